Context: an optimization exercise on an open-source flow, tuned for small area and a short achievable clock period. The choices shown serve that exercise and are no tape-out recipe. Where RTL was checked, it was by simulation tests only, not by an equivalence proof against the original. The runs stand in the order in which they began. Some may have run side by side, so a run need not build on the results above it, and the first need not be the original design. Some runs may be left out. An edit can pass the tests and still lose a function that they never use. Only the layout flow was run in run 2; the RTL was not checked for function there. Power figures rest on the tool's default switching activity, not on a simulated workload.

<file path="design/flow/run.sh">
#!/bin/bash
# synth_recipe.tcl (not shown) runs the flow's synth.tcl, then flattens the netlist and writes it again
# the make line also repeats each setting of config.mk as NAME=value (left out here)
make -C /OpenROAD-flow-scripts/flow DESIGN_CONFIG=/design/flow/config.mk WORK_HOME=/design/flow/orfs CLKGATE_MAP_FILE= SYNTH_SCRIPT=/design/flow/synth_recipe.tcl finish
</file>
<file path="design/flow/constraint.sdc">
create_clock -name core_clock -period 17.0 [get_ports {CLK}]
set_input_delay 3.4000 -clock core_clock [delete_from_list [all_inputs] [get_ports {CLK}]]
set_output_delay 3.4000 -clock core_clock [all_outputs]
set_load 0.01 [all_outputs]
</file>
<file path="design/flow/design.v">
module MUX #(parameter WIDTH =32) (
input        wire       [WIDTH-1:0]      In1,
input        wire       [WIDTH-1:0]      In2,
input        wire                        sel,
output       wire       [WIDTH-1:0]      out
);
assign out = (sel==1'b0) ? In1 : In2 ;
endmodule
module Adder #(parameter WIDTH =32) (
input        wire       [WIDTH-1:0]      A,
input        wire       [WIDTH-1:0]      B,
output       wire       [WIDTH-1:0]      C
);
assign C = A+B;
endmodule
module shift_left_twice #(parameter WIDTH =32) (
input        wire       [WIDTH-1:0]      IN,
output       wire       [WIDTH-1:0]      OUT
);
assign OUT = (IN << 2);
endmodule
module Sign_Extend #(parameter WIDTH = 32, parameter Imm_Size = 16)
(
input    wire     [Imm_Size-1:0]     Imm,
output   reg     [WIDTH-1:0]        SignImm
);
always @(*) 
begin
    if (Imm[Imm_Size-1]) 
    begin
        SignImm = {{(WIDTH-Imm_Size){1'b1}},Imm};
    end else 
    begin
        SignImm = {{(WIDTH-Imm_Size){1'b0}},Imm};
    end
end 
endmodule
module Program_Counter #(parameter WIDTH = 32 ) (
input   wire                      CLK ,
input   wire                      RST ,
input	wire	[WIDTH-1:0]		  PC_in,
output  reg     [WIDTH-1:0]		  PC
);
always @(posedge CLK or negedge RST) 
begin
  if (!RST) 
  begin
    PC <= 'b0;
  end else 
  begin
    PC <= PC_in;
  end  
end
endmodule
module Register_File #(parameter WIDTH =32, parameter DEPTH =100, parameter REG_ADDR=5) ( 
input	wire	[REG_ADDR-1:0]		A1,
input	wire	[REG_ADDR-1:0]		A2,
input	wire	[REG_ADDR-1:0]		A3,
input	wire	[WIDTH-1:0]			WD3,
input	wire						WE3,
input                               CLK,RST,
output  wire    [WIDTH-1:0]         RD1,RD2
);
reg     [WIDTH-1:0]     Reg_File    [0:DEPTH-1];
integer j;
always @(posedge CLK or negedge RST ) 
begin
    if (!RST) 
    begin
        for (j=0 ; j<=(DEPTH-1) ; j=j+1 ) 
        begin
            Reg_File[j] <= 'b0 ;
        end
    end else if (WE3) 
    begin
        Reg_File[A3] <= WD3 ;
    end  
end
assign RD1 = Reg_File[A1] ;
assign RD2 = Reg_File[A2] ;
endmodule
module ALU #(parameter WIDTH = 32)
(
input	wire	[WIDTH-1:0]		SrcA,
input	wire	[WIDTH-1:0]		SrcB,
input	wire	[2:0]			ALUControl,
output	reg		[WIDTH-1:0]		ALUResult,
output	wire					Zero
);
always @(*)
begin
	case (ALUControl)
    3'b000:begin
        ALUResult = SrcA & SrcB;
    end
    3'b001 : begin
		ALUResult = SrcA | SrcB ;
    end
    3'b010 : begin
		ALUResult = SrcA + SrcB ;
	end
	3'b100 : begin
		ALUResult = SrcA - SrcB ;
	end
    3'b101 : begin
	    ALUResult = SrcA * SrcB ;
	end
	3'b110 : begin
	    if (SrcA < SrcB) begin
            ALUResult = 'b1;
        end else begin
            ALUResult = 'b0;
        end
    end
	default : begin
		ALUResult = 'b0 ;
	end
	endcase
end
assign Zero = ( ALUResult == 'b0 ) ;
endmodule
module ALU_Decoder #(parameter Funct_size = 6 ) (
input   wire     [Funct_size-1:0]   Funct,
input   wire     [1:0]              ALUOp,
output  reg      [2:0]              ALUControl
);
always @(*) 
begin
    case (ALUOp)
        2'b00:
        begin
            ALUControl = 3'b010; 
        end
        2'b01:
        begin
            ALUControl = 3'b100;
        end
        2'b10:
        begin
            case (Funct)
                'b10_0000:     
                begin
                    ALUControl = 3'b010;
                end
                'b10_0010:     
                begin
                    ALUControl = 3'b100;
                end
                'b10_1010:     
                begin
                    ALUControl = 3'b110;
                end
                'b01_1100:     
                begin
                    ALUControl = 3'b101;
                end
                default: 
                begin
                    ALUControl = 3'b010;
                end
            endcase
        end
        2'b11 : 	
	    begin
		    ALUControl = 3'b010 ;
	    end
        default: 
        begin
            ALUControl = 3'b010;
        end 
    endcase
end 
endmodule
module Main_Decoder (
input   wire    [5:0]    Opcode,
output  reg                 Jump, MemtoReg, MemWrite ,Branch ,ALUSrc ,RegDst ,RegWrite,
output  reg     [1:0]    ALUOp
);
always @(*) 
begin
    case (Opcode)
    6'b10_0011:      
    begin
        Jump = 1'b0;
        ALUOp = 2'b00;
        MemWrite = 1'b0;
        RegWrite = 1'b1;
        RegDst = 1'b0;
        ALUSrc = 1'b1;
        MemtoReg = 1'b1;
        Branch = 1'b0;
    end
    6'b10_1011:      
    begin
        Jump = 1'b0;
        ALUOp = 2'b00;
        MemWrite = 1'b1;
        RegWrite = 1'b0;
        RegDst = 1'b0;
        ALUSrc = 1'b1;
        MemtoReg = 1'b1;
        Branch = 1'b0;
    end
    6'b00_0000 :      
    begin
        Jump = 1'b0;
        ALUOp = 2'b10;
        MemWrite = 1'b0;
        RegWrite = 1'b1;
        RegDst = 1'b1;
        ALUSrc = 1'b0;
        MemtoReg = 1'b0;
        Branch = 1'b0;
    end
    6'b00_1000 :      
    begin
        Jump = 1'b0;
        ALUOp = 2'b00;
        MemWrite = 1'b0;
        RegWrite = 1'b1;
        RegDst = 1'b0;
        ALUSrc = 1'b1;
        MemtoReg = 1'b0;
        Branch = 1'b0;
    end
    6'b00_0100 :      
    begin
        Jump = 1'b0;
        ALUOp = 2'b01;
        MemWrite = 1'b0;
        RegWrite = 1'b0;
        RegDst = 1'b0;
        ALUSrc = 1'b0;
        MemtoReg = 1'b0;
        Branch = 1'b1;
    end
    6'b00_0010:      
    begin
        Jump = 1'b1;
        ALUOp = 2'b00;
        MemWrite = 1'b0;
        RegWrite = 1'b0;
        RegDst = 1'b0;
        ALUSrc = 1'b0;
        MemtoReg = 1'b0;
        Branch = 1'b0;
    end
    default:            
    begin
        Jump = 1'b0;
        ALUOp = 2'b00;
        MemWrite = 1'b0;
        RegWrite = 1'b0;
        RegDst = 1'b0;
        ALUSrc = 1'b0;
        MemtoReg = 1'b0;
        Branch = 1'b0;
    end
endcase
end
endmodule
module Control_Unit (
input wire [5:0] Funct,
input wire [5:0] Opcode,
input wire       Zero,
output wire [2:0] ALUControl,
output wire       Jump,
output wire       PCSrc,
output wire       MemtoReg,
output wire       ALUSrc,
output wire       RegDst,
output wire       RegWrite,
output wire       MemWrite
);
wire [1:0] ALUOp;
wire       Branch;
ALU_Decoder U1 (
.ALUControl(ALUControl),
.ALUOp(ALUOp),
.Funct(Funct)
);
Main_Decoder U2 (
.Jump(Jump),
.MemtoReg(MemtoReg),
.MemWrite(MemWrite),
.Branch(Branch),
.ALUSrc(ALUSrc),
.RegDst(RegDst),
.RegWrite(RegWrite),
.ALUOp(ALUOp),
.Opcode(Opcode)
);
assign PCSrc = Zero & Branch;
endmodule
module Datapath #(
    parameter  WIDTH = 32,
    parameter  DEPTH = 100,
    parameter  IMMEDIATE_size = 16,
    parameter  REG_ADDR_size = 5,
    parameter Target_Addr_size = 26) 
(
input wire                  CLK,
input wire                  RST,
input wire                  Jump,
input wire  [2:0]           ALUControl,
input wire                  PCSrc,
input wire                  MemtoReg,
input wire                  ALUSrc,
input wire                  RegDst,
input wire                  RegWrite,
input wire  [WIDTH-1:0]     ReadData,
input wire  [REG_ADDR_size-1:0]           Rs_Addr,
input wire  [REG_ADDR_size-1:0]           Rt_Addr,
input wire	[REG_ADDR_size-1:0]		      Rd_Addr,
input wire  [IMMEDIATE_size-1:0]          Immediate_value,
input wire	[Target_Addr_size-1:0]	      Target_addr,    
output wire                 Zero,
output wire [WIDTH-1:0]     PC,
output wire [WIDTH-1:0]     ALUOut_ALUResult,
output wire [WIDTH-1:0]     WriteData
);
wire	[REG_ADDR_size-1:0]	    WriteReg ;
wire	[WIDTH-1:0]			    Result ;
wire	[WIDTH-1:0]			    SrcA ;
wire	[WIDTH-1:0]			    SrcB ;	
wire	[WIDTH-1:0]			    SignImm ;	
wire	[WIDTH-1:0]			    shift_left_out1 ;
wire	[Target_Addr_size+1:0]	shift_left_out2 ;
wire	[WIDTH-1:0]			    PCBranch ;
wire	[WIDTH-1:0]			    PCPlus4 ;
wire	[WIDTH-1:0]			    PC_in ;
wire	[WIDTH-1:0]			    PC_in_mux_out ;
wire    [WIDTH-1:0]             PCJump;
Register_File #(.WIDTH(WIDTH), .DEPTH(1 << REG_ADDR_size), .REG_ADDR(REG_ADDR_size))	Register_File_U1
(
.A1(Rs_Addr),
.A2(Rt_Addr),
.A3(WriteReg),
.WD3(Result),
.WE3(RegWrite),
.CLK(CLK),
.RST(RST),
.RD1(SrcA),
.RD2(WriteData)
);
MUX #(.WIDTH(WIDTH))	ALU_SrcB_MUX_U1
(
.In1(WriteData),
.In2(SignImm),
.sel(ALUSrc),
.out(SrcB)
);
MUX #(.WIDTH(REG_ADDR_size))	WriteReg_MUX_U2 
(
.In1(Rt_Addr),
.In2(Rd_Addr),
.sel(RegDst),
.out(WriteReg)
);
ALU #(.WIDTH(WIDTH))    ALU_U1 
(
.SrcA(SrcA),
.SrcB(SrcB),
.ALUControl(ALUControl),
.ALUResult(ALUOut_ALUResult),
.Zero(Zero)
);
MUX #(.WIDTH(WIDTH))	Result_MUX_U3 
(
.In1(ALUOut_ALUResult),
.In2(ReadData),
.sel(MemtoReg),
.out(Result)
);
Sign_Extend #(.WIDTH(WIDTH), .Imm_Size(IMMEDIATE_size))	Sign_Extend_U1 
(
.Imm(Immediate_value),
.SignImm(SignImm)
);
shift_left_twice #(.WIDTH(WIDTH))	shift_left_SignImm_U1
(
.IN(SignImm),
.OUT(shift_left_out1)
);
Adder #(.WIDTH(WIDTH))			PCBranch_Adder_U1
(
.A(shift_left_out1),
.B(PCPlus4),
.C(PCBranch)
);
shift_left_twice #(.WIDTH(Target_Addr_size+2))	shift_left_Target_addr_U1
(
.IN({2'b00,Target_addr}),
.OUT(shift_left_out2)
);
Adder #(.WIDTH(WIDTH))			PCPlus4_Adder_U1
(
.A(PC),
.B(32'd4),
.C(PCPlus4)
);
Program_Counter #(.WIDTH(WIDTH))	PC_U1
(
.PC_in(PC_in),
.CLK(CLK),
.RST(RST),
.PC(PC)
);
MUX #(.WIDTH(WIDTH))	PC_in_MUX_stage1_U1 
(
.In1(PCPlus4),
.In2(PCBranch),
.sel(PCSrc),
.out(PC_in_mux_out)
);
assign PCJump={PCPlus4[31:28],shift_left_out2[27:0]};
MUX #(.WIDTH(WIDTH))	PC_in_MUX_stage2_U1 
(
.In1(PC_in_mux_out),
.In2(PCJump),
.sel(Jump),
.out(PC_in)
);
endmodule
module MIPS #(
    parameter  WIDTH = 32,
    parameter  DEPTH = 100,
    parameter  IMMEDIATE_size = 16,
    parameter  REG_ADDR_size = 5,
    parameter Target_Addr_size = 26)  
(
input       wire        CLK,RST,
output      wire [WIDTH-1:0] PC,
input       wire [WIDTH-1:0] Instr,
output      wire [WIDTH-1:0] ALUOut,
output      wire [WIDTH-1:0] WriteData,
output      wire             MemWrite,
input       wire [WIDTH-1:0] ReadData
);
wire						Jump;
wire	[2:0]				ALUControl ;
wire                        Zero ;
wire                        PCSrc ;
wire                        MemtoReg ;
wire                        ALUSrc ;
wire                        RegDst ;
wire                        RegWrite ;
Control_Unit 	Control_Unit_U1
(
.Funct(Instr[5:0]),
.Opcode(Instr[31:26]),
.Zero(Zero),
.ALUControl(ALUControl),
.Jump(Jump),
.PCSrc(PCSrc),
.MemtoReg(MemtoReg),
.ALUSrc(ALUSrc),
.RegDst(RegDst),
.RegWrite(RegWrite),
.MemWrite(MemWrite)
);
Datapath #(.WIDTH(WIDTH), .DEPTH(DEPTH), .IMMEDIATE_size(IMMEDIATE_size), .REG_ADDR_size(REG_ADDR_size), .Target_Addr_size(Target_Addr_size) )		Datapath_U1
(
.CLK(CLK),
.RST(RST),
.Jump(Jump),
.ALUControl(ALUControl),
.PCSrc(PCSrc),
.MemtoReg(MemtoReg),
.ALUSrc(ALUSrc),
.RegDst(RegDst),
.RegWrite(RegWrite),
.ReadData(ReadData),
.Rs_Addr(Instr[25:21]),
.Rt_Addr(Instr[20:16]),
.Rd_Addr(Instr[15:11]),
.Immediate_value(Instr[15:0]),
.Target_addr(Instr[25:0]),    
.Zero(Zero),
.PC(PC),
.ALUOut_ALUResult(ALUOut),
.WriteData(WriteData)
);
endmodule
</file>
<file path="design/flow/config.mk">
export PLATFORM = sky130hd
export DESIGN_NAME = MIPS
export DESIGN_NICKNAME = MIPS
export VERILOG_FILES = /design/flow/design.v
export SDC_FILE = /design/flow/constraint.sdc
export NUM_CORES = 8
export LEC_CHECK = 0
export CAP_MARGIN = 20
export CORE_MARGIN = 2
export CORE_UTILIZATION = 40
export SETUP_SLACK_MARGIN = 0.5
export SLEW_MARGIN = 20
</file>
==> run summary, run 1 <==
STA
Across all hold checks on the routed design, the worst slack comes to 502 ps. The setup TNS is 0 ps. The number of pins exceeding their max-slew limit in the final report is 0. The worst slew slack as a fraction of its limit is 0.129. The final worst setup slack is 184 ps. Setup violations remaining at the end of the flow were counted as 0. The fmax is 59.5 MHz. Of the available clock period, the critical path in the final layout requires 0.989. The transition at the pin with the smallest max-transition slack is approximately 1300 ps. The count of endpoints failing hold in the final timing report is 0. Subtracting the final worst setup slack from the clock period gives approximately 17000 ps. The clock arrives with between 70 and 80 ps of skew. Setup repair after global routing could not meet its margin everywhere.

Route
The number of nets still failing antenna checks after routing is 0. The average routed wire per standard cell is 37.3 um. Summed over all layers, the routed wires come to 468000 um. The number of search-and-repair iterations in the first detailed-routing pass is 30. For this run, design rule violations remaining after detail routing come to 0. Using the TritonRoute via totals, the vias-per-cell ratio works out to 6.59.

The detailed router's first-iteration violation count is 13300. The via count is roughly 83000.

Place
The routability-driven placement congestion ratio is 1.11. The detailed-placement wirelength estimate is 349000 um. The number of instances in the placed design is 12200.

The count of buffers added on input and output ports is 160. Prior to clock tree synthesis, the placed netlist has a worst setup slack of -1110 ps.

Critical path
The capturing element type of the critical path is an output port. The largest single stage delay on the critical path is 560 ps. STA puts the critical path data arrival time at between 10000 and 15000 ps. Counting stages on the worst path, the most repeated cell is fa_1. The critical path in this run is classified as in2out.

At the worst endpoint, the required time is 13600 ps. The worst-path cell with the longest stage delay is fa_1. Tracing the worst setup path back leads to its startpoint at Instr[24]. The worst setup path is launched from an input pin. The start of the worst register-to-register path is Datapath_U1.Register_File_U1.Reg_File[30][7].

The critical-path maximum fanout is 14. Setup slack on the worst reg-to-reg path comes out at 3150 ps.

GRT
The largest net degree at the start of global routing is between 150 and 200. The first global-routing pass estimated 643000 um of wire. The number of global-route vias before repair was 78700.

Summed over all layers, the global routing overflow is 0. The total track usage is 0.477. The number of antenna violations at the first check in global routing is 47.

Floorplanning
The number of standard-cell rows in the floorplan is about 160. The overall die area is 193000 um2. The width of the chip is 439 um.

The region available for standard cell placement spans 188000 um2. The starting utilization of the core area is 0.403. 163 I/O pins were placed. The die is ~440 um tall.

Synth
Yosys attributes the largest share of cell area to dfrtp_1 35%, fa_1 11%, o21ai_0 7.2%, nand2_1 6.9%, nand3_1 3.9%. For this run, the number of Yosys warnings is 7. The synthesized area is 75600 um2.

The share of synthesized area in the top cell type comes to 0.349. A synthesized cell averages around 8.3 um2. By count the netlist is led by 1395 x nand2_1, 1094 x o21ai_0, 1054 x dfrtp_1. Of all flip-flops after synthesis, the portion carrying an async set or reset was 1.00. dfrtp_1 takes more of the synthesized area than any other cell. After synthesis, the netlist uses slightly below 100 different library cells. The most repeated cell in the gate-level netlist after synthesis is nand2_1. Of the synthesized area, sequential elements account for 0.349. The number of instances in the synthesized netlist is 9060.

The predominant post-synthesis flop cell is dfrtp_1. In this run, synthesis produced a sequential element count of between 1000 and 1500. The number of synthesized flops with an enable pin is 0.

Pwr
The leakage power is 45.4 nW. The worst-case IR drop observed on VDD is about 0.094 mV. Dividing total power by cell area gives a power density of slightly below 70 nW/um2.

Finish
The net total in the final layout is around 11000. For this run, the share of the core covered by cells in the final layout is 0.512. The number of filler cells placed in the layout is 18000. The fraction of final layout cells with drive strength greater than 1 is 0.197. The post-layout instance count excluding filler cells is roughly 13000. The area growth from synthesis to layout is 27.2%.

Hold path
In this run the most critical hold path is launched from Datapath_U1.Register_File_U1.Reg_File[11][28]. The type of the tightest min-delay check is reg2reg.

Clock tree
After clock tree synthesis, the clock-pin slew on the worst setup and hold paths is around 60 ps. The clock drives 1054 sinks. The clock insertion delay at the later pin of the skew report is just over 800 ps. The root buffer cell is clkbuf_16. The number of buffers between clock root and the deepest sink is 3. The number of buffers added by the clock tree synthesis step is 119. The H-tree generated during clock tree synthesis spans 3 levels.

TritonCTS built the clock tree.

Flow run
The max-capacitance violation count is 0.

Outcome
The flow ran to the end and the layout has no timing, DRC or antenna violations.
==> worst paths after layout <==
kind	end	cells past startpoint
max reg2reg	Datapath_U1.PC_U1.PC[16]	67
min reg2reg	Datapath_U1.Register_File_U1.Reg_File[11][28]	2
max in group asynchronous	Datapath_U1.PC_U1.PC[28]	4
min	Datapath_U1.Register_File_U1.Reg_File[11][28]	2
max	ALUOut[31]	46
min in group asynchronous	Datapath_U1.Register_File_U1.Reg_File[21][25]	1
==> per-layer routing <==
layer	part of all wire	track usage	routed length, um	vias up
met2	0.40	0.673	188000	6662
li1	-	-	-	33300
met3	0.13	0.154	61900	1909
met1	0.38	0.618	176000	40600
met5	0.00058	0	270	-
met4	0.090	0.332	42100	32
==> registers in the layout, summed over array words and instances (netlist names) <==
| signal | flops |
|---|---|
| Datapath_U1.PC_U1.PC | 30 |
| Datapath_U1.Register_File_U1.Reg_File | 1024 |
==> logic make-up after synthesis <==
group / after synthesis / share of synthesized area
AOI/OAI and AO/OA: 2169 / 0.182
xor gates and xnor gates: 137 / 0.0181
adders and majority gates: 630 / 0.145
buffers and inverters: 1403 / 0.0710
DFF: 1054 / 0.349
muxes: 72 / 0.0102
other: 1 / 0.0000496
and+or+nand+nor: 3594 / 0.225
==> power breakdown <==
group	leakage [nW]	internal, mW	switching (mW)	total [mW]
Sequential	14.6	2.57	0.0687	2.64
Combinational	28.7	0.439	0.797	1.24
Clock	2.02	1.60	1.19	2.79
Total	45.4	4.61	2.06	6.66
==> worst max-delay path, delay by kind of cell <==
family	cells	cell delay, ps
fa+ha+maj	9	3900
compound gates	12	2690
xor+xnor	1	130
simple gates	7	910
buf+inv	17	2300
==> placed cells by master, fill, tap and decap left out, types with 168 or more instances in the layout <==
master / instances
nand3_1: 583
o21ai_0: 1075
inv_1: 616
nand2_1: 1357
nor2_1: 489
dfrtp_1: 1054
a22oi_1: 301
nand4_1: 243
and3_1: 464
buf_12: 168
fa_1: 403
buf_4: 1079
ha_1: 206
==> metrics by stage <==
step	power, mW	area, um2
finish	6.66	96200
floorplan	3.19	75600
detailed placement	3.83	89300
global route	6.81	96100
CTS	6.61	95600
global placement	3.82	89300
==> final cells by class <==
cell class                      instances  area, um2  share of cell area
Sequential cell                      1054      26400               0.274
Inverter                              659       2500              0.0260
Clock inverter                         54        714             0.00743
Multi-Input combinational cell       6605      46000               0.478
Tap cell                             2495       3120              0.0325
Antenna cell                           23       57.6            0.000598
Timing Repair Buffer                 1478      14000               0.145
Clock buffer                          168       3410              0.0355
==> what timing repair did <==
item                                    CTS  global route
endpoints found under the hold margin     0             0
pin swaps                                82            44
endpoints found under the setup margin   16            44
gates cloned                              3             0
gates resized for setup                 316            85
setup buffers                           109             7
hold buffers                              0             0
==> inputs of run 2 (changes only) <==
==> design/flow/design.v (replaced) <==
module Register_File (
input  wire        CLK, RST,
input  wire        WE,
input  wire [4:0]  WA,
input  wire [31:0] WD,
input  wire [4:0]  A1, A2,
output wire [31:0] RD1, RD2
);
reg  [31:0] valid;
wire [31:0] wsel = WE ? (32'b1 << WA) : 32'b0;
wire [31:0] live = valid & ~wsel;
always @(posedge CLK or negedge RST) begin
  if (!RST) valid <= 32'b0;
  else      valid <= valid | wsel;
end
wire [31:0] sel1 = live & (32'b1 << A1);
wire [31:0] sel2 = live & (32'b1 << A2);
wire        hit1 = WE & (WA == A1);
wire        hit2 = WE & (WA == A2);
wire [31:0] rd1_or [0:32];
wire [31:0] rd2_or [0:32];
assign rd1_or[0] = {32{hit1}} & WD;
assign rd2_or[0] = {32{hit2}} & WD;
genvar i;
generate
  for (i = 0; i < 32; i = i + 1) begin : ENTRY
    reg [31:0] q;
    always @(posedge CLK)
      if (wsel[i]) q <= WD;
    assign rd1_or[i+1] = rd1_or[i] | ({32{sel1[i]}} & q);
    assign rd2_or[i+1] = rd2_or[i] | ({32{sel2[i]}} & q);
  end
endgenerate
assign RD1 = rd1_or[32];
assign RD2 = rd2_or[32];
endmodule
module ALU (
input  wire [31:0] X,
input  wire [31:0] Y,
output wire [31:0] S,
output wire [31:0] C,
output wire        NEG0
);
wire one0 = Y[0] ^ 1'b0;
wire two0 = (Y[1] & ~Y[0] & ~1'b0) | (~Y[1] & Y[0] & 1'b0);
wire neg0 = Y[1];
wire pp0_0 = ((one0 & X[0]) | (two0 & 1'b0)) ^ neg0;
wire pp0_1 = ((one0 & X[1]) | (two0 & X[0])) ^ neg0;
wire pp0_2 = ((one0 & X[2]) | (two0 & X[1])) ^ neg0;
wire pp0_3 = ((one0 & X[3]) | (two0 & X[2])) ^ neg0;
wire pp0_4 = ((one0 & X[4]) | (two0 & X[3])) ^ neg0;
wire pp0_5 = ((one0 & X[5]) | (two0 & X[4])) ^ neg0;
wire pp0_6 = ((one0 & X[6]) | (two0 & X[5])) ^ neg0;
wire pp0_7 = ((one0 & X[7]) | (two0 & X[6])) ^ neg0;
wire pp0_8 = ((one0 & X[8]) | (two0 & X[7])) ^ neg0;
wire pp0_9 = ((one0 & X[9]) | (two0 & X[8])) ^ neg0;
wire pp0_10 = ((one0 & X[10]) | (two0 & X[9])) ^ neg0;
wire pp0_11 = ((one0 & X[11]) | (two0 & X[10])) ^ neg0;
wire pp0_12 = ((one0 & X[12]) | (two0 & X[11])) ^ neg0;
wire pp0_13 = ((one0 & X[13]) | (two0 & X[12])) ^ neg0;
wire pp0_14 = ((one0 & X[14]) | (two0 & X[13])) ^ neg0;
wire pp0_15 = ((one0 & X[15]) | (two0 & X[14])) ^ neg0;
wire pp0_16 = ((one0 & X[16]) | (two0 & X[15])) ^ neg0;
wire pp0_17 = ((one0 & X[17]) | (two0 & X[16])) ^ neg0;
wire pp0_18 = ((one0 & X[18]) | (two0 & X[17])) ^ neg0;
wire pp0_19 = ((one0 & X[19]) | (two0 & X[18])) ^ neg0;
wire pp0_20 = ((one0 & X[20]) | (two0 & X[19])) ^ neg0;
wire pp0_21 = ((one0 & X[21]) | (two0 & X[20])) ^ neg0;
wire pp0_22 = ((one0 & X[22]) | (two0 & X[21])) ^ neg0;
wire pp0_23 = ((one0 & X[23]) | (two0 & X[22])) ^ neg0;
wire pp0_24 = ((one0 & X[24]) | (two0 & X[23])) ^ neg0;
wire pp0_25 = ((one0 & X[25]) | (two0 & X[24])) ^ neg0;
wire pp0_26 = ((one0 & X[26]) | (two0 & X[25])) ^ neg0;
wire pp0_27 = ((one0 & X[27]) | (two0 & X[26])) ^ neg0;
wire pp0_28 = ((one0 & X[28]) | (two0 & X[27])) ^ neg0;
wire pp0_29 = ((one0 & X[29]) | (two0 & X[28])) ^ neg0;
wire pp0_30 = ((one0 & X[30]) | (two0 & X[29])) ^ neg0;
wire pp0_31 = ((one0 & X[31]) | (two0 & X[30])) ^ neg0;
wire one1 = Y[2] ^ Y[1];
wire two1 = (Y[3] & ~Y[2] & ~Y[1]) | (~Y[3] & Y[2] & Y[1]);
wire neg1 = Y[3];
wire pp1_0 = ((one1 & X[0]) | (two1 & 1'b0)) ^ neg1;
wire pp1_1 = ((one1 & X[1]) | (two1 & X[0])) ^ neg1;
wire pp1_2 = ((one1 & X[2]) | (two1 & X[1])) ^ neg1;
wire pp1_3 = ((one1 & X[3]) | (two1 & X[2])) ^ neg1;
wire pp1_4 = ((one1 & X[4]) | (two1 & X[3])) ^ neg1;
wire pp1_5 = ((one1 & X[5]) | (two1 & X[4])) ^ neg1;
wire pp1_6 = ((one1 & X[6]) | (two1 & X[5])) ^ neg1;
wire pp1_7 = ((one1 & X[7]) | (two1 & X[6])) ^ neg1;
wire pp1_8 = ((one1 & X[8]) | (two1 & X[7])) ^ neg1;
wire pp1_9 = ((one1 & X[9]) | (two1 & X[8])) ^ neg1;
wire pp1_10 = ((one1 & X[10]) | (two1 & X[9])) ^ neg1;
wire pp1_11 = ((one1 & X[11]) | (two1 & X[10])) ^ neg1;
wire pp1_12 = ((one1 & X[12]) | (two1 & X[11])) ^ neg1;
wire pp1_13 = ((one1 & X[13]) | (two1 & X[12])) ^ neg1;
wire pp1_14 = ((one1 & X[14]) | (two1 & X[13])) ^ neg1;
wire pp1_15 = ((one1 & X[15]) | (two1 & X[14])) ^ neg1;
wire pp1_16 = ((one1 & X[16]) | (two1 & X[15])) ^ neg1;
wire pp1_17 = ((one1 & X[17]) | (two1 & X[16])) ^ neg1;
wire pp1_18 = ((one1 & X[18]) | (two1 & X[17])) ^ neg1;
wire pp1_19 = ((one1 & X[19]) | (two1 & X[18])) ^ neg1;
wire pp1_20 = ((one1 & X[20]) | (two1 & X[19])) ^ neg1;
wire pp1_21 = ((one1 & X[21]) | (two1 & X[20])) ^ neg1;
wire pp1_22 = ((one1 & X[22]) | (two1 & X[21])) ^ neg1;
wire pp1_23 = ((one1 & X[23]) | (two1 & X[22])) ^ neg1;
wire pp1_24 = ((one1 & X[24]) | (two1 & X[23])) ^ neg1;
wire pp1_25 = ((one1 & X[25]) | (two1 & X[24])) ^ neg1;
wire pp1_26 = ((one1 & X[26]) | (two1 & X[25])) ^ neg1;
wire pp1_27 = ((one1 & X[27]) | (two1 & X[26])) ^ neg1;
wire pp1_28 = ((one1 & X[28]) | (two1 & X[27])) ^ neg1;
wire pp1_29 = ((one1 & X[29]) | (two1 & X[28])) ^ neg1;
wire one2 = Y[4] ^ Y[3];
wire two2 = (Y[5] & ~Y[4] & ~Y[3]) | (~Y[5] & Y[4] & Y[3]);
wire neg2 = Y[5];
wire pp2_0 = ((one2 & X[0]) | (two2 & 1'b0)) ^ neg2;
wire pp2_1 = ((one2 & X[1]) | (two2 & X[0])) ^ neg2;
wire pp2_2 = ((one2 & X[2]) | (two2 & X[1])) ^ neg2;
wire pp2_3 = ((one2 & X[3]) | (two2 & X[2])) ^ neg2;
wire pp2_4 = ((one2 & X[4]) | (two2 & X[3])) ^ neg2;
wire pp2_5 = ((one2 & X[5]) | (two2 & X[4])) ^ neg2;
wire pp2_6 = ((one2 & X[6]) | (two2 & X[5])) ^ neg2;
wire pp2_7 = ((one2 & X[7]) | (two2 & X[6])) ^ neg2;
wire pp2_8 = ((one2 & X[8]) | (two2 & X[7])) ^ neg2;
wire pp2_9 = ((one2 & X[9]) | (two2 & X[8])) ^ neg2;
wire pp2_10 = ((one2 & X[10]) | (two2 & X[9])) ^ neg2;
wire pp2_11 = ((one2 & X[11]) | (two2 & X[10])) ^ neg2;
wire pp2_12 = ((one2 & X[12]) | (two2 & X[11])) ^ neg2;
wire pp2_13 = ((one2 & X[13]) | (two2 & X[12])) ^ neg2;
wire pp2_14 = ((one2 & X[14]) | (two2 & X[13])) ^ neg2;
wire pp2_15 = ((one2 & X[15]) | (two2 & X[14])) ^ neg2;
wire pp2_16 = ((one2 & X[16]) | (two2 & X[15])) ^ neg2;
wire pp2_17 = ((one2 & X[17]) | (two2 & X[16])) ^ neg2;
wire pp2_18 = ((one2 & X[18]) | (two2 & X[17])) ^ neg2;
wire pp2_19 = ((one2 & X[19]) | (two2 & X[18])) ^ neg2;
wire pp2_20 = ((one2 & X[20]) | (two2 & X[19])) ^ neg2;
wire pp2_21 = ((one2 & X[21]) | (two2 & X[20])) ^ neg2;
wire pp2_22 = ((one2 & X[22]) | (two2 & X[21])) ^ neg2;
wire pp2_23 = ((one2 & X[23]) | (two2 & X[22])) ^ neg2;
wire pp2_24 = ((one2 & X[24]) | (two2 & X[23])) ^ neg2;
wire pp2_25 = ((one2 & X[25]) | (two2 & X[24])) ^ neg2;
wire pp2_26 = ((one2 & X[26]) | (two2 & X[25])) ^ neg2;
wire pp2_27 = ((one2 & X[27]) | (two2 & X[26])) ^ neg2;
wire one3 = Y[6] ^ Y[5];
wire two3 = (Y[7] & ~Y[6] & ~Y[5]) | (~Y[7] & Y[6] & Y[5]);
wire neg3 = Y[7];
wire pp3_0 = ((one3 & X[0]) | (two3 & 1'b0)) ^ neg3;
wire pp3_1 = ((one3 & X[1]) | (two3 & X[0])) ^ neg3;
wire pp3_2 = ((one3 & X[2]) | (two3 & X[1])) ^ neg3;
wire pp3_3 = ((one3 & X[3]) | (two3 & X[2])) ^ neg3;
wire pp3_4 = ((one3 & X[4]) | (two3 & X[3])) ^ neg3;
wire pp3_5 = ((one3 & X[5]) | (two3 & X[4])) ^ neg3;
wire pp3_6 = ((one3 & X[6]) | (two3 & X[5])) ^ neg3;
wire pp3_7 = ((one3 & X[7]) | (two3 & X[6])) ^ neg3;
wire pp3_8 = ((one3 & X[8]) | (two3 & X[7])) ^ neg3;
wire pp3_9 = ((one3 & X[9]) | (two3 & X[8])) ^ neg3;
wire pp3_10 = ((one3 & X[10]) | (two3 & X[9])) ^ neg3;
wire pp3_11 = ((one3 & X[11]) | (two3 & X[10])) ^ neg3;
wire pp3_12 = ((one3 & X[12]) | (two3 & X[11])) ^ neg3;
wire pp3_13 = ((one3 & X[13]) | (two3 & X[12])) ^ neg3;
wire pp3_14 = ((one3 & X[14]) | (two3 & X[13])) ^ neg3;
wire pp3_15 = ((one3 & X[15]) | (two3 & X[14])) ^ neg3;
wire pp3_16 = ((one3 & X[16]) | (two3 & X[15])) ^ neg3;
wire pp3_17 = ((one3 & X[17]) | (two3 & X[16])) ^ neg3;
wire pp3_18 = ((one3 & X[18]) | (two3 & X[17])) ^ neg3;
wire pp3_19 = ((one3 & X[19]) | (two3 & X[18])) ^ neg3;
wire pp3_20 = ((one3 & X[20]) | (two3 & X[19])) ^ neg3;
wire pp3_21 = ((one3 & X[21]) | (two3 & X[20])) ^ neg3;
wire pp3_22 = ((one3 & X[22]) | (two3 & X[21])) ^ neg3;
wire pp3_23 = ((one3 & X[23]) | (two3 & X[22])) ^ neg3;
wire pp3_24 = ((one3 & X[24]) | (two3 & X[23])) ^ neg3;
wire pp3_25 = ((one3 & X[25]) | (two3 & X[24])) ^ neg3;
wire one4 = Y[8] ^ Y[7];
wire two4 = (Y[9] & ~Y[8] & ~Y[7]) | (~Y[9] & Y[8] & Y[7]);
wire neg4 = Y[9];
wire pp4_0 = ((one4 & X[0]) | (two4 & 1'b0)) ^ neg4;
wire pp4_1 = ((one4 & X[1]) | (two4 & X[0])) ^ neg4;
wire pp4_2 = ((one4 & X[2]) | (two4 & X[1])) ^ neg4;
wire pp4_3 = ((one4 & X[3]) | (two4 & X[2])) ^ neg4;
wire pp4_4 = ((one4 & X[4]) | (two4 & X[3])) ^ neg4;
wire pp4_5 = ((one4 & X[5]) | (two4 & X[4])) ^ neg4;
wire pp4_6 = ((one4 & X[6]) | (two4 & X[5])) ^ neg4;
wire pp4_7 = ((one4 & X[7]) | (two4 & X[6])) ^ neg4;
wire pp4_8 = ((one4 & X[8]) | (two4 & X[7])) ^ neg4;
wire pp4_9 = ((one4 & X[9]) | (two4 & X[8])) ^ neg4;
wire pp4_10 = ((one4 & X[10]) | (two4 & X[9])) ^ neg4;
wire pp4_11 = ((one4 & X[11]) | (two4 & X[10])) ^ neg4;
wire pp4_12 = ((one4 & X[12]) | (two4 & X[11])) ^ neg4;
wire pp4_13 = ((one4 & X[13]) | (two4 & X[12])) ^ neg4;
wire pp4_14 = ((one4 & X[14]) | (two4 & X[13])) ^ neg4;
wire pp4_15 = ((one4 & X[15]) | (two4 & X[14])) ^ neg4;
wire pp4_16 = ((one4 & X[16]) | (two4 & X[15])) ^ neg4;
wire pp4_17 = ((one4 & X[17]) | (two4 & X[16])) ^ neg4;
wire pp4_18 = ((one4 & X[18]) | (two4 & X[17])) ^ neg4;
wire pp4_19 = ((one4 & X[19]) | (two4 & X[18])) ^ neg4;
wire pp4_20 = ((one4 & X[20]) | (two4 & X[19])) ^ neg4;
wire pp4_21 = ((one4 & X[21]) | (two4 & X[20])) ^ neg4;
wire pp4_22 = ((one4 & X[22]) | (two4 & X[21])) ^ neg4;
wire pp4_23 = ((one4 & X[23]) | (two4 & X[22])) ^ neg4;
wire one5 = Y[10] ^ Y[9];
wire two5 = (Y[11] & ~Y[10] & ~Y[9]) | (~Y[11] & Y[10] & Y[9]);
wire neg5 = Y[11];
wire pp5_0 = ((one5 & X[0]) | (two5 & 1'b0)) ^ neg5;
wire pp5_1 = ((one5 & X[1]) | (two5 & X[0])) ^ neg5;
wire pp5_2 = ((one5 & X[2]) | (two5 & X[1])) ^ neg5;
wire pp5_3 = ((one5 & X[3]) | (two5 & X[2])) ^ neg5;
wire pp5_4 = ((one5 & X[4]) | (two5 & X[3])) ^ neg5;
wire pp5_5 = ((one5 & X[5]) | (two5 & X[4])) ^ neg5;
wire pp5_6 = ((one5 & X[6]) | (two5 & X[5])) ^ neg5;
wire pp5_7 = ((one5 & X[7]) | (two5 & X[6])) ^ neg5;
wire pp5_8 = ((one5 & X[8]) | (two5 & X[7])) ^ neg5;
wire pp5_9 = ((one5 & X[9]) | (two5 & X[8])) ^ neg5;
wire pp5_10 = ((one5 & X[10]) | (two5 & X[9])) ^ neg5;
wire pp5_11 = ((one5 & X[11]) | (two5 & X[10])) ^ neg5;
wire pp5_12 = ((one5 & X[12]) | (two5 & X[11])) ^ neg5;
wire pp5_13 = ((one5 & X[13]) | (two5 & X[12])) ^ neg5;
wire pp5_14 = ((one5 & X[14]) | (two5 & X[13])) ^ neg5;
wire pp5_15 = ((one5 & X[15]) | (two5 & X[14])) ^ neg5;
wire pp5_16 = ((one5 & X[16]) | (two5 & X[15])) ^ neg5;
wire pp5_17 = ((one5 & X[17]) | (two5 & X[16])) ^ neg5;
wire pp5_18 = ((one5 & X[18]) | (two5 & X[17])) ^ neg5;
wire pp5_19 = ((one5 & X[19]) | (two5 & X[18])) ^ neg5;
wire pp5_20 = ((one5 & X[20]) | (two5 & X[19])) ^ neg5;
wire pp5_21 = ((one5 & X[21]) | (two5 & X[20])) ^ neg5;
wire one6 = Y[12] ^ Y[11];
wire two6 = (Y[13] & ~Y[12] & ~Y[11]) | (~Y[13] & Y[12] & Y[11]);
wire neg6 = Y[13];
wire pp6_0 = ((one6 & X[0]) | (two6 & 1'b0)) ^ neg6;
wire pp6_1 = ((one6 & X[1]) | (two6 & X[0])) ^ neg6;
wire pp6_2 = ((one6 & X[2]) | (two6 & X[1])) ^ neg6;
wire pp6_3 = ((one6 & X[3]) | (two6 & X[2])) ^ neg6;
wire pp6_4 = ((one6 & X[4]) | (two6 & X[3])) ^ neg6;
wire pp6_5 = ((one6 & X[5]) | (two6 & X[4])) ^ neg6;
wire pp6_6 = ((one6 & X[6]) | (two6 & X[5])) ^ neg6;
wire pp6_7 = ((one6 & X[7]) | (two6 & X[6])) ^ neg6;
wire pp6_8 = ((one6 & X[8]) | (two6 & X[7])) ^ neg6;
wire pp6_9 = ((one6 & X[9]) | (two6 & X[8])) ^ neg6;
wire pp6_10 = ((one6 & X[10]) | (two6 & X[9])) ^ neg6;
wire pp6_11 = ((one6 & X[11]) | (two6 & X[10])) ^ neg6;
wire pp6_12 = ((one6 & X[12]) | (two6 & X[11])) ^ neg6;
wire pp6_13 = ((one6 & X[13]) | (two6 & X[12])) ^ neg6;
wire pp6_14 = ((one6 & X[14]) | (two6 & X[13])) ^ neg6;
wire pp6_15 = ((one6 & X[15]) | (two6 & X[14])) ^ neg6;
wire pp6_16 = ((one6 & X[16]) | (two6 & X[15])) ^ neg6;
wire pp6_17 = ((one6 & X[17]) | (two6 & X[16])) ^ neg6;
wire pp6_18 = ((one6 & X[18]) | (two6 & X[17])) ^ neg6;
wire pp6_19 = ((one6 & X[19]) | (two6 & X[18])) ^ neg6;
wire one7 = Y[14] ^ Y[13];
wire two7 = (Y[15] & ~Y[14] & ~Y[13]) | (~Y[15] & Y[14] & Y[13]);
wire neg7 = Y[15];
wire pp7_0 = ((one7 & X[0]) | (two7 & 1'b0)) ^ neg7;
wire pp7_1 = ((one7 & X[1]) | (two7 & X[0])) ^ neg7;
wire pp7_2 = ((one7 & X[2]) | (two7 & X[1])) ^ neg7;
wire pp7_3 = ((one7 & X[3]) | (two7 & X[2])) ^ neg7;
wire pp7_4 = ((one7 & X[4]) | (two7 & X[3])) ^ neg7;
wire pp7_5 = ((one7 & X[5]) | (two7 & X[4])) ^ neg7;
wire pp7_6 = ((one7 & X[6]) | (two7 & X[5])) ^ neg7;
wire pp7_7 = ((one7 & X[7]) | (two7 & X[6])) ^ neg7;
wire pp7_8 = ((one7 & X[8]) | (two7 & X[7])) ^ neg7;
wire pp7_9 = ((one7 & X[9]) | (two7 & X[8])) ^ neg7;
wire pp7_10 = ((one7 & X[10]) | (two7 & X[9])) ^ neg7;
wire pp7_11 = ((one7 & X[11]) | (two7 & X[10])) ^ neg7;
wire pp7_12 = ((one7 & X[12]) | (two7 & X[11])) ^ neg7;
wire pp7_13 = ((one7 & X[13]) | (two7 & X[12])) ^ neg7;
wire pp7_14 = ((one7 & X[14]) | (two7 & X[13])) ^ neg7;
wire pp7_15 = ((one7 & X[15]) | (two7 & X[14])) ^ neg7;
wire pp7_16 = ((one7 & X[16]) | (two7 & X[15])) ^ neg7;
wire pp7_17 = ((one7 & X[17]) | (two7 & X[16])) ^ neg7;
wire one8 = Y[16] ^ Y[15];
wire two8 = (Y[17] & ~Y[16] & ~Y[15]) | (~Y[17] & Y[16] & Y[15]);
wire neg8 = Y[17];
wire pp8_0 = ((one8 & X[0]) | (two8 & 1'b0)) ^ neg8;
wire pp8_1 = ((one8 & X[1]) | (two8 & X[0])) ^ neg8;
wire pp8_2 = ((one8 & X[2]) | (two8 & X[1])) ^ neg8;
wire pp8_3 = ((one8 & X[3]) | (two8 & X[2])) ^ neg8;
wire pp8_4 = ((one8 & X[4]) | (two8 & X[3])) ^ neg8;
wire pp8_5 = ((one8 & X[5]) | (two8 & X[4])) ^ neg8;
wire pp8_6 = ((one8 & X[6]) | (two8 & X[5])) ^ neg8;
wire pp8_7 = ((one8 & X[7]) | (two8 & X[6])) ^ neg8;
wire pp8_8 = ((one8 & X[8]) | (two8 & X[7])) ^ neg8;
wire pp8_9 = ((one8 & X[9]) | (two8 & X[8])) ^ neg8;
wire pp8_10 = ((one8 & X[10]) | (two8 & X[9])) ^ neg8;
wire pp8_11 = ((one8 & X[11]) | (two8 & X[10])) ^ neg8;
wire pp8_12 = ((one8 & X[12]) | (two8 & X[11])) ^ neg8;
wire pp8_13 = ((one8 & X[13]) | (two8 & X[12])) ^ neg8;
wire pp8_14 = ((one8 & X[14]) | (two8 & X[13])) ^ neg8;
wire pp8_15 = ((one8 & X[15]) | (two8 & X[14])) ^ neg8;
wire one9 = Y[18] ^ Y[17];
wire two9 = (Y[19] & ~Y[18] & ~Y[17]) | (~Y[19] & Y[18] & Y[17]);
wire neg9 = Y[19];
wire pp9_0 = ((one9 & X[0]) | (two9 & 1'b0)) ^ neg9;
wire pp9_1 = ((one9 & X[1]) | (two9 & X[0])) ^ neg9;
wire pp9_2 = ((one9 & X[2]) | (two9 & X[1])) ^ neg9;
wire pp9_3 = ((one9 & X[3]) | (two9 & X[2])) ^ neg9;
wire pp9_4 = ((one9 & X[4]) | (two9 & X[3])) ^ neg9;
wire pp9_5 = ((one9 & X[5]) | (two9 & X[4])) ^ neg9;
wire pp9_6 = ((one9 & X[6]) | (two9 & X[5])) ^ neg9;
wire pp9_7 = ((one9 & X[7]) | (two9 & X[6])) ^ neg9;
wire pp9_8 = ((one9 & X[8]) | (two9 & X[7])) ^ neg9;
wire pp9_9 = ((one9 & X[9]) | (two9 & X[8])) ^ neg9;
wire pp9_10 = ((one9 & X[10]) | (two9 & X[9])) ^ neg9;
wire pp9_11 = ((one9 & X[11]) | (two9 & X[10])) ^ neg9;
wire pp9_12 = ((one9 & X[12]) | (two9 & X[11])) ^ neg9;
wire pp9_13 = ((one9 & X[13]) | (two9 & X[12])) ^ neg9;
wire one10 = Y[20] ^ Y[19];
wire two10 = (Y[21] & ~Y[20] & ~Y[19]) | (~Y[21] & Y[20] & Y[19]);
wire neg10 = Y[21];
wire pp10_0 = ((one10 & X[0]) | (two10 & 1'b0)) ^ neg10;
wire pp10_1 = ((one10 & X[1]) | (two10 & X[0])) ^ neg10;
wire pp10_2 = ((one10 & X[2]) | (two10 & X[1])) ^ neg10;
wire pp10_3 = ((one10 & X[3]) | (two10 & X[2])) ^ neg10;
wire pp10_4 = ((one10 & X[4]) | (two10 & X[3])) ^ neg10;
wire pp10_5 = ((one10 & X[5]) | (two10 & X[4])) ^ neg10;
wire pp10_6 = ((one10 & X[6]) | (two10 & X[5])) ^ neg10;
wire pp10_7 = ((one10 & X[7]) | (two10 & X[6])) ^ neg10;
wire pp10_8 = ((one10 & X[8]) | (two10 & X[7])) ^ neg10;
wire pp10_9 = ((one10 & X[9]) | (two10 & X[8])) ^ neg10;
wire pp10_10 = ((one10 & X[10]) | (two10 & X[9])) ^ neg10;
wire pp10_11 = ((one10 & X[11]) | (two10 & X[10])) ^ neg10;
wire one11 = Y[22] ^ Y[21];
wire two11 = (Y[23] & ~Y[22] & ~Y[21]) | (~Y[23] & Y[22] & Y[21]);
wire neg11 = Y[23];
wire pp11_0 = ((one11 & X[0]) | (two11 & 1'b0)) ^ neg11;
wire pp11_1 = ((one11 & X[1]) | (two11 & X[0])) ^ neg11;
wire pp11_2 = ((one11 & X[2]) | (two11 & X[1])) ^ neg11;
wire pp11_3 = ((one11 & X[3]) | (two11 & X[2])) ^ neg11;
wire pp11_4 = ((one11 & X[4]) | (two11 & X[3])) ^ neg11;
wire pp11_5 = ((one11 & X[5]) | (two11 & X[4])) ^ neg11;
wire pp11_6 = ((one11 & X[6]) | (two11 & X[5])) ^ neg11;
wire pp11_7 = ((one11 & X[7]) | (two11 & X[6])) ^ neg11;
wire pp11_8 = ((one11 & X[8]) | (two11 & X[7])) ^ neg11;
wire pp11_9 = ((one11 & X[9]) | (two11 & X[8])) ^ neg11;
wire one12 = Y[24] ^ Y[23];
wire two12 = (Y[25] & ~Y[24] & ~Y[23]) | (~Y[25] & Y[24] & Y[23]);
wire neg12 = Y[25];
wire pp12_0 = ((one12 & X[0]) | (two12 & 1'b0)) ^ neg12;
wire pp12_1 = ((one12 & X[1]) | (two12 & X[0])) ^ neg12;
wire pp12_2 = ((one12 & X[2]) | (two12 & X[1])) ^ neg12;
wire pp12_3 = ((one12 & X[3]) | (two12 & X[2])) ^ neg12;
wire pp12_4 = ((one12 & X[4]) | (two12 & X[3])) ^ neg12;
wire pp12_5 = ((one12 & X[5]) | (two12 & X[4])) ^ neg12;
wire pp12_6 = ((one12 & X[6]) | (two12 & X[5])) ^ neg12;
wire pp12_7 = ((one12 & X[7]) | (two12 & X[6])) ^ neg12;
wire one13 = Y[26] ^ Y[25];
wire two13 = (Y[27] & ~Y[26] & ~Y[25]) | (~Y[27] & Y[26] & Y[25]);
wire neg13 = Y[27];
wire pp13_0 = ((one13 & X[0]) | (two13 & 1'b0)) ^ neg13;
wire pp13_1 = ((one13 & X[1]) | (two13 & X[0])) ^ neg13;
wire pp13_2 = ((one13 & X[2]) | (two13 & X[1])) ^ neg13;
wire pp13_3 = ((one13 & X[3]) | (two13 & X[2])) ^ neg13;
wire pp13_4 = ((one13 & X[4]) | (two13 & X[3])) ^ neg13;
wire pp13_5 = ((one13 & X[5]) | (two13 & X[4])) ^ neg13;
wire one14 = Y[28] ^ Y[27];
wire two14 = (Y[29] & ~Y[28] & ~Y[27]) | (~Y[29] & Y[28] & Y[27]);
wire neg14 = Y[29];
wire pp14_0 = ((one14 & X[0]) | (two14 & 1'b0)) ^ neg14;
wire pp14_1 = ((one14 & X[1]) | (two14 & X[0])) ^ neg14;
wire pp14_2 = ((one14 & X[2]) | (two14 & X[1])) ^ neg14;
wire pp14_3 = ((one14 & X[3]) | (two14 & X[2])) ^ neg14;
wire one15 = Y[30] ^ Y[29];
wire two15 = (Y[31] & ~Y[30] & ~Y[29]) | (~Y[31] & Y[30] & Y[29]);
wire neg15 = Y[31];
wire pp15_0 = ((one15 & X[0]) | (two15 & 1'b0)) ^ neg15;
wire pp15_1 = ((one15 & X[1]) | (two15 & X[0])) ^ neg15;
wire s0 = pp0_24 ^ pp1_22;
wire c0 = pp0_24 & pp1_22;
wire s1 = pp0_25 ^ pp1_23;
wire c1 = pp0_25 & pp1_23;
wire s2 = pp0_26 ^ pp1_24 ^ pp2_22;
wire c2 = (pp0_26 & pp1_24) | (pp0_26 & pp2_22) | (pp1_24 & pp2_22);
wire s3 = pp3_20 ^ pp4_18;
wire c3 = pp3_20 & pp4_18;
wire s4 = pp0_27 ^ pp1_25 ^ pp2_23;
wire c4 = (pp0_27 & pp1_25) | (pp0_27 & pp2_23) | (pp1_25 & pp2_23);
wire s5 = pp3_21 ^ pp4_19;
wire c5 = pp3_21 & pp4_19;
wire s6 = pp0_28 ^ pp1_26 ^ pp2_24;
wire c6 = (pp0_28 & pp1_26) | (pp0_28 & pp2_24) | (pp1_26 & pp2_24);
wire s7 = pp3_22 ^ pp4_20 ^ pp5_18;
wire c7 = (pp3_22 & pp4_20) | (pp3_22 & pp5_18) | (pp4_20 & pp5_18);
wire s8 = pp6_16 ^ pp7_14;
wire c8 = pp6_16 & pp7_14;
wire s9 = pp0_29 ^ pp1_27 ^ pp2_25;
wire c9 = (pp0_29 & pp1_27) | (pp0_29 & pp2_25) | (pp1_27 & pp2_25);
wire s10 = pp3_23 ^ pp4_21 ^ pp5_19;
wire c10 = (pp3_23 & pp4_21) | (pp3_23 & pp5_19) | (pp4_21 & pp5_19);
wire s11 = pp6_17 ^ pp7_15;
wire c11 = pp6_17 & pp7_15;
wire s12 = pp0_30 ^ pp1_28 ^ pp2_26;
wire c12 = (pp0_30 & pp1_28) | (pp0_30 & pp2_26) | (pp1_28 & pp2_26);
wire s13 = pp3_24 ^ pp4_22 ^ pp5_20;
wire c13 = (pp3_24 & pp4_22) | (pp3_24 & pp5_20) | (pp4_22 & pp5_20);
wire s14 = pp6_18 ^ pp7_16 ^ pp8_14;
wire c14 = (pp6_18 & pp7_16) | (pp6_18 & pp8_14) | (pp7_16 & pp8_14);
wire s15 = pp9_12 ^ pp10_10;
wire c15 = pp9_12 & pp10_10;
wire s16 = pp0_31 ^ pp1_29 ^ pp2_27;
wire c16 = (pp0_31 & pp1_29) | (pp0_31 & pp2_27) | (pp1_29 & pp2_27);
wire s17 = pp3_25 ^ pp4_23 ^ pp5_21;
wire c17 = (pp3_25 & pp4_23) | (pp3_25 & pp5_21) | (pp4_23 & pp5_21);
wire s18 = pp6_19 ^ pp7_17 ^ pp8_15;
wire c18 = (pp6_19 & pp7_17) | (pp6_19 & pp8_15) | (pp7_17 & pp8_15);
wire s19 = pp9_13 ^ pp10_11;
wire c19 = pp9_13 & pp10_11;
wire s20 = pp0_16 ^ pp1_14;
wire c20 = pp0_16 & pp1_14;
wire s21 = pp0_17 ^ pp1_15;
wire c21 = pp0_17 & pp1_15;
wire s22 = pp0_18 ^ pp1_16 ^ pp2_14;
wire c22 = (pp0_18 & pp1_16) | (pp0_18 & pp2_14) | (pp1_16 & pp2_14);
wire s23 = pp3_12 ^ pp4_10;
wire c23 = pp3_12 & pp4_10;
wire s24 = pp0_19 ^ pp1_17 ^ pp2_15;
wire c24 = (pp0_19 & pp1_17) | (pp0_19 & pp2_15) | (pp1_17 & pp2_15);
wire s25 = pp3_13 ^ pp4_11;
wire c25 = pp3_13 & pp4_11;
wire s26 = pp0_20 ^ pp1_18 ^ pp2_16;
wire c26 = (pp0_20 & pp1_18) | (pp0_20 & pp2_16) | (pp1_18 & pp2_16);
wire s27 = pp3_14 ^ pp4_12 ^ pp5_10;
wire c27 = (pp3_14 & pp4_12) | (pp3_14 & pp5_10) | (pp4_12 & pp5_10);
wire s28 = pp6_8 ^ pp7_6;
wire c28 = pp6_8 & pp7_6;
wire s29 = pp0_21 ^ pp1_19 ^ pp2_17;
wire c29 = (pp0_21 & pp1_19) | (pp0_21 & pp2_17) | (pp1_19 & pp2_17);
wire s30 = pp3_15 ^ pp4_13 ^ pp5_11;
wire c30 = (pp3_15 & pp4_13) | (pp3_15 & pp5_11) | (pp4_13 & pp5_11);
wire s31 = pp6_9 ^ pp7_7;
wire c31 = pp6_9 & pp7_7;
wire s32 = pp0_22 ^ pp1_20 ^ pp2_18;
wire c32 = (pp0_22 & pp1_20) | (pp0_22 & pp2_18) | (pp1_20 & pp2_18);
wire s33 = pp3_16 ^ pp4_14 ^ pp5_12;
wire c33 = (pp3_16 & pp4_14) | (pp3_16 & pp5_12) | (pp4_14 & pp5_12);
wire s34 = pp6_10 ^ pp7_8 ^ pp8_6;
wire c34 = (pp6_10 & pp7_8) | (pp6_10 & pp8_6) | (pp7_8 & pp8_6);
wire s35 = pp9_4 ^ pp10_2;
wire c35 = pp9_4 & pp10_2;
wire s36 = pp0_23 ^ pp1_21 ^ pp2_19;
wire c36 = (pp0_23 & pp1_21) | (pp0_23 & pp2_19) | (pp1_21 & pp2_19);
wire s37 = pp3_17 ^ pp4_15 ^ pp5_13;
wire c37 = (pp3_17 & pp4_15) | (pp3_17 & pp5_13) | (pp4_15 & pp5_13);
wire s38 = pp6_11 ^ pp7_9 ^ pp8_7;
wire c38 = (pp6_11 & pp7_9) | (pp6_11 & pp8_7) | (pp7_9 & pp8_7);
wire s39 = pp9_5 ^ pp10_3;
wire c39 = pp9_5 & pp10_3;
wire s40 = pp2_20 ^ pp3_18 ^ pp4_16;
wire c40 = (pp2_20 & pp3_18) | (pp2_20 & pp4_16) | (pp3_18 & pp4_16);
wire s41 = pp5_14 ^ pp6_12 ^ pp7_10;
wire c41 = (pp5_14 & pp6_12) | (pp5_14 & pp7_10) | (pp6_12 & pp7_10);
wire s42 = pp8_8 ^ pp9_6 ^ pp10_4;
wire c42 = (pp8_8 & pp9_6) | (pp8_8 & pp10_4) | (pp9_6 & pp10_4);
wire s43 = pp11_2 ^ pp12_0 ^ neg12;
wire c43 = (pp11_2 & pp12_0) | (pp11_2 & neg12) | (pp12_0 & neg12);
wire s44 = pp2_21 ^ pp3_19 ^ pp4_17;
wire c44 = (pp2_21 & pp3_19) | (pp2_21 & pp4_17) | (pp3_19 & pp4_17);
wire s45 = pp5_15 ^ pp6_13 ^ pp7_11;
wire c45 = (pp5_15 & pp6_13) | (pp5_15 & pp7_11) | (pp6_13 & pp7_11);
wire s46 = pp8_9 ^ pp9_7 ^ pp10_5;
wire c46 = (pp8_9 & pp9_7) | (pp8_9 & pp10_5) | (pp9_7 & pp10_5);
wire s47 = pp11_3 ^ pp12_1 ^ s1;
wire c47 = (pp11_3 & pp12_1) | (pp11_3 & s1) | (pp12_1 & s1);
wire s48 = pp5_16 ^ pp6_14 ^ pp7_12;
wire c48 = (pp5_16 & pp6_14) | (pp5_16 & pp7_12) | (pp6_14 & pp7_12);
wire s49 = pp8_10 ^ pp9_8 ^ pp10_6;
wire c49 = (pp8_10 & pp9_8) | (pp8_10 & pp10_6) | (pp9_8 & pp10_6);
wire s50 = pp11_4 ^ pp12_2 ^ pp13_0;
wire c50 = (pp11_4 & pp12_2) | (pp11_4 & pp13_0) | (pp12_2 & pp13_0);
wire s51 = neg13 ^ s2 ^ s3;
wire c51 = (neg13 & s2) | (neg13 & s3) | (s2 & s3);
wire s52 = pp5_17 ^ pp6_15 ^ pp7_13;
wire c52 = (pp5_17 & pp6_15) | (pp5_17 & pp7_13) | (pp6_15 & pp7_13);
wire s53 = pp8_11 ^ pp9_9 ^ pp10_7;
wire c53 = (pp8_11 & pp9_9) | (pp8_11 & pp10_7) | (pp9_9 & pp10_7);
wire s54 = pp11_5 ^ pp12_3 ^ pp13_1;
wire c54 = (pp11_5 & pp12_3) | (pp11_5 & pp13_1) | (pp12_3 & pp13_1);
wire s55 = s4 ^ s5 ^ c2;
wire c55 = (s4 & s5) | (s4 & c2) | (s5 & c2);
wire s56 = pp8_12 ^ pp9_10 ^ pp10_8;
wire c56 = (pp8_12 & pp9_10) | (pp8_12 & pp10_8) | (pp9_10 & pp10_8);
wire s57 = pp11_6 ^ pp12_4 ^ pp13_2;
wire c57 = (pp11_6 & pp12_4) | (pp11_6 & pp13_2) | (pp12_4 & pp13_2);
wire s58 = pp14_0 ^ neg14 ^ s6;
wire c58 = (pp14_0 & neg14) | (pp14_0 & s6) | (neg14 & s6);
wire s59 = s7 ^ s8 ^ c4;
wire c59 = (s7 & s8) | (s7 & c4) | (s8 & c4);
wire s60 = pp8_13 ^ pp9_11 ^ pp10_9;
wire c60 = (pp8_13 & pp9_11) | (pp8_13 & pp10_9) | (pp9_11 & pp10_9);
wire s61 = pp11_7 ^ pp12_5 ^ pp13_3;
wire c61 = (pp11_7 & pp12_5) | (pp11_7 & pp13_3) | (pp12_5 & pp13_3);
wire s62 = pp14_1 ^ s9 ^ s10;
wire c62 = (pp14_1 & s9) | (pp14_1 & s10) | (s9 & s10);
wire s63 = s11 ^ c6 ^ c7;
wire c63 = (s11 & c6) | (s11 & c7) | (c6 & c7);
wire s64 = pp11_8 ^ pp12_6 ^ pp13_4;
wire c64 = (pp11_8 & pp12_6) | (pp11_8 & pp13_4) | (pp12_6 & pp13_4);
wire s65 = pp14_2 ^ pp15_0 ^ neg15;
wire c65 = (pp14_2 & pp15_0) | (pp14_2 & neg15) | (pp15_0 & neg15);
wire s66 = s12 ^ s13 ^ s14;
wire c66 = (s12 & s13) | (s12 & s14) | (s13 & s14);
wire s67 = s15 ^ c9 ^ c10;
wire c67 = (s15 & c9) | (s15 & c10) | (c9 & c10);
wire s68 = pp11_9 ^ pp12_7 ^ pp13_5;
wire c68 = (pp11_9 & pp12_7) | (pp11_9 & pp13_5) | (pp12_7 & pp13_5);
wire s69 = pp14_3 ^ pp15_1 ^ s16;
wire c69 = (pp14_3 & pp15_1) | (pp14_3 & s16) | (pp15_1 & s16);
wire s70 = s17 ^ s18 ^ s19;
wire c70 = (s17 & s18) | (s17 & s19) | (s18 & s19);
wire s71 = c12 ^ c13 ^ c14;
wire c71 = (c12 & c13) | (c12 & c14) | (c13 & c14);
wire s72 = pp0_10 ^ pp1_8;
wire c72 = pp0_10 & pp1_8;
wire s73 = pp0_11 ^ pp1_9;
wire c73 = pp0_11 & pp1_9;
wire s74 = pp0_12 ^ pp1_10 ^ pp2_8;
wire c74 = (pp0_12 & pp1_10) | (pp0_12 & pp2_8) | (pp1_10 & pp2_8);
wire s75 = pp3_6 ^ pp4_4;
wire c75 = pp3_6 & pp4_4;
wire s76 = pp0_13 ^ pp1_11 ^ pp2_9;
wire c76 = (pp0_13 & pp1_11) | (pp0_13 & pp2_9) | (pp1_11 & pp2_9);
wire s77 = pp3_7 ^ pp4_5;
wire c77 = pp3_7 & pp4_5;
wire s78 = pp0_14 ^ pp1_12 ^ pp2_10;
wire c78 = (pp0_14 & pp1_12) | (pp0_14 & pp2_10) | (pp1_12 & pp2_10);
wire s79 = pp3_8 ^ pp4_6 ^ pp5_4;
wire c79 = (pp3_8 & pp4_6) | (pp3_8 & pp5_4) | (pp4_6 & pp5_4);
wire s80 = pp6_2 ^ pp7_0;
wire c80 = pp6_2 & pp7_0;
wire s81 = pp0_15 ^ pp1_13 ^ pp2_11;
wire c81 = (pp0_15 & pp1_13) | (pp0_15 & pp2_11) | (pp1_13 & pp2_11);
wire s82 = pp3_9 ^ pp4_7 ^ pp5_5;
wire c82 = (pp3_9 & pp4_7) | (pp3_9 & pp5_5) | (pp4_7 & pp5_5);
wire s83 = pp6_3 ^ pp7_1;
wire c83 = pp6_3 & pp7_1;
wire s84 = pp2_12 ^ pp3_10 ^ pp4_8;
wire c84 = (pp2_12 & pp3_10) | (pp2_12 & pp4_8) | (pp3_10 & pp4_8);
wire s85 = pp5_6 ^ pp6_4 ^ pp7_2;
wire c85 = (pp5_6 & pp6_4) | (pp5_6 & pp7_2) | (pp6_4 & pp7_2);
wire s86 = pp8_0 ^ neg8 ^ s20;
wire c86 = (pp8_0 & neg8) | (pp8_0 & s20) | (neg8 & s20);
wire s87 = pp2_13 ^ pp3_11 ^ pp4_9;
wire c87 = (pp2_13 & pp3_11) | (pp2_13 & pp4_9) | (pp3_11 & pp4_9);
wire s88 = pp5_7 ^ pp6_5 ^ pp7_3;
wire c88 = (pp5_7 & pp6_5) | (pp5_7 & pp7_3) | (pp6_5 & pp7_3);
wire s89 = pp8_1 ^ s21 ^ c20;
wire c89 = (pp8_1 & s21) | (pp8_1 & c20) | (s21 & c20);
wire s90 = pp5_8 ^ pp6_6 ^ pp7_4;
wire c90 = (pp5_8 & pp6_6) | (pp5_8 & pp7_4) | (pp6_6 & pp7_4);
wire s91 = pp8_2 ^ pp9_0 ^ neg9;
wire c91 = (pp8_2 & pp9_0) | (pp8_2 & neg9) | (pp9_0 & neg9);
wire s92 = s22 ^ s23 ^ c21;
wire c92 = (s22 & s23) | (s22 & c21) | (s23 & c21);
wire s93 = pp5_9 ^ pp6_7 ^ pp7_5;
wire c93 = (pp5_9 & pp6_7) | (pp5_9 & pp7_5) | (pp6_7 & pp7_5);
wire s94 = pp8_3 ^ pp9_1 ^ s24;
wire c94 = (pp8_3 & pp9_1) | (pp8_3 & s24) | (pp9_1 & s24);
wire s95 = s25 ^ c22 ^ c23;
wire c95 = (s25 & c22) | (s25 & c23) | (c22 & c23);
wire s96 = pp8_4 ^ pp9_2 ^ pp10_0;
wire c96 = (pp8_4 & pp9_2) | (pp8_4 & pp10_0) | (pp9_2 & pp10_0);
wire s97 = neg10 ^ s26 ^ s27;
wire c97 = (neg10 & s26) | (neg10 & s27) | (s26 & s27);
wire s98 = s28 ^ c24 ^ c25;
wire c98 = (s28 & c24) | (s28 & c25) | (c24 & c25);
wire s99 = pp8_5 ^ pp9_3 ^ pp10_1;
wire c99 = (pp8_5 & pp9_3) | (pp8_5 & pp10_1) | (pp9_3 & pp10_1);
wire s100 = s29 ^ s30 ^ s31;
wire c100 = (s29 & s30) | (s29 & s31) | (s30 & s31);
wire s101 = c26 ^ c27 ^ c28;
wire c101 = (c26 & c27) | (c26 & c28) | (c27 & c28);
wire s102 = pp11_0 ^ neg11 ^ s32;
wire c102 = (pp11_0 & neg11) | (pp11_0 & s32) | (neg11 & s32);
wire s103 = s33 ^ s34 ^ s35;
wire c103 = (s33 & s34) | (s33 & s35) | (s34 & s35);
wire s104 = c29 ^ c30 ^ c31;
wire c104 = (c29 & c30) | (c29 & c31) | (c30 & c31);
wire s105 = pp11_1 ^ s36 ^ s37;
wire c105 = (pp11_1 & s36) | (pp11_1 & s37) | (s36 & s37);
wire s106 = s38 ^ s39 ^ c32;
wire c106 = (s38 & s39) | (s38 & c32) | (s39 & c32);
wire s107 = c33 ^ c34 ^ c35;
wire c107 = (c33 & c34) | (c33 & c35) | (c34 & c35);
wire s108 = s0 ^ s40 ^ s41;
wire c108 = (s0 & s40) | (s0 & s41) | (s40 & s41);
wire s109 = s42 ^ s43 ^ c36;
wire c109 = (s42 & s43) | (s42 & c36) | (s43 & c36);
wire s110 = c37 ^ c38 ^ c39;
wire c110 = (c37 & c38) | (c37 & c39) | (c38 & c39);
wire s111 = c0 ^ s44 ^ s45;
wire c111 = (c0 & s44) | (c0 & s45) | (s44 & s45);
wire s112 = s46 ^ s47 ^ c40;
wire c112 = (s46 & s47) | (s46 & c40) | (s47 & c40);
wire s113 = c41 ^ c42 ^ c43;
wire c113 = (c41 & c42) | (c41 & c43) | (c42 & c43);
wire s114 = c1 ^ s48 ^ s49;
wire c114 = (c1 & s48) | (c1 & s49) | (s48 & s49);
wire s115 = s50 ^ s51 ^ c44;
wire c115 = (s50 & s51) | (s50 & c44) | (s51 & c44);
wire s116 = c45 ^ c46 ^ c47;
wire c116 = (c45 & c46) | (c45 & c47) | (c46 & c47);
wire s117 = c3 ^ s52 ^ s53;
wire c117 = (c3 & s52) | (c3 & s53) | (s52 & s53);
wire s118 = s54 ^ s55 ^ c48;
wire c118 = (s54 & s55) | (s54 & c48) | (s55 & c48);
wire s119 = c49 ^ c50 ^ c51;
wire c119 = (c49 & c50) | (c49 & c51) | (c50 & c51);
wire s120 = c5 ^ s56 ^ s57;
wire c120 = (c5 & s56) | (c5 & s57) | (s56 & s57);
wire s121 = s58 ^ s59 ^ c52;
wire c121 = (s58 & s59) | (s58 & c52) | (s59 & c52);
wire s122 = c53 ^ c54 ^ c55;
wire c122 = (c53 & c54) | (c53 & c55) | (c54 & c55);
wire s123 = c8 ^ s60 ^ s61;
wire c123 = (c8 & s60) | (c8 & s61) | (s60 & s61);
wire s124 = s62 ^ s63 ^ c56;
wire c124 = (s62 & s63) | (s62 & c56) | (s63 & c56);
wire s125 = c57 ^ c58 ^ c59;
wire c125 = (c57 & c58) | (c57 & c59) | (c58 & c59);
wire s126 = c11 ^ s64 ^ s65;
wire c126 = (c11 & s64) | (c11 & s65) | (s64 & s65);
wire s127 = s66 ^ s67 ^ c60;
wire c127 = (s66 & s67) | (s66 & c60) | (s67 & c60);
wire s128 = c61 ^ c62 ^ c63;
wire c128 = (c61 & c62) | (c61 & c63) | (c62 & c63);
wire s129 = c15 ^ s68 ^ s69;
wire c129 = (c15 & s68) | (c15 & s69) | (s68 & s69);
wire s130 = s70 ^ s71 ^ c64;
wire c130 = (s70 & s71) | (s70 & c64) | (s71 & c64);
wire s131 = c65 ^ c66 ^ c67;
wire c131 = (c65 & c66) | (c65 & c67) | (c66 & c67);
wire s132 = pp0_6 ^ pp1_4;
wire c132 = pp0_6 & pp1_4;
wire s133 = pp0_7 ^ pp1_5;
wire c133 = pp0_7 & pp1_5;
wire s134 = pp0_8 ^ pp1_6 ^ pp2_4;
wire c134 = (pp0_8 & pp1_6) | (pp0_8 & pp2_4) | (pp1_6 & pp2_4);
wire s135 = pp3_2 ^ pp4_0;
wire c135 = pp3_2 & pp4_0;
wire s136 = pp0_9 ^ pp1_7 ^ pp2_5;
wire c136 = (pp0_9 & pp1_7) | (pp0_9 & pp2_5) | (pp1_7 & pp2_5);
wire s137 = pp3_3 ^ pp4_1;
wire c137 = pp3_3 & pp4_1;
wire s138 = pp2_6 ^ pp3_4 ^ pp4_2;
wire c138 = (pp2_6 & pp3_4) | (pp2_6 & pp4_2) | (pp3_4 & pp4_2);
wire s139 = pp5_0 ^ neg5 ^ s72;
wire c139 = (pp5_0 & neg5) | (pp5_0 & s72) | (neg5 & s72);
wire s140 = pp2_7 ^ pp3_5 ^ pp4_3;
wire c140 = (pp2_7 & pp3_5) | (pp2_7 & pp4_3) | (pp3_5 & pp4_3);
wire s141 = pp5_1 ^ s73 ^ c72;
wire c141 = (pp5_1 & s73) | (pp5_1 & c72) | (s73 & c72);
wire s142 = pp5_2 ^ pp6_0 ^ neg6;
wire c142 = (pp5_2 & pp6_0) | (pp5_2 & neg6) | (pp6_0 & neg6);
wire s143 = s74 ^ s75 ^ c73;
wire c143 = (s74 & s75) | (s74 & c73) | (s75 & c73);
wire s144 = pp5_3 ^ pp6_1 ^ s76;
wire c144 = (pp5_3 & pp6_1) | (pp5_3 & s76) | (pp6_1 & s76);
wire s145 = s77 ^ c74 ^ c75;
wire c145 = (s77 & c74) | (s77 & c75) | (c74 & c75);
wire s146 = neg7 ^ s78 ^ s79;
wire c146 = (neg7 & s78) | (neg7 & s79) | (s78 & s79);
wire s147 = s80 ^ c76 ^ c77;
wire c147 = (s80 & c76) | (s80 & c77) | (c76 & c77);
wire s148 = s81 ^ s82 ^ s83;
wire c148 = (s81 & s82) | (s81 & s83) | (s82 & s83);
wire s149 = c78 ^ c79 ^ c80;
wire c149 = (c78 & c79) | (c78 & c80) | (c79 & c80);
wire s150 = s84 ^ s85 ^ s86;
wire c150 = (s84 & s85) | (s84 & s86) | (s85 & s86);
wire s151 = c81 ^ c82 ^ c83;
wire c151 = (c81 & c82) | (c81 & c83) | (c82 & c83);
wire s152 = s87 ^ s88 ^ s89;
wire c152 = (s87 & s88) | (s87 & s89) | (s88 & s89);
wire s153 = c84 ^ c85 ^ c86;
wire c153 = (c84 & c85) | (c84 & c86) | (c85 & c86);
wire s154 = s90 ^ s91 ^ s92;
wire c154 = (s90 & s91) | (s90 & s92) | (s91 & s92);
wire s155 = c87 ^ c88 ^ c89;
wire c155 = (c87 & c88) | (c87 & c89) | (c88 & c89);
wire s156 = s93 ^ s94 ^ s95;
wire c156 = (s93 & s94) | (s93 & s95) | (s94 & s95);
wire s157 = c90 ^ c91 ^ c92;
wire c157 = (c90 & c91) | (c90 & c92) | (c91 & c92);
wire s158 = s96 ^ s97 ^ s98;
wire c158 = (s96 & s97) | (s96 & s98) | (s97 & s98);
wire s159 = c93 ^ c94 ^ c95;
wire c159 = (c93 & c94) | (c93 & c95) | (c94 & c95);
wire s160 = s99 ^ s100 ^ s101;
wire c160 = (s99 & s100) | (s99 & s101) | (s100 & s101);
wire s161 = c96 ^ c97 ^ c98;
wire c161 = (c96 & c97) | (c96 & c98) | (c97 & c98);
wire s162 = s102 ^ s103 ^ s104;
wire c162 = (s102 & s103) | (s102 & s104) | (s103 & s104);
wire s163 = c99 ^ c100 ^ c101;
wire c163 = (c99 & c100) | (c99 & c101) | (c100 & c101);
wire s164 = s105 ^ s106 ^ s107;
wire c164 = (s105 & s106) | (s105 & s107) | (s106 & s107);
wire s165 = c102 ^ c103 ^ c104;
wire c165 = (c102 & c103) | (c102 & c104) | (c103 & c104);
wire s166 = s108 ^ s109 ^ s110;
wire c166 = (s108 & s109) | (s108 & s110) | (s109 & s110);
wire s167 = c105 ^ c106 ^ c107;
wire c167 = (c105 & c106) | (c105 & c107) | (c106 & c107);
wire s168 = s111 ^ s112 ^ s113;
wire c168 = (s111 & s112) | (s111 & s113) | (s112 & s113);
wire s169 = c108 ^ c109 ^ c110;
wire c169 = (c108 & c109) | (c108 & c110) | (c109 & c110);
wire s170 = s114 ^ s115 ^ s116;
wire c170 = (s114 & s115) | (s114 & s116) | (s115 & s116);
wire s171 = c111 ^ c112 ^ c113;
wire c171 = (c111 & c112) | (c111 & c113) | (c112 & c113);
wire s172 = s117 ^ s118 ^ s119;
wire c172 = (s117 & s118) | (s117 & s119) | (s118 & s119);
wire s173 = c114 ^ c115 ^ c116;
wire c173 = (c114 & c115) | (c114 & c116) | (c115 & c116);
wire s174 = s120 ^ s121 ^ s122;
wire c174 = (s120 & s121) | (s120 & s122) | (s121 & s122);
wire s175 = c117 ^ c118 ^ c119;
wire c175 = (c117 & c118) | (c117 & c119) | (c118 & c119);
wire s176 = s123 ^ s124 ^ s125;
wire c176 = (s123 & s124) | (s123 & s125) | (s124 & s125);
wire s177 = c120 ^ c121 ^ c122;
wire c177 = (c120 & c121) | (c120 & c122) | (c121 & c122);
wire s178 = s126 ^ s127 ^ s128;
wire c178 = (s126 & s127) | (s126 & s128) | (s127 & s128);
wire s179 = c123 ^ c124 ^ c125;
wire c179 = (c123 & c124) | (c123 & c125) | (c124 & c125);
wire s180 = s129 ^ s130 ^ s131;
wire c180 = (s129 & s130) | (s129 & s131) | (s130 & s131);
wire s181 = c126 ^ c127 ^ c128;
wire c181 = (c126 & c127) | (c126 & c128) | (c127 & c128);
wire s182 = pp0_4 ^ pp1_2;
wire c182 = pp0_4 & pp1_2;
wire s183 = pp0_5 ^ pp1_3;
wire c183 = pp0_5 & pp1_3;
wire s184 = pp2_2 ^ pp3_0 ^ neg3;
wire c184 = (pp2_2 & pp3_0) | (pp2_2 & neg3) | (pp3_0 & neg3);
wire s185 = pp2_3 ^ pp3_1 ^ s133;
wire c185 = (pp2_3 & pp3_1) | (pp2_3 & s133) | (pp3_1 & s133);
wire s186 = neg4 ^ s134 ^ s135;
wire c186 = (neg4 & s134) | (neg4 & s135) | (s134 & s135);
wire s187 = s136 ^ s137 ^ c134;
wire c187 = (s136 & s137) | (s136 & c134) | (s137 & c134);
wire s188 = s138 ^ s139 ^ c136;
wire c188 = (s138 & s139) | (s138 & c136) | (s139 & c136);
wire s189 = s140 ^ s141 ^ c138;
wire c189 = (s140 & s141) | (s140 & c138) | (s141 & c138);
wire s190 = s142 ^ s143 ^ c140;
wire c190 = (s142 & s143) | (s142 & c140) | (s143 & c140);
wire s191 = s144 ^ s145 ^ c142;
wire c191 = (s144 & s145) | (s144 & c142) | (s145 & c142);
wire s192 = s146 ^ s147 ^ c144;
wire c192 = (s146 & s147) | (s146 & c144) | (s147 & c144);
wire s193 = s148 ^ s149 ^ c146;
wire c193 = (s148 & s149) | (s148 & c146) | (s149 & c146);
wire s194 = s150 ^ s151 ^ c148;
wire c194 = (s150 & s151) | (s150 & c148) | (s151 & c148);
wire s195 = s152 ^ s153 ^ c150;
wire c195 = (s152 & s153) | (s152 & c150) | (s153 & c150);
wire s196 = s154 ^ s155 ^ c152;
wire c196 = (s154 & s155) | (s154 & c152) | (s155 & c152);
wire s197 = s156 ^ s157 ^ c154;
wire c197 = (s156 & s157) | (s156 & c154) | (s157 & c154);
wire s198 = s158 ^ s159 ^ c156;
wire c198 = (s158 & s159) | (s158 & c156) | (s159 & c156);
wire s199 = s160 ^ s161 ^ c158;
wire c199 = (s160 & s161) | (s160 & c158) | (s161 & c158);
wire s200 = s162 ^ s163 ^ c160;
wire c200 = (s162 & s163) | (s162 & c160) | (s163 & c160);
wire s201 = s164 ^ s165 ^ c162;
wire c201 = (s164 & s165) | (s164 & c162) | (s165 & c162);
wire s202 = s166 ^ s167 ^ c164;
wire c202 = (s166 & s167) | (s166 & c164) | (s167 & c164);
wire s203 = s168 ^ s169 ^ c166;
wire c203 = (s168 & s169) | (s168 & c166) | (s169 & c166);
wire s204 = s170 ^ s171 ^ c168;
wire c204 = (s170 & s171) | (s170 & c168) | (s171 & c168);
wire s205 = s172 ^ s173 ^ c170;
wire c205 = (s172 & s173) | (s172 & c170) | (s173 & c170);
wire s206 = s174 ^ s175 ^ c172;
wire c206 = (s174 & s175) | (s174 & c172) | (s175 & c172);
wire s207 = s176 ^ s177 ^ c174;
wire c207 = (s176 & s177) | (s176 & c174) | (s177 & c174);
wire s208 = s178 ^ s179 ^ c176;
wire c208 = (s178 & s179) | (s178 & c176) | (s179 & c176);
wire s209 = s180 ^ s181 ^ c178;
wire c209 = (s180 & s181) | (s180 & c178) | (s181 & c178);
wire s210 = pp0_2 ^ pp1_0;
wire c210 = pp0_2 & pp1_0;
wire s211 = pp0_3 ^ pp1_1;
wire c211 = pp0_3 & pp1_1;
wire s212 = pp2_0 ^ neg2 ^ s182;
wire c212 = (pp2_0 & neg2) | (pp2_0 & s182) | (neg2 & s182);
wire s213 = pp2_1 ^ s183 ^ c182;
wire c213 = (pp2_1 & s183) | (pp2_1 & c182) | (s183 & c182);
wire s214 = s132 ^ s184 ^ c183;
wire c214 = (s132 & s184) | (s132 & c183) | (s184 & c183);
wire s215 = c132 ^ s185 ^ c184;
wire c215 = (c132 & s185) | (c132 & c184) | (s185 & c184);
wire s216 = c133 ^ s186 ^ c185;
wire c216 = (c133 & s186) | (c133 & c185) | (s186 & c185);
wire s217 = c135 ^ s187 ^ c186;
wire c217 = (c135 & s187) | (c135 & c186) | (s187 & c186);
wire s218 = c137 ^ s188 ^ c187;
wire c218 = (c137 & s188) | (c137 & c187) | (s188 & c187);
wire s219 = c139 ^ s189 ^ c188;
wire c219 = (c139 & s189) | (c139 & c188) | (s189 & c188);
wire s220 = c141 ^ s190 ^ c189;
wire c220 = (c141 & s190) | (c141 & c189) | (s190 & c189);
wire s221 = c143 ^ s191 ^ c190;
wire c221 = (c143 & s191) | (c143 & c190) | (s191 & c190);
wire s222 = c145 ^ s192 ^ c191;
wire c222 = (c145 & s192) | (c145 & c191) | (s192 & c191);
wire s223 = c147 ^ s193 ^ c192;
wire c223 = (c147 & s193) | (c147 & c192) | (s193 & c192);
wire s224 = c149 ^ s194 ^ c193;
wire c224 = (c149 & s194) | (c149 & c193) | (s194 & c193);
wire s225 = c151 ^ s195 ^ c194;
wire c225 = (c151 & s195) | (c151 & c194) | (s195 & c194);
wire s226 = c153 ^ s196 ^ c195;
wire c226 = (c153 & s196) | (c153 & c195) | (s196 & c195);
wire s227 = c155 ^ s197 ^ c196;
wire c227 = (c155 & s197) | (c155 & c196) | (s197 & c196);
wire s228 = c157 ^ s198 ^ c197;
wire c228 = (c157 & s198) | (c157 & c197) | (s198 & c197);
wire s229 = c159 ^ s199 ^ c198;
wire c229 = (c159 & s199) | (c159 & c198) | (s199 & c198);
wire s230 = c161 ^ s200 ^ c199;
wire c230 = (c161 & s200) | (c161 & c199) | (s200 & c199);
wire s231 = c163 ^ s201 ^ c200;
wire c231 = (c163 & s201) | (c163 & c200) | (s201 & c200);
wire s232 = c165 ^ s202 ^ c201;
wire c232 = (c165 & s202) | (c165 & c201) | (s202 & c201);
wire s233 = c167 ^ s203 ^ c202;
wire c233 = (c167 & s203) | (c167 & c202) | (s203 & c202);
wire s234 = c169 ^ s204 ^ c203;
wire c234 = (c169 & s204) | (c169 & c203) | (s204 & c203);
wire s235 = c171 ^ s205 ^ c204;
wire c235 = (c171 & s205) | (c171 & c204) | (s205 & c204);
wire s236 = c173 ^ s206 ^ c205;
wire c236 = (c173 & s206) | (c173 & c205) | (s206 & c205);
wire s237 = c175 ^ s207 ^ c206;
wire c237 = (c175 & s207) | (c175 & c206) | (s207 & c206);
wire s238 = c177 ^ s208 ^ c207;
wire c238 = (c177 & s208) | (c177 & c207) | (s208 & c207);
wire s239 = c179 ^ s209 ^ c208;
wire c239 = (c179 & s209) | (c179 & c208) | (s209 & c208);
assign S[0] = pp0_0;
assign C[0] = 1'b0;
assign S[1] = pp0_1;
assign C[1] = 1'b0;
assign S[2] = neg1;
assign C[2] = s210;
assign S[3] = s211;
assign C[3] = c210;
assign S[4] = s212;
assign C[4] = c211;
assign S[5] = s213;
assign C[5] = c212;
assign S[6] = s214;
assign C[6] = c213;
assign S[7] = s215;
assign C[7] = c214;
assign S[8] = s216;
assign C[8] = c215;
assign S[9] = s217;
assign C[9] = c216;
assign S[10] = s218;
assign C[10] = c217;
assign S[11] = s219;
assign C[11] = c218;
assign S[12] = s220;
assign C[12] = c219;
assign S[13] = s221;
assign C[13] = c220;
assign S[14] = s222;
assign C[14] = c221;
assign S[15] = s223;
assign C[15] = c222;
assign S[16] = s224;
assign C[16] = c223;
assign S[17] = s225;
assign C[17] = c224;
assign S[18] = s226;
assign C[18] = c225;
assign S[19] = s227;
assign C[19] = c226;
assign S[20] = s228;
assign C[20] = c227;
assign S[21] = s229;
assign C[21] = c228;
assign S[22] = s230;
assign C[22] = c229;
assign S[23] = s231;
assign C[23] = c230;
assign S[24] = s232;
assign C[24] = c231;
assign S[25] = s233;
assign C[25] = c232;
assign S[26] = s234;
assign C[26] = c233;
assign S[27] = s235;
assign C[27] = c234;
assign S[28] = s236;
assign C[28] = c235;
assign S[29] = s237;
assign C[29] = c236;
assign S[30] = s238;
assign C[30] = c237;
assign S[31] = s239;
assign C[31] = c238;
assign NEG0 = neg0;
endmodule
module MIPS #(
    parameter  WIDTH = 32,
    parameter  DEPTH = 100,
    parameter  IMMEDIATE_size = 16,
    parameter  REG_ADDR_size = 5,
    parameter Target_Addr_size = 26)
(
input       wire        CLK,RST,
output      wire [WIDTH-1:0] PC,
input       wire [WIDTH-1:0] Instr,
output      wire [WIDTH-1:0] ALUOut,
output      wire [WIDTH-1:0] WriteData,
output      wire             MemWrite,
input       wire [WIDTH-1:0] ReadData
);
wire [5:0]  op    = Instr[31:26];
wire [5:0]  funct = Instr[5:0];
wire [4:0]  rs    = Instr[25:21];
wire [4:0]  rt    = Instr[20:16];
wire [4:0]  rd    = Instr[15:11];
wire [31:0] simm  = {{16{Instr[15]}}, Instr[15:0]};
wire op_r    = (op == 6'b000000);
wire op_addi = (op == 6'b001000);
wire op_lw   = (op == 6'b100011);
wire op_sw   = (op == 6'b101011);
wire op_beq  = (op == 6'b000100);
wire op_j    = (op == 6'b000010);
wire f_sub = (funct == 6'b100010);
wire f_slt = (funct == 6'b101010);
wire f_mul = (funct == 6'b011100);
wire is_sub = op_r & f_sub;
wire is_slt = op_r & f_slt;
wire is_mul = op_r & f_mul;
wire is_add = op_r & ~f_sub & ~f_slt & ~f_mul;
wire       reg_write = op_r | op_addi | op_lw;
wire [4:0] dest      = op_r ? rd : rt;
reg         wb_v;
reg  [4:0]  wb_d;
reg  [31:0] wb_s, wb_c;
reg         wb_ci;
wire [31:0] wb_sum = wb_s + wb_c + {31'b0, wb_ci};
wire [31:0] rsv, rtv;
Register_File RF (
.CLK(CLK), .RST(RST),
.WE(wb_v), .WA(wb_d), .WD(wb_sum),
.A1(rs), .A2(rt),
.RD1(rsv), .RD2(rtv)
);
wire [31:0] mul_s, mul_c;
wire        mul_ci;
ALU MUL (.X(rsv), .Y(rtv), .S(mul_s), .C(mul_c), .NEG0(mul_ci));
wire lt = (rsv < rtv);
wire [31:0] nxt_s = op_lw  ? ReadData :
                    is_slt ? {31'b0, lt} :
                    is_mul ? mul_s : rsv;
wire [31:0] nxt_c = is_mul  ? mul_c :
                    op_addi ? simm :
                    is_sub  ? ~rtv :
                    is_add  ? rtv : 32'b0;
wire        nxt_ci = is_sub | (is_mul & mul_ci);
always @(posedge CLK or negedge RST) begin
  if (!RST) wb_v <= 1'b0;
  else      wb_v <= reg_write;
end
always @(posedge CLK) begin
  wb_d  <= dest;
  wb_s  <= nxt_s;
  wb_c  <= nxt_c;
  wb_ci <= nxt_ci;
end
assign ALUOut    = rsv + simm;
assign WriteData = rtv;
assign MemWrite  = op_sw;
reg  [31:2] pc_q;
wire [31:2] pc4    = pc_q + 30'd1;
wire [31:2] pc_br  = pc4 + simm[29:0];
wire        take   = op_beq & (rsv == rtv);
wire [31:2] pc_nxt = op_j ? {pc4[31:28], Instr[25:0]} :
                     take ? pc_br : pc4;
always @(posedge CLK or negedge RST) begin
  if (!RST) pc_q <= 30'b0;
  else      pc_q <= pc_nxt;
end
assign PC = {pc_q, 2'b00};
endmodule
--- a/design/flow/config.mk
+++ b/design/flow/config.mk
@@ -5,6 +5,7 @@
 export SDC_FILE = /design/flow/constraint.sdc
 export NUM_CORES = 8
 export LEC_CHECK = 0
+export ABC_AREA = 1
 export CAP_MARGIN = 20
 export CORE_MARGIN = 2
 export CORE_UTILIZATION = 40
==> run summary, run 2 <==
Place
The number of instances in the placed design is 10800. The routability-driven placement congestion ratio is 1.16. Summed over all nets, the half-perimeter wirelength after detailed placement is 329000 um. At the placement stage, the worst setup path has a slack of 2580 ps. The number of I/O port buffers is 160.

Pwr
Summed over all cells, the static leakage comes to 35.9 nW. In this run the power density over the cells is 95.3 nW/um2. The peak ir drop on the vdd network is 0.0956 mV.

Outcome
The flow ran to the end and the layout has no timing, DRC or antenna violations.

Synth
The number of synthesized flops with an enable pin is 1024. Of all flip-flops after synthesis, the portion carrying an async set or reset was 0.0545. The largest total area in the synthesized netlist belongs to edfxtp_1. The number of synthesized register bits is around 1200.

Synthesis instantiated 76 different standard cells from the library. The share of the Yosys chip area taken by registers is 0.463. The Yosys step of the flow raised 2 warnings.

The share of Yosys cell area claimed by the top area cell type is 0.422. Synthesis handed over a netlist of 8244 instances. In this run the cell area of the synthesized design comes to 72900 um2.

In the synthesized netlist the dominant register cell turns out to be edfxtp_1. Ranked by total cell area, the synthesized netlist is headed by edfxtp_1 42%, nand2_1 8.9%, inv_1 5.4%, fa_1 5.2%, nor2_1 4.3%. Dividing the synthesized area by the synthesized cell count gives ~8.8 um2. By count the netlist is led by 1719 x nand2_1, 1050 x inv_1, 1024 x edfxtp_1. The most repeated cell in the gate-level netlist after synthesis is nand2_1.

Clock tree
The total of cells resized after clock tree synthesis is 0. The number of buffers between clock root and the deepest sink is 3. The number of hold buffers added after CTS was 0.

The register clock-pin slew on the reported worst setup and hold paths is 60 ps. TritonCTS built the clock tree. The number of sinks on the clock net is 1157. The clock insertion delay at the later pin of the skew report is about 900 ps. The H-tree was split into 4 levels.

Buffers added to address setup during post-CTS repair amount to 0. CTS placed an instance of clkbuf_16 at the clock tree root. The number of buffers added by the clock tree synthesis step is approximately 140.

STA
The part of the cycle the worst path needs is 0.879. Setup violations remaining at the end of the flow were counted as 0. The number of pins exceeding their max-slew limit in the final report is 0. Between clock sinks in the finished design, the worst skew comes to 101 ps. The final worst setup slack is roughly 2100 ps.

Based on the critical path, the design can be clocked at up to 67.0 MHz. At the pin with the least slew margin, the transition time is 1340 ps. Setup repair after global routing left no endpoint under its margin. The count of endpoints failing hold in the final timing report is 0. In the final timing run, aggregate negative setup slack is 0 ps. The worst pin sits at a relative slew slack of 0.104. The shortest clock period the worst path allows after layout is 14930 ps.

GRT
Entering global routing, the biggest net connects 63 pins. The first-pass GRT wire length is 641000 um. In the global route stage, overall resource usage came out at 0.521.

The number of global-route vias before repair is 70200. The number of antenna violations at the first check in global routing is 69. Summed over all layers, the global routing overflow is 0.

Route
In this run the remaining antenna-violating nets after routing total 0. The final routed wirelength across all metal layers is 497000 um. The final routed DRC violation total is 0. After detailed routing, the average wire length per cell comes to 44.9 um.

Detailed routing inserted a total of approximately 78000 vias. Using the TritonRoute via totals, the vias-per-cell ratio works out to 7.02. The detailed router finished its first iteration with 16100 violations. The first detailed-routing pass ran for 10 iterations.

Hold path
The type of the tightest min-delay check is reg2reg. The worst hold path was traced through 2 stages. The end of the worst hold path is RF.valid[4]. The origin of the worst min-delay path is RF.valid[4].

Critical path
The worst path arrival time is about 12000 ps. The startpoint identified for the worst register-to-register timing path is wb_v. The number of cells on the worst reg-to-reg path is 30. For the worst setup path, the data required time is around 14000 ps.

The worst register-to-register path has a setup slack of 6150 ps. The worst-path cell with the longest stage delay is inv_1. The worst setup path is captured at an output port.

In this design, the stage delay of the slowest critical-path cell is 910 ps. The capture instance of the worst register-to-register path is wb_s[27]. The kind of launch point of the worst setup path is an input pin. The most prevalent standard cell on the critical path is nand2_1.

The critical-path maximum fanout is 11. The worst setup path category is in2out.

Floorplanning
The number of standard-cell rows in the floorplan is 156. The number of placed I/O pins is 163. The overall die area is 186000 um2.

The starting utilization of the core area is 0.403. Measured along the x axis, the die boundary spans 431 um. Measured along the y axis, the die boundary spans 431 um. The region available for standard cell placement spans 181000 um2.

Finish
At the end of the flow the core is filled with cells to 0.460. From synthesis to final layout, the design area changed by 14.2%. The register with the most flip-flops in the layout has approximately 1000 of them. Summing all flip-flop and latch instances after layout gives between 30000 and 40000 um2. The most flop-heavy register is RF.ENTRY.q. The most common cell after layout, fill and taps aside is nand2_1. In the final layout, the multi-input gates occupy ~33000 um2. Counting the fill cells in the layout gives 17600. The post-layout instance count excluding filler cells is 11100. The final layout contains 8928 nets. Of the cells placed in the final design, the portion with a size suffix greater than 1 is 0.0980. The library cells used most frequently in the layout, excluding fill and tap cells, are 1719 x nand2_1, 1024 x edfxtp_1, 1018 x inv_1.

Flow run
The max-capacitance violation count is 0.
[run 2: cell types whose count changed after synthesis, sizes merged, moves of 223 or more]
| cell | delta |
|---|---|
| o21ai | -653 |
| fa | -223 |
| nand2 | +352 |
| and3 | -462 |
| o22ai | +415 |
| edfxtp | +1024 |
| nand3 | -234 |
| xor2 | +263 |
| clkbuf | -498 |
| nor2 | +328 |
| dfrtp | -991 |
| inv | +452 |
| nand4 | +228 |
| a22oi | -232 |
[run 2: worst max-delay path by stage]
| stage | start | endpoint | slack (ps) | cells after the start |
|---|---|---|---|---|
| 2_1_floorplan | Instr[21] | ALUOut[28] | 5470 | 34 |
| 3_3_place_gp | Instr[24] | ALUOut[29] | 2480 | 33 |
| 3_5_place_dp | Instr[24] | ALUOut[29] | 2580 | 33 |
| 4_1_cts | Instr[24] | ALUOut[29] | 2570 | 33 |
| 5_1_grt | Instr[24] | ALUOut[28] | 1910 | 32 |
| 6_report | Instr[24] | ALUOut[29] | 2070 | 33 |
[run 2: worst max-delay path, delay by kind of cell]
| kind | cells | cell delay, ps |
|---|---|---|
| AOI/OAI and AO/OA | 7 | 1590 |
| xor gates and xnor gates | 1 | 170 |
| adders and majority gates | 1 | 530 |
| buffers and inverters | 6 | 2710 |
| and+or+nand+nor | 18 | 3060 |
[run 2: per-layer routing]
layer | wire length (um) | GRT usage | vias to the layer above
met4 | 54900 | 0.434 | 45
li1 | - | - | 28900
met1 | 166000 | 0.598 | 37200
met2 | 190000 | 0.695 | 8745
met3 | 85800 | 0.292 | 2936
met5 | 628 | 0.0151 | -
[run 2: power breakdown]
part	internal (mW)	switching, mW	total [mW]
sequential	3.16	0.0683	3.23
clock	1.78	1.39	3.17
combinational	0.492	1.04	1.54
[run 2: cell families (layout without fill, tap and decap cells)]
group	after synthesis	in the layout	share of synthesized area
XOR/XNOR	332	332	0.0401
AO/OA/AOI/OAI	1329	1329	0.111
flip-flops	1157	1157	0.463
other	1	86	0.0000514
AND/OR/NAND/NOR	3604	3604	0.224
multiplexers	4	4	0.000566
adder cells (fa/ha/maj)	340	340	0.0777
buffers and inverters	1477	1863	0.0837
[run 2: final cells by class]
cell class,instances,share of cell area
antenna,84,0.00252
clock inverter,77,0.0120
sequential,1157,0.405
clock buffer,172,0.0440
inverter,1106,0.0507
multi-input combinational,5611,0.399
timing repair buffer,508,0.0513
tap,2370,0.0356
[run 2: through the flow]
stage / power, mW / instance area, um2 / hold WS, ps
CTS: 7.83 / 83000 / 475
finish: 7.94 / 83300 / 470
detailed placement: 4.74 / 78400 / 461
floorplan: 4.08 / 72900 / 428
global placement: 4.73 / 78300 / 456
global route: 8.10 / 83100 / 491
--- run 3: outline of the changes from run 2 ---
design/flow/design.v: 994 -> 2384 lines; modules unchanged: 0
  AOI222: new, 6 lines
  NAND4: new, 6 lines
  NAND3: new, 6 lines
  NOR3: new, 6 lines
  NOR4: new, 6 lines
  OAI22: new, 6 lines
  OAI31: new, 6 lines
  NAND2: new, 3 lines
  NOR2: new, 3 lines
  INV: new, 3 lines
  OAI21: new, 3 lines
  AOI21: new, 3 lines
  XOR2: new, 3 lines
  XNOR2: new, 3 lines
  Adder: new, 747 lines, not shown
  Register_File: edited, 36 -> 32 lines
  Read_Port: new, 22 lines
  ALU: edited, 873 -> 1425 lines, shown in part
  MIPS: edited, 85 -> 95 lines
==> module AOI222 as of run 3 <==
module AOI222 (
input  wire a1, a2, b1, b2, c1, c2,
output wire y
);
assign y = ~((a1 & a2) | (b1 & b2) | (c1 & c2));
endmodule
==> module NAND4 as of run 3 <==
module NAND4 (
input  wire a, b, c, d,
output wire y
);
assign y = ~(a & b & c & d);
endmodule
==> module NAND3 as of run 3 <==
module NAND3 (
input  wire a, b, c,
output wire y
);
assign y = ~(a & b & c);
endmodule
==> module NOR3 as of run 3 <==
module NOR3 (
input  wire a, b, c,
output wire y
);
assign y = ~(a | b | c);
endmodule
==> module NOR4 as of run 3 <==
module NOR4 (
input  wire a, b, c, d,
output wire y
);
assign y = ~(a | b | c | d);
endmodule
==> module OAI22 as of run 3 <==
module OAI22 (
input  wire a1, a2, b1, b2,
output wire y
);
assign y = ~((a1 | a2) & (b1 | b2));
endmodule
==> module OAI31 as of run 3 <==
module OAI31 (
input  wire a1, a2, a3, b1,
output wire y
);
assign y = ~((a1 | a2 | a3) & b1);
endmodule
==> module NAND2 as of run 3 <==
module NAND2 (input wire a, b, output wire y);
assign y = ~(a & b);
endmodule
==> module NOR2 as of run 3 <==
module NOR2 (input wire a, b, output wire y);
assign y = ~(a | b);
endmodule
==> module INV as of run 3 <==
module INV (input wire a, output wire y);
assign y = ~a;
endmodule
==> module OAI21 as of run 3 <==
module OAI21 (input wire a1, a2, b1, output wire y);
assign y = ~((a1 | a2) & b1);
endmodule
==> module AOI21 as of run 3 <==
module AOI21 (input wire a1, a2, b1, output wire y);
assign y = ~((a1 & a2) | b1);
endmodule
==> module XOR2 as of run 3 <==
module XOR2 (input wire a, b, output wire y);
assign y = a ^ b;
endmodule
==> module XNOR2 as of run 3 <==
module XNOR2 (input wire a, b, output wire y);
assign y = ~(a ^ b);
endmodule
==> module Register_File as of run 3 <==
module Register_File (
input  wire        CLK, RST,
input  wire        WE,
input  wire [4:0]  WA,
input  wire [31:0] WD,
input  wire [4:0]  A1, A2,
output wire [95:0] H1, H2,
output wire [31:0] RN1, RN2
);
reg  [31:0] valid;
wire [31:0] wsel = WE ? (32'b1 << WA) : 32'b0;
wire [31:0] live = valid & ~wsel;
always @(posedge CLK or negedge RST) begin
  if (!RST) valid <= 32'b0;
  else      valid <= valid | wsel;
end
wire [32:0] sel1 = {WE & (WA == A1), live & (32'b1 << A1)};
wire [32:0] sel2 = {WE & (WA == A2), live & (32'b1 << A2)};
wire [32*33-1:0] qa;
assign qa[32*32 +: 32] = WD;
genvar i;
generate
  for (i = 0; i < 32; i = i + 1) begin : ENTRY
    reg [31:0] q;
    always @(posedge CLK)
      if (wsel[i]) q <= WD;
    assign qa[32*i +: 32] = q;
  end
endgenerate
Read_Port P1 (.sel(sel1), .qa(qa), .h(H1), .rn(RN1));
Read_Port P2 (.sel(sel2), .qa(qa), .h(H2), .rn(RN2));
endmodule
==> module Read_Port as of run 3 <==
module Read_Port (
input  wire [32:0]       sel,
input  wire [32*33-1:0]  qa,
output wire [95:0]       h,
output wire [31:0]       rn
);
genvar b, k;
generate
  for (b = 0; b < 32; b = b + 1) begin : BIT
    wire [10:0] t;
    for (k = 0; k < 11; k = k + 1) begin : T
      AOI222 u (.a1(sel[3*k]),   .a2(qa[32*(3*k)   + b]),
                .b1(sel[3*k+1]), .b2(qa[32*(3*k+1) + b]),
                .c1(sel[3*k+2]), .c2(qa[32*(3*k+2) + b]), .y(t[k]));
    end
    NAND4 u0 (.a(t[0]), .b(t[1]), .c(t[2]),  .d(t[3]), .y(h[b]));
    NAND4 u1 (.a(t[4]), .b(t[5]), .c(t[6]),  .d(t[7]), .y(h[32+b]));
    NAND3 u2 (.a(t[8]), .b(t[9]), .c(t[10]),           .y(h[64+b]));
    NOR3  u3 (.a(h[b]), .b(h[32+b]), .c(h[64+b]), .y(rn[b]));
  end
endgenerate
endmodule
==> module ALU as of run 3, first 46 of 1425 lines <==
module ALU (
input  wire [31:0] XN,
input  wire [31:0] YN,
output wire [31:0] S,
output wire [31:0] C,
output wire [31:0] D,
output wire        NEG0
);
wire onen0 = ~(YN[0] ^ 1'b1);
wire twon0 = ~((~YN[1] & YN[0] & 1'b1) | (YN[1] & ~YN[0] & ~1'b1));
wire neg0 = ~YN[1];
wire pp0_0, mg0_0;
NOR2 u0 (.a(onen0), .b(XN[0]), .y(mg0_0));
XOR2 u1 (.a(mg0_0), .b(neg0), .y(pp0_0));
wire pp0_1, mg0_1;
OAI22 u2 (.a1(onen0), .a2(XN[1]), .b1(twon0), .b2(XN[0]), .y(mg0_1));
XOR2 u3 (.a(mg0_1), .b(neg0), .y(pp0_1));
wire pp0_2, mg0_2;
OAI22 u4 (.a1(onen0), .a2(XN[2]), .b1(twon0), .b2(XN[1]), .y(mg0_2));
XOR2 u5 (.a(mg0_2), .b(neg0), .y(pp0_2));
wire pp0_3, mg0_3;
OAI22 u6 (.a1(onen0), .a2(XN[3]), .b1(twon0), .b2(XN[2]), .y(mg0_3));
XOR2 u7 (.a(mg0_3), .b(neg0), .y(pp0_3));
wire pp0_4, mg0_4;
OAI22 u8 (.a1(onen0), .a2(XN[4]), .b1(twon0), .b2(XN[3]), .y(mg0_4));
XOR2 u9 (.a(mg0_4), .b(neg0), .y(pp0_4));
wire pp0_5, mg0_5;
OAI22 u10 (.a1(onen0), .a2(XN[5]), .b1(twon0), .b2(XN[4]), .y(mg0_5));
XOR2 u11 (.a(mg0_5), .b(neg0), .y(pp0_5));
wire pp0_6, mg0_6;
OAI22 u12 (.a1(onen0), .a2(XN[6]), .b1(twon0), .b2(XN[5]), .y(mg0_6));
XOR2 u13 (.a(mg0_6), .b(neg0), .y(pp0_6));
wire pp0_7, mg0_7;
OAI22 u14 (.a1(onen0), .a2(XN[7]), .b1(twon0), .b2(XN[6]), .y(mg0_7));
XOR2 u15 (.a(mg0_7), .b(neg0), .y(pp0_7));
wire pp0_8, mg0_8;
OAI22 u16 (.a1(onen0), .a2(XN[8]), .b1(twon0), .b2(XN[7]), .y(mg0_8));
XOR2 u17 (.a(mg0_8), .b(neg0), .y(pp0_8));
wire pp0_9, mg0_9;
OAI22 u18 (.a1(onen0), .a2(XN[9]), .b1(twon0), .b2(XN[8]), .y(mg0_9));
XOR2 u19 (.a(mg0_9), .b(neg0), .y(pp0_9));
wire pp0_10, mg0_10;
OAI22 u20 (.a1(onen0), .a2(XN[10]), .b1(twon0), .b2(XN[9]), .y(mg0_10));
XOR2 u21 (.a(mg0_10), .b(neg0), .y(pp0_10));
wire pp0_11, mg0_11;
OAI22 u22 (.a1(onen0), .a2(XN[11]), .b1(twon0), .b2(XN[10]), .y(mg0_11));
==> module MIPS, changes in run 3 <==
@@ -37,18 +37,26 @@
 reg         wb_v;
 reg  [4:0]  wb_d;
 reg  [31:0] wb_s, wb_c;
+reg  [31:20] wb_e;
 reg         wb_ci;
-wire [31:0] wb_sum = wb_s + wb_c + {31'b0, wb_ci};
-wire [31:0] rsv, rtv;
+wire [31:0] wb_e32 = {wb_e, 20'b0};
+wire [31:0] wb_t   = wb_s ^ wb_c ^ wb_e32;
+wire [31:0] wb_u   = (wb_s & wb_c) | (wb_s & wb_e32) | (wb_c & wb_e32);
+wire [31:0] wb_sum = wb_t + {wb_u[30:0], 1'b0} + {31'b0, wb_ci};
+wire [95:0] rsh, rth;
+wire [31:0] rsn, rtn;
+wire [31:0] rsv = ~rsn;
+wire [31:0] rtv = ~rtn;
 Register_File RF (
 .CLK(CLK), .RST(RST),
 .WE(wb_v), .WA(wb_d), .WD(wb_sum),
 .A1(rs), .A2(rt),
-.RD1(rsv), .RD2(rtv)
+.H1(rsh), .H2(rth),
+.RN1(rsn), .RN2(rtn)
 );
-wire [31:0] mul_s, mul_c;
+wire [31:0] mul_s, mul_c, mul_e;
 wire        mul_ci;
-ALU MUL (.X(rsv), .Y(rtv), .S(mul_s), .C(mul_c), .NEG0(mul_ci));
+ALU MUL (.XN(rsn), .YN(rtn), .S(mul_s), .C(mul_c), .D(mul_e), .NEG0(mul_ci));
 wire lt = (rsv < rtv);
 wire [31:0] nxt_s = op_lw  ? ReadData :
                     is_slt ? {31'b0, lt} :
@@ -57,6 +65,7 @@
                     op_addi ? simm :
                     is_sub  ? ~rtv :
                     is_add  ? rtv : 32'b0;
+wire [31:20] nxt_e = is_mul ? mul_e[31:20] : 12'b0;
 wire        nxt_ci = is_sub | (is_mul & mul_ci);
 always @(posedge CLK or negedge RST) begin
   if (!RST) wb_v <= 1'b0;
@@ -66,9 +75,10 @@
   wb_d  <= dest;
   wb_s  <= nxt_s;
   wb_c  <= nxt_c;
+  wb_e  <= nxt_e;
   wb_ci <= nxt_ci;
 end
-assign ALUOut    = rsv + simm;
+Adder AGU (.H(rsh), .AN(rsn), .B(simm), .S(ALUOut));
 assign WriteData = rtv;
 assign MemWrite  = op_sw;
 reg  [31:2] pc_q;
==> design/flow/config.mk (replaced) <==
export PLATFORM = sky130hd
export DESIGN_NAME = MIPS
export DESIGN_NICKNAME = MIPS
export VERILOG_FILES = /design/flow/design.v
export SDC_FILE = /design/flow/constraint.sdc
export NUM_CORES = 8
export LEC_CHECK = 0
export CAP_MARGIN = 20
export CORE_MARGIN = 2
export CORE_UTILIZATION = 40
export SETUP_SLACK_MARGIN = 5
export SLEW_MARGIN = 20
export SYNTH_HIERARCHICAL = 1
==> run summary, run 3 <==
Outcome
The run finished with no timing, DRC or antenna violations.

Route
The detail route stage leaves a number of antenna-violating nets equal to 0. The via count is 54100. In the routed design, unresolved DRC markers number 0. Dividing the detail-routed wire length by the instance count gives 35.7 um.

The mean number of vias per cell is about 7.0. The detailed router's first-iteration violation count is 11000. The final routed wirelength across all metal layers is between 200000 and 300000 um. The first detailed-routing pass took 13 iterations.

Floorplanning
The number of placed I/O pins is between 150 and 200. The core region is 160000 um2. The starting utilization of the core area is 0.402. The floorplan step set the die height to 405 um.

The width of the chip is just over 400 um. After floorplanning, the core was divided into 147 placement rows. The floorplan step defined a die boundary enclosing 164000 um2.

Clock tree
Clock-pin slew was measured on the worst setup and hold paths at 60 ps. In this run the number of H-tree levels came out at 4. The root buffer cell chosen for the clock tree is clkbuf_16. The number of buffers added by the clock tree synthesis step is approximately 130. The count of hold-fix buffers inserted at cts is 0. The number of sinks on the clock net is 1169. At the later pin of the worst-skew pair, clock insertion delay measures 810 ps. The number of buffers between clock root and the deepest sink is 3. TritonCTS built the clock tree.

Finish
The area growth from synthesis to layout is 17.1%. With fillers left out, the area of the finished cells amounts to between 70000 and 80000 um2. Leaving out fill and tap cells, the most frequent cell in the layout is edfxtp_1.

The number of filler cells placed in the layout is ~14000. RF.ENTRY.q holds more flip-flops than any other register. In the layout the commonest cells are 1024 x edfxtp_1, 704 x a222oi_1, 396 x inv_1.

The net total in the final layout is 5877. The fraction of final layout cells with drive strength greater than 1 is 0.155. The number of flip-flops under the largest register name is 1024.

The finished layout holds 7735 standard cells, fillers aside.

Critical path
The worst setup path category is in2out. The critical-path maximum fanout is 32. At the worst endpoint, the arrival time is between 8000 and 9000 ps. Data on the critical path is required at its endpoint by 13600 ps. The kind of launch point of the worst setup path is an input pin. The capturing element type of the critical path is an output port.

STA
The part of the cycle the worst path needs is 0.703. Subtracting the final worst setup slack from the clock period gives 11940 ps. Setup repair after global routing left no endpoint under its margin. In the final timing run, aggregate negative setup slack is 0 ps. The worst slew slack as a fraction of its limit is 0.165. The total of endpoints with negative setup slack in the final report is 0.

The number of pins exceeding their max-slew limit in the final report is 0. The final worst setup slack is 5060 ps. Across the routed clock network, the largest skew measured is 60.4 ps.

At the pin with the least slew margin, the transition time is 1250 ps. For this run, the top clock speed supported by timing is roughly 84 MHz. The count of endpoints failing hold in the final timing report came to 0.

Pwr
The net load switching power is approximately 2.2 mW. The fraction of power spent switching nets is 0.288. Cell internal power was estimated by the tool at 5.33 mW. IR analysis of the VDD net gives a maximum drop of 0.0969 mV. The leakage power is 28.4 nW. In this run the power density over the cells is 99.3 nW/um2. The share of total power dissipated in the clock network is 0.391. The share of power burned in combinational logic is 0.176. The share of total power dissipated in sequential elements is 0.433. The post-layout total power is ~7.5 mW.

Place
The routability-driven placement congestion ratio is 0.963. The total placed instance area is roughly 71000 um2. Input and output buffers added on the ports amount to 160. The detailed-placement wirelength estimate is 178000 um. Before CTS, the worst setup slack after placement is 4630 ps. The number of instances in the placed design is 7465.

Synth
The number of warning messages in the yosys log is 8. The cell area that synthesis handed to floorplanning was 64300 um2. After synthesis, the mean cell area works out to around 13 um2. The number of instances in the synthesized netlist is 5043.

GRT
The largest net degree at the start of global routing is 64. The total overflow left after global routing is 0. The first global-routing pass estimated around 380000 um of wire. The total track usage is 0.330. The number of antenna violations at the first check in global routing is 16. The number of global-route vias before repair came to 52100.

Hold path
The type of the tightest min-delay check is reg2reg.

Flow run
Across the run, the number of max-cap violations was 0.
[run 3: layout make-up]
type | count | area (um2) | area share
tap | 2160 | 2700 | 0.0359
timing repair buffer | 433 | 3650 | 0.0484
sequential | 1169 | 34000 | 0.451
multi-input combinational | 3329 | 29100 | 0.387
antenna | 3 | 7.51 | 0.0000996
clock buffer | 162 | 3450 | 0.0457
inverter | 398 | 1500 | 0.0199
clock inverter | 81 | 946 | 0.0126
[run 3: final timing paths]
kind	cells after the start	from	endpoint	slack [ps]
min in group asynchronous	2	RST	pc_q[23]	2780
worst min-delay path	1	RF.valid[13]	RF.valid[13]	470
max in group asynchronous	2	RST	RF.valid[21]	13560
worst min register to register	1	RF.valid[13]	RF.valid[13]	470
worst max register to register	27	wb_s[14]	wb_c[31]	7860
worst max-delay path	14	Instr[22]	ALUOut[15]	5060
[run 3: critical path: stages]
cell and delay [ps]:
dlymetal6s2s_1 500, or2_2 520, nor3_2 80, buf_4 350, a222oi_1 800, nand3_2 360
o31ai_2 480, o21ai_1 240, a21oi_2 210, o21ai_1 150, a21oi_2 190, inv_1 70
xor2_1 520, clkdlybuf4s50_1 660
[run 3: power groups by stage]
| stage | clock network (mW) | registers (mW) | logic [mW] |
|---|---|---|---|
| floorplan | 0 | 3.30 | 0.815 |
| global placement | 0 | 3.30 | 1.26 |
| detailed placement | 0 | 3.30 | 1.27 |
| CTS | 2.94 | 3.24 | 1.29 |
| global route | 3.05 | 3.25 | 1.42 |
| finish | 2.92 | 3.24 | 1.31 |
[run 3: layer usage]
layer  up-vias  GRT usage  wire, um
met1     26500      0.420     97400
li1      21600          -         -
met2      4853      0.480    116000
met4        18      0.213     20500
met3      1062      0.111     42400
met5         -          0       134
[run 3: repair_timing]
action | in CTS | in global routing
setup buffers | 7 | 17
pin swaps | 8 | 13
endpoints found under the setup margin | 23 | 27
gates resized for setup | 11 | 23
[run 3: through the flow]
stage / hold WS, ps / util
6_report: 466 / 0.470
5_1_grt: 473 / 0.470
4_1_cts: 466 / 0.469
3_5_place_dp: 449 / 0.441
3_3_place_gp: 445 / 0.441
2_1_floorplan: 426 / -
## Run 4: large edit since run 3, in outline
design/flow/design.v: 2384 -> 2451 lines; modules unchanged: 17
  ALU: edited, 1425 -> 1489 lines, shown in part
  MIPS: edited, 95 -> 98 lines
==> module ALU, changes in run 4, first 43 of 1636 lines <==
@@ -4,872 +4,905 @@
 output wire [31:0] S,
 output wire [31:0] C,
 output wire [31:0] D,
+output wire [31:0] F,
 output wire        NEG0
 );
-wire onen0 = ~(YN[0] ^ 1'b1);
-wire twon0 = ~((~YN[1] & YN[0] & 1'b1) | (YN[1] & ~YN[0] & ~1'b1));
-wire neg0 = ~YN[1];
+wire onen0, t0, twon0, neg0;
+assign onen0 = YN[0];
+XOR2 u0 (.a(YN[1]), .b(YN[0]), .y(t0));
+NAND2 u1 (.a(onen0), .b(t0), .y(twon0));
+INV u2 (.a(YN[1]), .y(neg0));
 wire pp0_0, mg0_0;
-NOR2 u0 (.a(onen0), .b(XN[0]), .y(mg0_0));
-XOR2 u1 (.a(mg0_0), .b(neg0), .y(pp0_0));
+NOR2 u3 (.a(onen0), .b(XN[0]), .y(mg0_0));
+XOR2 u4 (.a(mg0_0), .b(neg0), .y(pp0_0));
 wire pp0_1, mg0_1;
-OAI22 u2 (.a1(onen0), .a2(XN[1]), .b1(twon0), .b2(XN[0]), .y(mg0_1));
-XOR2 u3 (.a(mg0_1), .b(neg0), .y(pp0_1));
+OAI22 u5 (.a1(onen0), .a2(XN[1]), .b1(twon0), .b2(XN[0]), .y(mg0_1));
+XOR2 u6 (.a(mg0_1), .b(neg0), .y(pp0_1));
 wire pp0_2, mg0_2;
-OAI22 u4 (.a1(onen0), .a2(XN[2]), .b1(twon0), .b2(XN[1]), .y(mg0_2));
-XOR2 u5 (.a(mg0_2), .b(neg0), .y(pp0_2));
+OAI22 u7 (.a1(onen0), .a2(XN[2]), .b1(twon0), .b2(XN[1]), .y(mg0_2));
+XOR2 u8 (.a(mg0_2), .b(neg0), .y(pp0_2));
 wire pp0_3, mg0_3;
-OAI22 u6 (.a1(onen0), .a2(XN[3]), .b1(twon0), .b2(XN[2]), .y(mg0_3));
-XOR2 u7 (.a(mg0_3), .b(neg0), .y(pp0_3));
+OAI22 u9 (.a1(onen0), .a2(XN[3]), .b1(twon0), .b2(XN[2]), .y(mg0_3));
+XOR2 u10 (.a(mg0_3), .b(neg0), .y(pp0_3));
 wire pp0_4, mg0_4;
-OAI22 u8 (.a1(onen0), .a2(XN[4]), .b1(twon0), .b2(XN[3]), .y(mg0_4));
-XOR2 u9 (.a(mg0_4), .b(neg0), .y(pp0_4));
+OAI22 u11 (.a1(onen0), .a2(XN[4]), .b1(twon0), .b2(XN[3]), .y(mg0_4));
+XOR2 u12 (.a(mg0_4), .b(neg0), .y(pp0_4));
 wire pp0_5, mg0_5;
-OAI22 u10 (.a1(onen0), .a2(XN[5]), .b1(twon0), .b2(XN[4]), .y(mg0_5));
-XOR2 u11 (.a(mg0_5), .b(neg0), .y(pp0_5));
==> module MIPS, changes in run 4 <==
@@ -38,11 +38,12 @@
 reg  [4:0]  wb_d;
 reg  [31:0] wb_s, wb_c;
 reg  [31:20] wb_e;
+reg         wb_f;
 reg         wb_ci;
 wire [31:0] wb_e32 = {wb_e, 20'b0};
 wire [31:0] wb_t   = wb_s ^ wb_c ^ wb_e32;
 wire [31:0] wb_u   = (wb_s & wb_c) | (wb_s & wb_e32) | (wb_c & wb_e32);
-wire [31:0] wb_sum = wb_t + {wb_u[30:0], 1'b0} + {31'b0, wb_ci};
+wire [31:0] wb_sum = (wb_t + {wb_u[30:0], 1'b0} + {31'b0, wb_ci}) ^ {wb_f, 31'b0};
 wire [95:0] rsh, rth;
 wire [31:0] rsn, rtn;
 wire [31:0] rsv = ~rsn;
@@ -54,9 +55,9 @@
 .H1(rsh), .H2(rth),
 .RN1(rsn), .RN2(rtn)
 );
-wire [31:0] mul_s, mul_c, mul_e;
+wire [31:0] mul_s, mul_c, mul_e, mul_f;
 wire        mul_ci;
-ALU MUL (.XN(rsn), .YN(rtn), .S(mul_s), .C(mul_c), .D(mul_e), .NEG0(mul_ci));
+ALU MUL (.XN(rsn), .YN(rtn), .S(mul_s), .C(mul_c), .D(mul_e), .F(mul_f), .NEG0(mul_ci));
 wire lt = (rsv < rtv);
 wire [31:0] nxt_s = op_lw  ? ReadData :
                     is_slt ? {31'b0, lt} :
@@ -66,6 +67,7 @@
                     is_sub  ? ~rtv :
                     is_add  ? rtv : 32'b0;
 wire [31:20] nxt_e = is_mul ? mul_e[31:20] : 12'b0;
+wire        nxt_f  = is_mul & mul_f[31];
 wire        nxt_ci = is_sub | (is_mul & mul_ci);
 always @(posedge CLK or negedge RST) begin
   if (!RST) wb_v <= 1'b0;
@@ -76,6 +78,7 @@
   wb_s  <= nxt_s;
   wb_c  <= nxt_c;
   wb_e  <= nxt_e;
+  wb_f  <= nxt_f;
   wb_ci <= nxt_ci;
 end
 Adder AGU (.H(rsh), .AN(rsn), .B(simm), .S(ALUOut));
removed: design/flow/run.sh
==> design/flow/flow/run.sh (new file) <==
#!/bin/bash
# Own flow: the standard layout (standard.sh, its synthesis unchanged) with
# two changes to the layout steps:
#  - setup repair aims for 7 ns of slack (SETUP_SLACK_MARGIN=7), so the
#    layout is sized for a shorter period than the 17 ns it is built at;
#  - the port buffers are buf_2 cells (BUFFER_PORTS_ARGS).
# make's output goes to make.log here; each ORFS step's full log is in
# orfs/logs/<platform>/MIPS/base/.
set -euo pipefail
cd "$(dirname "$0")/.."
sed 's|"\${@:-finish}"|SETUP_SLACK_MARGIN=7 "BUFFER_PORTS_ARGS=-buffer_cell sky130_fd_sc_hd__buf_2" "${@:-finish}"|' \
  standard.sh > own_standard.sh
grep -q 'SETUP_SLACK_MARGIN=7' own_standard.sh
bash own_standard.sh finish > make.log 2>&1
==> design/flow/standard.sh (new file) <==
#!/bin/bash
# synth_recipe.tcl (not shown) runs the flow's synth.tcl, then flattens the netlist and writes it again
# the make line also repeats each setting of config.mk as NAME=value (left out here)
make -C /OpenROAD-flow-scripts/flow DESIGN_CONFIG=/design/flow/config.mk WORK_HOME=/design/flow/orfs CLKGATE_MAP_FILE= SYNTH_SCRIPT=/design/flow/synth_recipe.tcl "${@:-finish}"
--- a/design/flow/config.mk
+++ b/design/flow/config.mk
@@ -7,7 +7,8 @@
 export LEC_CHECK = 0
 export CAP_MARGIN = 20
 export CORE_MARGIN = 2
-export CORE_UTILIZATION = 40
-export SETUP_SLACK_MARGIN = 5
+export CORE_UTILIZATION = 55
+export CTS_CLUSTER_DIAMETER = 80
+export CTS_CLUSTER_SIZE = 30
 export SLEW_MARGIN = 20
 export SYNTH_HIERARCHICAL = 1
==> run summary, run 4 <==
Outcome
The run finished with no timing, DRC or antenna violations.

Critical path
The kind of launch point of the worst setup path is an input pin. The critical path depth in cells is 16. The worst setup path is of the in2out kind. The capturing element type of the critical path is an output port. Measured in cells, the most critical reg-to-reg path has a length of 25.

In this run the critical register-to-register path is launched from wb_d[4]. The worst register-to-register path ends at wb_s[18]. The worst path arrival time is roughly 6800 ps. The endpoint of the most critical setup path is ALUOut[27]. The sum of buffers and inverters on the critical path is 5.

The worst-case register-to-register setup slack is 8380 ps. The required time of the critical path is 13600 ps. The highest cell delay on the worst timing path is 680 ps. The critical path goes through buf_12, nand2b_4, buf_4, nor3_2, buf_6, a222oi_1, nand4_1, buf_4, nor4_4, nor2_2, a21oi_2, o21ai_2, a21oi_2, o21ai_2, xor2_4, buf_2. The worst-path cell with the longest stage delay is a222oi_1. The first element of the critical path is Instr[22]. The critical-path maximum fanout is 16. The kind of cell with the highest combined delay along the critical path is compound AO/OA/AOI/OAI gates.

STA
Across all hold checks on the routed design, the worst slack comes to 476 ps. Counting I/O delays and the setup requirement, the final critical path takes 10190 ps. The count of endpoints failing hold in the final timing report came to 0. The total of endpoints with negative setup slack in the final report is 0. The number of pins exceeding their max-slew limit in the final report is 0.

Setup repair after global routing could not meet its margin everywhere. The clock skew after layout is 52.1 ps. The fmax is 98.1 MHz. The final worst setup slack is 6810 ps. The setup TNS is 0 ps.

The worst slew slack as a fraction of its limit is 0.285. For the pin with the worst max-slew slack, the measured transition is 1070 ps. Of the available clock period, the critical path in the final layout requires 0.599.

Place
The number of I/O port buffers is 160. At the end of routability-driven placement, the weighted congestion stood at 0.959. The wire-length estimate of the detail-placed layout is roughly 170000 um. OpenSTA, run right after detailed placement, puts the worst setup slack at 5970 ps.

GRT
The number of antenna violations at the first check in global routing is 5. The first global-routing pass estimated 369000 um of wire. The number of global-route vias before repair is 50800.

The total overflow left after global routing is 0. Entering global routing, the biggest net connects 64 pins. The total track usage is 0.428.

Floorplanning
In this run the count of I/O pins placed on the die edge is 163. The starting utilization of the core area is 0.555. The floorplan has 125 rows. From bottom edge to top edge, the die measures ~350 um. The overall die area is 120000 um2. The width of the chip is roughly 350 um. The floorplan step defined a core boundary enclosing 116000 um2.

Finish
Counting flops per register, the top entry is RF.ENTRY.q. The number of flip-flops under the largest register name is just over 1000. Compared with the post-synthesis result, the final layout area differs by 16.1%. Leaving out fill and tap cells, the most frequent cells in the layout are 1024 x edfxtp_1, 704 x a222oi_1, 375 x inv_1. The net total in the final layout is 5949. Leaving out fill and tap cells, the most frequent cell in the layout is edfxtp_1. The fraction of final layout cells with drive strength greater than 1 is 0.233.

Pwr
For this design the ratio of total power to cell area is 85.0 nW/um2. The part of the power in the clock network is 0.274. The share of power burned in combinational logic is 0.217. The net load switching power is 1.99 mW. The internal portion of the total power is 4.38 mW.

The leakage power is 28.6 nW. The peak ir drop on the vdd network is 0.0866 mV. Of the total power, the share spent switching nets is 0.312. The fraction of power consumed by sequential logic is 0.508.

Route
The final routed DRC violation total is 0. In the routed layout, each cell is associated on average with a via count of 7.53. The via count is 53500. The average routed wire per standard cell is 37.3 um. The first routing iteration left 11200 violations.

The final routed wirelength across all metal layers is 265000 um. The number of nets still failing antenna checks after routing is 0. The first detailed-routing pass took 13 iterations.

Clock tree
The root buffer cell is clkbuf_16. The number of buffers added by the clock tree synthesis step is 57. The clock drives 1170 sinks. For this design, the CTS-stage hold fixing added 0 buffers. TritonCTS built the clock tree. The clock insertion delay at the later pin of the skew report is 750 ps. Counting along the longest clock path gives a buffer depth of 3. The register clock-pin slew on the reported worst setup and hold paths is about 110 ps. The H-tree level count is 2.

Flow run
Across the run, the number of max-cap violations was 0.

Hold path
The type of the tightest min-delay check is reg2reg.

Synth
Yosys printed 8 warnings. Dividing the synthesized area by the synthesized cell count gives 12.8 um2. The number of instances in the synthesized netlist is 5063. The synthesized area is roughly 65000 um2.
[run 4: worst min path at each step]
stage,to,depth (start not counted),start,slack (ps)
final,RF.valid[6],1,RF.valid[6],480
after global placement,RF.valid[30],1,RF.valid[30],440
after floorplan,RF.valid[23],1,RF.valid[23],430
after global routing,RF.valid[14],1,RF.valid[14],490
after CTS,RF.valid[30],1,RF.valid[30],470
after detailed placement,RF.valid[23],1,RF.valid[23],450
[run 4: power by group through the flow]
stage	Sequential, mW	Combinational [mW]	Clock, mW
floorplan	3.30	0.920	0
global placement	3.30	1.29	0
detailed placement	3.30	1.30	0
CTS	3.24	1.34	1.75
global route	3.24	1.50	1.85
finish	3.24	1.39	1.75
[run 4: per-layer routing]
metal | part of all wire | vias to the layer above | track usage
met5 | 0 | - | 0
met3 | 0.14 | 746 | 0.106
met2 | 0.42 | 4478 | 0.622
li1 | - | 21700 | -
met1 | 0.36 | 26500 | 0.580
met4 | 0.073 | 0 | 0.261
[run 4: layout make-up]
cell class | count | area, um2
inverter | 410 | 1550
antenna | 3 | 7.51
multi-input combinational | 3329 | 30900
clock buffer | 70 | 1520
tap | 1524 | 1910
fill | 8972 | 41400
sequential | 1170 | 34000
clock inverter | 29 | 507
timing repair buffer | 568 | 4540
[run 4: timing repair]
action	CTS	global route
pin swaps	126	94
buffers inserted	133	42
cloned	5	3
endpoints found under the setup margin	44	49
endpoints found under the hold margin	0	0
gates resized for setup	196	101
[run 4: metrics by stage]
step                      utilization  std cells  instance area [um2]  power, mW
after global routing            0.644       7100                75000       6.59
after floorplan                     -       5065                65600       4.22
after global placement          0.600       6815                69800       4.59
after detailed placement        0.600       6817                69800       4.60
final                           0.644       7103                75000       6.37
after CTS                       0.637       7054                74100       6.33
==> inputs of run 5 (changes only) <==
--- a/design/flow/design.v
+++ b/design/flow/design.v
@@ -61,6 +61,14 @@
 module XNOR2 (input wire a, b, output wire y);
 assign y = ~(a ^ b);
 endmodule
+module FA (input wire a, b, ci, output wire s, co);
+assign s  = a ^ b ^ ci;
+assign co = (a & b) | (a & ci) | (b & ci);
+endmodule
+module HA (input wire a, b, output wire s, co);
+assign s  = a ^ b;
+assign co = a & b;
+endmodule
 module Adder (
 input  wire [95:0] H,
 input  wire [31:0] AN,
@@ -1767,434 +1775,434 @@
 wire pp15_1, mg15_1;
 OAI22 u605 (.a1(onen15), .a2(XN[1]), .b1(twon15), .b2(XN[0]), .y(mg15_1));
 XOR2 u606 (.a(mg15_1), .b(neg15), .y(pp15_1));
-wire s0 = neg1 ^ pp0_2;
-wire c0 = neg1 & pp0_2;
-wire s1 = pp0_3 ^ pp1_1;
-wire c1 = pp0_3 & pp1_1;
-wire s2 = neg2 ^ pp0_4 ^ pp1_2;
-wire c2 = (neg2 & pp0_4) | (neg2 & pp1_2) | (pp0_4 & pp1_2);
-wire s3 = pp2_0 ^ c1;
-wire c3 = pp2_0 & c1;
-wire s4 = pp0_5 ^ pp1_3 ^ pp2_1;
-wire c4 = (pp0_5 & pp1_3) | (pp0_5 & pp2_1) | (pp1_3 & pp2_1);
-wire s5 = c2 ^ s4;
-wire c5 = c2 & s4;
-wire s6 = neg3 ^ pp0_6 ^ pp1_4;
-wire c6 = (neg3 & pp0_6) | (neg3 & pp1_4) | (pp0_6 & pp1_4);
-wire s7 = pp2_2 ^ pp3_0 ^ c4;
-wire c7 = (pp2_2 & pp3_0) | (pp2_2 & c4) | (pp3_0 & c4);
-wire s8 = s6 ^ c5;
-wire c8 = s6 & c5;
-wire s9 = pp0_7 ^ pp1_5 ^ pp2_3;
-wire c9 = (pp0_7 & pp1_5) | (pp0_7 & pp2_3) | (pp1_5 & pp2_3);
-wire s10 = pp3_1 ^ c6 ^ s9;
-wire c10 = (pp3_1 & c6) | (pp3_1 & s9) | (c6 & s9);
-wire s11 = c7 ^ s10;
-wire c11 = c7 & s10;
-wire s12 = neg4 ^ pp0_8 ^ pp1_6;
-wire c12 = (neg4 & pp0_8) | (neg4 & pp1_6) | (pp0_8 & pp1_6);
-wire s13 = pp2_4 ^ pp3_2 ^ pp4_0;
-wire c13 = (pp2_4 & pp3_2) | (pp2_4 & pp4_0) | (pp3_2 & pp4_0);
-wire s14 = c9 ^ s12 ^ s13;
-wire c14 = (c9 & s12) | (c9 & s13) | (s12 & s13);
-wire s15 = c10 ^ s14;
-wire c15 = c10 & s14;
-wire s16 = pp0_9 ^ pp1_7 ^ pp2_5;
-wire c16 = (pp0_9 & pp1_7) | (pp0_9 & pp2_5) | (pp1_7 & pp2_5);
-wire s17 = pp3_3 ^ pp4_1 ^ c12;
-wire c17 = (pp3_3 & pp4_1) | (pp3_3 & c12) | (pp4_1 & c12);
-wire s18 = c13 ^ s16 ^ c14;
-wire c18 = (c13 & s16) | (c13 & c14) | (s16 & c14);
-wire s19 = s17 ^ c15;
-wire c19 = s17 & c15;
-wire s20 = neg5 ^ pp0_10 ^ pp1_8;
-wire c20 = (neg5 & pp0_10) | (neg5 & pp1_8) | (pp0_10 & pp1_8);
-wire s21 = pp2_6 ^ pp3_4 ^ pp4_2;
-wire c21 = (pp2_6 & pp3_4) | (pp2_6 & pp4_2) | (pp3_4 & pp4_2);
-wire s22 = pp5_0 ^ c16 ^ s20;
-wire c22 = (pp5_0 & c16) | (pp5_0 & s20) | (c16 & s20);
-wire s23 = s21 ^ c17 ^ s22;
-wire c23 = (s21 & c17) | (s21 & s22) | (c17 & s22);
-wire s24 = c18 ^ s23;
-wire c24 = c18 & s23;
-wire s25 = pp0_11 ^ pp1_9 ^ pp2_7;
-wire c25 = (pp0_11 & pp1_9) | (pp0_11 & pp2_7) | (pp1_9 & pp2_7);
-wire s26 = pp3_5 ^ pp4_3 ^ pp5_1;
-wire c26 = (pp3_5 & pp4_3) | (pp3_5 & pp5_1) | (pp4_3 & pp5_1);
-wire s27 = c20 ^ c21 ^ s25;
-wire c27 = (c20 & c21) | (c20 & s25) | (c21 & s25);
-wire s28 = s26 ^ c22 ^ s27;
-wire c28 = (s26 & c22) | (s26 & s27) | (c22 & s27);
-wire s29 = c23 ^ s28;
-wire c29 = c23 & s28;
-wire s30 = neg6 ^ pp0_12 ^ pp1_10;
-wire c30 = (neg6 & pp0_12) | (neg6 & pp1_10) | (pp0_12 & pp1_10);
-wire s31 = pp2_8 ^ pp3_6 ^ pp4_4;
-wire c31 = (pp2_8 & pp3_6) | (pp2_8 & pp4_4) | (pp3_6 & pp4_4);
-wire s32 = pp5_2 ^ pp6_0 ^ c25;
-wire c32 = (pp5_2 & pp6_0) | (pp5_2 & c25) | (pp6_0 & c25);
-wire s33 = c26 ^ s30 ^ s31;
-wire c33 = (c26 & s30) | (c26 & s31) | (s30 & s31);
-wire s34 = c27 ^ s32 ^ s33;
-wire c34 = (c27 & s32) | (c27 & s33) | (s32 & s33);
-wire s35 = c28 ^ s34;
-wire c35 = c28 & s34;
-wire s36 = pp0_13 ^ pp1_11 ^ pp2_9;
-wire c36 = (pp0_13 & pp1_11) | (pp0_13 & pp2_9) | (pp1_11 & pp2_9);
-wire s37 = pp3_7 ^ pp4_5 ^ pp5_3;
-wire c37 = (pp3_7 & pp4_5) | (pp3_7 & pp5_3) | (pp4_5 & pp5_3);
-wire s38 = pp6_1 ^ c30 ^ c31;
-wire c38 = (pp6_1 & c30) | (pp6_1 & c31) | (c30 & c31);
-wire s39 = s36 ^ s37 ^ c32;
-wire c39 = (s36 & s37) | (s36 & c32) | (s37 & c32);
-wire s40 = c33 ^ s38 ^ s39;
-wire c40 = (c33 & s38) | (c33 & s39) | (s38 & s39);
-wire s41 = c34 ^ c35;
-wire c41 = c34 & c35;
-wire s42 = neg7 ^ pp0_14 ^ pp1_12;
-wire c42 = (neg7 & pp0_14) | (neg7 & pp1_12) | (pp0_14 & pp1_12);
-wire s43 = pp2_10 ^ pp3_8 ^ pp4_6;
-wire c43 = (pp2_10 & pp3_8) | (pp2_10 & pp4_6) | (pp3_8 & pp4_6);
-wire s44 = pp5_4 ^ pp6_2 ^ pp7_0;
-wire c44 = (pp5_4 & pp6_2) | (pp5_4 & pp7_0) | (pp6_2 & pp7_0);
-wire s45 = c36 ^ c37 ^ s42;
-wire c45 = (c36 & c37) | (c36 & s42) | (c37 & s42);
-wire s46 = s43 ^ s44 ^ c38;
-wire c46 = (s43 & s44) | (s43 & c38) | (s44 & c38);
-wire s47 = s45 ^ c39 ^ s46;
-wire c47 = (s45 & c39) | (s45 & s46) | (c39 & s46);
-wire s48 = c40 ^ s47;
-wire c48 = c40 & s47;
-wire s49 = pp0_15 ^ pp1_13 ^ pp2_11;
-wire c49 = (pp0_15 & pp1_13) | (pp0_15 & pp2_11) | (pp1_13 & pp2_11);
-wire s50 = pp3_9 ^ pp4_7 ^ pp5_5;
-wire c50 = (pp3_9 & pp4_7) | (pp3_9 & pp5_5) | (pp4_7 & pp5_5);
-wire s51 = pp6_3 ^ pp7_1 ^ c42;
-wire c51 = (pp6_3 & pp7_1) | (pp6_3 & c42) | (pp7_1 & c42);
-wire s52 = c43 ^ c44 ^ s49;
-wire c52 = (c43 & c44) | (c43 & s49) | (c44 & s49);
-wire s53 = s50 ^ c45 ^ s51;
-wire c53 = (s50 & c45) | (s50 & s51) | (c45 & s51);
-wire s54 = s52 ^ c46 ^ s53;
-wire c54 = (s52 & c46) | (s52 & s53) | (c46 & s53);
-wire s55 = c47 ^ s54;
-wire c55 = c47 & s54;
-wire s56 = neg8 ^ pp0_16 ^ pp1_14;
-wire c56 = (neg8 & pp0_16) | (neg8 & pp1_14) | (pp0_16 & pp1_14);
-wire s57 = pp2_12 ^ pp3_10 ^ pp4_8;
-wire c57 = (pp2_12 & pp3_10) | (pp2_12 & pp4_8) | (pp3_10 & pp4_8);
-wire s58 = pp5_6 ^ pp6_4 ^ pp7_2;
-wire c58 = (pp5_6 & pp6_4) | (pp5_6 & pp7_2) | (pp6_4 & pp7_2);
-wire s59 = pp8_0 ^ c49 ^ c50;
-wire c59 = (pp8_0 & c49) | (pp8_0 & c50) | (c49 & c50);
-wire s60 = s56 ^ s57 ^ s58;
-wire c60 = (s56 & s57) | (s56 & s58) | (s57 & s58);
-wire s61 = c51 ^ c52 ^ s59;
-wire c61 = (c51 & c52) | (c51 & s59) | (c52 & s59);
-wire s62 = s60 ^ c53 ^ s61;
-wire c62 = (s60 & c53) | (s60 & s61) | (c53 & s61);
-wire s63 = c54 ^ s62;
-wire c63 = c54 & s62;
-wire s64 = pp0_17 ^ pp1_15 ^ pp2_13;
-wire c64 = (pp0_17 & pp1_15) | (pp0_17 & pp2_13) | (pp1_15 & pp2_13);
-wire s65 = pp3_11 ^ pp4_9 ^ pp5_7;
-wire c65 = (pp3_11 & pp4_9) | (pp3_11 & pp5_7) | (pp4_9 & pp5_7);
-wire s66 = pp6_5 ^ pp7_3 ^ pp8_1;
-wire c66 = (pp6_5 & pp7_3) | (pp6_5 & pp8_1) | (pp7_3 & pp8_1);
-wire s67 = c56 ^ c57 ^ c58;
-wire c67 = (c56 & c57) | (c56 & c58) | (c57 & c58);
-wire s68 = s64 ^ s65 ^ s66;
-wire c68 = (s64 & s65) | (s64 & s66) | (s65 & s66);
-wire s69 = c59 ^ c60 ^ s67;
-wire c69 = (c59 & c60) | (c59 & s67) | (c60 & s67);
-wire s70 = s68 ^ c61 ^ s69;
-wire c70 = (s68 & c61) | (s68 & s69) | (c61 & s69);
-wire s71 = c62 ^ s70;
-wire c71 = c62 & s70;
-wire s72 = neg9 ^ pp0_18 ^ pp1_16;
-wire c72 = (neg9 & pp0_18) | (neg9 & pp1_16) | (pp0_18 & pp1_16);
-wire s73 = pp2_14 ^ pp3_12 ^ pp4_10;
-wire c73 = (pp2_14 & pp3_12) | (pp2_14 & pp4_10) | (pp3_12 & pp4_10);
-wire s74 = pp5_8 ^ pp6_6 ^ pp7_4;
-wire c74 = (pp5_8 & pp6_6) | (pp5_8 & pp7_4) | (pp6_6 & pp7_4);
-wire s75 = pp8_2 ^ pp9_0 ^ c64;
-wire c75 = (pp8_2 & pp9_0) | (pp8_2 & c64) | (pp9_0 & c64);
-wire s76 = c65 ^ c66 ^ s72;
-wire c76 = (c65 & c66) | (c65 & s72) | (c66 & s72);
-wire s77 = s73 ^ s74 ^ c67;
-wire c77 = (s73 & s74) | (s73 & c67) | (s74 & c67);
-wire s78 = c68 ^ s75 ^ s76;
-wire c78 = (c68 & s75) | (c68 & s76) | (s75 & s76);
-wire s79 = c69 ^ s77 ^ s78;
-wire c79 = (c69 & s77) | (c69 & s78) | (s77 & s78);
-wire s80 = c70 ^ s79;
-wire c80 = c70 & s79;
-wire s81 = pp0_19 ^ pp1_17 ^ pp2_15;
-wire c81 = (pp0_19 & pp1_17) | (pp0_19 & pp2_15) | (pp1_17 & pp2_15);
-wire s82 = pp3_13 ^ pp4_11 ^ pp5_9;
-wire c82 = (pp3_13 & pp4_11) | (pp3_13 & pp5_9) | (pp4_11 & pp5_9);
-wire s83 = pp6_7 ^ pp7_5 ^ pp8_3;
-wire c83 = (pp6_7 & pp7_5) | (pp6_7 & pp8_3) | (pp7_5 & pp8_3);
-wire s84 = pp9_1 ^ c72 ^ c73;
-wire c84 = (pp9_1 & c72) | (pp9_1 & c73) | (c72 & c73);
-wire s85 = c74 ^ s81 ^ s82;
-wire c85 = (c74 & s81) | (c74 & s82) | (s81 & s82);
-wire s86 = s83 ^ c75 ^ c76;
-wire c86 = (s83 & c75) | (s83 & c76) | (c75 & c76);
-wire s87 = s84 ^ s85 ^ c77;
-wire c87 = (s84 & s85) | (s84 & c77) | (s85 & c77);
-wire s88 = c78 ^ s86 ^ s87;
-wire c88 = (c78 & s86) | (c78 & s87) | (s86 & s87);
-wire s89 = c79 ^ c80;
-wire c89 = c79 & c80;
-wire s90 = neg10 ^ pp0_20 ^ pp1_18;
-wire c90 = (neg10 & pp0_20) | (neg10 & pp1_18) | (pp0_20 & pp1_18);
-wire s91 = pp2_16 ^ pp3_14 ^ pp4_12;
-wire c91 = (pp2_16 & pp3_14) | (pp2_16 & pp4_12) | (pp3_14 & pp4_12);
-wire s92 = pp5_10 ^ pp6_8 ^ pp7_6;
-wire c92 = (pp5_10 & pp6_8) | (pp5_10 & pp7_6) | (pp6_8 & pp7_6);
-wire s93 = pp8_4 ^ pp9_2 ^ pp10_0;
-wire c93 = (pp8_4 & pp9_2) | (pp8_4 & pp10_0) | (pp9_2 & pp10_0);
-wire s94 = c81 ^ c82 ^ c83;
-wire c94 = (c81 & c82) | (c81 & c83) | (c82 & c83);
-wire s95 = s90 ^ s91 ^ s92;
-wire c95 = (s90 & s91) | (s90 & s92) | (s91 & s92);
-wire s96 = s93 ^ c84 ^ c85;
-wire c96 = (s93 & c84) | (s93 & c85) | (c84 & c85);
-wire s97 = s94 ^ s95 ^ c86;
-wire c97 = (s94 & s95) | (s94 & c86) | (s95 & c86);
-wire s98 = s96 ^ c87 ^ s97;
-wire c98 = (s96 & c87) | (s96 & s97) | (c87 & s97);
-wire s99 = pp0_21 ^ pp1_19 ^ pp2_17;
-wire c99 = (pp0_21 & pp1_19) | (pp0_21 & pp2_17) | (pp1_19 & pp2_17);
-wire s100 = pp3_15 ^ pp4_13 ^ pp5_11;
-wire c100 = (pp3_15 & pp4_13) | (pp3_15 & pp5_11) | (pp4_13 & pp5_11);
-wire s101 = pp6_9 ^ pp7_7 ^ pp8_5;
-wire c101 = (pp6_9 & pp7_7) | (pp6_9 & pp8_5) | (pp7_7 & pp8_5);
-wire s102 = pp9_3 ^ pp10_1 ^ c90;
-wire c102 = (pp9_3 & pp10_1) | (pp9_3 & c90) | (pp10_1 & c90);
-wire s103 = c91 ^ c92 ^ c93;
-wire c103 = (c91 & c92) | (c91 & c93) | (c92 & c93);
-wire s104 = s99 ^ s100 ^ s101;
-wire c104 = (s99 & s100) | (s99 & s101) | (s100 & s101);
-wire s105 = c94 ^ c95 ^ s102;
-wire c105 = (c94 & c95) | (c94 & s102) | (c95 & s102);
-wire s106 = s103 ^ s104 ^ c96;
-wire c106 = (s103 & s104) | (s103 & c96) | (s104 & c96);
-wire s107 = s105 ^ c97;
-wire c107 = s105 & c97;
-wire s108 = neg11 ^ pp0_22 ^ pp1_20;
-wire c108 = (neg11 & pp0_22) | (neg11 & pp1_20) | (pp0_22 & pp1_20);
-wire s109 = pp2_18 ^ pp3_16 ^ pp4_14;
-wire c109 = (pp2_18 & pp3_16) | (pp2_18 & pp4_14) | (pp3_16 & pp4_14);
-wire s110 = pp5_12 ^ pp6_10 ^ pp7_8;
-wire c110 = (pp5_12 & pp6_10) | (pp5_12 & pp7_8) | (pp6_10 & pp7_8);
-wire s111 = pp8_6 ^ pp9_4 ^ pp10_2;
-wire c111 = (pp8_6 & pp9_4) | (pp8_6 & pp10_2) | (pp9_4 & pp10_2);
-wire s112 = pp11_0 ^ c99 ^ c100;
-wire c112 = (pp11_0 & c99) | (pp11_0 & c100) | (c99 & c100);
-wire s113 = c101 ^ s108 ^ s109;
-wire c113 = (c101 & s108) | (c101 & s109) | (s108 & s109);
-wire s114 = s110 ^ s111 ^ c102;
-wire c114 = (s110 & s111) | (s110 & c102) | (s111 & c102);
-wire s115 = c103 ^ c104 ^ s112;
-wire c115 = (c103 & c104) | (c103 & s112) | (c104 & s112);
-wire s116 = s113 ^ c105 ^ s114;
-wire c116 = (s113 & c105) | (s113 & s114) | (c105 & s114);
-wire s117 = s115 ^ c106;
-wire c117 = s115 & c106;
-wire s118 = pp0_23 ^ pp1_21 ^ pp2_19;
-wire c118 = (pp0_23 & pp1_21) | (pp0_23 & pp2_19) | (pp1_21 & pp2_19);
-wire s119 = pp3_17 ^ pp4_15 ^ pp5_13;
-wire c119 = (pp3_17 & pp4_15) | (pp3_17 & pp5_13) | (pp4_15 & pp5_13);
-wire s120 = pp6_11 ^ pp7_9 ^ pp8_7;
-wire c120 = (pp6_11 & pp7_9) | (pp6_11 & pp8_7) | (pp7_9 & pp8_7);
-wire s121 = pp9_5 ^ pp10_3 ^ pp11_1;
-wire c121 = (pp9_5 & pp10_3) | (pp9_5 & pp11_1) | (pp10_3 & pp11_1);
-wire s122 = c108 ^ c109 ^ c110;
-wire c122 = (c108 & c109) | (c108 & c110) | (c109 & c110);
-wire s123 = c111 ^ s118 ^ s119;
-wire c123 = (c111 & s118) | (c111 & s119) | (s118 & s119);
-wire s124 = s120 ^ s121 ^ c112;
-wire c124 = (s120 & s121) | (s120 & c112) | (s121 & c112);
-wire s125 = c113 ^ s122 ^ s123;
-wire c125 = (c113 & s122) | (c113 & s123) | (s122 & s123);
-wire s126 = c114 ^ c115 ^ s124;
-wire c126 = (c114 & c115) | (c114 & s124) | (c115 & s124);
-wire s127 = s125 ^ c116;
-wire c127 = s125 & c116;
-wire s128 = neg12 ^ pp0_24 ^ pp1_22;
-wire c128 = (neg12 & pp0_24) | (neg12 & pp1_22) | (pp0_24 & pp1_22);
-wire s129 = pp2_20 ^ pp3_18 ^ pp4_16;
-wire c129 = (pp2_20 & pp3_18) | (pp2_20 & pp4_16) | (pp3_18 & pp4_16);
-wire s130 = pp5_14 ^ pp6_12 ^ pp7_10;
-wire c130 = (pp5_14 & pp6_12) | (pp5_14 & pp7_10) | (pp6_12 & pp7_10);
-wire s131 = pp8_8 ^ pp9_6 ^ pp10_4;
-wire c131 = (pp8_8 & pp9_6) | (pp8_8 & pp10_4) | (pp9_6 & pp10_4);
-wire s132 = pp11_2 ^ pp12_0 ^ c118;
-wire c132 = (pp11_2 & pp12_0) | (pp11_2 & c118) | (pp12_0 & c118);
-wire s133 = c119 ^ c120 ^ c121;
-wire c133 = (c119 & c120) | (c119 & c121) | (c120 & c121);
-wire s134 = s128 ^ s129 ^ s130;
-wire c134 = (s128 & s129) | (s128 & s130) | (s129 & s130);
-wire s135 = s131 ^ c122 ^ c123;
-wire c135 = (s131 & c122) | (s131 & c123) | (c122 & c123);
-wire s136 = s132 ^ s133 ^ s134;
-wire c136 = (s132 & s133) | (s132 & s134) | (s133 & s134);
-wire s137 = c124 ^ c125 ^ s135;
-wire c137 = (c124 & c125) | (c124 & s135) | (c125 & s135);
-wire s138 = s136 ^ c126;
-wire c138 = s136 & c126;
-wire s139 = pp0_25 ^ pp1_23 ^ pp2_21;
-wire c139 = (pp0_25 & pp1_23) | (pp0_25 & pp2_21) | (pp1_23 & pp2_21);
-wire s140 = pp3_19 ^ pp4_17 ^ pp5_15;
-wire c140 = (pp3_19 & pp4_17) | (pp3_19 & pp5_15) | (pp4_17 & pp5_15);
-wire s141 = pp6_13 ^ pp7_11 ^ pp8_9;
-wire c141 = (pp6_13 & pp7_11) | (pp6_13 & pp8_9) | (pp7_11 & pp8_9);
-wire s142 = pp9_7 ^ pp10_5 ^ pp11_3;
-wire c142 = (pp9_7 & pp10_5) | (pp9_7 & pp11_3) | (pp10_5 & pp11_3);
-wire s143 = pp12_1 ^ c128 ^ c129;
-wire c143 = (pp12_1 & c128) | (pp12_1 & c129) | (c128 & c129);
-wire s144 = c130 ^ c131 ^ s139;
-wire c144 = (c130 & c131) | (c130 & s139) | (c131 & s139);
-wire s145 = s140 ^ s141 ^ s142;
-wire c145 = (s140 & s141) | (s140 & s142) | (s141 & s142);
-wire s146 = c132 ^ c133 ^ c134;
-wire c146 = (c132 & c133) | (c132 & c134) | (c133 & c134);
-wire s147 = s143 ^ s144 ^ s145;
-wire c147 = (s143 & s144) | (s143 & s145) | (s144 & s145);
-wire s148 = c135 ^ c136 ^ s146;
-wire c148 = (c135 & c136) | (c135 & s146) | (c136 & s146);
-wire s149 = s147 ^ c137;
-wire c149 = s147 & c137;
-wire s150 = neg13 ^ pp0_26 ^ pp1_24;
-wire c150 = (neg13 & pp0_26) | (neg13 & pp1_24) | (pp0_26 & pp1_24);
-wire s151 = pp2_22 ^ pp3_20 ^ pp4_18;
-wire c151 = (pp2_22 & pp3_20) | (pp2_22 & pp4_18) | (pp3_20 & pp4_18);
-wire s152 = pp5_16 ^ pp6_14 ^ pp7_12;
-wire c152 = (pp5_16 & pp6_14) | (pp5_16 & pp7_12) | (pp6_14 & pp7_12);
-wire s153 = pp8_10 ^ pp9_8 ^ pp10_6;
-wire c153 = (pp8_10 & pp9_8) | (pp8_10 & pp10_6) | (pp9_8 & pp10_6);
-wire s154 = pp11_4 ^ pp12_2 ^ pp13_0;
-wire c154 = (pp11_4 & pp12_2) | (pp11_4 & pp13_0) | (pp12_2 & pp13_0);
-wire s155 = c139 ^ c140 ^ c141;
-wire c155 = (c139 & c140) | (c139 & c141) | (c140 & c141);
-wire s156 = c142 ^ s150 ^ s151;
-wire c156 = (c142 & s150) | (c142 & s151) | (s150 & s151);
-wire s157 = s152 ^ s153 ^ s154;
-wire c157 = (s152 & s153) | (s152 & s154) | (s153 & s154);
-wire s158 = c143 ^ c144 ^ c145;
-wire c158 = (c143 & c144) | (c143 & c145) | (c144 & c145);
-wire s159 = s155 ^ s156 ^ s157;
-wire c159 = (s155 & s156) | (s155 & s157) | (s156 & s157);
-wire s160 = c146 ^ c147 ^ s158;
-wire c160 = (c146 & c147) | (c146 & s158) | (c147 & s158);
-wire s161 = s159 ^ c148;
-wire c161 = s159 & c148;
-wire s162 = pp0_27 ^ pp1_25 ^ pp2_23;
-wire c162 = (pp0_27 & pp1_25) | (pp0_27 & pp2_23) | (pp1_25 & pp2_23);
-wire s163 = pp3_21 ^ pp4_19 ^ pp5_17;
-wire c163 = (pp3_21 & pp4_19) | (pp3_21 & pp5_17) | (pp4_19 & pp5_17);
-wire s164 = pp6_15 ^ pp7_13 ^ pp8_11;
-wire c164 = (pp6_15 & pp7_13) | (pp6_15 & pp8_11) | (pp7_13 & pp8_11);
-wire s165 = pp9_9 ^ pp10_7 ^ pp11_5;
-wire c165 = (pp9_9 & pp10_7) | (pp9_9 & pp11_5) | (pp10_7 & pp11_5);
-wire s166 = pp12_3 ^ pp13_1 ^ c150;
-wire c166 = (pp12_3 & pp13_1) | (pp12_3 & c150) | (pp13_1 & c150);
-wire s167 = c151 ^ c152 ^ c153;
-wire c167 = (c151 & c152) | (c151 & c153) | (c152 & c153);
-wire s168 = c154 ^ s162 ^ s163;
-wire c168 = (c154 & s162) | (c154 & s163) | (s162 & s163);
-wire s169 = s164 ^ s165 ^ c155;
-wire c169 = (s164 & s165) | (s164 & c155) | (s165 & c155);
-wire s170 = c156 ^ c157 ^ s166;
-wire c170 = (c156 & c157) | (c156 & s166) | (c157 & s166);
-wire s171 = s167 ^ s168 ^ c158;
-wire c171 = (s167 & s168) | (s167 & c158) | (s168 & c158);
-wire s172 = s169 ^ c159 ^ s170;
-wire c172 = (s169 & c159) | (s169 & s170) | (c159 & s170);
-wire s173 = s171 ^ c160;
-wire c173 = s171 & c160;
-wire s174 = neg14 ^ pp0_28 ^ pp1_26;
-wire c174 = (neg14 & pp0_28) | (neg14 & pp1_26) | (pp0_28 & pp1_26);
-wire s175 = pp2_24 ^ pp3_22 ^ pp4_20;
-wire c175 = (pp2_24 & pp3_22) | (pp2_24 & pp4_20) | (pp3_22 & pp4_20);
-wire s176 = pp5_18 ^ pp6_16 ^ pp7_14;
-wire c176 = (pp5_18 & pp6_16) | (pp5_18 & pp7_14) | (pp6_16 & pp7_14);
-wire s177 = pp8_12 ^ pp9_10 ^ pp10_8;
-wire c177 = (pp8_12 & pp9_10) | (pp8_12 & pp10_8) | (pp9_10 & pp10_8);
-wire s178 = pp11_6 ^ pp12_4 ^ pp13_2;
-wire c178 = (pp11_6 & pp12_4) | (pp11_6 & pp13_2) | (pp12_4 & pp13_2);
-wire s179 = pp14_0 ^ c162 ^ c163;
-wire c179 = (pp14_0 & c162) | (pp14_0 & c163) | (c162 & c163);
-wire s180 = c164 ^ c165 ^ s174;
-wire c180 = (c164 & c165) | (c164 & s174) | (c165 & s174);
-wire s181 = s175 ^ s176 ^ s177;
-wire c181 = (s175 & s176) | (s175 & s177) | (s176 & s177);
-wire s182 = s178 ^ c166 ^ c167;
-wire c182 = (s178 & c166) | (s178 & c167) | (c166 & c167);
-wire s183 = c168 ^ s179 ^ s180;
-wire c183 = (c168 & s179) | (c168 & s180) | (s179 & s180);
-wire s184 = s181 ^ c169 ^ c170;
-wire c184 = (s181 & c169) | (s181 & c170) | (c169 & c170);
-wire s185 = s182 ^ s183 ^ c171;
-wire c185 = (s182 & s183) | (s182 & c171) | (s183 & c171);
-wire s186 = s184 ^ c172;
-wire c186 = s184 & c172;
-wire s187 = pp0_29 ^ pp1_27 ^ pp2_25;
-wire c187 = (pp0_29 & pp1_27) | (pp0_29 & pp2_25) | (pp1_27 & pp2_25);
-wire s188 = pp3_23 ^ pp4_21 ^ pp5_19;
-wire c188 = (pp3_23 & pp4_21) | (pp3_23 & pp5_19) | (pp4_21 & pp5_19);
-wire s189 = pp6_17 ^ pp7_15 ^ pp8_13;
-wire c189 = (pp6_17 & pp7_15) | (pp6_17 & pp8_13) | (pp7_15 & pp8_13);
-wire s190 = pp9_11 ^ pp10_9 ^ pp11_7;
-wire c190 = (pp9_11 & pp10_9) | (pp9_11 & pp11_7) | (pp10_9 & pp11_7);
-wire s191 = pp12_5 ^ pp13_3 ^ pp14_1;
-wire c191 = (pp12_5 & pp13_3) | (pp12_5 & pp14_1) | (pp13_3 & pp14_1);
-wire s192 = c174 ^ c175 ^ c176;
-wire c192 = (c174 & c175) | (c174 & c176) | (c175 & c176);
-wire s193 = c177 ^ c178 ^ s187;
-wire c193 = (c177 & c178) | (c177 & s187) | (c178 & s187);
-wire s194 = s188 ^ s189 ^ s190;
-wire c194 = (s188 & s189) | (s188 & s190) | (s189 & s190);
-wire s195 = s191 ^ c179 ^ c180;
-wire c195 = (s191 & c179) | (s191 & c180) | (c179 & c180);
-wire s196 = c181 ^ s192 ^ s193;
-wire c196 = (c181 & s192) | (c181 & s193) | (s192 & s193);
-wire s197 = s194 ^ c182 ^ c183;
-wire c197 = (s194 & c182) | (s194 & c183) | (c182 & c183);
-wire s198 = s195 ^ s196 ^ c184;
-wire c198 = (s195 & s196) | (s195 & c184) | (s196 & c184);
-wire s199 = s197 ^ c186;
-wire c199 = s197 & c186;
-wire s200 = neg15 ^ pp0_30 ^ pp1_28;
-wire c200 = (neg15 & pp0_30) | (neg15 & pp1_28) | (pp0_30 & pp1_28);
-wire s201 = pp2_26 ^ pp3_24 ^ pp4_22;
-wire c201 = (pp2_26 & pp3_24) | (pp2_26 & pp4_22) | (pp3_24 & pp4_22);
-wire s202 = pp5_20 ^ pp6_18 ^ pp7_16;
-wire c202 = (pp5_20 & pp6_18) | (pp5_20 & pp7_16) | (pp6_18 & pp7_16);
-wire s203 = pp8_14 ^ pp9_12 ^ pp10_10;
-wire c203 = (pp8_14 & pp9_12) | (pp8_14 & pp10_10) | (pp9_12 & pp10_10);
-wire s204 = pp11_8 ^ pp12_6 ^ pp13_4;
-wire c204 = (pp11_8 & pp12_6) | (pp11_8 & pp13_4) | (pp12_6 & pp13_4);
-wire s205 = pp14_2 ^ pp15_0 ^ c187;
-wire c205 = (pp14_2 & pp15_0) | (pp14_2 & c187) | (pp15_0 & c187);
-wire s206 = c188 ^ c189 ^ c190;
-wire c206 = (c188 & c189) | (c188 & c190) | (c189 & c190);
-wire s207 = c191 ^ s200 ^ s201;
-wire c207 = (c191 & s200) | (c191 & s201) | (s200 & s201);
-wire s208 = s202 ^ s203 ^ s204;
-wire c208 = (s202 & s203) | (s202 & s204) | (s203 & s204);
-wire s209 = c192 ^ c193 ^ c194;
-wire c209 = (c192 & c193) | (c192 & c194) | (c193 & c194);
-wire s210 = s205 ^ s206 ^ s207;
-wire c210 = (s205 & s206) | (s205 & s207) | (s206 & s207);
-wire s211 = s208 ^ c195 ^ c196;
-wire c211 = (s208 & c195) | (s208 & c196) | (c195 & c196);
-wire s212 = s209 ^ s210 ^ c197;
-wire c212 = (s209 & s210) | (s209 & c197) | (s210 & c197);
-wire s213 = s211 ^ c198;
-wire c213 = s211 & c198;
+wire s0, c0;
+HA u607 (.a(neg1), .b(pp0_2), .s(s0), .co(c0));
+wire s1, c1;
+HA u608 (.a(pp0_3), .b(pp1_1), .s(s1), .co(c1));
+wire s2, c2;
+FA u609 (.a(neg2), .b(pp0_4), .ci(pp1_2), .s(s2), .co(c2));
+wire s3, c3;
+HA u610 (.a(pp2_0), .b(c1), .s(s3), .co(c3));
+wire s4, c4;
+FA u611 (.a(pp0_5), .b(pp1_3), .ci(pp2_1), .s(s4), .co(c4));
+wire s5, c5;
+HA u612 (.a(c2), .b(s4), .s(s5), .co(c5));
+wire s6, c6;
+FA u613 (.a(neg3), .b(pp0_6), .ci(pp1_4), .s(s6), .co(c6));
+wire s7, c7;
+FA u614 (.a(pp2_2), .b(pp3_0), .ci(c4), .s(s7), .co(c7));
+wire s8, c8;
+HA u615 (.a(s6), .b(c5), .s(s8), .co(c8));
+wire s9, c9;
+FA u616 (.a(pp0_7), .b(pp1_5), .ci(pp2_3), .s(s9), .co(c9));
+wire s10, c10;
+FA u617 (.a(pp3_1), .b(c6), .ci(s9), .s(s10), .co(c10));
+wire s11, c11;
+HA u618 (.a(c7), .b(s10), .s(s11), .co(c11));
+wire s12, c12;
+FA u619 (.a(neg4), .b(pp0_8), .ci(pp1_6), .s(s12), .co(c12));
+wire s13, c13;
+FA u620 (.a(pp2_4), .b(pp3_2), .ci(pp4_0), .s(s13), .co(c13));
+wire s14, c14;
+FA u621 (.a(c9), .b(s12), .ci(s13), .s(s14), .co(c14));
+wire s15, c15;
+HA u622 (.a(c10), .b(s14), .s(s15), .co(c15));
+wire s16, c16;
+FA u623 (.a(pp0_9), .b(pp1_7), .ci(pp2_5), .s(s16), .co(c16));
+wire s17, c17;
+FA u624 (.a(pp3_3), .b(pp4_1), .ci(c12), .s(s17), .co(c17));
+wire s18, c18;
+FA u625 (.a(c13), .b(s16), .ci(c14), .s(s18), .co(c18));
+wire s19, c19;
+HA u626 (.a(s17), .b(c15), .s(s19), .co(c19));
+wire s20, c20;
+FA u627 (.a(neg5), .b(pp0_10), .ci(pp1_8), .s(s20), .co(c20));
+wire s21, c21;
+FA u628 (.a(pp2_6), .b(pp3_4), .ci(pp4_2), .s(s21), .co(c21));
+wire s22, c22;
+FA u629 (.a(pp5_0), .b(c16), .ci(s20), .s(s22), .co(c22));
+wire s23, c23;
+FA u630 (.a(s21), .b(c17), .ci(s22), .s(s23), .co(c23));
+wire s24, c24;
+HA u631 (.a(c18), .b(s23), .s(s24), .co(c24));
+wire s25, c25;
+FA u632 (.a(pp0_11), .b(pp1_9), .ci(pp2_7), .s(s25), .co(c25));
+wire s26, c26;
+FA u633 (.a(pp3_5), .b(pp4_3), .ci(pp5_1), .s(s26), .co(c26));
+wire s27, c27;
+FA u634 (.a(c20), .b(c21), .ci(s25), .s(s27), .co(c27));
+wire s28, c28;
+FA u635 (.a(s26), .b(c22), .ci(s27), .s(s28), .co(c28));
+wire s29, c29;
+HA u636 (.a(c23), .b(s28), .s(s29), .co(c29));
+wire s30, c30;
+FA u637 (.a(neg6), .b(pp0_12), .ci(pp1_10), .s(s30), .co(c30));
+wire s31, c31;
+FA u638 (.a(pp2_8), .b(pp3_6), .ci(pp4_4), .s(s31), .co(c31));
+wire s32, c32;
+FA u639 (.a(pp5_2), .b(pp6_0), .ci(c25), .s(s32), .co(c32));
+wire s33, c33;
+FA u640 (.a(c26), .b(s30), .ci(s31), .s(s33), .co(c33));
+wire s34, c34;
+FA u641 (.a(c27), .b(s32), .ci(s33), .s(s34), .co(c34));
+wire s35, c35;
+HA u642 (.a(c28), .b(s34), .s(s35), .co(c35));
+wire s36, c36;
+FA u643 (.a(pp0_13), .b(pp1_11), .ci(pp2_9), .s(s36), .co(c36));
+wire s37, c37;
+FA u644 (.a(pp3_7), .b(pp4_5), .ci(pp5_3), .s(s37), .co(c37));
+wire s38, c38;
+FA u645 (.a(pp6_1), .b(c30), .ci(c31), .s(s38), .co(c38));
+wire s39, c39;
+FA u646 (.a(s36), .b(s37), .ci(c32), .s(s39), .co(c39));
+wire s40, c40;
+FA u647 (.a(c33), .b(s38), .ci(s39), .s(s40), .co(c40));
+wire s41, c41;
+HA u648 (.a(c34), .b(c35), .s(s41), .co(c41));
+wire s42, c42;
+FA u649 (.a(neg7), .b(pp0_14), .ci(pp1_12), .s(s42), .co(c42));
+wire s43, c43;
+FA u650 (.a(pp2_10), .b(pp3_8), .ci(pp4_6), .s(s43), .co(c43));
+wire s44, c44;
+FA u651 (.a(pp5_4), .b(pp6_2), .ci(pp7_0), .s(s44), .co(c44));
+wire s45, c45;
+FA u652 (.a(c36), .b(c37), .ci(s42), .s(s45), .co(c45));
+wire s46, c46;
+FA u653 (.a(s43), .b(s44), .ci(c38), .s(s46), .co(c46));
+wire s47, c47;
+FA u654 (.a(s45), .b(c39), .ci(s46), .s(s47), .co(c47));
+wire s48, c48;
+HA u655 (.a(c40), .b(s47), .s(s48), .co(c48));
+wire s49, c49;
+FA u656 (.a(pp0_15), .b(pp1_13), .ci(pp2_11), .s(s49), .co(c49));
+wire s50, c50;
+FA u657 (.a(pp3_9), .b(pp4_7), .ci(pp5_5), .s(s50), .co(c50));
+wire s51, c51;
+FA u658 (.a(pp6_3), .b(pp7_1), .ci(c42), .s(s51), .co(c51));
+wire s52, c52;
+FA u659 (.a(c43), .b(c44), .ci(s49), .s(s52), .co(c52));
+wire s53, c53;
+FA u660 (.a(s50), .b(c45), .ci(s51), .s(s53), .co(c53));
+wire s54, c54;
+FA u661 (.a(s52), .b(c46), .ci(s53), .s(s54), .co(c54));
+wire s55, c55;
+HA u662 (.a(c47), .b(s54), .s(s55), .co(c55));
+wire s56, c56;
+FA u663 (.a(neg8), .b(pp0_16), .ci(pp1_14), .s(s56), .co(c56));
+wire s57, c57;
+FA u664 (.a(pp2_12), .b(pp3_10), .ci(pp4_8), .s(s57), .co(c57));
+wire s58, c58;
+FA u665 (.a(pp5_6), .b(pp6_4), .ci(pp7_2), .s(s58), .co(c58));
+wire s59, c59;
+FA u666 (.a(pp8_0), .b(c49), .ci(c50), .s(s59), .co(c59));
+wire s60, c60;
+FA u667 (.a(s56), .b(s57), .ci(s58), .s(s60), .co(c60));
+wire s61, c61;
+FA u668 (.a(c51), .b(c52), .ci(s59), .s(s61), .co(c61));
+wire s62, c62;
+FA u669 (.a(s60), .b(c53), .ci(s61), .s(s62), .co(c62));
+wire s63, c63;
+HA u670 (.a(c54), .b(s62), .s(s63), .co(c63));
+wire s64, c64;
+FA u671 (.a(pp0_17), .b(pp1_15), .ci(pp2_13), .s(s64), .co(c64));
+wire s65, c65;
+FA u672 (.a(pp3_11), .b(pp4_9), .ci(pp5_7), .s(s65), .co(c65));
+wire s66, c66;
+FA u673 (.a(pp6_5), .b(pp7_3), .ci(pp8_1), .s(s66), .co(c66));
+wire s67, c67;
+FA u674 (.a(c56), .b(c57), .ci(c58), .s(s67), .co(c67));
+wire s68, c68;
+FA u675 (.a(s64), .b(s65), .ci(s66), .s(s68), .co(c68));
+wire s69, c69;
+FA u676 (.a(c59), .b(c60), .ci(s67), .s(s69), .co(c69));
+wire s70, c70;
+FA u677 (.a(s68), .b(c61), .ci(s69), .s(s70), .co(c70));
+wire s71, c71;
+HA u678 (.a(c62), .b(s70), .s(s71), .co(c71));
+wire s72, c72;
+FA u679 (.a(neg9), .b(pp0_18), .ci(pp1_16), .s(s72), .co(c72));
+wire s73, c73;
+FA u680 (.a(pp2_14), .b(pp3_12), .ci(pp4_10), .s(s73), .co(c73));
+wire s74, c74;
+FA u681 (.a(pp5_8), .b(pp6_6), .ci(pp7_4), .s(s74), .co(c74));
+wire s75, c75;
+FA u682 (.a(pp8_2), .b(pp9_0), .ci(c64), .s(s75), .co(c75));
+wire s76, c76;
+FA u683 (.a(c65), .b(c66), .ci(s72), .s(s76), .co(c76));
+wire s77, c77;
+FA u684 (.a(s73), .b(s74), .ci(c67), .s(s77), .co(c77));
+wire s78, c78;
+FA u685 (.a(c68), .b(s75), .ci(s76), .s(s78), .co(c78));
+wire s79, c79;
+FA u686 (.a(c69), .b(s77), .ci(s78), .s(s79), .co(c79));
+wire s80, c80;
+HA u687 (.a(c70), .b(s79), .s(s80), .co(c80));
+wire s81, c81;
+FA u688 (.a(pp0_19), .b(pp1_17), .ci(pp2_15), .s(s81), .co(c81));
+wire s82, c82;
+FA u689 (.a(pp3_13), .b(pp4_11), .ci(pp5_9), .s(s82), .co(c82));
+wire s83, c83;
+FA u690 (.a(pp6_7), .b(pp7_5), .ci(pp8_3), .s(s83), .co(c83));
+wire s84, c84;
+FA u691 (.a(pp9_1), .b(c72), .ci(c73), .s(s84), .co(c84));
+wire s85, c85;
+FA u692 (.a(c74), .b(s81), .ci(s82), .s(s85), .co(c85));
+wire s86, c86;
+FA u693 (.a(s83), .b(c75), .ci(c76), .s(s86), .co(c86));
+wire s87, c87;
+FA u694 (.a(s84), .b(s85), .ci(c77), .s(s87), .co(c87));
+wire s88, c88;
+FA u695 (.a(c78), .b(s86), .ci(s87), .s(s88), .co(c88));
+wire s89, c89;
+HA u696 (.a(c79), .b(c80), .s(s89), .co(c89));
+wire s90, c90;
+FA u697 (.a(neg10), .b(pp0_20), .ci(pp1_18), .s(s90), .co(c90));
+wire s91, c91;
+FA u698 (.a(pp2_16), .b(pp3_14), .ci(pp4_12), .s(s91), .co(c91));
+wire s92, c92;
+FA u699 (.a(pp5_10), .b(pp6_8), .ci(pp7_6), .s(s92), .co(c92));
+wire s93, c93;
+FA u700 (.a(pp8_4), .b(pp9_2), .ci(pp10_0), .s(s93), .co(c93));
+wire s94, c94;
+FA u701 (.a(c81), .b(c82), .ci(c83), .s(s94), .co(c94));
+wire s95, c95;
+FA u702 (.a(s90), .b(s91), .ci(s92), .s(s95), .co(c95));
+wire s96, c96;
+FA u703 (.a(s93), .b(c84), .ci(c85), .s(s96), .co(c96));
+wire s97, c97;
+FA u704 (.a(s94), .b(s95), .ci(c86), .s(s97), .co(c97));
+wire s98, c98;
+FA u705 (.a(s96), .b(c87), .ci(s97), .s(s98), .co(c98));
+wire s99, c99;
+FA u706 (.a(pp0_21), .b(pp1_19), .ci(pp2_17), .s(s99), .co(c99));
+wire s100, c100;
+FA u707 (.a(pp3_15), .b(pp4_13), .ci(pp5_11), .s(s100), .co(c100));
+wire s101, c101;
+FA u708 (.a(pp6_9), .b(pp7_7), .ci(pp8_5), .s(s101), .co(c101));
+wire s102, c102;
+FA u709 (.a(pp9_3), .b(pp10_1), .ci(c90), .s(s102), .co(c102));
+wire s103, c103;
+FA u710 (.a(c91), .b(c92), .ci(c93), .s(s103), .co(c103));
+wire s104, c104;
+FA u711 (.a(s99), .b(s100), .ci(s101), .s(s104), .co(c104));
+wire s105, c105;
+FA u712 (.a(c94), .b(c95), .ci(s102), .s(s105), .co(c105));
+wire s106, c106;
+FA u713 (.a(s103), .b(s104), .ci(c96), .s(s106), .co(c106));
+wire s107, c107;
+HA u714 (.a(s105), .b(c97), .s(s107), .co(c107));
+wire s108, c108;
+FA u715 (.a(neg11), .b(pp0_22), .ci(pp1_20), .s(s108), .co(c108));
+wire s109, c109;
+FA u716 (.a(pp2_18), .b(pp3_16), .ci(pp4_14), .s(s109), .co(c109));
+wire s110, c110;
+FA u717 (.a(pp5_12), .b(pp6_10), .ci(pp7_8), .s(s110), .co(c110));
+wire s111, c111;
+FA u718 (.a(pp8_6), .b(pp9_4), .ci(pp10_2), .s(s111), .co(c111));
+wire s112, c112;
+FA u719 (.a(pp11_0), .b(c99), .ci(c100), .s(s112), .co(c112));
+wire s113, c113;
+FA u720 (.a(c101), .b(s108), .ci(s109), .s(s113), .co(c113));
+wire s114, c114;
+FA u721 (.a(s110), .b(s111), .ci(c102), .s(s114), .co(c114));
+wire s115, c115;
+FA u722 (.a(c103), .b(c104), .ci(s112), .s(s115), .co(c115));
+wire s116, c116;
+FA u723 (.a(s113), .b(c105), .ci(s114), .s(s116), .co(c116));
+wire s117, c117;
+HA u724 (.a(s115), .b(c106), .s(s117), .co(c117));
+wire s118, c118;
+FA u725 (.a(pp0_23), .b(pp1_21), .ci(pp2_19), .s(s118), .co(c118));
+wire s119, c119;
+FA u726 (.a(pp3_17), .b(pp4_15), .ci(pp5_13), .s(s119), .co(c119));
+wire s120, c120;
+FA u727 (.a(pp6_11), .b(pp7_9), .ci(pp8_7), .s(s120), .co(c120));
+wire s121, c121;
+FA u728 (.a(pp9_5), .b(pp10_3), .ci(pp11_1), .s(s121), .co(c121));
+wire s122, c122;
+FA u729 (.a(c108), .b(c109), .ci(c110), .s(s122), .co(c122));
+wire s123, c123;
+FA u730 (.a(c111), .b(s118), .ci(s119), .s(s123), .co(c123));
+wire s124, c124;
+FA u731 (.a(s120), .b(s121), .ci(c112), .s(s124), .co(c124));
+wire s125, c125;
+FA u732 (.a(c113), .b(s122), .ci(s123), .s(s125), .co(c125));
+wire s126, c126;
+FA u733 (.a(c114), .b(c115), .ci(s124), .s(s126), .co(c126));
+wire s127, c127;
+HA u734 (.a(s125), .b(c116), .s(s127), .co(c127));
+wire s128, c128;
+FA u735 (.a(neg12), .b(pp0_24), .ci(pp1_22), .s(s128), .co(c128));
+wire s129, c129;
+FA u736 (.a(pp2_20), .b(pp3_18), .ci(pp4_16), .s(s129), .co(c129));
+wire s130, c130;
+FA u737 (.a(pp5_14), .b(pp6_12), .ci(pp7_10), .s(s130), .co(c130));
+wire s131, c131;
+FA u738 (.a(pp8_8), .b(pp9_6), .ci(pp10_4), .s(s131), .co(c131));
+wire s132, c132;
+FA u739 (.a(pp11_2), .b(pp12_0), .ci(c118), .s(s132), .co(c132));
+wire s133, c133;
+FA u740 (.a(c119), .b(c120), .ci(c121), .s(s133), .co(c133));
+wire s134, c134;
+FA u741 (.a(s128), .b(s129), .ci(s130), .s(s134), .co(c134));
+wire s135, c135;
+FA u742 (.a(s131), .b(c122), .ci(c123), .s(s135), .co(c135));
+wire s136, c136;
+FA u743 (.a(s132), .b(s133), .ci(s134), .s(s136), .co(c136));
+wire s137, c137;
+FA u744 (.a(c124), .b(c125), .ci(s135), .s(s137), .co(c137));
+wire s138, c138;
+HA u745 (.a(s136), .b(c126), .s(s138), .co(c138));
+wire s139, c139;
+FA u746 (.a(pp0_25), .b(pp1_23), .ci(pp2_21), .s(s139), .co(c139));
+wire s140, c140;
+FA u747 (.a(pp3_19), .b(pp4_17), .ci(pp5_15), .s(s140), .co(c140));
+wire s141, c141;
+FA u748 (.a(pp6_13), .b(pp7_11), .ci(pp8_9), .s(s141), .co(c141));
+wire s142, c142;
+FA u749 (.a(pp9_7), .b(pp10_5), .ci(pp11_3), .s(s142), .co(c142));
+wire s143, c143;
+FA u750 (.a(pp12_1), .b(c128), .ci(c129), .s(s143), .co(c143));
+wire s144, c144;
+FA u751 (.a(c130), .b(c131), .ci(s139), .s(s144), .co(c144));
+wire s145, c145;
+FA u752 (.a(s140), .b(s141), .ci(s142), .s(s145), .co(c145));
+wire s146, c146;
+FA u753 (.a(c132), .b(c133), .ci(c134), .s(s146), .co(c146));
+wire s147, c147;
+FA u754 (.a(s143), .b(s144), .ci(s145), .s(s147), .co(c147));
+wire s148, c148;
+FA u755 (.a(c135), .b(c136), .ci(s146), .s(s148), .co(c148));
+wire s149, c149;
+HA u756 (.a(s147), .b(c137), .s(s149), .co(c149));
+wire s150, c150;
+FA u757 (.a(neg13), .b(pp0_26), .ci(pp1_24), .s(s150), .co(c150));
+wire s151, c151;
+FA u758 (.a(pp2_22), .b(pp3_20), .ci(pp4_18), .s(s151), .co(c151));
+wire s152, c152;
+FA u759 (.a(pp5_16), .b(pp6_14), .ci(pp7_12), .s(s152), .co(c152));
+wire s153, c153;
+FA u760 (.a(pp8_10), .b(pp9_8), .ci(pp10_6), .s(s153), .co(c153));
+wire s154, c154;
+FA u761 (.a(pp11_4), .b(pp12_2), .ci(pp13_0), .s(s154), .co(c154));
+wire s155, c155;
+FA u762 (.a(c139), .b(c140), .ci(c141), .s(s155), .co(c155));
+wire s156, c156;
+FA u763 (.a(c142), .b(s150), .ci(s151), .s(s156), .co(c156));
+wire s157, c157;
+FA u764 (.a(s152), .b(s153), .ci(s154), .s(s157), .co(c157));
+wire s158, c158;
+FA u765 (.a(c143), .b(c144), .ci(c145), .s(s158), .co(c158));
+wire s159, c159;
+FA u766 (.a(s155), .b(s156), .ci(s157), .s(s159), .co(c159));
+wire s160, c160;
+FA u767 (.a(c146), .b(c147), .ci(s158), .s(s160), .co(c160));
+wire s161, c161;
+HA u768 (.a(s159), .b(c148), .s(s161), .co(c161));
+wire s162, c162;
+FA u769 (.a(pp0_27), .b(pp1_25), .ci(pp2_23), .s(s162), .co(c162));
+wire s163, c163;
+FA u770 (.a(pp3_21), .b(pp4_19), .ci(pp5_17), .s(s163), .co(c163));
+wire s164, c164;
+FA u771 (.a(pp6_15), .b(pp7_13), .ci(pp8_11), .s(s164), .co(c164));
+wire s165, c165;
+FA u772 (.a(pp9_9), .b(pp10_7), .ci(pp11_5), .s(s165), .co(c165));
+wire s166, c166;
+FA u773 (.a(pp12_3), .b(pp13_1), .ci(c150), .s(s166), .co(c166));
+wire s167, c167;
+FA u774 (.a(c151), .b(c152), .ci(c153), .s(s167), .co(c167));
+wire s168, c168;
+FA u775 (.a(c154), .b(s162), .ci(s163), .s(s168), .co(c168));
+wire s169, c169;
+FA u776 (.a(s164), .b(s165), .ci(c155), .s(s169), .co(c169));
+wire s170, c170;
+FA u777 (.a(c156), .b(c157), .ci(s166), .s(s170), .co(c170));
+wire s171, c171;
+FA u778 (.a(s167), .b(s168), .ci(c158), .s(s171), .co(c171));
+wire s172, c172;
+FA u779 (.a(s169), .b(c159), .ci(s170), .s(s172), .co(c172));
+wire s173, c173;
+HA u780 (.a(s171), .b(c160), .s(s173), .co(c173));
+wire s174, c174;
+FA u781 (.a(neg14), .b(pp0_28), .ci(pp1_26), .s(s174), .co(c174));
+wire s175, c175;
+FA u782 (.a(pp2_24), .b(pp3_22), .ci(pp4_20), .s(s175), .co(c175));
+wire s176, c176;
+FA u783 (.a(pp5_18), .b(pp6_16), .ci(pp7_14), .s(s176), .co(c176));
+wire s177, c177;
+FA u784 (.a(pp8_12), .b(pp9_10), .ci(pp10_8), .s(s177), .co(c177));
+wire s178, c178;
+FA u785 (.a(pp11_6), .b(pp12_4), .ci(pp13_2), .s(s178), .co(c178));
+wire s179, c179;
+FA u786 (.a(pp14_0), .b(c162), .ci(c163), .s(s179), .co(c179));
+wire s180, c180;
+FA u787 (.a(c164), .b(c165), .ci(s174), .s(s180), .co(c180));
+wire s181, c181;
+FA u788 (.a(s175), .b(s176), .ci(s177), .s(s181), .co(c181));
+wire s182, c182;
+FA u789 (.a(s178), .b(c166), .ci(c167), .s(s182), .co(c182));
+wire s183, c183;
+FA u790 (.a(c168), .b(s179), .ci(s180), .s(s183), .co(c183));
+wire s184, c184;
+FA u791 (.a(s181), .b(c169), .ci(c170), .s(s184), .co(c184));
+wire s185, c185;
+FA u792 (.a(s182), .b(s183), .ci(c171), .s(s185), .co(c185));
+wire s186, c186;
+HA u793 (.a(s184), .b(c172), .s(s186), .co(c186));
+wire s187, c187;
+FA u794 (.a(pp0_29), .b(pp1_27), .ci(pp2_25), .s(s187), .co(c187));
+wire s188, c188;
+FA u795 (.a(pp3_23), .b(pp4_21), .ci(pp5_19), .s(s188), .co(c188));
+wire s189, c189;
+FA u796 (.a(pp6_17), .b(pp7_15), .ci(pp8_13), .s(s189), .co(c189));
+wire s190, c190;
+FA u797 (.a(pp9_11), .b(pp10_9), .ci(pp11_7), .s(s190), .co(c190));
+wire s191, c191;
+FA u798 (.a(pp12_5), .b(pp13_3), .ci(pp14_1), .s(s191), .co(c191));
+wire s192, c192;
+FA u799 (.a(c174), .b(c175), .ci(c176), .s(s192), .co(c192));
+wire s193, c193;
+FA u800 (.a(c177), .b(c178), .ci(s187), .s(s193), .co(c193));
+wire s194, c194;
+FA u801 (.a(s188), .b(s189), .ci(s190), .s(s194), .co(c194));
+wire s195, c195;
+FA u802 (.a(s191), .b(c179), .ci(c180), .s(s195), .co(c195));
+wire s196, c196;
+FA u803 (.a(c181), .b(s192), .ci(s193), .s(s196), .co(c196));
+wire s197, c197;
+FA u804 (.a(s194), .b(c182), .ci(c183), .s(s197), .co(c197));
+wire s198, c198;
+FA u805 (.a(s195), .b(s196), .ci(c184), .s(s198), .co(c198));
+wire s199, c199;
+HA u806 (.a(s197), .b(c186), .s(s199), .co(c199));
+wire s200, c200;
+FA u807 (.a(neg15), .b(pp0_30), .ci(pp1_28), .s(s200), .co(c200));
+wire s201, c201;
+FA u808 (.a(pp2_26), .b(pp3_24), .ci(pp4_22), .s(s201), .co(c201));
+wire s202, c202;
+FA u809 (.a(pp5_20), .b(pp6_18), .ci(pp7_16), .s(s202), .co(c202));
+wire s203, c203;
+FA u810 (.a(pp8_14), .b(pp9_12), .ci(pp10_10), .s(s203), .co(c203));
+wire s204, c204;
+FA u811 (.a(pp11_8), .b(pp12_6), .ci(pp13_4), .s(s204), .co(c204));
+wire s205, c205;
+FA u812 (.a(pp14_2), .b(pp15_0), .ci(c187), .s(s205), .co(c205));
+wire s206, c206;
+FA u813 (.a(c188), .b(c189), .ci(c190), .s(s206), .co(c206));
+wire s207, c207;
+FA u814 (.a(c191), .b(s200), .ci(s201), .s(s207), .co(c207));
+wire s208, c208;
+FA u815 (.a(s202), .b(s203), .ci(s204), .s(s208), .co(c208));
+wire s209, c209;
+FA u816 (.a(c192), .b(c193), .ci(c194), .s(s209), .co(c209));
+wire s210, c210;
+FA u817 (.a(s205), .b(s206), .ci(s207), .s(s210), .co(c210));
+wire s211, c211;
+FA u818 (.a(s208), .b(c195), .ci(c196), .s(s211), .co(c211));
+wire s212, c212;
+FA u819 (.a(s209), .b(s210), .ci(c197), .s(s212), .co(c212));
+wire s213, c213;
+HA u820 (.a(s211), .b(c198), .s(s213), .co(c213));
 wire x214 = pp0_31 ^ pp1_29;
 wire x215 = pp2_27 ^ pp3_25;
 wire x216 = pp4_23 ^ pp5_21;
==> run summary, run 5 <==
Route
The detailed router's first-iteration violation count is 11400. The number of search-and-repair iterations in the first detailed-routing pass is 14. The final routed wirelength across all metal layers is about 260000 um. In the routed design, unresolved DRC markers number 0. After detailed routing, the average wire length per cell comes to 38.4 um.

The via count is 52300. The detail route stage leaves a number of antenna-violating nets equal to 0. Dividing the detail-routed via count by the number of cells gives 7.73.

GRT
In the global route stage, met2 resource usage came out at 0.621. In the global route stage, met1 resource usage came out at 0.555. Across every metal layer, demand over resource in global routing totals 0.425. For this run the aggregate overflow at the end of global routing stands at 0. The number of global-route vias before repair is 50400. The number of antenna violations at the first check in global routing is 8. The met3 routing resource usage after global routing is 0.123. The largest net degree at the start of global routing is 83. The first-pass GRT wire length is roughly 360000 um. The most used routing layer in global routing is met2.

Synth
The mapped netlist covers around 64000 um2. The number of warning messages in the yosys log is 8. The mean instance size in the synthesized netlist is 13.3 um2. The cell count after synthesis came out at 4769.

STA
The worst slew slack as a fraction of its limit is 0.296. The fmax is between 90 and 100 MHz. The number of pins exceeding their max-slew limit in the final report is 0. The clock period could shrink to 10140 ps. Of the available clock period, the critical path in the final layout requires 0.597.

After routing, the total negative slack on setup checks comes to 0 ps. The count of endpoints failing hold in the final timing report was 0. Clock skew on the completed layout was measured at roughly 90 ps. Setup slack on the critical path of the routed design comes to 6860 ps.

For the pin with the worst max-slew slack, the measured transition is 1050 ps. Setup violations remaining at the end of the flow were counted as 0. On the final layout, the worst hold slack is 474 ps. Setup repair after global routing could not meet its margin everywhere.

Hold path
The type of the tightest min-delay check is reg2reg.

Critical path
On the worst path, the slowest cell contributes a delay of 420 ps. For the worst setup path, the data required time is 13600 ps. The kind of launch point of the worst setup path is an input pin. The most numerous cell type found on the critical path is o21ai_2. The critical-path maximum fanout is 8. The slowest stage of the critical path is the a222oi_1 cell. The worst setup path category is in2out. The worst setup path is captured at an output port. Walking the worst path, the cells encountered are buf_8, or2_4, buf_6, nor3_4, buf_12, clkbuf_16, a222oi_1, nand4_1, buf_4, nor4_4, o21ai_2, a21oi_2, o21ai_2, a21oi_2, o21ai_2, xor2_2, buf_2.

The worst path arrival time is just under 7000 ps.

Clock tree
In this run, CTS created clock tree buffers numbering 55. Counting along the longest clock path gives a buffer depth of 3. CTS saw approximately 1200 sinks. The H-tree level count is 2. The CTS tree is yes. The cell sitting at the root of the clock tree is a clkbuf_16.

The clock reaches the later pin of the worst-skew pair after around 750 ps. The register clock-pin slew on the reported worst setup and hold paths is 100 ps.

Finish
The register with the most flip-flops in the final layout is RF.ENTRY.q. The library cell used most frequently in the layout, excluding fill and tap cells, is edfxtp_1. Of the cells placed in the final design, the portion with a size suffix greater than 1 is 0.243.

From synthesis to final layout, the design area changed by 15.5%. The number of filler cells placed in the layout is 8754. The final layout contains 5620 nets. For this run, the share of the core covered by cells in the final layout is 0.641. The final standard cell area without fillers is 73400 um2.

The post-layout instance count excluding filler cells is a little under 7000. The number of flip-flops under the largest register name is approximately 1000. Leaving out fill and tap cells, the most frequent cells in the layout are 1024 x edfxtp_1, 704 x a222oi_1, 317 x xor2_1.

Place
The number of instances in the placed design is 6516. Prior to clock tree synthesis, the placed netlist has a worst setup slack of 6090 ps. The number of I/O port buffers is 160. Routability-driven placement finished with a final weighted congestion of slightly below 1.

The total placed instance area is 68800 um2. After legalization and detailed placement, the total HPWL measured 163000 um.

Pwr
The post-layout total power is 6.27 mW. The leakage power is between 20 and 30 nW. The total power divided by cell area is 85.4 nW/um2. The peak ir drop on the vdd network is 0.0809 mV.

Floorplanning
The core area is 115000 um2. The die is around 340 um wide. The overall die area is 118000 um2.

The number of placed I/O pins is 163. The floorplan step set the die height to 344 um. The initialized floorplan defines 124 standard-cell rows. The initial utilization of the core area, before any placement, comes to 0.555.

Flow run
The max-capacitance violation count is 0.

Outcome
The run finished with no timing, DRC or antenna violations.
-- run 5: per-layer routing --
metal / wire length (um) / part of all wire / vias up
met5: 54 / 0.00021 / -
met1: 91200 / 0.35 / 26000
met3: 37800 / 0.15 / 904
met2: 111000 / 0.43 / 4401
li1: - / - / 21000
met4: 19700 / 0.076 / 4
-- run 5: cell type report --
| cell class | count | area, um2 | share of cell area |
|---|---|---|---|
| Antenna cell | 4 | 10.0 | 0.000136 |
| Clock buffer | 69 | 1460 | 0.0199 |
| Clock inverter | 23 | 440 | 0.00600 |
| Inverter | 130 | 492 | 0.00670 |
| Multi-Input combinational cell | 3323 | 30900 | 0.422 |
| Sequential cell | 1170 | 34000 | 0.463 |
| Tap cell | 1512 | 1890 | 0.0258 |
| Timing Repair Buffer | 527 | 4150 | 0.0566 |
-- run 5: critical path, delay by kind of cell --
family | cells | cell delay (ps)
AND/OR/NAND/NOR | 4 | 800
buffers and inverters | 6 | 1010
XOR/XNOR | 1 | 340
AO/OA/AOI/OAI | 6 | 1140
-- run 5: where the power goes --
| part | internal (mW) | total [mW] | switching [mW] |
|---|---|---|---|
| Sequential | 3.18 | 3.23 | 0.0565 |
| Combinational | 0.493 | 1.34 | 0.843 |
| Clock | 0.689 | 1.70 | 1.01 |
| Total | 4.36 | 6.27 | 1.91 |
-- run 5: worst paths after layout --
path	cells after the start	slack, ps	start	to
worst max-delay path	17	6860	Instr[22]	ALUOut[17]
worst min-delay path	1	470	RF.valid[31]	RF.valid[31]
worst max register to register	27	8410	wb_s[0]	wb_c[19]
worst min register to register	1	470	RF.valid[31]	RF.valid[31]
max in group asynchronous	2	13390	RST	pc_q[4]
min in group asynchronous	1	2590	RST	RF.valid[10]
-- run 5: what timing repair did --
item | in CTS | in global routing
hold buffers | 0 | 0
endpoints found under the setup margin | 46 | 43
buffers inserted | 105 | 31
resized for setup | 138 | 140
pin swaps | 95 | 89
endpoints found under the hold margin | 0 | 0
cloned | 2 | 8
--- run 6: outline of the changes from run 5 ---
design/flow/design.v: 2459 -> 3385 lines; modules unchanged: 19
  EQ32: new, 21 lines
  PC_Adder: new, 435 lines, not shown
  ALU: edited, 1489 -> 1505 lines, shown in part
  WB_Adder: new, 454 lines
  MIPS: edited, 98 -> 98 lines
==> module EQ32 as of run 6 <==
module EQ32 (
input  wire [31:0] AN, BN,
output wire        NE
);
wire [31:0] e;
wire [7:0]  n;
wire [1:0]  z;
genvar i;
generate
  for (i = 0; i < 32; i = i + 1) begin : BIT
    XNOR2 u (.a(AN[i]), .b(BN[i]), .y(e[i]));
  end
  for (i = 0; i < 8; i = i + 1) begin : G4
    NAND4 u (.a(e[4*i]), .b(e[4*i+1]), .c(e[4*i+2]), .d(e[4*i+3]), .y(n[i]));
  end
  for (i = 0; i < 2; i = i + 1) begin : G16
    NOR4 u (.a(n[4*i]), .b(n[4*i+1]), .c(n[4*i+2]), .d(n[4*i+3]), .y(z[i]));
  end
endgenerate
NAND2 u (.a(z[0]), .b(z[1]), .y(NE));
endmodule
==> module ALU, changes in run 6, first 45 of 2027 lines <==
@@ -7,10 +7,11 @@
 output wire [31:0] F,
 output wire        NEG0
 );
-wire onen0, t0, twon0, neg0;
+wire onen0, onenb0, t0, twon0, neg0;
 assign onen0 = YN[0];
+assign onenb0 = YN[0];
 XOR2 u0 (.a(YN[1]), .b(YN[0]), .y(t0));
-NAND2 u1 (.a(onen0), .b(t0), .y(twon0));
+NAND2 u1 (.a(onenb0), .b(t0), .y(twon0));
 INV u2 (.a(YN[1]), .y(neg0));
 wire pp0_0, mg0_0;
 NOR2 u3 (.a(onen0), .b(XN[0]), .y(mg0_0));
@@ -108,1229 +109,1244 @@
 wire pp0_31, mg0_31;
 OAI22 u65 (.a1(onen0), .a2(XN[31]), .b1(twon0), .b2(XN[30]), .y(mg0_31));
 XOR2 u66 (.a(mg0_31), .b(neg0), .y(pp0_31));
-wire onen1, t1, twon1, neg1;
+wire onen1, onenb1, t1, twon1, neg1;
 XNOR2 u67 (.a(YN[2]), .b(YN[1]), .y(onen1));
-XOR2 u68 (.a(YN[3]), .b(YN[2]), .y(t1));
-NAND2 u69 (.a(onen1), .b(t1), .y(twon1));
-INV u70 (.a(YN[3]), .y(neg1));
+XNOR2 u68 (.a(YN[2]), .b(YN[1]), .y(onenb1));
+XOR2 u69 (.a(YN[3]), .b(YN[2]), .y(t1));
+NAND2 u70 (.a(onenb1), .b(t1), .y(twon1));
+INV u71 (.a(YN[3]), .y(neg1));
 wire pp1_0, mg1_0;
-NOR2 u71 (.a(onen1), .b(XN[0]), .y(mg1_0));
-XOR2 u72 (.a(mg1_0), .b(neg1), .y(pp1_0));
+NOR2 u72 (.a(onen1), .b(XN[0]), .y(mg1_0));
+XOR2 u73 (.a(mg1_0), .b(neg1), .y(pp1_0));
 wire pp1_1, mg1_1;
-OAI22 u73 (.a1(onen1), .a2(XN[1]), .b1(twon1), .b2(XN[0]), .y(mg1_1));
-XOR2 u74 (.a(mg1_1), .b(neg1), .y(pp1_1));
+OAI22 u74 (.a1(onen1), .a2(XN[1]), .b1(twon1), .b2(XN[0]), .y(mg1_1));
+XOR2 u75 (.a(mg1_1), .b(neg1), .y(pp1_1));
 wire pp1_2, mg1_2;
-OAI22 u75 (.a1(onen1), .a2(XN[2]), .b1(twon1), .b2(XN[1]), .y(mg1_2));
-XOR2 u76 (.a(mg1_2), .b(neg1), .y(pp1_2));
+OAI22 u76 (.a1(onen1), .a2(XN[2]), .b1(twon1), .b2(XN[1]), .y(mg1_2));
+XOR2 u77 (.a(mg1_2), .b(neg1), .y(pp1_2));
 wire pp1_3, mg1_3;
-OAI22 u77 (.a1(onen1), .a2(XN[3]), .b1(twon1), .b2(XN[2]), .y(mg1_3));
==> module WB_Adder as of run 6 <==
module WB_Adder (
input  wire [31:0]  S, C,
input  wire [31:20] E,
input  wire         CI, F,
output wire [31:0]  SUM
);
wire t_1;
wire u_2;
wire t_3;
wire u_4;
wire t_5;
wire u_6;
wire t_7;
wire u_8;
wire t_9;
wire u_10;
wire t_11;
wire u_12;
wire t_13;
wire u_14;
wire t_15;
wire u_16;
wire t_17;
wire u_18;
wire t_19;
wire u_20;
wire t_21;
wire u_22;
wire t_23;
wire u_24;
wire g_25;
wire s_26;
wire g_27;
wire p_28;
wire x_29;
wire g_30;
wire p_31;
wire x_32;
wire g_33;
wire p_34;
wire x_35;
wire g_36;
wire p_37;
wire x_38;
wire g_39;
wire p_40;
wire x_41;
wire g_42;
wire p_43;
wire x_44;
wire g_45;
wire p_46;
wire x_47;
wire g_48;
wire p_49;
wire x_50;
wire g_51;
wire p_52;
wire x_53;
wire g_54;
wire p_55;
wire x_56;
wire g_57;
wire p_58;
wire x_59;
wire g_60;
wire p_61;
wire x_62;
wire g_63;
wire p_64;
wire x_65;
wire g_66;
wire p_67;
wire x_68;
wire g_69;
wire p_70;
wire x_71;
wire g_72;
wire p_73;
wire x_74;
wire g_75;
wire p_76;
wire x_77;
wire g_78;
wire p_79;
wire x_80;
wire g_81;
wire p_82;
wire x_83;
wire g_84;
wire p_85;
wire x_86;
wire g_87;
wire p_88;
wire x_89;
wire g_90;
wire p_91;
wire x_92;
wire g_93;
wire p_94;
wire x_95;
wire g_96;
wire p_97;
wire x_98;
wire g_99;
wire p_100;
wire x_101;
wire g_102;
wire p_103;
wire x_104;
wire g_105;
wire p_106;
wire x_107;
wire g_108;
wire p_109;
wire x_110;
wire g_111;
wire p_112;
wire x_113;
wire g_114;
wire p_115;
wire x_116;
wire i_117;
wire g_118;
wire g_119;
wire a_120;
wire g_121;
wire a_122;
wire g_123;
wire a_124;
wire g_125;
wire a_126;
wire g_127;
wire a_128;
wire g_129;
wire a_130;
wire g_131;
wire a_132;
wire g_133;
wire a_134;
wire g_135;
wire a_136;
wire i_137;
wire a_138;
wire g_139;
wire a_140;
wire g_141;
wire a_142;
wire g_143;
wire a_144;
wire g_145;
wire a_146;
wire g_147;
wire a_148;
wire g_149;
wire g_150;
wire a_151;
wire g_152;
wire a_153;
wire g_154;
wire a_155;
wire g_156;
wire a_157;
wire i_158;
wire g_159;
wire a_160;
wire g_161;
wire a_162;
wire g_163;
wire a_164;
wire g_165;
wire g_166;
wire a_167;
wire g_168;
wire a_169;
wire g_170;
wire a_171;
wire g_172;
wire g_173;
wire a_174;
wire g_175;
wire i_176;
wire g_177;
wire i_178;
wire g_179;
wire g_180;
wire g_181;
wire i_182;
wire g_183;
wire g_184;
wire g_185;
wire i_186;
wire g_187;
wire i_188;
wire i_189;
wire g_190;
wire i_191;
wire g_192;
wire g_193;
wire i_194;
wire g_195;
wire g_196;
wire g_197;
wire i_198;
wire g_199;
wire g_200;
wire i_201;
wire g_202;
wire g_203;
wire g_204;
wire g_205;
wire a_206;
wire i_207;
wire g_208;
wire g_209;
wire g_210;
wire i_211;
wire g_212;
wire g_213;
wire s31_214;
FA u0 (.a(S[20]), .b(C[20]), .ci(E[20]), .s(t_1), .co(u_2));
FA u1 (.a(S[21]), .b(C[21]), .ci(E[21]), .s(t_3), .co(u_4));
FA u2 (.a(S[22]), .b(C[22]), .ci(E[22]), .s(t_5), .co(u_6));
FA u3 (.a(S[23]), .b(C[23]), .ci(E[23]), .s(t_7), .co(u_8));
FA u4 (.a(S[24]), .b(C[24]), .ci(E[24]), .s(t_9), .co(u_10));
FA u5 (.a(S[25]), .b(C[25]), .ci(E[25]), .s(t_11), .co(u_12));
FA u6 (.a(S[26]), .b(C[26]), .ci(E[26]), .s(t_13), .co(u_14));
FA u7 (.a(S[27]), .b(C[27]), .ci(E[27]), .s(t_15), .co(u_16));
FA u8 (.a(S[28]), .b(C[28]), .ci(E[28]), .s(t_17), .co(u_18));
FA u9 (.a(S[29]), .b(C[29]), .ci(E[29]), .s(t_19), .co(u_20));
FA u10 (.a(S[30]), .b(C[30]), .ci(E[30]), .s(t_21), .co(u_22));
FA u11 (.a(S[31]), .b(C[31]), .ci(E[31]), .s(t_23), .co(u_24));
FA u12 (.a(S[0]), .b(C[0]), .ci(CI), .s(s_26), .co(g_25));
NAND2 u13 (.a(S[1]), .b(C[1]), .y(g_27));
NOR2 u14 (.a(S[1]), .b(C[1]), .y(p_28));
XOR2 u15 (.a(S[1]), .b(C[1]), .y(x_29));
NAND2 u16 (.a(S[2]), .b(C[2]), .y(g_30));
NOR2 u17 (.a(S[2]), .b(C[2]), .y(p_31));
XOR2 u18 (.a(S[2]), .b(C[2]), .y(x_32));
NAND2 u19 (.a(S[3]), .b(C[3]), .y(g_33));
NOR2 u20 (.a(S[3]), .b(C[3]), .y(p_34));
XOR2 u21 (.a(S[3]), .b(C[3]), .y(x_35));
NAND2 u22 (.a(S[4]), .b(C[4]), .y(g_36));
NOR2 u23 (.a(S[4]), .b(C[4]), .y(p_37));
XOR2 u24 (.a(S[4]), .b(C[4]), .y(x_38));
NAND2 u25 (.a(S[5]), .b(C[5]), .y(g_39));
NOR2 u26 (.a(S[5]), .b(C[5]), .y(p_40));
XOR2 u27 (.a(S[5]), .b(C[5]), .y(x_41));
NAND2 u28 (.a(S[6]), .b(C[6]), .y(g_42));
NOR2 u29 (.a(S[6]), .b(C[6]), .y(p_43));
XOR2 u30 (.a(S[6]), .b(C[6]), .y(x_44));
NAND2 u31 (.a(S[7]), .b(C[7]), .y(g_45));
NOR2 u32 (.a(S[7]), .b(C[7]), .y(p_46));
XOR2 u33 (.a(S[7]), .b(C[7]), .y(x_47));
NAND2 u34 (.a(S[8]), .b(C[8]), .y(g_48));
NOR2 u35 (.a(S[8]), .b(C[8]), .y(p_49));
XOR2 u36 (.a(S[8]), .b(C[8]), .y(x_50));
NAND2 u37 (.a(S[9]), .b(C[9]), .y(g_51));
NOR2 u38 (.a(S[9]), .b(C[9]), .y(p_52));
XOR2 u39 (.a(S[9]), .b(C[9]), .y(x_53));
NAND2 u40 (.a(S[10]), .b(C[10]), .y(g_54));
NOR2 u41 (.a(S[10]), .b(C[10]), .y(p_55));
XOR2 u42 (.a(S[10]), .b(C[10]), .y(x_56));
NAND2 u43 (.a(S[11]), .b(C[11]), .y(g_57));
NOR2 u44 (.a(S[11]), .b(C[11]), .y(p_58));
XOR2 u45 (.a(S[11]), .b(C[11]), .y(x_59));
NAND2 u46 (.a(S[12]), .b(C[12]), .y(g_60));
NOR2 u47 (.a(S[12]), .b(C[12]), .y(p_61));
XOR2 u48 (.a(S[12]), .b(C[12]), .y(x_62));
NAND2 u49 (.a(S[13]), .b(C[13]), .y(g_63));
NOR2 u50 (.a(S[13]), .b(C[13]), .y(p_64));
XOR2 u51 (.a(S[13]), .b(C[13]), .y(x_65));
NAND2 u52 (.a(S[14]), .b(C[14]), .y(g_66));
NOR2 u53 (.a(S[14]), .b(C[14]), .y(p_67));
XOR2 u54 (.a(S[14]), .b(C[14]), .y(x_68));
NAND2 u55 (.a(S[15]), .b(C[15]), .y(g_69));
NOR2 u56 (.a(S[15]), .b(C[15]), .y(p_70));
XOR2 u57 (.a(S[15]), .b(C[15]), .y(x_71));
NAND2 u58 (.a(S[16]), .b(C[16]), .y(g_72));
NOR2 u59 (.a(S[16]), .b(C[16]), .y(p_73));
XOR2 u60 (.a(S[16]), .b(C[16]), .y(x_74));
NAND2 u61 (.a(S[17]), .b(C[17]), .y(g_75));
NOR2 u62 (.a(S[17]), .b(C[17]), .y(p_76));
XOR2 u63 (.a(S[17]), .b(C[17]), .y(x_77));
NAND2 u64 (.a(S[18]), .b(C[18]), .y(g_78));
NOR2 u65 (.a(S[18]), .b(C[18]), .y(p_79));
XOR2 u66 (.a(S[18]), .b(C[18]), .y(x_80));
NAND2 u67 (.a(S[19]), .b(C[19]), .y(g_81));
NOR2 u68 (.a(S[19]), .b(C[19]), .y(p_82));
XOR2 u69 (.a(S[19]), .b(C[19]), .y(x_83));
NAND2 u70 (.a(t_3), .b(u_2), .y(g_84));
NOR2 u71 (.a(t_3), .b(u_2), .y(p_85));
XOR2 u72 (.a(t_3), .b(u_2), .y(x_86));
NAND2 u73 (.a(t_5), .b(u_4), .y(g_87));
NOR2 u74 (.a(t_5), .b(u_4), .y(p_88));
XOR2 u75 (.a(t_5), .b(u_4), .y(x_89));
NAND2 u76 (.a(t_7), .b(u_6), .y(g_90));
NOR2 u77 (.a(t_7), .b(u_6), .y(p_91));
XOR2 u78 (.a(t_7), .b(u_6), .y(x_92));
NAND2 u79 (.a(t_9), .b(u_8), .y(g_93));
NOR2 u80 (.a(t_9), .b(u_8), .y(p_94));
XOR2 u81 (.a(t_9), .b(u_8), .y(x_95));
NAND2 u82 (.a(t_11), .b(u_10), .y(g_96));
NOR2 u83 (.a(t_11), .b(u_10), .y(p_97));
XOR2 u84 (.a(t_11), .b(u_10), .y(x_98));
NAND2 u85 (.a(t_13), .b(u_12), .y(g_99));
NOR2 u86 (.a(t_13), .b(u_12), .y(p_100));
XOR2 u87 (.a(t_13), .b(u_12), .y(x_101));
NAND2 u88 (.a(t_15), .b(u_14), .y(g_102));
NOR2 u89 (.a(t_15), .b(u_14), .y(p_103));
XOR2 u90 (.a(t_15), .b(u_14), .y(x_104));
NAND2 u91 (.a(t_17), .b(u_16), .y(g_105));
NOR2 u92 (.a(t_17), .b(u_16), .y(p_106));
XOR2 u93 (.a(t_17), .b(u_16), .y(x_107));
NAND2 u94 (.a(t_19), .b(u_18), .y(g_108));
NOR2 u95 (.a(t_19), .b(u_18), .y(p_109));
XOR2 u96 (.a(t_19), .b(u_18), .y(x_110));
NAND2 u97 (.a(t_21), .b(u_20), .y(g_111));
NOR2 u98 (.a(t_21), .b(u_20), .y(p_112));
XOR2 u99 (.a(t_21), .b(u_20), .y(x_113));
NAND2 u100 (.a(t_23), .b(u_22), .y(g_114));
NOR2 u101 (.a(t_23), .b(u_22), .y(p_115));
XOR2 u102 (.a(t_23), .b(u_22), .y(x_116));
INV u103 (.a(g_25), .y(i_117));
OAI21 u104 (.a1(p_28), .a2(i_117), .b1(g_27), .y(g_118));
OAI21 u105 (.a1(p_34), .a2(g_30), .b1(g_33), .y(g_119));
NOR2 u106 (.a(p_34), .b(p_31), .y(a_120));
OAI21 u107 (.a1(p_40), .a2(g_36), .b1(g_39), .y(g_121));
NOR2 u108 (.a(p_40), .b(p_37), .y(a_122));
OAI21 u109 (.a1(p_46), .a2(g_42), .b1(g_45), .y(g_123));
NOR2 u110 (.a(p_46), .b(p_43), .y(a_124));
OAI21 u111 (.a1(p_52), .a2(g_48), .b1(g_51), .y(g_125));
NOR2 u112 (.a(p_52), .b(p_49), .y(a_126));
OAI21 u113 (.a1(p_58), .a2(g_54), .b1(g_57), .y(g_127));
NOR2 u114 (.a(p_58), .b(p_55), .y(a_128));
OAI21 u115 (.a1(p_64), .a2(g_60), .b1(g_63), .y(g_129));
NOR2 u116 (.a(p_64), .b(p_61), .y(a_130));
OAI21 u117 (.a1(p_70), .a2(g_66), .b1(g_69), .y(g_131));
NOR2 u118 (.a(p_70), .b(p_67), .y(a_132));
OAI21 u119 (.a1(p_76), .a2(g_72), .b1(g_75), .y(g_133));
NOR2 u120 (.a(p_76), .b(p_73), .y(a_134));
OAI21 u121 (.a1(p_82), .a2(g_78), .b1(g_81), .y(g_135));
NOR2 u122 (.a(p_82), .b(p_79), .y(a_136));
INV u123 (.a(t_1), .y(i_137));
NOR2 u124 (.a(p_85), .b(i_137), .y(a_138));
OAI21 u125 (.a1(p_91), .a2(g_87), .b1(g_90), .y(g_139));
NOR2 u126 (.a(p_91), .b(p_88), .y(a_140));
OAI21 u127 (.a1(p_97), .a2(g_93), .b1(g_96), .y(g_141));
NOR2 u128 (.a(p_97), .b(p_94), .y(a_142));
OAI21 u129 (.a1(p_103), .a2(g_99), .b1(g_102), .y(g_143));
NOR2 u130 (.a(p_103), .b(p_100), .y(a_144));
OAI21 u131 (.a1(p_109), .a2(g_105), .b1(g_108), .y(g_145));
NOR2 u132 (.a(p_109), .b(p_106), .y(a_146));
OAI21 u133 (.a1(p_115), .a2(g_111), .b1(g_114), .y(g_147));
NOR2 u134 (.a(p_115), .b(p_112), .y(a_148));
AOI21 u135 (.a1(a_120), .a2(g_118), .b1(g_119), .y(g_149));
AOI21 u136 (.a1(a_124), .a2(g_121), .b1(g_123), .y(g_150));
NAND2 u137 (.a(a_124), .b(a_122), .y(a_151));
AOI21 u138 (.a1(a_128), .a2(g_125), .b1(g_127), .y(g_152));
NAND2 u139 (.a(a_128), .b(a_126), .y(a_153));
AOI21 u140 (.a1(a_132), .a2(g_129), .b1(g_131), .y(g_154));
NAND2 u141 (.a(a_132), .b(a_130), .y(a_155));
AOI21 u142 (.a1(a_136), .a2(g_133), .b1(g_135), .y(g_156));
NAND2 u143 (.a(a_136), .b(a_134), .y(a_157));
INV u144 (.a(g_84), .y(i_158));
AOI21 u145 (.a1(a_140), .a2(i_158), .b1(g_139), .y(g_159));
NAND2 u146 (.a(a_140), .b(a_138), .y(a_160));
AOI21 u147 (.a1(a_144), .a2(g_141), .b1(g_143), .y(g_161));
NAND2 u148 (.a(a_144), .b(a_142), .y(a_162));
AOI21 u149 (.a1(a_148), .a2(g_145), .b1(g_147), .y(g_163));
NAND2 u150 (.a(a_148), .b(a_146), .y(a_164));
OAI21 u151 (.a1(a_151), .a2(g_149), .b1(g_150), .y(g_165));
OAI21 u152 (.a1(a_155), .a2(g_152), .b1(g_154), .y(g_166));
NOR2 u153 (.a(a_155), .b(a_153), .y(a_167));
OAI21 u154 (.a1(a_160), .a2(g_156), .b1(g_159), .y(g_168));
NOR2 u155 (.a(a_160), .b(a_157), .y(a_169));
OAI21 u156 (.a1(a_164), .a2(g_161), .b1(g_163), .y(g_170));
NOR2 u157 (.a(a_164), .b(a_162), .y(a_171));
AOI21 u158 (.a1(a_167), .a2(g_165), .b1(g_166), .y(g_172));
AOI21 u159 (.a1(a_171), .a2(g_168), .b1(g_170), .y(g_173));
NAND2 u160 (.a(a_171), .b(a_169), .y(a_174));
OAI21 u161 (.a1(a_174), .a2(g_172), .b1(g_173), .y(g_175));
INV u162 (.a(g_172), .y(i_176));
AOI21 u163 (.a1(a_169), .a2(i_176), .b1(g_168), .y(g_177));
INV u164 (.a(g_165), .y(i_178));
OAI21 u165 (.a1(a_153), .a2(i_178), .b1(g_152), .y(g_179));
OAI21 u166 (.a1(a_157), .a2(g_172), .b1(g_156), .y(g_180));
OAI21 u167 (.a1(a_162), .a2(g_177), .b1(g_161), .y(g_181));
INV u168 (.a(g_149), .y(i_182));
AOI21 u169 (.a1(a_122), .a2(i_182), .b1(g_121), .y(g_183));
AOI21 u170 (.a1(a_126), .a2(g_165), .b1(g_125), .y(g_184));
AOI21 u171 (.a1(a_130), .a2(g_179), .b1(g_129), .y(g_185));
INV u172 (.a(g_172), .y(i_186));
AOI21 u173 (.a1(a_134), .a2(i_186), .b1(g_133), .y(g_187));
INV u174 (.a(a_138), .y(i_188));
INV u175 (.a(g_180), .y(i_189));
OAI21 u176 (.a1(i_188), .a2(i_189), .b1(g_84), .y(g_190));
INV u177 (.a(g_177), .y(i_191));
AOI21 u178 (.a1(a_142), .a2(i_191), .b1(g_141), .y(g_192));
AOI21 u179 (.a1(a_146), .a2(g_181), .b1(g_145), .y(g_193));
INV u180 (.a(g_118), .y(i_194));
OAI21 u181 (.a1(p_31), .a2(i_194), .b1(g_30), .y(g_195));
OAI21 u182 (.a1(p_37), .a2(g_149), .b1(g_36), .y(g_196));
OAI21 u183 (.a1(p_43), .a2(g_183), .b1(g_42), .y(g_197));
INV u184 (.a(g_165), .y(i_198));
OAI21 u185 (.a1(p_49), .a2(i_198), .b1(g_48), .y(g_199));
OAI21 u186 (.a1(p_55), .a2(g_184), .b1(g_54), .y(g_200));
INV u187 (.a(g_179), .y(i_201));
OAI21 u188 (.a1(p_61), .a2(i_201), .b1(g_60), .y(g_202));
OAI21 u189 (.a1(p_67), .a2(g_185), .b1(g_66), .y(g_203));
OAI21 u190 (.a1(p_73), .a2(g_172), .b1(g_72), .y(g_204));
OAI21 u191 (.a1(p_79), .a2(g_187), .b1(g_78), .y(g_205));
NAND2 u192 (.a(t_1), .b(g_180), .y(a_206));
INV u193 (.a(g_190), .y(i_207));
OAI21 u194 (.a1(p_88), .a2(i_207), .b1(g_87), .y(g_208));
OAI21 u195 (.a1(p_94), .a2(g_177), .b1(g_93), .y(g_209));
OAI21 u196 (.a1(p_100), .a2(g_192), .b1(g_99), .y(g_210));
INV u197 (.a(g_181), .y(i_211));
OAI21 u198 (.a1(p_106), .a2(i_211), .b1(g_105), .y(g_212));
OAI21 u199 (.a1(p_112), .a2(g_193), .b1(g_111), .y(g_213));
XOR2 u200 (.a(x_29), .b(g_25), .y(SUM[1]));
XOR2 u201 (.a(x_32), .b(g_118), .y(SUM[2]));
XOR2 u202 (.a(x_35), .b(g_195), .y(SUM[3]));
XNOR2 u203 (.a(x_38), .b(g_149), .y(SUM[4]));
XOR2 u204 (.a(x_41), .b(g_196), .y(SUM[5]));
XNOR2 u205 (.a(x_44), .b(g_183), .y(SUM[6]));
XOR2 u206 (.a(x_47), .b(g_197), .y(SUM[7]));
XOR2 u207 (.a(x_50), .b(g_165), .y(SUM[8]));
XOR2 u208 (.a(x_53), .b(g_199), .y(SUM[9]));
XNOR2 u209 (.a(x_56), .b(g_184), .y(SUM[10]));
XOR2 u210 (.a(x_59), .b(g_200), .y(SUM[11]));
XOR2 u211 (.a(x_62), .b(g_179), .y(SUM[12]));
XOR2 u212 (.a(x_65), .b(g_202), .y(SUM[13]));
XNOR2 u213 (.a(x_68), .b(g_185), .y(SUM[14]));
XOR2 u214 (.a(x_71), .b(g_203), .y(SUM[15]));
XNOR2 u215 (.a(x_74), .b(g_172), .y(SUM[16]));
XOR2 u216 (.a(x_77), .b(g_204), .y(SUM[17]));
XNOR2 u217 (.a(x_80), .b(g_187), .y(SUM[18]));
XOR2 u218 (.a(x_83), .b(g_205), .y(SUM[19]));
XOR2 u219 (.a(t_1), .b(g_180), .y(SUM[20]));
XNOR2 u220 (.a(x_86), .b(a_206), .y(SUM[21]));
XOR2 u221 (.a(x_89), .b(g_190), .y(SUM[22]));
XOR2 u222 (.a(x_92), .b(g_208), .y(SUM[23]));
XNOR2 u223 (.a(x_95), .b(g_177), .y(SUM[24]));
XOR2 u224 (.a(x_98), .b(g_209), .y(SUM[25]));
XNOR2 u225 (.a(x_101), .b(g_192), .y(SUM[26]));
XOR2 u226 (.a(x_104), .b(g_210), .y(SUM[27]));
XOR2 u227 (.a(x_107), .b(g_181), .y(SUM[28]));
XOR2 u228 (.a(x_110), .b(g_212), .y(SUM[29]));
XNOR2 u229 (.a(x_113), .b(g_193), .y(SUM[30]));
XOR2 u230 (.a(x_116), .b(g_213), .y(s31_214));
XOR2 u231 (.a(s31_214), .b(F), .y(SUM[31]));
assign SUM[0] = s_26;
endmodule
==> module MIPS, changes in run 6 <==
@@ -40,10 +40,8 @@
 reg  [31:20] wb_e;
 reg         wb_f;
 reg         wb_ci;
-wire [31:0] wb_e32 = {wb_e, 20'b0};
-wire [31:0] wb_t   = wb_s ^ wb_c ^ wb_e32;
-wire [31:0] wb_u   = (wb_s & wb_c) | (wb_s & wb_e32) | (wb_c & wb_e32);
-wire [31:0] wb_sum = (wb_t + {wb_u[30:0], 1'b0} + {31'b0, wb_ci}) ^ {wb_f, 31'b0};
+wire [31:0] wb_sum;
+WB_Adder WBA (.S(wb_s), .C(wb_c), .E(wb_e), .CI(wb_ci), .F(wb_f), .SUM(wb_sum));
 wire [95:0] rsh, rth;
 wire [31:0] rsn, rtn;
 wire [31:0] rsv = ~rsn;
@@ -85,9 +83,11 @@
 assign WriteData = rtv;
 assign MemWrite  = op_sw;
 reg  [31:2] pc_q;
-wire [31:2] pc4    = pc_q + 30'd1;
-wire [31:2] pc_br  = pc4 + simm[29:0];
-wire        take   = op_beq & (rsv == rtv);
+wire        ne;
+EQ32 CMP (.AN(rsn), .BN(rtn), .NE(ne));
+wire        take = op_beq & ~ne;
+wire [31:2] pc4, pc_br;
+PC_Adder PCA (.A(pc_q), .B(simm[29:0]), .SUM(pc_br), .INC(pc4));
 wire [31:2] pc_nxt = op_j ? {pc4[31:28], Instr[25:0]} :
                      take ? pc_br : pc4;
 always @(posedge CLK or negedge RST) begin
--- a/design/flow/config.mk
+++ b/design/flow/config.mk
@@ -7,8 +7,9 @@
 export LEC_CHECK = 0
 export CAP_MARGIN = 20
 export CORE_MARGIN = 2
-export CORE_UTILIZATION = 55
-export CTS_CLUSTER_DIAMETER = 80
-export CTS_CLUSTER_SIZE = 30
+export CORE_UTILIZATION = 65
+export CTS_CLUSTER_DIAMETER = 70
+export CTS_CLUSTER_SIZE = 25
+export PLACE_DENSITY = 0.72
 export SLEW_MARGIN = 20
 export SYNTH_HIERARCHICAL = 1
==> run summary, run 6 <==
Outcome
The flow ran to the end and the layout has no timing, DRC or antenna violations.

STA
The fmax is 98.0 MHz. The total of endpoints with negative setup slack in the final report is 0. Setup repair after global routing could not meet its margin everywhere. The number of pins exceeding their max-slew limit in the final report is 0. Subtracting the final worst setup slack from the clock period gives about 10000 ps. The count of endpoints failing hold in the final timing report is 0.

At the pin with the least slew margin, the transition time is 1080 ps. In this run the tightest slew margin relative to its limit is 0.281. Across the routed clock network, the largest skew measured is 43.7 ps. The setup TNS is 0 ps. In the finished design, the share of the clock period the worst path needs comes to 0.600.

Place
The number of I/O port buffers is 160. The routability-driven placement congestion ratio is 0.972. Once detailed placement completed, the half-perimeter wirelength came to 152000 um.

Synth
For this run, the number of Yosys warnings is 8. In this run the mean area of a mapped cell was 13.3 um2. The synthesized area is approximately 63000 um2. The number of instances in the synthesized netlist is 4713.

Critical path
The sum of buffers and inverters on the critical path is 5. The start of the worst register-to-register path is wb_s[0]. The worst setup path is of the in2out kind.

STA puts the critical path data arrival time at 6800 ps. In this run the critical register-to-register path is captured at wb_s[30]. The slowest stage of the critical path is the a222oi_1 cell. The kind of cell with the highest combined delay along the critical path is compound AO/OA/AOI/OAI gates.

Across all register-to-register paths, the minimum setup slack is between 8000 and 9000 ps. The critical path goes through buf_6, or3_4, nor3_4, clkbuf_16, buf_6, a222oi_1, nand4_1, buf_4, nor4_4, o21ai_2, a21oi_2, o21ai_2, a21oi_2, o21ai_1, xor2_2, buf_2. The number of cells on the worst reg-to-reg path is 25. The kind of launch point of the worst setup path is an input pin. The capturing element type of the critical path is an output port. The required time of the critical path is 13600 ps.

For this run, the slowest stage of the critical path takes 600 ps. The critical-path maximum fanout is 10.

Route
The wire length on met3 is 43500 um. The final routed DRC violation total is 0. The via count is about 52000. The detail route stage leaves a number of antenna-violating nets equal to 0. The final routed wirelength across all metal layers is 246000 um. The detailed router put a total of slightly below 80000 um of wire on met1. The highest layer touched by signal routing is met5. The detailed router's first-iteration violation count is about 12000. The mean number of vias per cell is 8.07. For this run, the detailed router's first-pass iteration total came to 15. Dividing the detail-routed wire length by the instance count gives 37.9 um. Summed over all nets, wire length on met2 after detailed routing comes to around 100000 um.

Hold path
Along the worst hold path, the cell count comes to 1. The end of the worst hold path is RF.valid[11]. The tightest min-delay check is of the reg2reg type. The startpoint identified for the worst hold timing path is RF.valid[11].

GRT
The number of antenna violations at the first check in global routing is 2. The first global-routing pass estimated 345000 um of wire. Across every metal layer, demand over resource in global routing totals 0.486. Entering global routing, the biggest net connects 95 pins.

The number of global-route vias before repair is 50200. The total congestion overflow after global routing is 0.

Clock tree
The root buffer cell is clkbuf_16. The number of sinks on the clock net is 1170. The number of buffers added by the clock tree synthesis step is 67. In this run the number of H-tree levels came out at 3. The register clock-pin slew on the reported worst setup and hold paths is 80 ps. TritonCTS built the clock tree.

Clock latency on the worst-skew pair, taken at its later pin, is 700 ps. The longest clock path from root to sink contains 3 buffers.

Floorplanning
The width of the chip is 315 um. Row generation in the floorplan step produced 114 rows. The overall die area is 99200 um2. The starting utilization of the core area is 0.653. The core area is 96300 um2. The die outline height is about 310 um.

The number of placed I/O pins is between 150 and 200.

Finish
The most common cell after layout, fill and taps aside is edfxtp_1. The most flop-heavy register is RF.ENTRY.q. From synthesis to final layout, the design area changed by 15.2%. In the final layout, the share of cells above drive strength 1 is 0.246.

The net total in the final layout is 5513. The number of flip-flops under the largest register name is 1024. Leaving out fill and tap cells, the most frequent cells in the layout are 1024 x edfxtp_1, 704 x a222oi_1, 386 x xor2_1.

Pwr
The post-layout total power is 6.26 mW. The peak ir drop on the vdd network is 0.120 mV. The leakage power is 27.8 nW. Power spread over the standard cell area amounts to 86.5 nW/um2.

Flow run
Max-cap violations in this run came to 0.
## run 6: worst register-to-register path: stages, from the launching register on
cell,delay (ps)
dfxtp_1,350
fa_1,500
inv_1,90
o21ai_1,170
a21oi_2,360
o21ai_2,200
a21oi_2,610
inv_1,140
a21oi_2,310
o21ai_1,290
inv_1,110
o21ai_1,110
xor2_2,190
buf_4,270
a222oi_1,360
nand3_1,260
nor3_2,840
o22ai_1,220
xor2_1,210
fa_1,560
fa_2,450
fa_1,570
fa_2,450
nor2_1,130
a21oi_1,70
a22o_1,240
## run 6: area by class of cell
cell class / instances / area, um2
inverters: 138 / 541
multi-input cells: 3258 / 30000
flip-flops and latches: 1170 / 34000
fillers: 6135 / 23900
clock buffers: 85 / 1790
well taps: 1276 / 1600
clock inverters: 31 / 403
repair buffers: 526 / 4050
diodes: 2 / 5.00
## run 6: worst max-delay path by stage
stage | from | slack (ps) | cells after the start | endpoint
finish | Instr[23] | 6800 | 16 | ALUOut[17]
global placement | Instr[21] | 5970 | 14 | ALUOut[21]
detailed placement | Instr[21] | 5950 | 14 | ALUOut[21]
global route | Instr[25] | 6810 | 17 | ALUOut[21]
CTS | Instr[25] | 6920 | 15 | ALUOut[21]
floorplan | Instr[22] | 5850 | 12 | ALUOut[29]
## run 6: repair_timing
item	CTS	global route
hold buffers	0	0
gates resized for setup	129	95
buffers inserted	108	41
pin swaps	107	69
endpoints found under the setup margin	43	44
cloned	2	4
## run 6: report_power, final
part           total (mW)  switching (mW)  internal (mW)
logic                1.18           0.748          0.437
registers            3.24          0.0624           3.18
clock network        1.83            1.01          0.820
total                6.26            1.82           4.43
## run 6: per-layer routing
metal	global-route usage	vias to the layer above
met4	0.340	2
met2	0.693	5389
met1	0.620	25000
met3	0.175	1257
li1	-	20600
met5	0.00145	-
## run 6: stage by stage
step                 util  area, um2  cells  hold slack [ps]  setup slack, ps
floorplan               -      63900   4715              426             5850
global placement    0.704      67800   6210              442             5970
detailed placement  0.704      67800   6212              446             5950
CTS                 0.744      71600   6438              470             6920
global route        0.752      72400   6484              491             6810
finish              0.752      72400   6486              470             6800

==> what the ideal ports hide <==
How much do the figures lean on ideal ports? The routed layouts below were timed once more, with nothing changed but the port constraints. Step 1 sets driving cells, clkbuf_16 on the clock port and buf_2 on the other inputs (assumed; they add their load-dependent delay and slew). Step 2 moves the port delays by t, midway between the first and last clock arrival at a register: inputs arrive t later, outputs are due t later. That takes back most of the time a late clock gives input paths. Three values: ideal ports, drivers, drivers and shift; two values: the first two.
run | shift t [ns] | setup slack, ns | cell pins on the clock port's net
run 1 | 0.859 | 0.184 / 0.149 / -0.340 | 1
run 2 | 0.939 | 2.065 / 2.024 / 2.024 | 1
run 3 | 0.859 | 5.056 / 5.007 / 5.007 | 1
run 4 | 0.810 | 6.811 / 6.645 / 6.451 | 1
run 5 | 0.791 | 6.855 / 6.659 / 6.323 | 1
run 6 | 0.754 | 6.796 / 6.737 / 6.584 | 1
With both steps, setup timing fails in run 1, where it was met with ideal ports. The setup slack of run 5, which loses most, moves by -0.196 ns with the drivers and by -0.532 ns with both steps.
